This is an optimization exercise on Yosys and OpenROAD, whose aim is small area and a short achievable clock period, not a production implementation.
Where RTL was checked, it was by simulation tests only, not by an equivalence proof against the original.
The runs stand in the order in which they began. Some may have run side by side, so a run need not build on the results above it, and the first need not be the original design.
Not every run is shown, and edits may drop behaviour that the tests do not exercise.
No functional check of the RTL was part of runs 2 to 4, 14 and 15.
Power figures rest on the tool's default switching activity, not on a simulated workload.

File: flow/design.v
module ifetcher_pcCtrl #(PCW=32)(
	iClk,
	iResetn,
	iJumpVld,
	iJumpPC,
	iNext,
	oPC
);
	input iClk,iResetn;
	input iNext;
	input iJumpVld;
	input [PCW-1:0] iJumpPC;
	output reg [PCW-1:0] oPC;
	reg [PCW-1:0] rPCCount;
	reg iNext_d1;
	reg [PCW-1:0] rPCHold;  
	always @(posedge iClk or negedge iResetn) begin
		if (!iResetn) begin
			rPCCount<={PCW{1'b0}};
			iNext_d1<=1'b0;
			rPCHold<={PCW{1'b0}};
		end else begin
			if (iNext) begin
				rPCCount<=oPC+3'b100;
			end else begin
				rPCCount<=rPCCount;
			end
			iNext_d1<=iNext;
			rPCHold<=oPC;
		end
	end
	always @(*) begin
		case ({iNext_d1,iJumpVld})
			2'b01: oPC=iJumpPC;
			2'b10: oPC=rPCCount;
			2'b11: oPC=iJumpPC;
			default: oPC=rPCHold;
		endcase
	end
endmodule
module ifetcher_cachePort#(PCW=32,IW=32) (
	iClk,
	iResetn,
	fromCache_resp,
	fromCache_instr,
	toCache_req,
	toCache_pc,
	iRcvFifoFull,
	oRcvFifoWE,
	oRcvFifoWD,
	oNext,
	iPC,
	oCountDone,
	oCountEn
);
	input iClk,iResetn;
	input iRcvFifoFull;
	input fromCache_resp;
	input [PCW-1:0] iPC;
	input [IW*4-1:0] fromCache_instr;
	output toCache_req;
	output oNext;
	output oRcvFifoWE;
	output [PCW-1:0] toCache_pc;
	output oCountDone;
	output [IW*4-1:0] oRcvFifoWD;
	output oCountEn;
	assign oNext=fromCache_resp;
	assign toCache_pc=iPC;
	assign oCountDone=fromCache_resp;
	assign oRcvFifoWD=fromCache_instr;
	assign oRcvFifoWE=fromCache_resp;
	reg rToCache_req;
	assign toCache_req=rToCache_req;
	assign oCountEn=rToCache_req;
	always @(posedge iClk or negedge iResetn) begin
		if (!iResetn) begin
			rToCache_req<=1'b0;
		end else begin
			case ({fromCache_resp,iRcvFifoFull})
				2'b01: rToCache_req<=1'b0;
				2'b10: rToCache_req<=1'b1;
				2'b11: rToCache_req<=1'b0;
				default: rToCache_req<=1'b1;
			endcase
		end
	end
endmodule
module ifetcher_jumpReset #(CW=8) (
	iClk,
	iResetn,
	iJumpVld,
	iCounter,
	oClear,
	oClearSync
);
	input iClk,iResetn;
	input iJumpVld;
	input [CW-1:0] iCounter;
	output oClear;
	output oClearSync;
	reg rClear;
	reg jumpVld_hold;
	wire outstanding;
	assign outstanding = (|iCounter)? 1'b1:1'b0;
	assign oClear=rClear;
	assign oClearSync=rClear|(jumpVld_hold&!outstanding);
	always @(posedge iClk or negedge iResetn) begin
		if (!iResetn) begin
			rClear<=1'b0;
			jumpVld_hold<=1'b0;
		end else begin
			if (iJumpVld)
				jumpVld_hold<=1'b1;
			else if (rClear)
				jumpVld_hold<=1'b0;
			if (jumpVld_hold&!outstanding) rClear<=1'b1;
			if (rClear) rClear<=1'b0;  
		end
	end
endmodule
module ifetcher_timeoutCounter #(CW=8) (
	iClk,
	iResetn,
	iCountEn,
	iCountDone,
	oTimeoutFatal,
	oCounter
);
	output [CW-1:0] oCounter;
	input iClk,iResetn;
	input iCountEn,iCountDone;
	output oTimeoutFatal;
	reg [CW-1:0] rCounter;
	assign oTimeoutFatal=(&rCounter)? 1'b1 : 1'b0;
	assign oCounter=rCounter;
	always @(posedge iClk or negedge iResetn) begin
		if (!iResetn) begin
			rCounter<={CW{1'b0}};
		end else begin
			case ({iCountDone,iCountEn})
				2'b01: rCounter<=rCounter+1'b1;
				2'b10,2'b11: rCounter<={CW{1'b0}};  
				default: rCounter<=rCounter;
			endcase
		end
	end
endmodule
module ifetcher_rcvdb #(IW=32) (
	iClk,
	iResetn,
	iClear,
	iWE,
	iWD,
	iRE,
	oRD,
	oEmpty,
	oFull
);
	input iClk,iResetn;
	input iClear,iWE,iRE;
	output oEmpty,oFull;
	input  [IW*4-1:0] iWD;
	output [IW*4-1:0] oRD;
	wire [2:0] count;
	reg[IW*4-1:0] mem[7:0];
	reg[2:0] rPtr,wPtr;
	assign oEmpty=(rPtr==wPtr)? 1'b1:1'b0;
	assign count=wPtr-rPtr;
	assign oFull=(count>=3'd6)? 1'b1:1'b0;
	assign oRD=mem[rPtr];
	always @(posedge iClk or negedge iResetn) begin
		if (!iResetn) begin
			rPtr<=3'h0;
			wPtr<=3'h0;
		end else if (iClear) begin
			rPtr<=3'h0;
			wPtr<=3'h0;
		end else begin
			if (iWE) begin
				wPtr<=wPtr+1'b1;
			end
			if (iRE) begin
				rPtr<=rPtr+1'b1;
			end
		end
	end
	always @(posedge iClk) begin
		if (iWE) begin
			mem[wPtr]<=iWD;
		end
	end
endmodule
module ifetcher_top #(PCW=32,IW=32,CW=8) (
	iClk,
	iResetn,
	fromCache_resp,
	fromCache_instr,
	toCache_req,
	toCache_pc,
	iJumpVld,
	iJumpPC,
	fromDec_RE,
	toDec_RD,
	toDec_empty,
	oTimeoutFatal
);  
	input iClk,iResetn;
	input fromCache_resp;
	input iJumpVld;
	input [PCW-1:0] iJumpPC;
	input [IW*4-1:0] fromCache_instr;
	input fromDec_RE;
	output toCache_req;
	output [PCW-1:0] toCache_pc;
	output oTimeoutFatal;
	output [IW*4-1:0] toDec_RD;
	output toDec_empty;
	wire wNext;
	wire [PCW-1:0] wPC;
	wire wRcvFifoFull,wRcvFifoWE;
	wire [IW*4-1:0] wRcvFifoWD;
	wire wCountDone,wCountEn;
	wire [CW-1:0] wCounter;
	wire wClear;
	wire wClearSync;
	ifetcher_pcCtrl #(PCW) pcCtrl(
		.iClk    (iClk),
		.iResetn (iResetn),
		.iJumpVld(iJumpVld),
		.iJumpPC (iJumpPC),
		.iNext   (wNext),
		.oPC     (wPC)
	);
	ifetcher_cachePort #(PCW,IW) cachePort(
		.iClk           (iClk),
		.iResetn        (iResetn),
		.fromCache_resp (fromCache_resp),
		.fromCache_instr(fromCache_instr),
		.toCache_req    (toCache_req),
		.toCache_pc     (toCache_pc),
		.iRcvFifoFull   (wRcvFifoFull),
		.oRcvFifoWE     (wRcvFifoWE),
		.oRcvFifoWD     (wRcvFifoWD),
		.oNext          (wNext),
		.iPC            (wPC),
		.oCountDone     (wCountDone),
		.oCountEn       (wCountEn)
	);
	ifetcher_jumpReset #(CW) jumpReset(
		.iClk    (iClk),
		.iResetn (iResetn),
		.iJumpVld(iJumpVld),
		.iCounter(wCounter),
		.oClear  (wClear),
		.oClearSync(wClearSync)
	);
	ifetcher_timeoutCounter #(CW) timeoutCunter(
		.iClk         (iClk),
		.iResetn      (iResetn),
		.iCountEn     (wCountEn),
		.iCountDone   (wCountDone),
		.oTimeoutFatal(oTimeoutFatal),
		.oCounter     (wCounter)
	);
	ifetcher_rcvdb #(IW) rcvdb(
		.iClk   (iClk),
		.iResetn(iResetn),
		.iClear (wClearSync),
		.iWE    (wRcvFifoWE),
		.iWD    (wRcvFifoWD),
		.iRE    (fromDec_RE),
		.oRD    (toDec_RD),
		.oEmpty (toDec_empty),
		.oFull  (wRcvFifoFull)
	);
endmodule  
File: flow/run.sh
#!/bin/bash
# synth_recipe.tcl (not shown) runs the flow's synth.tcl, then flattens the netlist and writes it again
# the make line also repeats each setting of config.mk as NAME=value (left out here)
make -C /OpenROAD-flow-scripts/flow DESIGN_CONFIG=/design/flow/config.mk WORK_HOME=/design/flow/orfs CLKGATE_MAP_FILE= SYNTH_SCRIPT=/design/flow/synth_recipe.tcl finish
File: flow/config.mk
export PLATFORM = sky130hd
export DESIGN_NAME = ifetcher_top
export DESIGN_NICKNAME = ifetcher_top
export VERILOG_FILES = /design/flow/design.v
export SDC_FILE = /design/flow/constraint.sdc
export NUM_CORES = 4
export LEC_CHECK = 0
export CAP_MARGIN = 20
export CORE_MARGIN = 2
export CORE_UTILIZATION = 30
export PLACE_DENSITY = 0.5
export SLEW_MARGIN = 20
File: flow/constraint.sdc
create_clock -name core_clock -period 4.0 [get_ports {iClk}]
set_input_delay 0.8000 -clock core_clock [delete_from_list [all_inputs] [get_ports {iClk}]]
set_output_delay 0.8000 -clock core_clock [all_outputs]
set_load 0.01 [all_outputs]
==> results.txt, run 1 <==
* Reg power frac at 0.418
* Final Hold Fails at 0
* CP bufs+invs at 3
* Antenna Violating Nets Remaining at 0
* Clock sinks at roughly 1100
* Slew headroom at 0.477
* Mapped cell area at around 43000 sq um
* Critical Path AT at approximately 3000 ps
* Clock H-tree levels at 3
* Pins over their slew limit at 0
* Worst Setup SP: rcvdb.rPtr[0]
* Synth top cells by count: edfxtp_1, mux4_2, mux2_2
* CTS tree: yes
* Clock Skew at between 20 and 30 ps
* Distinct cells, synth at between 40 and 50
* Die H at approximately 380 um
* Cells after synthesis at 1904
* Residual DRC at 0
* Cell mode on critical path: buf_12
* Int Pwr at between 20000 and 25000 uW
* Fin area at ~53000 sq um
* Top delay family on crit path: buffers and inverters
* Sw frac at 0.263
* Slowest CP cell: clkdlybuf4s50_1
* Final Wtd Congestion at around 0.75
* Worst R2R Setup Slack at 1370 ps
* Initial antenna violation count at 13
* Root buf cell: clkbuf_16
* Clock Path Buffers at 3
* Max-Cap Viols at 0
* Final Routed Wirelength at a little over 100000 um
* Largest area contributor in the netlist: edfxtp_1
* Cts bufs inserted at 119
* # nets final at 2528
* Synth area leaders: edfxtp_1, mux4_2, dfrtp_1
* Comb power frac at 0.252
* Synth top area share at 0.722
* Via count at ~20000
* DRT Pass-1 Iters at 5
* Area added between synthesis and finish at 24.7%
* Vias in the first global route at approximately 22000
* Critical Path Sink Type: primary output
* First-pass GRT wire length at roughly 150000 um
* R2R depth at 9
* Max Clk Rate at around 0.26 GHz
* Hpwl dp at about 60000 um
* Max VDD drop at roughly 0.43 mV
* Count leader, synth: edfxtp_1
* Sequential area share after synthesis at 0.771
* Initial drt markers at around 1200
* Die Wd at 381 um
* Mapped Nets at around 2100
* FFs w/ async S/R, synth at 0.0741
* Clock slew at reported path FFs at ~60 ps
* EDFF count, synth at between 1000 and 1500
* Worst-path cell chain: buf_12 > buf_12 > mux4_2 > mux2_2 > clkdlybuf4s50_1
* GRT Util Overall at 0.142
* Die area at roughly 140000 sq um
* Final period utilization at 0.953
* Worst Setup Path Type: flip-flop to primary output
* Core area at roughly 140000 sq um
* RSZ-0062 raised after global routing: no
* Reg2reg end: pcCtrl.rPCCount[30]
* Pwr/cell area at roughly 630 nW/um^2
* Clk Latency, worst-skew pair at between 700 and 800 ps
* Drt wl/cell at 23.7 um
* Fin crit period at between 3000 and 4000 ps
* Net Sw Power at slightly below 9000 uW
* Post-Route Utilization at 0.376
* DR vias/cell at about 4.7
* Clock Power Share at 0.330
* Number of synthesized register bits at roughly 1100
* Top_reg_cell synth: edfxtp_1
* Worst slew pin tran at approximately 780 ps
* I/O Pins at 328
* Delay of the slowest critical-path stage at about 570 ps
* GR Overflow Total at 0
* Synth warnings at 5
* Startpoint types: flip-flop
* Layout cells sized above 1 at 0.287
* Hold Path Class: primary input to async pin
* Rows at ~140
* CTS Hold Bufs at 0
* Worst-path fanout max at 22
* Avg Cell Area, Syn at roughly 22 sq um
* Dpl cell area at just under 50000 sq um
* Outcome: finished clean
* Worst Path Required at about 3200 ps
* Final setup viols at 0
* Critical R2R Launch: pcCtrl.iNext_d1
* # port buffers at between 300 and 400
* Largest net degree at the start of global routing at a little under 80
* Lkg Pwr at approximately 0.017 uW
* Starting Density at 0.301
[registers in the layout (all words and copies together), names as in the netlist]
signal / cells
pcCtrl.rPCCount: 32
jumpReset.jumpVld_hold: 1
pcCtrl.rPCHold: 32
rcvdb.wPtr: 3
timeoutCunter.rCounter: 8
jumpReset.rClear: 1
pcCtrl.iNext_d1: 1
rcvdb.mem: 1024
rcvdb.rPtr: 3
cachePort.rToCache_req: 1
[metal layers]
metal / track usage / vias up / wire (um)
li1: - / 8792 / -
met1: 0.183 / 11000 / 44300
met2: 0.237 / 462 / 51300
met3: 0.0309 / 138 / 5170
met4: 0.0446 / 16 / 2230
met5: 0 / - / 90
[cell families (layout without fill, tap and decap cells)]
logic type               after synthesis  after routing  synth area share
XOR/XNOR                              36             36           0.00741
AND/OR/NAND/NOR                      143            143            0.0180
adder cells (fa/ha/maj)                8              8           0.00253
AO/OA/AOI/OAI                         56             56           0.00758
multiplexers                         436            436             0.182
other                                  0              3                 0
flip-flops                          1106           1106             0.771
buffers and inverters                119            670            0.0119
[cell usage in the layout (no fill, tap or decap), types with 33 or more instances in the layout]
cell type	count
edfxtp_1	1024
clkdlybuf4s50_1	324
mux4_2	256
mux2_2	141
clkbuf_16	120
dfrtp_1	79
buf_4	58
nor2_1	50
buf_12	39
mux2i_1	33
[stage by stage]
step | hold WS [ps] | setup TNS (ps) | power (uW) | worst slack (ps) | instances
floorplan | 403 | -437180 | 18800 | -796 | 1904
global placement | 416 | 0 | 22700 | 539 | 4115
detailed placement | 426 | 0 | 22800 | 505 | 4115
CTS | 113 | 0 | 34100 | 43.7 | 4345
global route | 197 | 0 | 34900 | 29.8 | 4347
finish | 179 | 0 | 33400 | 187 | 4348
[power by group through the flow]
stage	logic [uW]	registers, uW	clock network (uW)
after floorplan	4640	14200	0
after global placement	8420	14200	0
after detailed placement	8460	14300	0
after CTS	8710	14000	11400
after global routing	9040	14000	11900
final	8410	14000	11000
[area by class of cell]
class / instances / area (sq um)
Clock inverter: 71 / 836
Tap cell: 1890 / 2360
Sequential cell: 1106 / 32800
Timing Repair Buffer: 423 / 4470
Multi-Input combinational cell: 679 / 9360
Antenna cell: 3 / 7.51
Inverter: 26 / 97.6
Clock buffer: 150 / 3150
Fill cell: 12900 / 88100
[timing repair]
action / in CTS / in global routing
endpoints found under the setup margin: 128 / 0
setup buffers: 9 / 0
gates resized for setup: 0 / 0
[how the worst max path moves through the flow]
stage | slack (ps) | cells after the start | end
after global placement | 540 | 4 | toCache_pc[6]
after CTS | 40 | 5 | toDec_RD[95]
after floorplan | -800 | 3 | rcvdb.mem[3][0]
after detailed placement | 510 | 4 | toCache_pc[6]
after global routing | 30 | 5 | toDec_RD[95]
final | 190 | 5 | toDec_RD[81]
==> run 2, diff against run 1 <==
==> flow/design.v (replaced) <==
module ifetcher_top #(parameter PCW=32, parameter IW=32, parameter CW=8) (
	iClk,
	iResetn,
	fromCache_resp,
	fromCache_instr,
	toCache_req,
	toCache_pc,
	iJumpVld,
	iJumpPC,
	fromDec_RE,
	toDec_RD,
	toDec_empty,
	oTimeoutFatal
);
	input iClk,iResetn;
	input fromCache_resp;
	input iJumpVld;
	input [PCW-1:0] iJumpPC;
	input [IW*4-1:0] fromCache_instr;
	input fromDec_RE;
	output toCache_req;
	output [PCW-1:0] toCache_pc;
	output oTimeoutFatal;
	output [IW*4-1:0] toDec_RD;
	output toDec_empty;
	localparam N = 7;
	localparam W = IW*4;
	reg [PCW-1:0] rPC;
	wire [PCW-1:0] pc = iJumpVld ? iJumpPC : rPC;
	assign toCache_pc = pc;
	wire [PCW-1:0] pcInc = {pc[PCW-1:2] + 1'b1, pc[1:0]};
	always @(posedge iClk or negedge iResetn) begin
		if (!iResetn)
			rPC <= {PCW{1'b0}};
		else if (fromCache_resp)
			rPC <= pcInc;
		else
			rPC <= pc;
	end
	reg rReq;
	reg [CW-1:0] rCnt;
	reg rFatal;
	reg rJumpPend;
	reg rFlush;
	reg [2:0] rCount;
	reg rEmpty;
	assign toCache_req = rReq;
	assign oTimeoutFatal = rFatal;
	assign toDec_empty = rEmpty;
	wire cntZero = ~|rCnt;
	wire clear = rFlush | (rJumpPend & cntZero);
	wire [CW-1:0] cntNext = fromCache_resp ? {CW{1'b0}} :
	                        rReq ? rCnt + 1'b1 : rCnt;
	wire [2:0] countNext = clear ? 3'd0 :
	                       rCount + {2'b0,fromCache_resp} - {2'b0,fromDec_RE};
	always @(posedge iClk or negedge iResetn) begin
		if (!iResetn) begin
			rReq <= 1'b0;
			rCnt <= {CW{1'b0}};
			rFatal <= 1'b0;
			rJumpPend <= 1'b0;
			rFlush <= 1'b0;
			rCount <= 3'd0;
			rEmpty <= 1'b1;
		end else begin
			rReq <= (rCount < 3'd6);
			rCnt <= cntNext;
			rFatal <= &cntNext;
			if (iJumpVld)
				rJumpPend <= 1'b1;
			else if (rFlush)
				rJumpPend <= 1'b0;
			rFlush <= ~rFlush & rJumpPend & cntZero;
			rCount <= countNext;
			rEmpty <= (countNext == 3'd0);
		end
	end
	reg [N-1:0] rWSel, rRSel;
	always @(posedge iClk or negedge iResetn) begin
		if (!iResetn) begin
			rWSel <= {{N-1{1'b0}},1'b1};
			rRSel <= {{N-1{1'b0}},1'b1};
		end else if (clear) begin
			rWSel <= {{N-1{1'b0}},1'b1};
			rRSel <= {{N-1{1'b0}},1'b1};
		end else begin
			if (fromCache_resp)
				rWSel <= {rWSel[N-2:0],rWSel[N-1]};
			if (fromDec_RE)
				rRSel <= {rRSel[N-2:0],rRSel[N-1]};
		end
	end
	reg [W-1:0] mem [0:N-1];
	integer i;
	always @(posedge iClk) begin
		for (i = 0; i < N; i = i + 1)
			if (fromCache_resp & rWSel[i])
				mem[i] <= fromCache_instr;
	end
	reg [W-1:0] rd;
	always @(*) begin
		rd = {W{1'b0}};
		for (i = 0; i < N; i = i + 1)
			rd = rd | (mem[i] & {W{rRSel[i]}});
	end
	assign toDec_RD = rd;
endmodule
==> results.txt, run 2 <==
* RSZ-0062 raised after global routing: no
* EDFF count, synth at between 800 and 900
* Die Wd at between 300 and 400 um
* Worst R2R Setup Slack at about 1900 ps
* Vias in the first global route at 20300
* Post-Synth XOR/XNOR Area at 0.00887
* Startpoint types: flip-flop
* Clock slew at reported path FFs at roughly 60 ps
* Final Hold Fails at 0
* Met1 Track Usage GR at 0.204
* Final setup viols at 0
* GR Overflow Total at 0
* Area added between synthesis and finish at 26.5%
* Outcome: finished clean
* Largest family of logic cells by synthesized area: compound AO/OA/AOI/OAI gates
* Count leader, synth: edfxtp_1
* Via count at slightly below 20000
* GRT Util Overall at 0.159
* Lkg Pwr at ~0.014 uW
* Clock sinks at between 900 and 1000
* Adder-cell area share of the yosys netlist at 0.00275
* Slowest CP cell: dfrtp_4
* Rows at about 120
* Number of synthesized register bits at around 960
* Worst-path fanout max at 48
* Fin crit period at around 3900 ps
* Starting Density at 0.302
* Pins over their slew limit at 0
* Sequential area share after synthesis at 0.824
* Max reg flops at approximately 900
* Setup ws final at roughly 120 ps
* Layout cells sized above 1 at 0.122
* Root buf cell: clkbuf_16
* Mapped Nets at 2001
* Synth top area share at 0.779
* Mapped cell area at around 35000 sq um
* CP bufs+invs at 2
* Drt wl/cell at ~25 um
* Synth warnings at 2
* Residual DRC at 0
* # fillers at 10400
* Reg2reg end: rPC[28]
* Slew headroom at 0.267
* Global route hottest layer: met2
* Clk Latency, worst-skew pair at about 680 ps
* Largest area contributor in the netlist: edfxtp_1
* CTS tree: yes
* Delay of the slowest critical-path stage at 1020 ps
* Hpwl dp at between 50000 and 60000 um
* Final Wtd Congestion at approximately 0.77
* Synth area leaders: edfxtp_1, a22oi_1, dfrtp_1
* Avg Cell Area, Syn at ~19 sq um
* FF+latch area at between 20000 and 30000 sq um
* Dpl cell area at just over 40000 sq um
* DRT Pass-1 Iters at 6
* Clock H-tree levels at 3
* Pwr/cell area at 621 nW/um^2
* Commonest non-fill, non-tap cell in the layout: edfxtp_1
* Max Clk Rate at 0.258 GHz
* Max-Cap Viols at 0
* Core area at around 110000 sq um
* Largest net degree at the start of global routing at 75
* Critical Path AT at just over 3000 ps
* Final period utilization at 0.970
* Top delay family on crit path: flip-flops
* Initial drt markers at roughly 1900
* Worst Setup Path Type: flip-flop to primary output
* Clock Skew at 25.1 ps
* Antenna Violating Nets Remaining at 0
* # port buffers at 327
* R2R depth at 7
* Mux cell area share after synthesis at 0.0119
* Critical Path Sink Type: primary output
* Die area at around 120000 sq um
* # nets final at roughly 2400
* Biggest regs: mem (896), rPC (32), rCnt (8)
* DR vias/cell at ~5
* Met2 GRT Util at 0.272
* Hold Path Class: primary input to async pin
* Max VDD drop at 0.341 mV
* Cells after synthesis at roughly 1800
* Die H at around 340 um
* Setup TNS at 0 ps
* Cts bufs inserted at about 100
* Worst slew pin tran at 1100 ps
* Setup crit end: toDec_RD[92]
* Post-Place Worst Slack at a little under 800 ps
* Initial antenna violation count at 11
* Worst Path Required at between 3000 and 4000 ps
* Area of the multi-input gates at 5590 sq um
* Post-Synth Simple-Gate Area at 0.0383
* Reg with most FFs: mem
* Critical R2R Launch: rPC[2]
* Commonest cells after routing, fill and taps aside: edfxtp_1, clkdlybuf4s50_1, a22oi_1
* Top_reg_cell synth: edfxtp_1
* Clock Path Buffers at 3
* Distinct cells, synth at a little over 50
* Worst-path cell chain: buf_12 > a222oi_1 > nand3_1 > clkdlybuf4s50_1
* Worst Setup SP: rRSel[2]
* First-pass GRT wire length at 138000 um
* Synth top cells by count: edfxtp_1, a22oi_1, nand3_1
* Synth Area in Compound Gates at 0.0995
* Worst path depth at 4
* CTS Hold Bufs at 0
* Post-CTS setup buffer count at 0
* CTS resizes at 0
* Fin area at between 40000 and 50000 sq um
* Met3 Use GR at 0.0304
* Final Routed Wirelength at between 90000 and 100000 um
* I/O Pins at ~330
* FFs w/ async S/R, synth at 0.0647
-- run 2: cell count changes after synthesis, moves of 23 or more --
cell / change
a22oi_1: +257
mux4_2: -256
nand3_1: +132
a222oi_1: +128
edfxtp_1: -128
mux2_2: -117
clkbuf_1: +49
buf_1: -28
dfrtp_1: -23
-- run 2: final cells by class --
type | count | area share
Clock inverter | 53 | 0.0116
Tap cell | 1512 | 0.0433
Inverter | 17 | 0.00146
Clock buffer | 127 | 0.0620
Multi-Input combinational cell | 743 | 0.128
Timing Repair Buffer | 421 | 0.102
Sequential cell | 958 | 0.652
Antenna cell | 2 | 0.000114
-- run 2: worst min path at each step --
stage	from	to	slack, ps	cells after the start
after floorplan	rFlush	rFlush	400	1
after global placement	rFlush	rFlush	410	1
after detailed placement	rFlush	rFlush	440	1
after CTS	iResetn	rPC[3]	280	1
after global routing	iResetn	rPC[3]	130	1
final	iResetn	rPC[3]	120	1
-- run 2: cell families after synthesis --
family	after synthesis
AOI/OAI and AO/OA	415
xor gates and xnor gates	35
adders and majority gates	7
and+or+nand+nor	248
buffers and inverters	128
muxes	38
DFF	958
-- run 2: through the flow --
step | cells | hold slack (ps) | power (uW) | utilization
finish | 3833 | 117 | 27200 | 0.382
global route | 3832 | 132 | 28300 | 0.382
detailed placement | 3651 | 439 | 18400 | 0.354
global placement | 3651 | 415 | 18300 | 0.354
floorplan | 1829 | 403 | 14700 | -
CTS | 3831 | 281 | 27600 | 0.382
-- run 2: where the power goes --
group	leakage [uW]	switching, uW	internal [uW]
combinational	0.00367	3310	2670
sequential	0.00890	294	11800
clock	0.00157	3810	5300
-- run 2: routing by layer --
metal  vias up  share of wire
li1       8551              -
met1     10200           0.41
met2       620           0.50
met3       145          0.063
met4        18          0.021
met5         -         0.0013
==> run 3, diff against run 2 <==
--- a/flow/design.v
+++ b/flow/design.v
@@ -77,31 +77,45 @@
 	end
-	reg [N-1:0] rWSel, rRSel;
+	localparam NB = N-1;
+	reg [NB-1:0] rWSel, rRSel;
+	reg rBEmpty;
+	reg [W-1:0] rHead;
+	reg [W-1:0] ring [0:NB-1];
+	wire toHead = rEmpty | (fromDec_RE & rBEmpty);
+	wire ringWr = fromCache_resp & ~toHead;
+	wire ringRd = fromDec_RE & ~rBEmpty;
 	always @(posedge iClk or negedge iResetn) begin
 		if (!iResetn) begin
-			rWSel <= {{N-1{1'b0}},1'b1};
-			rRSel <= {{N-1{1'b0}},1'b1};
-		end else if (clear) begin
-			rWSel <= {{N-1{1'b0}},1'b1};
-			rRSel <= {{N-1{1'b0}},1'b1};
+			rWSel <= {{NB-1{1'b0}},1'b1};
+			rRSel <= {{NB-1{1'b0}},1'b1};
+			rBEmpty <= 1'b1;
 		end else begin
-			if (fromCache_resp)
-				rWSel <= {rWSel[N-2:0],rWSel[N-1]};
-			if (fromDec_RE)
-				rRSel <= {rRSel[N-2:0],rRSel[N-1]};
+			if (clear) begin
+				rWSel <= {{NB-1{1'b0}},1'b1};
+				rRSel <= {{NB-1{1'b0}},1'b1};
+			end else begin
+				if (ringWr)
+					rWSel <= {rWSel[NB-2:0],rWSel[NB-1]};
+				if (ringRd)
+					rRSel <= {rRSel[NB-2:0],rRSel[NB-1]};
+			end
+			rBEmpty <= (countNext <= 3'd1);
 		end
 	end
-	reg [W-1:0] mem [0:N-1];
 	integer i;
 	always @(posedge iClk) begin
-		for (i = 0; i < N; i = i + 1)
+		for (i = 0; i < NB; i = i + 1)
 			if (fromCache_resp & rWSel[i])
-				mem[i] <= fromCache_instr;
+				ring[i] <= fromCache_instr;
 	end
-	reg [W-1:0] rd;
+	reg [W-1:0] ringRD;
 	always @(*) begin
-		rd = {W{1'b0}};
-		for (i = 0; i < N; i = i + 1)
-			rd = rd | (mem[i] & {W{rRSel[i]}});
+		ringRD = {W{1'b0}};
+		for (i = 0; i < NB; i = i + 1)
+			ringRD = ringRD | (ring[i] & {W{rRSel[i]}});
 	end
-	assign toDec_RD = rd;
+	always @(posedge iClk) begin
+		if (fromDec_RE | rEmpty)
+			rHead <= rBEmpty ? fromCache_instr : ringRD;
+	end
+	assign toDec_RD = rHead;
 endmodule
==> results.txt, run 3 <==
* Synth top area share at 0.754
* Clock Path Buffers at 3
* Max-Cap Viols at 0
* I/O Pins at between 300 and 400
* GR Overflow Total at 0
* Startpoint types: primary input
* Synth Area in Compound Gates at 0.0875
* DR vias/cell at 4.97
* Pins over their slew limit at 0
* CTS Hold Bufs at 0
* CTS tree: yes
* Root buf cell: clkbuf_16
* Dpl cell area at 41300 sq um
* Vias in the first global route at ~20000
* Initial drt markers at 1445
* Max VDD drop at ~0.36 mV
* Lkg Pwr at between 0.01 and 0.015 uW
* GRT Util Overall at 0.154
* Slew headroom at 0.336
* Post-Synth XOR/XNOR Area at 0.00834
* R2R depth at 4
* RSZ-0062 raised after global routing: no
* Max reg flops at ~770
* Fin area at about 45000 sq um
* Critical R2R Launch: rRSel[0]
* Final period utilization at 0.839
* Layout cells sized above 1 at 0.161
* Post-Synth Simple-Gate Area at 0.0374
* First-pass GRT wire length at roughly 140000 um
* Drt wl/cell at 24.2 um
* Fin crit period at between 3000 and 4000 ps
* Final Routed Wirelength at around 96000 um
* Post-CTS setup buffer count at 0
* Final Hold Fails at 0
* Setup crit end: toCache_pc[30]
* Cts bufs inserted at a little over 100
* Met3 Use GR at 0.0334
* EDFF count, synth at ~900
* Clk Latency, worst-skew pair at 680 ps
* Clock H-tree levels at 3
* Reg with most FFs: ring
* PnR Total Power at about 27000 uW
* Hpwl dp at 53700 um
* FF+latch area at roughly 28000 sq um
* # nets final at 2505
* Residual DRC at 0
* Met1 Track Usage GR at 0.195
* Top_reg_cell synth: edfxtp_1
* Hold Path Class: primary input to async pin
* Critical Path AT at roughly 2600 ps
* Largest net degree at the start of global routing at between 60 and 70
* FFs w/ async S/R, synth at 0.0637
* # fillers at approximately 11000
* Synth top cells by count: edfxtp_1, a22oi_1, mux2_2
* Critical Path Sink Type: primary output
* Area of the multi-input gates at approximately 6800 sq um
* Met2 GRT Util at 0.262
* Area added between synthesis and finish at 24.8%
* Worst Setup SP: iJumpVld
* Max Clk Rate at approximately 0.30 GHz
* Die area at about 120000 sq um
* Placed Cells at between 3000 and 4000
* Post-Layout Cell Count at between 3000 and 4000
* Worst-path fanout max at 26
* Synth area leaders: edfxtp_1, a22oi_1, mux2_2
* Clock slew at reported path FFs at 60 ps
* Mux cell area share after synthesis at 0.0535
* Final setup viols at 0
* Clock sinks at roughly 960
* Antenna Violating Nets Remaining at 0
* Rows at 126
* Distinct cells, synth at between 40 and 50
* Avg Cell Area, Syn at between 15 and 20 sq um
* Number of synthesized register bits at 957
* Adder-cell area share of the yosys netlist at 0.00266
* Die Wd at 349 um
* Final Wtd Congestion at a little under 0.8
* Largest area contributor in the netlist: edfxtp_1
* Initial antenna violation count at 15
* Mapped Nets at between 2000 and 2500
* Via count at 19700
* Reg2reg end: rHead[34]
* DRT Pass-1 Iters at 5
* Die H at approximately 350 um
* Starting Density at 0.302
* CTS resizes at 0
* Core area at 118000 sq um
* Cells after synthesis at 1954
* Commonest non-fill, non-tap cell in the layout: edfxtp_1
* Largest family of logic cells by synthesized area: compound AO/OA/AOI/OAI gates
* Sequential area share after synthesis at 0.796
* Post-Route Utilization at 0.378
* Outcome: finished clean
* Count leader, synth: edfxtp_1
* Commonest cells after routing, fill and taps aside: edfxtp_1, a22oi_1, clkdlybuf4s50_1
* Clock Skew at between 30 and 40 ps
* Worst slew pin tran at 996 ps
* Worst Path Required at around 3200 ps
* # port buffers at approximately 330
* Worst R2R Setup Slack at between 1500 and 2000 ps
* Synth warnings at 2
* Global route hottest layer: met2
* Biggest regs: ring (768), rHead (128), rPC (32)
* Mapped cell area at 35700 sq um
* Pwr/cell area at about 610 nW/um^2
* Setup TNS at 0 ps
* Worst Setup Path Type: primary input to primary output
==> run 3: changes by cell type in the layout (fill, tap and decap cells not counted), sizes merged, moves of 4 or more <==
cell	before	now
a222oi	128	0
mux2i	14	21
diode	2	6
a22oi	258	386
nor2	35	26
buf	96	59
nand2	23	27
clkbuf	127	134
mux2	24	151
==> run 3: critical path: stages <==
cell             delay (ps)
buf_2                   480
buf_4                   320
mux2i_1                 380
inv_1                    70
clkdlybuf4s50_1         480
==> run 3: cell families after synthesis <==
kind of cell	Yosys count
flip-flops	957
AO/OA/AOI/OAI	415
AND/OR/NAND/NOR	241
multiplexers	172
buffers and inverters	128
XOR/XNOR	34
adder cells (fa/ha/maj)	7
==> run 3: how the worst min path moves through the flow <==
stage                        from       end  slack [ps]  cells past startpoint
after floorplan            rFlush  rRSel[0]         480                      2
after global placement     rPC[0]    rPC[0]         480                      1
after detailed placement   rPC[0]    rPC[0]         490                      1
after CTS                 iResetn    rPC[0]         200                      1
after global routing      iResetn   rCnt[0]         270                      1
final                     iResetn    rPC[2]         230                      1
==> run 3: metrics by stage <==
step | setup WS (ps) | hold slack (ps)
CTS | 597 | 199
global placement | 632 | 480
detailed placement | 593 | 492
global route | 495 | 272
floorplan | 725 | 480
finish | 645 | 228
==> run 3: power breakdown <==
group | switching [uW] | leakage [uW] | total [uW] | internal [uW]
logic | 2580 | 0.00386 | 5150 | 2570
clock network | 3890 | 0.00158 | 9110 | 5220
registers | 756 | 0.00906 | 13100 | 12400
total | 7240 | 0.0145 | 27400 | 20100
==> run 3: metal layers <==
metal,wire (um),vias up,share of wire
met2,47700,548,0.50
met3,5430,136,0.057
met4,2030,18,0.021
met5,116,-,0.0012
li1,-,8733,-
met1,40400,10300,0.42
==> run 3: area by class of cell <==
cell class / instances / area share
diodes: 6 / 0.000337
clock buffers: 134 / 0.0613
clock inverters: 54 / 0.0116
inverters: 18 / 0.00152
multi-input cells: 869 / 0.152
flip-flops and latches: 957 / 0.639
well taps: 1536 / 0.0431
repair buffers: 384 / 0.0915
==> run 4, diff against run 3 <==
--- a/flow/config.mk
+++ b/flow/config.mk
@@ -7,6 +7,8 @@
 export LEC_CHECK = 0
+export ABC_CLOCK_PERIOD_IN_PS = 2500
 export CAP_MARGIN = 20
 export CORE_MARGIN = 2
-export CORE_UTILIZATION = 30
-export PLACE_DENSITY = 0.5
+export CORE_UTILIZATION = 50
+export PLACE_DENSITY = 0.65
+export SETUP_SLACK_MARGIN = 1.4
 export SLEW_MARGIN = 20
==> results.txt, run 4 <==
* Slew headroom at 0.284
* Synth top area share at 0.754
* Final setup viols at 0
* Hpwl dp at 46100 um
* Synth top cells by count: edfxtp_1, a22oi_1, mux2_2
* Critical Path Sink Type: primary output
* Layout cells sized above 1 at 0.168
* Clock H-tree levels at 3
* # nets final at 2499
* Max-Cap Viols at 0
* Fin area at 43600 sq um
* CTS Hold Bufs at 0
* GR Overflow Total at 0
* Reg with most FFs: ring
* Placed Cells at 3149
* Hold Path Class: primary input to async pin
* Final Wtd Congestion at between 0.8 and 0.9
* Worst R2R Setup Slack at ~1800 ps
* Largest net degree at the start of global routing at 82
* Outcome: finished clean
* First-pass GRT wire length at 127000 um
* Area added between synthesis and finish at 22.2%
* Final Routed Wirelength at about 84000 um
* Commonest non-fill, non-tap cell in the layout: edfxtp_1
* Max reg flops at ~770
* I/O Pins at roughly 330
* Pins over their slew limit at 0
* Post-Layout Cell Count at approximately 3300
* Commonest cells after routing, fill and taps aside: edfxtp_1, a22oi_1, clkdlybuf4s50_1
* Biggest regs: ring (768), rHead (128), rPC (32)
* Worst Path Required at approximately 3200 ps
* Post-Place Worst Slack at between 500 and 600 ps
* Starting Density at 0.507
* Number of synthesized register bits at 957
* Antenna Violating Nets Remaining at 0
* Setup ws final at 1390 ps
* Delay of the slowest critical-path stage at approximately 290 ps
* EDFF count, synth at 896
* Die H at 271 um
* Distinct cells, synth at 49
* Fin crit period at around 2600 ps
* Clock slew at reported path FFs at around 60 ps
* Root buf cell: clkbuf_16
* Final Hold Fails at 0
* Die area at between 70000 and 80000 sq um
* Clk Latency, worst-skew pair at approximately 650 ps
* Cts bufs inserted at 95
* Initial drt markers at around 1600
* Avg Cell Area, Syn at approximately 18 sq um
* Critical Path AT at around 1800 ps
* Worst-path fanout max at 11
* Dpl cell area at 40300 sq um
* Mapped Nets at 2126
* Sequential area share after synthesis at 0.796
* Clock Skew at about 26 ps
* Cells after synthesis at approximately 2000
* Lkg Pwr at ~0.015 uW
* Pwr/cell area at between 600 and 700 nW/um^2
* Vias in the first global route at ~20000
* Clock Path Buffers at 3
* Cell mode on critical path: buf_16
* Max Clk Rate at 0.384 GHz
* DRT Pass-1 Iters at 8
* Core area at 70400 sq um
* GRT Util Overall at 0.228
* FFs w/ async S/R, synth at 0.0637
* Via count at 19500
* DR vias/cell at roughly 5.8
* Startpoint types: primary input
* Final period utilization at 0.652
* Count leader, synth: edfxtp_1
* Largest area contributor in the netlist: edfxtp_1
* Mapped cell area at 35700 sq um
* Residual DRC at 0
* Die Wd at ~270 um
* Worst slew pin tran at 1070 ps
* Slowest CP cell: dlygate4sd2_1
* RSZ-0062 raised after global routing: yes
* Rows at 97
* Top_reg_cell synth: edfxtp_1
* Synth area leaders: edfxtp_1, a22oi_1, mux2_2
* Max VDD drop at between 0.3 and 0.4 mV
* Worst Setup Path Type: primary input to primary output
* Setup TNS at 0 ps
* Initial antenna violation count at 14
* PnR Total Power at approximately 27000 uW
* CTS tree: yes
* Synth warnings at 2
* Drt wl/cell at between 20 and 30 um
* Clock sinks at ~960
* # port buffers at between 300 and 400
* Worst-path cell chain: buf_16 > buf_16 > buf_4 > mux2i_2 > inv_1 > dlygate4sd2_1
==> run 4: path summary, 6_finish.rpt <==
path                          start            end  cells past startpoint
max                        iJumpVld  toCache_pc[7]                      6
min                         iResetn        rPC[29]                      1
max reg2reg                rRSel[1]       rHead[4]                      4
min reg2reg                  rPC[1]         rPC[1]                      1
max in group asynchronous   iResetn       rWSel[0]                      2
min in group core_clock      rPC[1]         rPC[1]                      1
==> run 4: cell type report <==
type	count	area, sq um
diodes	5	12.5
inverters	18	67.6
repair buffers	386	4020
well taps	940	1180
fillers	5010	26700
clock buffers	106	2440
clock inverters	66	612
multi-input cells	869	6860
flip-flops and latches	957	28500
==> run 4: worst max-delay path, delay by kind of cell <==
family,cells,cell delay [ps]
multiplexers,1,240
buffers and inverters,5,760
==> run 4: per-stage QoR <==
| step | utilization | hold slack (ps) |
|---|---|---|
| floorplan | - | 480 |
| global placement | 0.573 | 483 |
| detailed placement | 0.573 | 492 |
| CTS | 0.620 | 374 |
| global route | 0.620 | 195 |
| finish | 0.620 | 172 |
==> run 4: cells by family (layout without fill, tap and decap cells) <==
family / count (synthesis) / after routing / synth area share
multiplexers: 172 / 172 / 0.0535
buffers and inverters: 128 / 576 / 0.0142
AO/OA/AOI/OAI: 415 / 415 / 0.0875
XOR/XNOR: 34 / 34 / 0.00834
AND/OR/NAND/NOR: 241 / 241 / 0.0374
other: 0 / 5 / 0
adder cells (fa/ha/maj): 7 / 7 / 0.00266
flip-flops: 957 / 957 / 0.796
==> run 4: power by group <==
part	internal (uW)	total, uW	switching [uW]
Clock	4980	8650	3670
Sequential	12400	13100	723
Combinational	2530	5000	2470
==> run 4: per-layer routing <==
metal | vias up | wire, um | track usage
li1 | 8708 | - | -
met1 | 9993 | 35600 | 0.308
met2 | 657 | 41700 | 0.379
met3 | 111 | 5660 | 0.0468
met4 | 16 | 1350 | 0.0659
met5 | - | 94 | 0
==> run 4: repair_timing <==
item                       4_1_cts  5_1_grt
resized for setup               84       15
setup endpoints to repair       33       22
pin swaps                        0        0
buffers inserted                14        5
cloned                           2        0
==> run 5, diff against run 4 <==
--- a/flow/design.v
+++ b/flow/design.v
@@ -109,7 +109,8 @@
 	end
-	reg [W-1:0] ringRD;
+	wire [NB-1:0] rdSel = rRSel & {NB{~rBEmpty}};
+	reg [W-1:0] headD;
 	always @(*) begin
-		ringRD = {W{1'b0}};
+		headD = fromCache_instr & {W{rBEmpty}};
 		for (i = 0; i < NB; i = i + 1)
-			ringRD = ringRD | (ring[i] & {W{rRSel[i]}});
+			headD = headD | (ring[i] & {W{rdSel[i]}});
 	end
@@ -117,3 +118,3 @@
 		if (fromDec_RE | rEmpty)
-			rHead <= rBEmpty ? fromCache_instr : ringRD;
+			rHead <= headD;
 	end
--- a/flow/config.mk
+++ b/flow/config.mk
@@ -7,8 +7,10 @@
 export LEC_CHECK = 0
-export ABC_CLOCK_PERIOD_IN_PS = 2500
+export ABC_CLOCK_PERIOD_IN_PS = 2000
 export CAP_MARGIN = 20
 export CORE_MARGIN = 2
-export CORE_UTILIZATION = 50
-export PLACE_DENSITY = 0.65
-export SETUP_SLACK_MARGIN = 1.4
+export CORE_UTILIZATION = 65
+export CTS_BUF_LIST = sky130_fd_sc_hd__clkbuf_8
+export CTS_CLUSTER_SIZE = 30
+export PLACE_DENSITY = 0.7
+export SETUP_SLACK_MARGIN = 2.0
 export SLEW_MARGIN = 20
==> results.txt, run 5 <==
* Outcome: finished clean
* Count leader, synth: edfxtp_1
* GRT Util Overall at 0.328
* Largest area contributor in the netlist: edfxtp_1
* Top_reg_cell synth: edfxtp_1
* Lkg Pwr at ~0.016 uW
* # port buffers at between 300 and 400
* Initial antenna violation count at 17
* Die area at about 55000 sq um
* Residual DRC at 0
* EDFF count, synth at 896
* DRT Pass-1 Iters at 9
* Worst slew pin tran at around 670 ps
* Commonest cells after routing, fill and taps aside: edfxtp_1, a22oi_1, clkbuf_8
* Final setup viols at 0
* Hold Path Class: primary input to flip-flop
* Final period utilization at 0.630
* Critical Path AT at approximately 1700 ps
* Final Wtd Congestion at ~0.80
* # nets final at between 2000 and 3000
* GR Overflow Total at 0
* Reg with most FFs: ring
* Layout cells sized above 1 at 0.290
* Max Clk Rate at 0.397 GHz
* Clock slew at reported path FFs at 60 ps
* Clock sinks at 957
* Die Wd at ~230 um
* Clock Path Buffers at 3
* Worst Path Required at 3200 ps
* Max VDD drop at 0.417 mV
* Critical Path Sink Type: primary output
* Area added between synthesis and finish at 28.1%
* RSZ-0062 raised after global routing: yes
* I/O Pins at 328
* Pwr/cell area at 581 nW/um^2
* Die H at between 200 and 250 um
* Antenna Violating Nets Remaining at 0
* Dpl cell area at between 30000 and 40000 sq um
* Commonest non-fill, non-tap cell in the layout: edfxtp_1
* Cts bufs inserted at about 150
* Mux cell area share after synthesis at 0.0133
* Hpwl dp at approximately 42000 um
* CTS tree: yes
* Synth top area share at 0.777
* Root buf cell: clkbuf_8
* # fillers at ~2400
* Adder-cell area share of the yosys netlist at 0.00275
* Clock H-tree levels at 4
* Max-Cap Viols at 0
* WL met1 at between 30000 and 40000 um
* Core area at between 50000 and 60000 sq um
* DR top layer: met5
* Wire length on met2 at a little under 50000 um
* Worst-path cell chain: mux2i_1 > inv_1 > buf_6
* Startpoint types: flip-flop
* Mapped Nets at 2007
* Sequential area share after synthesis at 0.821
* Post-Synth Simple-Gate Area at 0.0397
* Biggest regs: ring (768), rHead (128), rPC (32)
* Slowest CP cell: dfrtp_1
* Worst Setup Path Type: flip-flop to primary output
* Fin crit period at 2520 ps
* Drt wl/cell at ~32 um
* Mapped cell area at between 30000 and 40000 sq um
* Slew headroom at 0.556
* Initial drt markers at around 3800
* PnR Total Power at roughly 26000 uW
* Via count at around 22000
* Distinct cells, synth at 56
* Largest family of logic cells by synthesized area: compound AO/OA/AOI/OAI gates
* Max reg flops at between 700 and 800
* Worst-path fanout max at 2
* DR vias/cell at around 6.8
* Final Hold Fails at 0
* Fin area at 44400 sq um
* FFs w/ async S/R, synth at 0.0637
* Clk Latency, worst-skew pair at 810 ps
* First-pass GRT wire length at 133000 um
* Synth top cells by count: edfxtp_1, a22oi_1, nand3_1
* Avg Cell Area, Syn at roughly 19 sq um
* Rows at 84
* Synth area leaders: edfxtp_1, a22oi_1, dfrtp_1
* Met3 Wirelength at around 14000 um
* Post-Synth XOR/XNOR Area at 0.00835
* Delay of the slowest critical-path stage at about 400 ps
* Synth Area in Compound Gates at 0.0987
* Setup TNS at 0 ps
* Starting Density at 0.658
* Cells after synthesis at between 1500 and 2000
* Clock Skew at 47.3 ps
* Pins over their slew limit at 0
* Number of synthesized register bits at between 900 and 1000
* Final Routed Wirelength at ~100000 um
* Synth warnings at 2
* Vias in the first global route at about 21000
* Largest net degree at the start of global routing at between 80 and 90
[run 5: changes by cell type in the layout (fill, tap and decap cells not counted), sizes merged, moves of 54 or more]
| cell | before | now |
|---|---|---|
| a222oi | 0 | 128 |
| a22oi | 386 | 257 |
| buf | 63 | 381 |
| clkbuf | 110 | 170 |
| clkdlybuf4s50 | 274 | 129 |
| inv | 22 | 76 |
| mux2 | 151 | 24 |
[run 5: repair_timing]
action	in CTS	in global routing
cloned	25	32
pin swaps	67	126
hold endpoints to repair	19	0
setup endpoints to repair	973	327
resized for setup	839	144
hold buffers	1	0
buffers inserted	94	48
[run 5: worst max-delay path, delay by kind of cell, from the launching register on]
| family | cells | cell delay, ps |
|---|---|---|
| muxes | 1 | 230 |
| buffers and inverters | 2 | 290 |
| DFF | 1 | 400 |
[run 5: path summary, 6_finish.rpt]
check / slack (ps) / cells past startpoint / end / start
setup / recovery: 1480 / 3 / toCache_pc[20] / rPC[20]
hold / removal: 370 / 3 / rPC[0] / iJumpPC[0]
setup reg to reg: 1520 / 16 / rPC[21] / rPC[20]
hold reg to reg: 530 / 2 / rHead[31] / ring[5][31]
max in group asynchronous: 2470 / 3 / rRSel[4] / iResetn
min in group asynchronous: 520 / 2 / rPC[13] / iResetn
[run 5: cell families (layout without fill, tap and decap cells)]
logic type,after synthesis,in the layout
compound gates,410,410
xor+xnor,33,33
fa+ha+maj,7,7
buf+inv,131,833
flops,957,957
mux,43,43
other cells,0,14
simple gates,254,258
[run 5: metal layers]
| layer | up-vias | global-route usage |
|---|---|---|
| li1 | 8992 | - |
| met1 | 11100 | 0.450 |
| met2 | 1792 | 0.520 |
| met3 | 287 | 0.0771 |
| met4 | 12 | 0.126 |
| met5 | - | 0 |
[run 5: through the flow]
step           setup slack (ps)  hold WS (ps)   util  instances
3_5_place_dp                740           479  0.741       2778
2_1_floorplan              1230           480      -       1835
4_1_cts                    1560           341  0.813       3149
6_report                   1480           370  0.843       3243
5_1_grt                    1420           343  0.843       3239
3_3_place_gp                771           476  0.741       2778
[run 5: layout make-up]
class / count / area [sq um] / area share
tap: 688 / 861 / 0.0194
clock buffer: 151 / 2080 / 0.0468
sequential: 957 / 28400 / 0.641
inverter: 17 / 63.8 / 0.00144
antenna: 14 / 35.0 / 0.000790
clock inverter: 100 / 464 / 0.0105
multi-input combinational: 751 / 6390 / 0.144
timing repair buffer: 565 / 6040 / 0.136
[run 5: report_power, final]
part / switching (uW) / leakage, uW / total, uW / internal, uW
Clock: 3720 / 0.00148 / 7230 / 3510
Sequential: 489 / 0.00909 / 13000 / 12500
Combinational: 3230 / 0.00512 / 5590 / 2350
Total: 7440 / 0.0157 / 25800 / 18300
==> run 6, diff against run 5 <==
==> flow/flow/run.sh (new file) <==
#!/bin/bash
# Standard layout, with plain buf_1 cells as the port buffers.
set -euo pipefail
export BUFFER_PORTS_ARGS="-buffer_cell sky130_fd_sc_hd__buf_1"
bash standard.sh > flow_make.log 2>&1
==> flow/standard.sh (new file) <==
#!/bin/bash
# synth_recipe.tcl (not shown) runs the flow's synth.tcl, then flattens the netlist and writes it again
# the make line also repeats each setting of config.mk as NAME=value (left out here)
make -C /OpenROAD-flow-scripts/flow DESIGN_CONFIG=/design/flow/config.mk WORK_HOME=/design/flow/orfs CLKGATE_MAP_FILE= SYNTH_SCRIPT=/design/flow/synth_recipe.tcl "${@:-finish}"
removed: flow/run.sh
==> results.txt, run 6 <==
* Die area at ~55000 sq um
* Synth top cells by count: edfxtp_1, a22oi_1, nand3_1
* Outcome: finished clean
* Post-Synth Simple-Gate Area at 0.0397
* Top_reg_cell synth: edfxtp_1
* Max Clk Rate at roughly 0.4 GHz
* Startpoint types: flip-flop
* Clock Path Buffers at 3
* Avg Cell Area, Syn at between 15 and 20 sq um
* RSZ-0062 raised after global routing: yes
* Critical Path Sink Type: primary output
* Root buf cell: clkbuf_8
* Max reg flops at 768
* Initial antenna violation count at 14
* Final setup viols at 0
* Residual DRC at 0
* # fillers at 2834
* Final Routed Wirelength at 90100 um
* Clock slew at reported path FFs at approximately 60 ps
* Drt wl/cell at 28.5 um
* First-pass GRT wire length at about 120000 um
* Cts bufs inserted at 150
* Largest family of logic cells by synthesized area: compound AO/OA/AOI/OAI gates
* Mux cell area share after synthesis at 0.0133
* Mapped Nets at about 2000
* Reg with most FFs: ring
* Via count at about 21000
* Pwr/cell area at roughly 600 nW/um^2
* Lkg Pwr at approximately 0.014 uW
* Starting Density at 0.658
* Commonest non-fill, non-tap cell in the layout: edfxtp_1
* Number of synthesized register bits at around 960
* Rows at 84
* Largest area contributor in the netlist: edfxtp_1
* Layout cells sized above 1 at 0.232
* Worst Setup Path Type: flip-flop to primary output
* GRT Util Overall at 0.303
* Largest net degree at the start of global routing at 81
* Delay of the slowest critical-path stage at slightly above 400 ps
* Clock H-tree levels at 4
* Post-Place Worst Slack at between 1000 and 1500 ps
* Count leader, synth: edfxtp_1
* Slowest CP cell: dfrtp_1
* Fin crit period at approximately 2400 ps
* DR vias/cell at around 6.6
* Setup ws final at around 1600 ps
* Slew headroom at 0.498
* Synth top area share at 0.777
* Die Wd at 235 um
* Max-Cap Viols at 0
* Worst slew pin tran at 752 ps
* Final Wtd Congestion at about 0.85
* Adder-cell area share of the yosys netlist at 0.00275
* Clk Latency, worst-skew pair at ~800 ps
* I/O Pins at 328
* Clock Skew at between 20 and 30 ps
* Area added between synthesis and finish at 20.1%
* Clock sinks at roughly 960
* CTS tree: yes
* Antenna Violating Nets Remaining at 0
* Initial drt markers at approximately 3000
* Hold Path Class: primary input to flip-flop
* Post-Synth XOR/XNOR Area at 0.00835
* Pins over their slew limit at 0
* Sequential area share after synthesis at 0.821
* Vias in the first global route at a little over 20000
* Worst Path Required at about 3200 ps
* Die H at between 200 and 250 um
* Cells after synthesis at approximately 1800
* Mapped cell area at 34600 sq um
* Worst-path fanout max at 2
* Synth Area in Compound Gates at 0.0987
* Distinct cells, synth at 56
* Synth area leaders: edfxtp_1, a22oi_1, dfrtp_1
* FFs w/ async S/R, synth at 0.0637
* Worst hold slack at ~270 ps
* EDFF count, synth at about 900
* Final period utilization at 0.612
* Critical Path AT at approximately 1700 ps
* Worst-path cell chain: mux2_4 > buf_6
* Final Hold Fails at 0
* GR Overflow Total at 0
* Max VDD drop at approximately 0.47 mV
* PnR Total Power at between 20000 and 25000 uW
* Commonest cells after routing, fill and taps aside: edfxtp_1, a22oi_1, buf_1
* Setup TNS at 0 ps
* Synth warnings at 2
* # port buffers at ~330
* DRT Pass-1 Iters at 7
* Post-Route Utilization at 0.790
* # nets final at about 2500
* Biggest regs: ring (768), rHead (128), rPC (32)
* Hpwl dp at ~41000 um
* Core area at 52700 sq um
[run 6: cell counts after synthesis]
Identical to the previous run, type by type.
[run 6: critical path: cells and delay by family, from the launching register on]
kind | cells | cell delay [ps]
DFF | 1 | 410
muxes | 1 | 310
buffers and inverters | 1 | 130
[run 6: logic make-up (layout without fill, tap and decap cells)]
kind of cell / Yosys count / in the layout
DFF: 957 / 957
AOI/OAI and AO/OA: 410 / 410
and+or+nand+nor: 254 / 259
buffers and inverters: 131 / 761
muxes: 43 / 43
xor gates and xnor gates: 33 / 33
adders and majority gates: 7 / 7
other: 0 / 9
[run 6: report_power, final]
| group | switching, uW | leakage, uW | total, uW | internal (uW) |
|---|---|---|---|---|
| Combinational | 2800 | 0.00380 | 4590 | 1790 |
| Sequential | 471 | 0.00909 | 12900 | 12500 |
| Clock | 3640 | 0.00151 | 7280 | 3640 |
| Total | 6920 | 0.0144 | 24800 | 17900 |
[run 6: worst paths after layout]
check / startpoint / to / slack, ps / depth (start not counted)
setup / recovery: rPC[18] / toCache_pc[18] / 1550 / 2
hold / removal: iJumpPC[1] / rPC[1] / 270 / 2
setup reg to reg: rPC[22] / rPC[22] / 1610 / 17
hold reg to reg: rPC[1] / rPC[1] / 520 / 1
max in group asynchronous: iResetn / rReq / 2460 / 3
min in group asynchronous: iResetn / rPC[16] / 530 / 2
[run 6: cell type report]
class                   count  area [sq um]  area share
diodes                      9          22.5    0.000542
clock buffers             155          2130      0.0513
clock inverters           106           478      0.0115
inverters                  17          63.8     0.00153
multi-input cells         752          6030       0.145
flip-flops and latches    957         28400       0.684
well taps                 688           861      0.0207
repair buffers            483          3560      0.0856
[run 6: routing by layer]
metal | vias to the layer above | routed length, um | GRT usage
met2 | 1278 | 44000 | 0.485
met5 | - | 86 | 0
li1 | 8817 | - | -
met3 | 190 | 8900 | 0.0677
met1 | 10700 | 34400 | 0.416
met4 | 12 | 2740 | 0.111
[run 6: per-stage QoR]
step | area [sq um] | instances
floorplan | 34800 | 1835
detailed placement | 36900 | 2774
CTS | 40800 | 3115
finish | 41600 | 3167
global route | 41600 | 3164
global placement | 36900 | 2774
[run 6: what timing repair did]
item | in CTS | in global routing
setup endpoints to repair | 360 | 251
hold buffers | 1 | 0
hold endpoints to repair | 21 | 0
setup buffers | 67 | 26
pin swaps | 3 | 34
gates resized for setup | 125 | 174
cloned | 12 | 17
==> run 7, diff against run 6 <==
--- a/flow/design.v
+++ b/flow/design.v
@@ -28,5 +28,7 @@
 	reg [PCW-1:0] rPC;
-	wire [PCW-1:0] pc = iJumpVld ? iJumpPC : rPC;
-	assign toCache_pc = pc;
-	wire [PCW-1:0] pcInc = {pc[PCW-1:2] + 1'b1, pc[1:0]};
+	assign toCache_pc = iJumpVld ? iJumpPC : rPC;
+	wire [PCW-1:0] jumpInc = {iJumpPC[PCW-1:2] + 1'b1, iJumpPC[1:0]};
+	wire [PCW-1:0] holdInc = {rPC[PCW-1:2] + 1'b1, rPC[1:0]};
+	wire [PCW-1:0] jumpNext = fromCache_resp ? jumpInc : iJumpPC;
+	wire [PCW-1:0] holdNext = fromCache_resp ? holdInc : rPC;
 	always @(posedge iClk or negedge iResetn) begin
@@ -34,6 +36,4 @@
 			rPC <= {PCW{1'b0}};
-		else if (fromCache_resp)
-			rPC <= pcInc;
 		else
-			rPC <= pc;
+			rPC <= iJumpVld ? jumpNext : holdNext;
 	end
==> flow/flow/run.sh (replaced) <==
#!/bin/bash
# Standard layout, with plain buf_1 cells as the port buffers and a clock
# tree of fewer, larger leaf clusters without dummy loads.
set -euo pipefail
export BUFFER_PORTS_ARGS="-buffer_cell sky130_fd_sc_hd__buf_1"
export CTS_ARGS="-sink_clustering_enable -repair_clock_nets -dont_use_dummy_load -buf_list sky130_fd_sc_hd__clkbuf_16 -sink_clustering_size 30 -sink_clustering_max_diameter 45"
bash standard.sh > flow_make.log 2>&1
--- a/flow/config.mk
+++ b/flow/config.mk
@@ -11,4 +11,2 @@
 export CORE_UTILIZATION = 65
-export CTS_BUF_LIST = sky130_fd_sc_hd__clkbuf_8
-export CTS_CLUSTER_SIZE = 30
 export PLACE_DENSITY = 0.7
@@ -16 +14,2 @@
 export SLEW_MARGIN = 20
+export TNS_END_PERCENT = 0
==> results.txt, run 7 <==
* Cells after synthesis at about 1900
* Synth warnings at 2
* DRT Pass-1 Iters at 6
* PnR Total Power at around 24000 uW
* I/O Pins at approximately 330
* Post-Place Worst Slack at ~1000 ps
* Largest net degree at the start of global routing at between 100 and 150
* # port buffers at approximately 330
* Post-Synth XOR/XNOR Area at 0.0132
* Sequential area share after synthesis at 0.807
* Setup TNS at 0 ps
* FFs w/ async S/R, synth at 0.0637
* Rows at 85
* Residual DRC at 0
* Count leader, synth: edfxtp_1
* Mapped cell area at around 35000 sq um
* Critical Path AT at 1540 ps
* Global route hottest layer: met2
* Root buf cell: clkbuf_16
* Worst hold slack at roughly 240 ps
* Area added between synthesis and finish at 13.9%
* Max Clk Rate at ~0.43 GHz
* First-pass GRT wire length at roughly 120000 um
* CTS tree: yes
* Lkg Pwr at approximately 0.013 uW
* Mux cell area share after synthesis at 0.0177
* Antenna Violating Nets Remaining at 0
* Distinct cells, synth at 46
* Setup ws final at approximately 1700 ps
* Die H at 237 um
* Final period utilization at 0.586
* Largest area contributor in the netlist: edfxtp_1
* Final setup viols at 0
* Fin crit period at between 2000 and 2500 ps
* Final Wtd Congestion at 0.857
* Clock sinks at roughly 960
* DR vias/cell at between 6 and 7
* Initial drt markers at roughly 2600
* Critical Path Sink Type: primary output
* Synth top cells by count: edfxtp_1, a22oi_1, nand3_1
* Via count at roughly 20000
* Final Routed Wirelength at about 83000 um
* Met1 Track Usage GR at 0.397
* Clock H-tree levels at 3
* # nets final at approximately 2500
* GRT Util Overall at 0.293
* EDFF count, synth at 896
* Worst Path Required at about 3200 ps
* Adder-cell area share of the yosys netlist at 0.00305
* Largest family of logic cells by synthesized area: compound AO/OA/AOI/OAI gates
* Worst-path fanout max at 5
* Synth area leaders: edfxtp_1, a22oi_1, dfrtp_1
* Slew headroom at 0.281
* Commonest non-fill, non-tap cell in the layout: edfxtp_1
* Met3 Use GR at 0.0673
* Commonest cells after routing, fill and taps aside: edfxtp_1, buf_1, a22oi_1
* Die Wd at between 200 and 250 um
* Met2 GRT Util at 0.472
* Synth Area in Compound Gates at 0.0979
* Cts bufs inserted at 85
* Clk Latency, worst-skew pair at roughly 640 ps
* Final Hold Fails at 0
* Clock slew at reported path FFs at roughly 70 ps
* Vias in the first global route at 20200
* Outcome: finished clean
* Die area at approximately 56000 sq um
* RSZ-0062 raised after global routing: yes
* Hpwl dp at around 44000 um
* Core area at 53700 sq um
* Clock Path Buffers at 3
* Hold Path Class: primary input to async pin
* Clock Skew at between 50 and 60 ps
* GR Overflow Total at 0
* Post-Synth Simple-Gate Area at 0.0462
* Layout cells sized above 1 at 0.0980
* Avg Cell Area, Syn at 18.1 sq um
* Max-Cap Viols at 0
* Mapped Nets at ~2100
* CTS Hold Bufs at 0
* Post-Layout Cell Count at 3013
* Worst Setup Path Type: primary input to primary output
* Biggest regs: ring (768), rHead (128), rPC (32)
* Max VDD drop at 0.472 mV
* Synth top area share at 0.763
* Drt wl/cell at 27.4 um
* Pins over their slew limit at 0
* Initial antenna violation count at 17
* Worst slew pin tran at ~1100 ps
* Startpoint types: primary input
* Placed Cells at 2896
* Top_reg_cell synth: edfxtp_1
* Max reg flops at roughly 770
* Starting Density at 0.656
* Reg with most FFs: ring
* Number of synthesized register bits at around 960
* Pwr/cell area at roughly 590 nW/um^2
-- run 7: what timing repair did --
action | in CTS | in global routing
setup endpoints to repair | 786 | 987
setup buffers | 5 | 10
cloned | 4 | 3
pin swaps | 0 | 1
gates resized for setup | 11 | 30
-- run 7: stage by stage --
step / utilization / instance area [sq um]
floorplan: - / 35300
finish: 0.748 / 40200
global route: 0.747 / 40100
CTS: 0.743 / 39900
global placement: 0.700 / 37600
detailed placement: 0.700 / 37600
-- run 7: final timing paths --
path	from	end	slack [ps]	cells after the start
worst min-delay path	iResetn	rPC[26]	240	1
min in group core_clock	rFlush	rFlush	440	1
max in group asynchronous	iResetn	rRSel[0]	2770	2
worst max-delay path	iJumpVld	toCache_pc[2]	1660	4
worst max register to register	rBEmpty	rHead[79]	1750	4
worst min register to register	rFlush	rFlush	440	1
-- run 7: cell families after synthesis --
group                    after synthesis
AO/OA/AOI/OAI                        424
XOR/XNOR                              53
adder cells (fa/ha/maj)                8
buffers and inverters                140
flip-flops                           957
multiplexers                          59
AND/OR/NAND/NOR                      304
-- run 7: report_power, final --
group,switching (uW),internal [uW]
registers,545,12500
logic,2630,1310
clock network,3160,3720
-- run 7: layout make-up --
type | instances | area [sq um]
diodes | 10 | 25.0
fillers | 3187 | 13600
flip-flops and latches | 957 | 28400
multi-input cells | 851 | 6410
clock buffers | 85 | 2130
repair buffers | 395 | 2210
well taps | 696 | 871
inverters | 19 | 71.3
-- run 7: routing by layer --
layer	vias up	part of all wire	wire, um
met3	170	0.097	8030
li1	8821	-	-
met4	14	0.029	2360
met5	-	0.0012	96
met1	10400	0.39	31800
met2	988	0.49	40300
-- run 7: critical path, cell delays in order --
cell and delay (ps):
clkbuf_16 150, clkbuf_16 150, mux2_4 310, buf_6 120
==> run 8, diff against run 7 <==
==> flow/flow/run.sh (replaced) <==
#!/bin/bash
# Standard layout, with plain buf_1 cells as the port buffers and a clock
# tree of fewer, larger leaf clusters without dummy loads.
set -euo pipefail
export BUFFER_PORTS_ARGS="-buffer_cell sky130_fd_sc_hd__buf_1"
export CTS_ARGS="-sink_clustering_enable -repair_clock_nets -dont_use_dummy_load -buf_list sky130_fd_sc_hd__clkbuf_16 -sink_clustering_size 24 -sink_clustering_max_diameter 60"
bash standard.sh > flow_make.log 2>&1
==> results.txt, run 8 <==
* Outcome: finished clean
* Layout cells sized above 1 at 0.0866
* Hold Path Class: primary input to async pin
* Worst slew pin tran at around 1000 ps
* Reg with most FFs: ring
* Synth warnings at 2
* Die Wd at around 240 um
* First-pass GRT wire length at about 120000 um
* Commonest non-fill, non-tap cell in the layout: edfxtp_1
* Via count at 20200
* GR Overflow Total at 0
* Area added between synthesis and finish at 11.5%
* Clock Path Buffers at 3
* # port buffers at 327
* Startpoint types: primary input
* Clk Latency, worst-skew pair at 630 ps
* Biggest regs: ring (768), rHead (128), rPC (32)
* Avg Cell Area, Syn at between 15 and 20 sq um
* Sequential area share after synthesis at 0.807
* Residual DRC at 0
* Core area at around 54000 sq um
* Cells after synthesis at just under 2000
* Distinct cells, synth at between 40 and 50
* Synth top cells by count: edfxtp_1, a22oi_1, nand3_1
* Clock sinks at around 960
* Pins over their slew limit at 0
* Dpl cell area at ~38000 sq um
* Max reg flops at roughly 770
* Max VDD drop at ~0.5 mV
* Vias in the first global route at just under 20000
* Worst-path fanout max at 5
* Critical Path Sink Type: primary output
* Hpwl dp at 44300 um
* Reg power frac at 0.590
* Commonest cells after routing, fill and taps aside: edfxtp_1, buf_1, a22oi_1
* Met3 Wirelength at 7330 um
* Net Sw Power at about 6000 uW
* Clock Skew at around 41 ps
* Fin crit period at 2340 ps
* FFs w/ async S/R, synth at 0.0637
* Int Pwr at around 16000 uW
* Antenna Violating Nets Remaining at 0
* Clock Power Share at 0.231
* Critical Path AT at around 1500 ps
* Final setup viols at 0
* Lkg Pwr at 0.0126 uW
* Pwr/cell area at around 560 nW/um^2
* DRT Pass-1 Iters at 7
* EDFF count, synth at approximately 900
* Final Hold Fails at 0
* Synth top area share at 0.763
* Wire length on met2 at approximately 40000 um
* Initial antenna violation count at 19
* Drt wl/cell at 27.4 um
* Top_reg_cell synth: edfxtp_1
* Initial drt markers at ~2600
* Clock H-tree levels at 2
* Die area at about 56000 sq um
* Final period utilization at 0.585
* WL met1 at ~32000 um
* DR top layer: met5
* Largest net degree at the start of global routing at approximately 100
* Mapped Nets at approximately 2100
* Synth area leaders: edfxtp_1, a22oi_1, dfrtp_1
* # nets final at 2451
* GRT Util Overall at 0.288
* Reg2reg end: rHead[96]
* Final Routed Wirelength at about 82000 um
* Die H at around 240 um
* Root buf cell: clkbuf_16
* DR vias/cell at 6.76
* Critical R2R Launch: rBEmpty
* Number of synthesized register bits at approximately 960
* I/O Pins at around 330
* Worst Setup Path Type: primary input to primary output
* Starting Density at 0.656
* Max-Cap Viols at 0
* Fin area at around 39000 sq um
* CTS tree: yes
* Final Wtd Congestion at 0.857
* Rows at 85
* Clock slew at reported path FFs at 80 ps
* CTS Hold Bufs at 0
* R2R depth at 4
* Worst Path Required at roughly 3200 ps
* Max Clk Rate at between 0.4 and 0.5 GHz
* Mapped cell area at 35300 sq um
* Largest area contributor in the netlist: edfxtp_1
* Sw frac at 0.274
* Count leader, synth: edfxtp_1
* Slew headroom at 0.314
* PnR Total Power at between 20000 and 25000 uW
* RSZ-0062 raised after global routing: yes
* Comb power frac at 0.179
* Cts bufs inserted at 50
* Worst R2R Setup Slack at ~1800 ps
* # fillers at roughly 3300
* Setup TNS at 0 ps
==> run 8: cell counts after synthesis <==
Identical to the previous run, type by type.
==> run 8: final cells by class <==
type                       instances  area, sq um  area share
tap                              696          871      0.0222
timing repair buffer             399         2240      0.0570
clock buffer                      50         1250      0.0318
multi-input combinational        851         6400       0.163
sequential                       957        28400       0.724
inverter                          19         71.3     0.00181
antenna                           10         25.0    0.000637
==> run 8: logic make-up after synthesis <==
group	count (synthesis)	share of synthesized area
compound gates	424	0.0979
xor+xnor	53	0.0132
fa+ha+maj	8	0.00305
buf+inv	140	0.0152
flops	957	0.807
mux	59	0.0177
simple gates	304	0.0462
==> run 8: critical path, cell delays in order <==
cell and delay [ps]:
clkbuf_16 150, clkbuf_16 150, mux2_4 310, buf_6 120
==> run 8: timing repair <==
| item | 4_1_cts | 5_1_grt |
|---|---|---|
| setup endpoints to repair | 806 | 939 |
| pin swaps | 0 | 0 |
| gates cloned | 4 | 3 |
| setup buffers | 5 | 14 |
| gates resized for setup | 12 | 30 |
==> run 8: worst max-delay path by stage <==
stage	to	cells past startpoint	slack (ps)	from
after CTS	toCache_pc[2]	4	1610	iJumpVld
after global placement	toCache_pc[2]	4	1040	iJumpVld
after floorplan	ring[4][0]	3	1600	fromCache_resp
final	toCache_pc[2]	4	1660	iJumpVld
after global routing	toCache_pc[2]	4	1650	iJumpVld
after detailed placement	toCache_pc[2]	4	1000	iJumpVld
==> run 8: power by group through the flow <==
stage	registers [uW]	logic, uW	clock network [uW]
6_report	13000	3950	5080
5_1_grt	13100	4280	5490
4_1_cts	13000	3890	5150
3_5_place_dp	13300	3740	0
3_3_place_gp	13200	3690	0
2_1_floorplan	13400	1800	0
==> run 8: per-stage QoR <==
| step | setup slack [ps] | instances | util | hold slack (ps) |
|---|---|---|---|---|
| floorplan | 1600 | 1945 | - | 403 |
| global placement | 1040 | 2896 | 0.700 | 413 |
| detailed placement | 998 | 2896 | 0.700 | 444 |
| CTS | 1610 | 2955 | 0.727 | 229 |
| global route | 1650 | 2978 | 0.732 | 269 |
| finish | 1660 | 2982 | 0.732 | 247 |
==> run 8: routing by layer <==
metal  track usage  up-vias
met3        0.0598      155
met4         0.102       18
li1              -     8757
met1         0.397    10300
met5             0        -
met2         0.465      984
==> run 9, diff against run 8 <==
--- a/flow/config.mk
+++ b/flow/config.mk
@@ -7,3 +7,3 @@
 export LEC_CHECK = 0
-export ABC_CLOCK_PERIOD_IN_PS = 2000
+export ABC_CLOCK_PERIOD_IN_PS = 300
 export CAP_MARGIN = 20
==> results.txt, run 9 <==
* Dpl cell area at 37600 sq um
* Fin area at roughly 40000 sq um
* Worst slew pin tran at a little over 1000 ps
* # nets final at between 2000 and 2500
* I/O Pins at 328
* CTS Hold Bufs at 0
* Pwr/cell area at 560 nW/um^2
* Synth warnings at 2
* Max Clk Rate at 0.427 GHz
* Synth top cells by count: edfxtp_1, a22oi_1, nand3_1
* Synth area leaders: edfxtp_1, a22oi_1, dfrtp_1
* Hpwl dp at 44300 um
* Layout cells sized above 1 at 0.0866
* Largest area contributor in the netlist: edfxtp_1
* Initial drt markers at 2554
* EDFF count, synth at 896
* Clk Latency, worst-skew pair at 630 ps
* Area added between synthesis and finish at 11.5%
* Avg Cell Area, Syn at approximately 18 sq um
* Worst R2R Setup Slack at approximately 1800 ps
* Drt wl/cell at between 20 and 30 um
* Final setup viols at 0
* Clock Skew at around 41 ps
* Residual DRC at 0
* Clock Path Buffers at 3
* Commonest cells after routing, fill and taps aside: edfxtp_1, buf_1, a22oi_1
* Commonest non-fill, non-tap cell in the layout: edfxtp_1
* Critical Path Sink Type: primary output
* Largest net degree at the start of global routing at roughly 100
* Reg with most FFs: ring
* Post-Place Worst Slack at between 900 and 1000 ps
* Pins over their slew limit at 0
* CTS tree: yes
* Core area at roughly 54000 sq um
* Root buf cell: clkbuf_16
* Via count at ~20000
* Outcome: finished clean
* Worst Setup Path Type: primary input to primary output
* Rows at 85
* # fillers at roughly 3300
* Distinct cells, synth at 46
* Die Wd at between 200 and 250 um
* Final Routed Wirelength at between 80000 and 90000 um
* Setup TNS at 0 ps
* FFs w/ async S/R, synth at 0.0637
* Die H at between 200 and 250 um
* Cells after synthesis at 1945
* First-pass GRT wire length at between 100000 and 150000 um
* RSZ-0062 raised after global routing: yes
* Biggest regs: ring (768), rHead (128), rPC (32)
* Final period utilization at 0.585
* Setup ws final at 1660 ps
* Clock sinks at 957
* Fin crit period at around 2300 ps
* Top_reg_cell synth: edfxtp_1
* Max-Cap Viols at 0
* Count leader, synth: edfxtp_1
* Vias in the first global route at roughly 20000
* Worst-path fanout max at 5
* Lkg Pwr at around 0.013 uW
* DRT Pass-1 Iters at 7
* Initial antenna violation count at 19
* Mapped cell area at ~35000 sq um
* Number of synthesized register bits at 957
* Slew headroom at 0.314
* Mapped Nets at roughly 2100
* Clock slew at reported path FFs at 80 ps
* # port buffers at about 330
* Max VDD drop at ~0.50 mV
* Hold Path Class: primary input to async pin
* DR vias/cell at slightly below 7
* Critical Path AT at between 1500 and 2000 ps
* Final Wtd Congestion at ~0.86
* Starting Density at 0.656
* Cts bufs inserted at 50
* Max reg flops at between 700 and 800
* Final Hold Fails at 0
* Clock H-tree levels at 2
* Antenna Violating Nets Remaining at 0
* Synth top area share at 0.763
* GRT Util Overall at 0.288
* Worst Path Required at roughly 3200 ps
* Startpoint types: primary input
* GR Overflow Total at 0
* Sequential area share after synthesis at 0.807
* Die area at 56100 sq um
run 9: cell counts after synthesis:
Identical to the previous run, type by type.
run 9: what timing repair did:
item / in CTS / in global routing
gates cloned: 4 / 3
setup buffers: 5 / 14
setup endpoints to repair: 806 / 939
gates resized for setup: 12 / 30
run 9: through the flow:
stage          utilization  hold WS (ps)  cells  total power [uW]
3_3_place_gp         0.700           413   2896             16900
4_1_cts              0.727           229   2955             22000
2_1_floorplan            -           403   1945             15200
3_5_place_dp         0.700           444   2896             17000
6_report             0.732           247   2982             22000
5_1_grt              0.732           269   2978             22800
run 9: metal layers:
metal	global-route usage	vias to the layer above	wire (um)
li1	-	8757	-
met1	0.397	10300	31900
met2	0.465	984	39900
met3	0.0598	155	7330
met4	0.102	18	2510
met5	0	-	116
run 9: logic make-up after synthesis:
| kind of cell | share of synthesized area |
|---|---|
| adder cells (fa/ha/maj) | 0.00305 |
| buffers and inverters | 0.0152 |
| AO/OA/AOI/OAI | 0.0979 |
| flip-flops | 0.807 |
| AND/OR/NAND/NOR | 0.0462 |
| XOR/XNOR | 0.0132 |
| multiplexers | 0.0177 |
run 9: worst max-delay path, stage by stage:
cell and delay, ps:
clkbuf_16 150, clkbuf_16 150, mux2_4 310, buf_6 120
run 9: layout make-up:
| cell class | instances | area [sq um] | share of cell area |
|---|---|---|---|
| repair buffers | 399 | 2240 | 0.0570 |
| diodes | 10 | 25.0 | 0.000637 |
| flip-flops and latches | 957 | 28400 | 0.724 |
| multi-input cells | 851 | 6400 | 0.163 |
| well taps | 696 | 871 | 0.0222 |
| clock buffers | 50 | 1250 | 0.0318 |
| inverters | 19 | 71.3 | 0.00181 |
run 9: worst paths after layout:
kind / start / cells past startpoint / to
max in group asynchronous: iResetn / 2 / rBEmpty
max: iJumpVld / 4 / toCache_pc[2]
max reg2reg: rBEmpty / 4 / rHead[96]
min: iResetn / 1 / rPC[27]
min reg2reg: rFlush / 1 / rFlush
min in group core_clock: rFlush / 1 / rFlush
run 9: report_power, final:
part           internal, uW  switching (uW)  total, uW
clock                  2220            2860       5080
combinational          1310            2640       3950
sequential            12400             536      13000
==> run 10, diff against run 9 <==
==> flow/flow/run.sh (replaced) <==
#!/bin/bash
# Standard synthesis, then a small netlist rewrite of the toCache_pc muxes
# (flow/eco_pc.tcl), then the standard layout with plain buf_1 port buffers
# and a clock tree of larger leaf clusters without dummy loads.
set -euo pipefail
export BUFFER_PORTS_ARGS="-buffer_cell sky130_fd_sc_hd__buf_1"
export CTS_ARGS="-sink_clustering_enable -repair_clock_nets -dont_use_dummy_load -buf_list sky130_fd_sc_hd__clkbuf_16 -sink_clustering_size 24 -sink_clustering_max_diameter 60"
bash standard.sh synth > flow_synth.log 2>&1
R=orfs/results/${FLOW_PLATFORM}/ifetcher_top/base
ECO_IN=$R/1_synth.odb ECO_OUT=$R/1_synth.odb openroad -no_init -exit flow/eco_pc.tcl > flow_eco.log 2>&1
bash standard.sh > flow_make.log 2>&1
==> flow/flow/eco_pc.tcl (new file) <==
# Post-synthesis rewrite of the toCache_pc output muxes: each address bit
# gets its own NAND-NAND mux (iJumpVld ? iJumpPC[i] : rPC[i]) that drives
# only the port; logic the old mux output also fed keeps the old mux.
# Logic left without loads is then removed. No register is touched.
read_db $::env(ECO_IN)
set block [ord::get_db_block]
proc master {n} { return [[ord::get_db] findMaster sky130_fd_sc_hd__$n] }
proc bnet {name} {
  foreach bt [[ord::get_db_block] getBTerms] { if {[$bt getName] eq $name} { return [$bt getNet] } }
  error "no port $name"
}
set ffq [dict create]
foreach inst [$block getInsts] {
  if {[regexp {^rPC\\?\[([0-9]+)\\?\]} [$inst getName] -> i]} {
    dict set ffq $i [[$inst findITerm Q] getNet]
  }
}
if {[dict size $ffq] != 32} { error "found [dict size $ffq] rPC flops" }
set jv [bnet iJumpVld]
set inv [odb::dbInst_create $block [master inv_2] eco_jvb]
set jvb [odb::dbNet_create $block eco_jvb_n]
[$inv findITerm A] connect $jv
[$inv findITerm Y] connect $jvb
for {set i 0} {$i < 32} {incr i} {
  set onet [bnet "toCache_pc\[$i\]"]
  set old [odb::dbNet_create $block eco_pc_old_$i]
  foreach it [$onet getITerms] { $it disconnect; $it connect $old }
  set a [odb::dbNet_create $block eco_pc_a_$i]
  set b [odb::dbNet_create $block eco_pc_b_$i]
  set g1 [odb::dbInst_create $block [master nand2_1] eco_pc_g1_$i]
  set g2 [odb::dbInst_create $block [master nand2_1] eco_pc_g2_$i]
  set g3 [odb::dbInst_create $block [master nand2_1] eco_pc_g3_$i]
  [$g1 findITerm A] connect $jv
  [$g1 findITerm B] connect [bnet "iJumpPC\[$i\]"]
  [$g1 findITerm Y] connect $a
  [$g2 findITerm A] connect $jvb
  [$g2 findITerm B] connect [dict get $ffq $i]
  [$g2 findITerm Y] connect $b
  [$g3 findITerm A] connect $a
  [$g3 findITerm B] connect $b
  [$g3 findITerm Y] connect $onet
}
# remove logic whose outputs drive nothing
set removed 0
while 1 {
  set dead {}
  foreach inst [$block getInsts] {
    set outs 0; set used 0
    foreach it [$inst getITerms] {
      if {[$it getSigType] ne "SIGNAL"} continue
      if {![$it isOutputSignal]} continue
      incr outs
      set n [$it getNet]
      if {$n eq "NULL" || $n eq ""} continue
      if {[llength [$n getBTerms]] > 0 || [llength [$n getITerms]] > 1} { set used 1 }
    }
    if {$outs > 0 && !$used} { lappend dead $inst }
  }
  if {[llength $dead] == 0} break
  foreach inst $dead {
    set nets {}
    foreach it [$inst getITerms] { set n [$it getNet]; if {$n ne "NULL" && $n ne ""} { lappend nets $n } }
    odb::dbInst_destroy $inst
    incr removed
    foreach n $nets { if {[llength [$n getITerms]] == 0 && [llength [$n getBTerms]] == 0} { odb::dbNet_destroy $n } }
  }
}
puts "eco_pc: removed $removed dead instances"
write_db $::env(ECO_OUT)
--- a/flow/config.mk
+++ b/flow/config.mk
@@ -7,3 +7,3 @@
 export LEC_CHECK = 0
-export ABC_CLOCK_PERIOD_IN_PS = 300
+export ABC_CLOCK_PERIOD_IN_PS = 2000
 export CAP_MARGIN = 20
==> results.txt, run 10 <==
* Outcome: finished clean
* Root buf cell: clkbuf_16
* Antenna Violating Nets Remaining at 0
* DR vias/cell at slightly below 7
* Area added between synthesis and finish at 12.2%
* Core area at 53800 sq um
* Residual DRC at 0
* Worst hold slack at ~280 ps
* Dpl cell area at 37800 sq um
* # nets final at approximately 2500
* Slowest CP cell: dfstp_4
* Max reg flops at 768
* Reg2reg end: rHead[87]
* Largest net degree at the start of global routing at 100
* Critical Path Sink Type: flip-flop
* Starting Density at 0.657
* Final Routed Wirelength at ~84000 um
* PnR Total Power at between 20000 and 25000 uW
* Delay of the slowest critical-path stage at slightly below 700 ps
* Die H at 237 um
* Worst-path fanout max at 18
* Worst-path cell chain: buf_4 > nor2b_4 > buf_4 > buf_4 > a222oi_1 > nand3_1
* Biggest regs: ring (768), rHead (128), rPC (32)
* Worst slew pin tran at between 900 and 1000 ps
* Startpoint types: flip-flop
* Pwr/cell area at between 500 and 600 nW/um^2
* Initial antenna violation count at 17
* Hold Path Class: primary input to async pin
* Cell mode on critical path: buf_4
* Mapped Nets at approximately 2200
* Final Hold Fails at 0
* Cts bufs inserted at 52
* Drt wl/cell at around 28 um
* I/O Pins at 328
* Worst Path Required at approximately 4400 ps
* Critical Path AT at about 2600 ps
* Critical R2R Launch: rBEmpty
* Clock sinks at around 960
* Avg Cell Area, Syn at ~18 sq um
* DRT Pass-1 Iters at 8
* Fin area at about 40000 sq um
* Max VDD drop at 0.475 mV
* Fin crit period at between 2000 and 2500 ps
* Cells after synthesis at just over 2000
* Die Wd at ~240 um
* Top delay family on crit path: flip-flops
* # port buffers at 327
* Setup TNS at 0 ps
* Worst Setup Path Type: flip-flop to flip-flop
* Final setup viols at 0
* Clk Latency, worst-skew pair at between 600 and 700 ps
* Final period utilization at 0.561
* Mapped cell area at 35300 sq um
* Post-Route Utilization at 0.737
* Worst R2R Setup Slack at 1760 ps
* GRT Util Overall at 0.293
* Initial drt markers at ~2600
* GR Overflow Total at 0
* Commonest cells after routing, fill and taps aside: edfxtp_1, buf_1, a22oi_1
* Clock Skew at around 47 ps
* First-pass GRT wire length at approximately 120000 um
* Clock H-tree levels at 2
* R2R depth at 6
* RSZ-0062 raised after global routing: yes
* Pins over their slew limit at 0
* CTS tree: yes
* Final Wtd Congestion at 0.841
* Reg with most FFs: ring
* Rows at between 80 and 90
* Vias in the first global route at 20400
* Synth warnings at 2
* Layout cells sized above 1 at 0.0950
* Clock Path Buffers at 3
* Max-Cap Viols at 0
* Lkg Pwr at around 0.013 uW
* Hpwl dp at between 40000 and 50000 um
* CP bufs+invs at 3
* Commonest non-fill, non-tap cell in the layout: edfxtp_1
* Max Clk Rate at between 0.4 and 0.5 GHz
* # fillers at between 3000 and 4000
* Die area at 56200 sq um
* Via count at 20700
* Clock slew at reported path FFs at 90 ps
* Slew headroom at 0.378
-- run 10: report_power, final --
| group | switching (uW) | internal, uW | leakage (uW) | total (uW) |
|---|---|---|---|---|
| logic | 2700 | 1320 | 0.00316 | 4020 |
| clock network | 2840 | 2310 | 0.000641 | 5140 |
| registers | 493 | 12400 | 0.00909 | 12900 |
| total | 6030 | 16100 | 0.0129 | 22100 |
-- run 10: cell type report --
| class | instances | area, sq um | share of cell area |
|---|---|---|---|
| clock buffer | 52 | 1300 | 0.0328 |
| sequential | 957 | 28400 | 0.718 |
| inverter | 20 | 105 | 0.00265 |
| timing repair buffer | 396 | 2370 | 0.0599 |
| multi-input combinational | 921 | 6510 | 0.164 |
| tap | 696 | 871 | 0.0220 |
| timing repair inverter | 1 | 11.3 | 0.000284 |
| antenna | 8 | 20.0 | 0.000505 |
-- run 10: repair_timing --
item	CTS	global route
pin swaps	6	11
hold buffers	0	0
setup endpoints to repair	899	998
buffers inserted	2	12
hold endpoints to repair	0	0
cloned	9	6
gates resized for setup	34	58
-- run 10: per-layer routing --
| layer | wire length (um) | part of all wire | GRT usage | vias to the layer above |
|---|---|---|---|---|
| met4 | 1740 | 0.021 | 0.0770 | 16 |
| met1 | 33200 | 0.39 | 0.415 | 10500 |
| met3 | 8200 | 0.097 | 0.0581 | 133 |
| met2 | 41000 | 0.49 | 0.478 | 1054 |
| li1 | - | - | - | 8933 |
| met5 | 99 | 0.0012 | 0 | - |
-- run 10: worst max path at each step --
stage,from,to,slack (ps),cells after the start
floorplan,fromCache_resp,ring[4][0],1600,3
global placement,fromCache_resp,ring[1][70],1070,4
detailed placement,fromCache_resp,ring[1][68],1060,4
CTS,iJumpVld,toCache_pc[15],1740,5
global route,rBEmpty,rHead[42],1800,4
finish,rBEmpty,rHead[87],1760,6
-- run 10: metrics by stage --
| stage | setup slack (ps) | instances |
|---|---|---|
| after floorplan | 1600 | 2012 |
| after global placement | 1070 | 2961 |
| after CTS | 1740 | 3025 |
| after global routing | 1800 | 3046 |
| final | 1760 | 3051 |
| after detailed placement | 1060 | 2962 |
==> run 11, diff against run 10 <==
==> flow/flow/run.sh (replaced) <==
#!/bin/bash
# Standard layout, with plain buf_1 cells as the port buffers and a clock
# tree of fewer, larger leaf clusters without dummy loads.
set -euo pipefail
export BUFFER_PORTS_ARGS="-buffer_cell sky130_fd_sc_hd__buf_1"
export CTS_ARGS="-sink_clustering_enable -repair_clock_nets -dont_use_dummy_load -buf_list sky130_fd_sc_hd__clkbuf_16 -sink_clustering_size 24 -sink_clustering_max_diameter 60"
bash standard.sh > flow_make.log 2>&1
--- a/flow/config.mk
+++ b/flow/config.mk
@@ -7,7 +7,7 @@
 export LEC_CHECK = 0
-export ABC_CLOCK_PERIOD_IN_PS = 2000
+export ABC_AREA = 1
 export CAP_MARGIN = 20
 export CORE_MARGIN = 2
-export CORE_UTILIZATION = 65
-export PLACE_DENSITY = 0.7
+export CORE_UTILIZATION = 75
+export PLACE_DENSITY = 0.8
 export SETUP_SLACK_MARGIN = 2.0
removed: flow/flow/eco_pc.tcl
==> results.txt, run 11 <==
* Outcome: finished clean
* Final Wtd Congestion at between 0.9 and 1
* Biggest regs: ring (768), rHead (128), rPC (32)
* Clock Skew at just under 60 ps
* Critical Path AT at 2670 ps
* Residual DRC at 0
* Avg Cell Area, Syn at 13.4 sq um
* GR Overflow Total at 0
* Worst slew pin tran at around 860 ps
* Synth warnings at 2
* Setup TNS at 0 ps
* Core area at a little under 50000 sq um
* Number of synthesized register bits at about 960
* Max VDD drop at around 0.54 mV
* Top_reg_cell synth: edfxtp_1
* Drt wl/cell at ~25 um
* Rows at 81
* Worst-path fanout max at 55
* Commonest non-fill, non-tap cell in the layout: nand2_1
* Cells after synthesis at ~2800
* Commonest cells after routing, fill and taps aside: nand2_1, edfxtp_1, buf_1
* Largest area contributor in the netlist: edfxtp_1
* Mapped cell area at 37300 sq um
* Hpwl dp at between 50000 and 60000 um
* Count leader, synth: nand2_1
* Distinct cells, synth at 47
* Lkg Pwr at 0.0142 uW
* Final setup viols at 0
* Cts bufs inserted at 51
* CTS tree: yes
* Worst Path Required at 4340 ps
* Synth top cells by count: nand2_1, edfxtp_1, nand3_1
* EDFF count, synth at 896
* Area added between synthesis and finish at 9.74%
* Largest net degree at the start of global routing at between 100 and 150
* RSZ-0062 raised after global routing: yes
* Post-Layout Cell Count at ~3800
* Die H at 227 um
* Antenna Violating Nets Remaining at 0
* Worst Setup Path Type: flip-flop to flip-flop
* Pwr/cell area at between 500 and 600 nW/um^2
* DR vias/cell at about 6.5
* Max Clk Rate at approximately 0.43 GHz
* Clock sinks at between 900 and 1000
* Post-Route Utilization at 0.835
* First-pass GRT wire length at 137000 um
* Pins over their slew limit at 0
* Via count at between 20000 and 25000
* Starting Density at 0.761
* DRT Pass-1 Iters at 6
* # nets final at 3271
* Final period utilization at 0.583
* # fillers at around 2500
* Clock Path Buffers at 3
* Clock H-tree levels at 2
* Die Wd at around 230 um
* I/O Pins at around 330
* Max-Cap Viols at 0
* Mapped Nets at around 3000
* Synth area leaders: edfxtp_1, nand2_1, dfrtp_1
* Hold Path Class: primary input to async pin
* Clock slew at reported path FFs at roughly 90 ps
* Reg with most FFs: ring
* Initial drt markers at 3185
* Final Hold Fails at 0
* Sequential area share after synthesis at 0.762
* Die area at 51600 sq um
* Fin crit period at 2330 ps
* CTS Hold Bufs at 0
* Root buf cell: clkbuf_16
* PnR Total Power at 24600 uW
* Vias in the first global route at ~24000
* GRT Util Overall at 0.360
* Slew headroom at 0.426
* # port buffers at 327
* Layout cells sized above 1 at 0.0775
* Initial antenna violation count at 20
* Max reg flops at roughly 770
* Clk Latency, worst-skew pair at 630 ps
* Startpoint types: flip-flop
* Final Routed Wirelength at approximately 93000 um
* Placed Cells at about 3700
* FFs w/ async S/R, synth at 0.0637
* Critical Path Sink Type: flip-flop
* Synth top area share at 0.721
[run 11: changes by cell type in the layout (fill, tap and decap cells not counted), moves of 60 or more]
cell	previous run	this run
inv_1	18	87
a222oi_1	128	0
a22oi_1	256	2
a221oi_1	0	100
nand4_1	23	83
nand2_1	115	918
nor2_1	32	93
[run 11: per-layer routing]
layer | track usage | part of all wire | vias to the layer above
met4 | 0.151 | 0.034 | 16
met5 | 0 | 0.0010 | -
met1 | 0.474 | 0.36 | 12000
li1 | - | - | 10600
met3 | 0.0869 | 0.12 | 246
met2 | 0.587 | 0.49 | 1734
[run 11: kinds of logic after synthesis]
| logic type | after synthesis | share of synthesized area |
|---|---|---|
| AOI/OAI and AO/OA | 242 | 0.0517 |
| xor gates and xnor gates | 13 | 0.00305 |
| and+or+nand+nor | 1339 | 0.151 |
| DFF | 957 | 0.762 |
| buffers and inverters | 223 | 0.0292 |
| adders and majority gates | 8 | 0.00288 |
[run 11: report_power, final]
part,internal [uW],total (uW),switching (uW),leakage [uW]
Sequential,13200,13900,718,0.00914
Combinational,1540,5520,3980,0.00446
Clock,2260,5110,2850,0.000629
[run 11: per-stage QoR]
stage / cell area [sq um] / setup slack, ps / hold WS, ps
floorplan: 37400 / 582 / 437
global placement: 39200 / 1290 / 449
detailed placement: 39200 / 1250 / 455
CTS: 40800 / 1710 / 186
global route: 40900 / 1640 / 221
finish: 41000 / 1670 / 200
[run 11: what timing repair did]
| item | 4_1_cts | 5_1_grt |
|---|---|---|
| gates cloned | 2 | 2 |
| resized for setup | 72 | 21 |
| setup endpoints to repair | 263 | 336 |
| setup buffers | 12 | 0 |
| pin swaps | 1 | 0 |
[run 11: final timing paths]
kind	to	from	slack (ps)	depth (start not counted)
min in group core_clock	rPC[1]	iJumpPC[1]	450	3
max in group asynchronous	rPC[0]	iResetn	2760	2
hold / removal	rPC[24]	iResetn	200	1
hold reg to reg	rPC[0]	rPC[0]	460	2
setup / recovery	rHead[61]	rBEmpty	1670	6
setup reg to reg	rHead[61]	rBEmpty	1670	6
[run 11: layout make-up]
class	instances	area (sq um)	area share
flip-flops and latches	957	28400	0.695
well taps	664	831	0.0203
clock buffers	51	1280	0.0312
diodes	13	32.5	0.000794
inverters	104	470	0.0115
multi-input cells	1602	7900	0.193
repair buffers	382	2000	0.0488
[run 11: critical path, stage by stage (launching register included)]
cell      delay (ps)
dfstp_4          670
inv_4             60
nand2_1          140
inv_6            220
buf_4            330
a221oi_1         460
nand3_1          160
==> run 12, diff against run 11 <==
--- a/flow/design.v
+++ b/flow/design.v
@@ -28,7 +28,5 @@
 	reg [PCW-1:0] rPC;
-	assign toCache_pc = iJumpVld ? iJumpPC : rPC;
-	wire [PCW-1:0] jumpInc = {iJumpPC[PCW-1:2] + 1'b1, iJumpPC[1:0]};
-	wire [PCW-1:0] holdInc = {rPC[PCW-1:2] + 1'b1, rPC[1:0]};
-	wire [PCW-1:0] jumpNext = fromCache_resp ? jumpInc : iJumpPC;
-	wire [PCW-1:0] holdNext = fromCache_resp ? holdInc : rPC;
+	wire [PCW-1:0] pc = iJumpVld ? iJumpPC : rPC;
+	assign toCache_pc = pc;
+	wire [PCW-1:0] pcInc = {pc[PCW-1:2] + 1'b1, pc[1:0]};
 	always @(posedge iClk or negedge iResetn) begin
@@ -36,4 +34,6 @@
 			rPC <= {PCW{1'b0}};
+		else if (fromCache_resp)
+			rPC <= pcInc;
 		else
-			rPC <= iJumpVld ? jumpNext : holdNext;
+			rPC <= pc;
 	end
==> flow/flow/run.sh (replaced) <==
#!/bin/bash
# Standard synthesis, then a small netlist rewrite of the toCache_pc muxes
# (flow/eco_pc.tcl), then the standard layout with plain buf_1 port buffers
# and a clock tree of larger leaf clusters without dummy loads.
set -euo pipefail
export BUFFER_PORTS_ARGS="-buffer_cell sky130_fd_sc_hd__buf_1"
export CTS_ARGS="-sink_clustering_enable -repair_clock_nets -dont_use_dummy_load -buf_list sky130_fd_sc_hd__clkbuf_16 -sink_clustering_size 24 -sink_clustering_max_diameter 60"
bash standard.sh synth > flow_synth.log 2>&1
R=orfs/results/${FLOW_PLATFORM}/ifetcher_top/base
ECO_IN=$R/1_synth.odb ECO_OUT=$R/1_synth.odb openroad -no_init -exit flow/eco_pc.tcl > flow_eco.log 2>&1
bash standard.sh > flow_make.log 2>&1
==> flow/flow/eco_pc.tcl: back to that of run 10 <==
--- a/flow/config.mk
+++ b/flow/config.mk
@@ -7,7 +7,7 @@
 export LEC_CHECK = 0
-export ABC_AREA = 1
+export ABC_CLOCK_PERIOD_IN_PS = 2000
 export CAP_MARGIN = 20
 export CORE_MARGIN = 2
-export CORE_UTILIZATION = 75
-export PLACE_DENSITY = 0.8
+export CORE_UTILIZATION = 65
+export PLACE_DENSITY = 0.7
 export SETUP_SLACK_MARGIN = 2.0
==> results.txt, run 12 <==
* Avg Cell Area, Syn at 18.1 sq um
* Rows at 85
* Clock Skew at 43.1 ps
* Commonest cells after routing, fill and taps aside: edfxtp_1, buf_1, a22oi_1
* Worst slew pin tran at around 1100 ps
* I/O Pins at approximately 330
* Setup TNS at 0 ps
* Slew headroom at 0.280
* Clock H-tree levels at 2
* Initial antenna violation count at 18
* Final Routed Wirelength at approximately 80000 um
* Critical Path Sink Type: primary output
* Root buf cell: clkbuf_16
* DRT Pass-1 Iters at 7
* Antenna Violating Nets Remaining at 0
* # port buffers at between 300 and 400
* Die H at ~240 um
* Worst hold slack at 371 ps
* Area of the multi-input gates at 6100 sq um
* Worst Setup Path Type: primary input to primary output
* Max reg flops at approximately 770
* Via count at just under 20000
* CTS Hold Bufs at 0
* Worst-path fanout max at 8
* PnR Total Power at approximately 22000 uW
* Vias in the first global route at 19100
* FF+latch area at roughly 28000 sq um
* Mapped Nets at 2101
* Cell mode on critical path: nand2_1
* First-pass GRT wire length at between 100000 and 150000 um
* Max Clk Rate at around 0.46 GHz
* Delay of the slowest critical-path stage at between 150 and 200 ps
* Setup ws final at about 1800 ps
* GRT Util Overall at 0.278
* Clock slew at reported path FFs at approximately 60 ps
* Commonest non-fill, non-tap cell in the layout: edfxtp_1
* Largest net degree at the start of global routing at 129
* Starting Density at 0.654
* Residual DRC at 0
* Worst Path Required at about 3200 ps
* Clock sinks at 957
* Hpwl dp at between 40000 and 50000 um
* Startpoint types: primary input
* Synth warnings at 2
* Hold Path Class: primary input to async pin
* Post-Place Worst Slack at 932 ps
* Max-Cap Viols at 0
* Slowest CP cell: clkbuf_16
* Drt wl/cell at between 20 and 30 um
* DR vias/cell at approximately 6.7
* Final Hold Fails at 0
* Core area at between 50000 and 60000 sq um
* Die area at ~56000 sq um
* GR Overflow Total at 0
* Lkg Pwr at roughly 0.013 uW
* Fin crit period at between 2000 and 2500 ps
* Clk Latency, worst-skew pair at approximately 620 ps
* Reg with most FFs: ring
* Area added between synthesis and finish at 11.6%
* Final period utilization at 0.540
* Critical Path AT at ~1400 ps
* Mapped cell area at around 35000 sq um
* # fillers at between 3000 and 4000
* Worst-path cell chain: buf_16 > clkbuf_16 > nand2_1 > nand2_1 > buf_2
* RSZ-0062 raised after global routing: yes
* Die Wd at 236 um
* Cts bufs inserted at 52
* Pwr/cell area at 567 nW/um^2
* Final setup viols at 0
* Initial drt markers at around 2500
* Final Wtd Congestion at 0.854
* # nets final at around 2400
* Layout cells sized above 1 at 0.0902
* Outcome: finished clean
* Pins over their slew limit at 0
* Biggest regs: ring (768), rHead (128), rPC (32)
* Fin area at approximately 40000 sq um
* Max VDD drop at roughly 0.43 mV
* Dpl cell area at about 37000 sq um
* CTS tree: yes
* Clock Path Buffers at 3
* Cells after synthesis at a little under 2000
## run 12: timing repair
| item | CTS | global route |
|---|---|---|
| resized for setup | 8 | 49 |
| setup buffers | 1 | 8 |
| pin swaps | 1 | 4 |
| cloned | 1 | 7 |
| endpoints found under the setup margin | 926 | 565 |
## run 12: where the power goes
group	switching, uW	internal [uW]	total, uW
sequential	487	12400	12900
combinational	2680	1400	4080
clock	2820	2310	5130
total	5990	16200	22100
## run 12: final cells by class
class                           instances  share of cell area
Clock buffer                           52              0.0333
Sequential cell                       957               0.728
Antenna cell                           10            0.000641
Timing Repair Buffer                  383              0.0568
Multi-Input combinational cell        843               0.156
Inverter                               16             0.00221
Tap cell                              696              0.0223
## run 12: final timing paths
kind	startpoint	slack (ps)	end	cells past startpoint
hold reg to reg	rPC[0]	520	rPC[0]	1
hold / removal	iResetn	370	rPC[20]	1
setup reg to reg	rBEmpty	1910	rHead[69]	4
min in group core_clock	iJumpVld	470	rJumpPend	2
max in group asynchronous	iResetn	2690	rBEmpty	2
setup / recovery	iJumpVld	1840	toCache_pc[25]	5
## run 12: layer usage
metal	GRT usage	routed length, um
met1	0.395	32100
met3	0.0652	7470
met4	0.0708	1660
met5	0	144
met2	0.444	38400
## run 12: worst max-delay path, delay by kind of cell
kind / cells / cell delay, ps
buffers and inverters: 3 / 430
and+or+nand+nor: 2 / 120
## run 12: stage by stage
step                utilization  instances
floorplan                     -       1929
global placement          0.697       2878
detailed placement        0.697       2878
CTS                       0.723       2932
global route              0.730       2953
finish                    0.730       2957
==> run 13, diff against run 12 <==
--- a/flow/design.v
+++ b/flow/design.v
@@ -45,6 +45,6 @@
 	reg [2:0] rCount;
-	reg rEmpty;
+	reg rFilled;  
 	assign toCache_req = rReq;
 	assign oTimeoutFatal = rFatal;
-	assign toDec_empty = rEmpty;
+	assign toDec_empty = ~rFilled;
 	wire cntZero = ~|rCnt;
@@ -63,3 +63,3 @@
 			rCount <= 3'd0;
-			rEmpty <= 1'b1;
+			rFilled <= 1'b0;
 		end else begin
@@ -74,3 +74,3 @@
 			rCount <= countNext;
-			rEmpty <= (countNext == 3'd0);
+			rFilled <= (countNext != 3'd0);
 		end
@@ -82,3 +82,3 @@
 	reg [W-1:0] ring [0:NB-1];
-	wire toHead = rEmpty | (fromDec_RE & rBEmpty);
+	wire toHead = ~rFilled | (fromDec_RE & rBEmpty);
 	wire ringWr = fromCache_resp & ~toHead;
@@ -117,3 +117,3 @@
 	always @(posedge iClk) begin
-		if (fromDec_RE | rEmpty)
+		if (fromDec_RE | ~rFilled)
 			rHead <= headD;
--- a/flow/flow/run.sh
+++ b/flow/flow/run.sh
@@ -3,5 +3,7 @@
 # (flow/eco_pc.tcl), then the standard layout with plain buf_1 port buffers
-# and a clock tree of larger leaf clusters without dummy loads.
+# and a clock tree of larger leaf clusters without dummy loads; pin
+# placement constrained by flow/io.tcl.
 set -euo pipefail
 export BUFFER_PORTS_ARGS="-buffer_cell sky130_fd_sc_hd__buf_1"
+export IO_CONSTRAINTS="$PWD/flow/io.tcl"
 export CTS_ARGS="-sink_clustering_enable -repair_clock_nets -dont_use_dummy_load -buf_list sky130_fd_sc_hd__clkbuf_16 -sink_clustering_size 24 -sink_clustering_max_diameter 60"
==> flow/flow/io.tcl (new file) <==
# Keep the jump address, the fetch address and iJumpVld together on one
# edge, bit by bit, with iJumpVld in the middle; the clock pin mid-edge.
set_io_pin_constraint -group -order -region bottom:* -pin_names [list {iJumpPC[0]} {toCache_pc[0]} {iJumpPC[1]} {toCache_pc[1]} {iJumpPC[2]} {toCache_pc[2]} {iJumpPC[3]} {toCache_pc[3]} {iJumpPC[4]} {toCache_pc[4]} {iJumpPC[5]} {toCache_pc[5]} {iJumpPC[6]} {toCache_pc[6]} {iJumpPC[7]} {toCache_pc[7]} {iJumpPC[8]} {toCache_pc[8]} {iJumpPC[9]} {toCache_pc[9]} {iJumpPC[10]} {toCache_pc[10]} {iJumpPC[11]} {toCache_pc[11]} {iJumpPC[12]} {toCache_pc[12]} {iJumpPC[13]} {toCache_pc[13]} {iJumpPC[14]} {toCache_pc[14]} {iJumpPC[15]} {toCache_pc[15]} {iJumpVld} {iJumpPC[16]} {toCache_pc[16]} {iJumpPC[17]} {toCache_pc[17]} {iJumpPC[18]} {toCache_pc[18]} {iJumpPC[19]} {toCache_pc[19]} {iJumpPC[20]} {toCache_pc[20]} {iJumpPC[21]} {toCache_pc[21]} {iJumpPC[22]} {toCache_pc[22]} {iJumpPC[23]} {toCache_pc[23]} {iJumpPC[24]} {toCache_pc[24]} {iJumpPC[25]} {toCache_pc[25]} {iJumpPC[26]} {toCache_pc[26]} {iJumpPC[27]} {toCache_pc[27]} {iJumpPC[28]} {toCache_pc[28]} {iJumpPC[29]} {toCache_pc[29]} {iJumpPC[30]} {toCache_pc[30]} {iJumpPC[31]} {toCache_pc[31]}]
set_io_pin_constraint -region top:100-137 -pin_names [list iClk]
--- a/flow/config.mk
+++ b/flow/config.mk
@@ -10,4 +10,4 @@
 export CORE_MARGIN = 2
-export CORE_UTILIZATION = 65
-export PLACE_DENSITY = 0.7
+export CORE_UTILIZATION = 75
+export PLACE_DENSITY = 0.8
 export SETUP_SLACK_MARGIN = 2.0
==> results.txt, run 13 <==
* Outcome: finished clean
* Final Hold Fails at 0
* Placed Cells at ~2800
* Final period utilization at 0.553
* Die H at 220 um
* Met2 GRT Util at 0.565
* R2R depth at 8
* Clock H-tree levels at 2
* Reg with most FFs: ring
* I/O Pins at around 330
* Clock slew at reported path FFs at around 90 ps
* Worst-path cell chain: buf_1 > nand2_1 > nand2_1 > clkbuf_2
* Top delay family on crit path: buffers and inverters
* Worst slew pin tran at just under 1000 ps
* Delay of the slowest critical-path stage at ~260 ps
* Post-Route Utilization at 0.847
* CP bufs+invs at 2
* Worst Path Required at ~3200 ps
* Setup TNS at 0 ps
* Met1 Track Usage GR at 0.455
* Max-Cap Viols at 0
* Rows at approximately 80
* GRT Util Overall at 0.342
* Critical Path Sink Type: primary output
* Global route hottest layer: met2
* Starting Density at 0.756
* Critical Path AT at 1410 ps
* Fin area at approximately 40000 sq um
* Synth warnings at 2
* Slew headroom at 0.351
* Max reg flops at about 770
* Vias in the first global route at between 20000 and 25000
* Root buf cell: clkbuf_16
* Max Clk Rate at ~0.45 GHz
* Slowest CP cell: buf_1
* DRT Pass-1 Iters at 10
* DR vias/cell at between 7 and 8
* Die area at 48300 sq um
* # nets final at approximately 2500
* Pwr/cell area at ~560 nW/um^2
* Biggest regs: ring (768), rHead (128), rPC (32)
* Via count at between 20000 and 25000
* Cell mode on critical path: nand2_1
* Dpl cell area at around 37000 sq um
* Antenna Violating Nets Remaining at 0
* Fin crit period at about 2200 ps
* Worst path depth at 4
* Max VDD drop at between 0.5 and 0.6 mV
* First-pass GRT wire length at 122000 um
* CTS tree: yes
* Post-Layout Cell Count at 2897
* Area added between synthesis and finish at 12.1%
* Mapped cell area at between 30000 and 40000 sq um
* Cells after synthesis at roughly 1900
* Avg Cell Area, Syn at ~18 sq um
* Initial antenna violation count at 14
* Initial drt markers at 3380
* Clock Skew at ~50 ps
* Hold Path Class: primary input to async pin
* Die Wd at ~220 um
* Mapped Nets at roughly 2100
* Met3 Use GR at 0.0689
* Final Routed Wirelength at approximately 84000 um
* # port buffers at about 330
* Cts bufs inserted at 50
* Commonest non-fill, non-tap cell in the layout: edfxtp_1
* Clk Latency, worst-skew pair at 630 ps
* RSZ-0062 raised after global routing: yes
* Largest net degree at the start of global routing at just under 100
* Residual DRC at 0
* GR Overflow Total at 0
* Startpoint types: primary input
* Clock Path Buffers at 3
* Core area at 46300 sq um
* Pins over their slew limit at 0
* Lkg Pwr at between 0.01 and 0.015 uW
* Final Wtd Congestion at approximately 0.9
* Layout cells sized above 1 at 0.104
* Drt wl/cell at 29.0 um
* Worst Setup Path Type: primary input to primary output
* Final setup viols at 0
* Worst-path fanout max at 4
* Clock sinks at roughly 960
* Hpwl dp at roughly 44000 um
* Commonest cells after routing, fill and taps aside: edfxtp_1, buf_1, a22oi_1
run 13: per-stage QoR:
stage / hold WS [ps] / setup slack, ps / total power [uW]
finish: 355 / 1790 / 22000
global route: 419 / 1770 / 22700
CTS: 400 / 1850 / 21900
detailed placement: 503 / 1070 / 16800
global placement: 490 / 1170 / 16700
floorplan: 476 / 1580 / 15100
run 13: final timing paths:
| check | slack [ps] | startpoint | end |
|---|---|---|---|
| max | 1790 | iJumpPC[27] | toCache_pc[27] |
| min | 360 | iResetn | rPC[18] |
| max reg2reg | 1880 | rPC[7] | rPC[25] |
| min reg2reg | 510 | rPC[0] | rPC[0] |
| max in group asynchronous | 2750 | iResetn | rWSel[0] |
| min in group core_clock | 490 | iJumpPC[1] | rPC[1] |
run 13: report_power, final:
group          switching (uW)  leakage [uW]  internal (uW)
combinational            2720       0.00322           1220
sequential                520       0.00909          12500
clock                    2830      0.000616           2220
run 13: worst reg2reg max path, cell delays in order (launching register included):
cell      delay (ps)
dfrtp_2          410
buf_4            130
nand4b_4         120
a221oi_4         400
nand4b_4         250
buf_4            220
buf_6            100
nor3b_2          190
xor2_1           190
run 13: final cells by class:
type	count	area, sq um
repair inverters	1	16.3
flip-flops and latches	957	28400
inverters	17	90.1
clock buffers	50	1250
well taps	607	759
fillers	2002	7090
diodes	8	20.0
multi-input cells	845	6120
repair buffers	412	2460
run 13: repair_timing:
action	4_1_cts	5_1_grt
setup endpoints to repair	353	706
resized for setup	29	44
setup buffers	6	27
cloned	8	5
hold buffers	0	0
endpoints found under the hold margin	0	0
pin swaps	4	16
run 13: metal layers:
metal,part of all wire,vias up
met1,0.35,10400
met4,0.036,14
met3,0.11,216
met5,0.0011,-
met2,0.50,1528
li1,-,8649
==> run 14, diff against run 13 <==
--- a/flow/design.v
+++ b/flow/design.v
@@ -40,2 +40,3 @@
 	reg rReq;
+	reg rFullD;  
 	reg [CW-1:0] rCnt;
@@ -52,3 +53,3 @@
 	wire [CW-1:0] cntNext = fromCache_resp ? {CW{1'b0}} :
-	                        rReq ? rCnt + 1'b1 : rCnt;
+	                        ~rFullD ? rCnt + 1'b1 : rCnt;
 	wire [2:0] countNext = clear ? 3'd0 :
@@ -58,2 +59,3 @@
 			rReq <= 1'b0;
+			rFullD <= 1'b1;
 			rCnt <= {CW{1'b0}};
@@ -66,2 +68,3 @@
 			rReq <= (rCount < 3'd6);
+			rFullD <= (rCount >= 3'd6);
 			rCnt <= cntNext;
--- a/flow/config.mk
+++ b/flow/config.mk
@@ -10,6 +10,6 @@
 export CORE_MARGIN = 2
-export CORE_UTILIZATION = 75
-export PLACE_DENSITY = 0.8
+export CORE_UTILIZATION = 65
+export PLACE_DENSITY = 0.7
 export SETUP_SLACK_MARGIN = 2.0
 export SLEW_MARGIN = 20
-export TNS_END_PERCENT = 0
+export TNS_END_PERCENT = 15
==> results.txt, run 14 <==
* # nets final at around 2400
* # port buffers at 327
* Drt wl/cell at 28.3 um
* Clock H-tree levels at 2
* Max-Cap Viols at 0
* Slowest CP cell: buf_16
* Largest net degree at the start of global routing at 77
* Wire length on met2 at between 40000 and 50000 um
* Clock Skew at about 60 ps
* Initial drt markers at around 2800
* Cells after synthesis at approximately 1900
* Avg Cell Area, Syn at between 15 and 20 sq um
* Met3 Wirelength at about 7500 um
* Fin crit period at ~2200 ps
* Hpwl dp at ~44000 um
* Hold Path Class: primary input to async pin
* Die Wd at roughly 240 um
* CTS Hold Bufs at 0
* Worst R2R Setup Slack at between 1500 and 2000 ps
* Final period utilization at 0.561
* GRT Util Overall at 0.301
* Final Routed Wirelength at about 84000 um
* Initial antenna violation count at 18
* Biggest regs: ring (768), rHead (128), rPC (32)
* Worst slew pin tran at slightly below 1000 ps
* Max Clk Rate at 0.445 GHz
* Core area at around 54000 sq um
* Cts bufs inserted at 50
* CTS tree: yes
* Rows at 85
* Clk Latency, worst-skew pair at approximately 620 ps
* DR top layer: met5
* Max reg flops at 768
* Clock slew at reported path FFs at roughly 80 ps
* Critical Path Sink Type: primary output
* Critical Path AT at ~1500 ps
* Comb power frac at 0.192
* WL met1 at 31700 um
* Mapped cell area at 35000 sq um
* Net Sw Power at around 6200 uW
* Max VDD drop at between 0.4 and 0.5 mV
* Via count at approximately 20000
* Sw frac at 0.277
* Antenna Violating Nets Remaining at 0
* Residual DRC at 0
* Worst-path fanout max at 8
* DR vias/cell at around 6.7
* Startpoint types: primary input
* Reg with most FFs: ring
* Final Hold Fails at 0
* Worst Setup Path Type: primary input to primary output
* I/O Pins at 328
* Die H at 236 um
* DRT Pass-1 Iters at 8
* FF+latch area at roughly 28000 sq um
* Mapped Nets at 2100
* Vias in the first global route at slightly below 20000
* Root buf cell: clkbuf_16
* First-pass GRT wire length at 124000 um
* GR Overflow Total at 0
* Slew headroom at 0.335
* RSZ-0062 raised after global routing: yes
* Placed Cells at ~2900
* Commonest cells after routing, fill and taps aside: edfxtp_1, buf_1, a22oi_1
* Setup TNS at 0 ps
* Area added between synthesis and finish at 12.5%
* Delay of the slowest critical-path stage at 170 ps
* Commonest non-fill, non-tap cell in the layout: edfxtp_1
* Synth warnings at 2
* Layout cells sized above 1 at 0.106
* # fillers at 3198
* Worst-path cell chain: buf_16 > buf_16 > inv_12 > nand2_1 > nand2_1 > buf_2
* Lkg Pwr at between 0.01 and 0.015 uW
* Reg power frac at 0.581
* Area of the multi-input gates at approximately 6300 sq um
* Final setup viols at 0
* Int Pwr at 16100 uW
* Die area at ~56000 sq um
* Pins over their slew limit at 0
* Starting Density at 0.654
* Final Wtd Congestion at 0.888
* Post-Layout Cell Count at around 3000
* Clock Power Share at 0.227
* Outcome: finished clean
* Pwr/cell area at 565 nW/um^2
* Clock sinks at about 960
* Worst Path Required at 3200 ps
* Clock Path Buffers at 3
-- run 14: changes by cell type in the layout (fill, tap and decap cells not counted), moves of 8 or more --
cell,change
nand2_1,-18
buf_2,+21
clkbuf_2,-25
buf_4,-15
mux2i_1,-8
nand2_2,+11
-- run 14: repair_timing --
item,4_1_cts,5_1_grt
resized for setup,57,27
cloned,16,0
pin swaps,2,13
buffers inserted,19,1
setup endpoints to repair,605,174
-- run 14: layout make-up --
class / instances / area share
Antenna cell: 8 / 0.000508
Inverter: 11 / 0.00146
Multi-Input combinational cell: 853 / 0.159
Timing Repair Buffer: 397 / 0.0619
Clock buffer: 50 / 0.0317
Sequential cell: 958 / 0.722
Timing Repair inverter: 3 / 0.00111
Tap cell: 696 / 0.0221
-- run 14: power by group through the flow --
stage | registers [uW] | clock network, uW | logic (uW)
floorplan | 13400 | 0 | 1840
global placement | 13200 | 0 | 3790
detailed placement | 13200 | 0 | 3850
CTS | 12900 | 5130 | 4260
global route | 13000 | 5470 | 4590
finish | 12900 | 5060 | 4270
-- run 14: per-stage QoR --
step           power [uW]  area (sq um)  setup WS [ps]  utilization  hold slack [ps]
6_report            22300         39400           1750        0.736              169
5_1_grt             23100         39400           1750        0.736              208
4_1_cts             22300         39300           1790        0.733              161
3_5_place_dp        17100         37400            842        0.698              504
3_3_place_gp        17000         37400            900        0.698              499
2_1_floorplan       15200         35100           1400            -              476
-- run 14: layer usage --
layer | up-vias | track usage
li1 | 8665 | -
met1 | 10200 | 0.411
met2 | 970 | 0.498
met3 | 169 | 0.0525
met4 | 18 | 0.108
met5 | - | 0
-- run 14: worst paths after layout --
kind,from,end,depth (start not counted)
worst min-delay path,iResetn,rCount[2],1
worst max-delay path,iJumpVld,toCache_pc[8],6
worst max register to register,rBEmpty,rHead[37],5
worst min register to register,rPC[0],rPC[0],1
min in group core_clock,iJumpPC[1],rPC[1],2
max in group asynchronous,iResetn,rPC[15],2
-- run 14: critical path: cells and delay by family --
kind,cells,cell delay (ps)
buffers and inverters,4,500
and+or+nand+nor,2,150
==> run 15, diff against run 14 <==
--- a/flow/flow/eco_pc.tcl
+++ b/flow/flow/eco_pc.tcl
@@ -1,4 +1,6 @@
 # Post-synthesis rewrite of the toCache_pc output muxes: each address bit
-# gets its own NAND-NAND mux (iJumpVld ? iJumpPC[i] : rPC[i]) that drives
-# only the port; logic the old mux output also fed keeps the old mux.
+# gets its own mux (iJumpVld ? iJumpPC[i] : rPC[i]) that drives only the
+# port, built as o21ai(iJumpVld, ~rPC[i], nand2(iJumpVld, iJumpPC[i])) so
+# that iJumpVld needs no inverter; logic the old mux output also fed keeps
+# the old mux.
 # Logic left without loads is then removed. No register is touched.
@@ -19,6 +21,2 @@
 set jv [bnet iJumpVld]
-set inv [odb::dbInst_create $block [master inv_2] eco_jvb]
-set jvb [odb::dbNet_create $block eco_jvb_n]
-[$inv findITerm A] connect $jv
-[$inv findITerm Y] connect $jvb
 for {set i 0} {$i < 32} {incr i} {
@@ -28,6 +26,8 @@
   set a [odb::dbNet_create $block eco_pc_a_$i]
-  set b [odb::dbNet_create $block eco_pc_b_$i]
+  set qn [odb::dbNet_create $block eco_pc_qn_$i]
+  set gi [odb::dbInst_create $block [master inv_1] eco_pc_inv_$i]
   set g1 [odb::dbInst_create $block [master nand2_1] eco_pc_g1_$i]
-  set g2 [odb::dbInst_create $block [master nand2_1] eco_pc_g2_$i]
-  set g3 [odb::dbInst_create $block [master nand2_1] eco_pc_g3_$i]
+  set g3 [odb::dbInst_create $block [master o21ai_1] eco_pc_g3_$i]
+  [$gi findITerm A] connect [dict get $ffq $i]
+  [$gi findITerm Y] connect $qn
   [$g1 findITerm A] connect $jv
@@ -35,7 +35,5 @@
   [$g1 findITerm Y] connect $a
-  [$g2 findITerm A] connect $jvb
-  [$g2 findITerm B] connect [dict get $ffq $i]
-  [$g2 findITerm Y] connect $b
-  [$g3 findITerm A] connect $a
-  [$g3 findITerm B] connect $b
+  [$g3 findITerm A1] connect $jv
+  [$g3 findITerm A2] connect $qn
+  [$g3 findITerm B1] connect $a
   [$g3 findITerm Y] connect $onet
--- a/flow/config.mk
+++ b/flow/config.mk
@@ -14,2 +14,2 @@
 export SLEW_MARGIN = 20
-export TNS_END_PERCENT = 15
+export TNS_END_PERCENT = 0
==> results.txt, run 15 <==
* Max Clk Rate at about 0.46 GHz
* Mapped cell area at 35100 sq um
* First-pass GRT wire length at 121000 um
* # port buffers at about 330
* Root buf cell: clkbuf_16
* CTS Hold Bufs at 0
* Core area at roughly 54000 sq um
* DR top layer: met5
* # nets final at between 2000 and 2500
* Die area at around 56000 sq um
* Clock Path Buffers at 3
* Via count at 19800
* Pwr/cell area at 564 nW/um^2
* Largest net degree at the start of global routing at 82
* Critical Path Sink Type: primary output
* Pins over their slew limit at 0
* Worst Setup Path Type: primary input to primary output
* GRT Util Overall at 0.286
* DR vias/cell at 6.68
* Critical Path AT at 1390 ps
* Commonest cells after routing, fill and taps aside: edfxtp_1, buf_1, a22oi_1
* Worst hold slack at between 200 and 250 ps
* PnR Total Power at around 22000 uW
* Max reg flops at between 700 and 800
* Avg Cell Area, Syn at roughly 18 sq um
* Worst-path fanout max at 7
* Top delay family on crit path: buffers and inverters
* Cts bufs inserted at 51
* Die Wd at around 240 um
* I/O Pins at ~330
* Final Hold Fails at 0
* Initial drt markers at roughly 2400
* Starting Density at 0.654
* Slew headroom at 0.447
* CP bufs+invs at 3
* Drt wl/cell at 27.1 um
* Hpwl dp at 42200 um
* Wire length on met2 at between 30000 and 40000 um
* Synth warnings at 2
* CTS tree: yes
* Layout cells sized above 1 at 0.103
* Startpoint types: primary input
* Final setup viols at 0
* R2R depth at 4
* Critical R2R Launch: rBEmpty
* RSZ-0062 raised after global routing: yes
* DRT Pass-1 Iters at 9
* Worst Path Required at 3200 ps
* Clock sinks at 958
* Clock H-tree levels at 2
* GR Overflow Total at 0
* Final Wtd Congestion at approximately 0.9
* Vias in the first global route at 19900
* Residual DRC at 0
* Worst path depth at 4
* Initial antenna violation count at 12
* Hold Path Class: primary input to async pin
* Clock slew at reported path FFs at ~80 ps
* Reg with most FFs: ring
* Lkg Pwr at around 0.013 uW
* Worst-path cell chain: clkbuf_16 > buf_16 > o21ai_2 > buf_2
* Delay of the slowest critical-path stage at 160 ps
* Area added between synthesis and finish at 11.7%
* Worst slew pin tran at about 830 ps
* Clock Skew at a little over 50 ps
* Slowest CP cell: clkbuf_16
* Clk Latency, worst-skew pair at 630 ps
* Antenna Violating Nets Remaining at 0
* Cells after synthesis at about 1900
* Met3 Wirelength at 7190 um
* Max VDD drop at around 0.53 mV
* Final period utilization at 0.548
* Outcome: finished clean
* Rows at 85
* Die H at 236 um
* Biggest regs: ring (768), rHead (128), rPC (32)
* Commonest non-fill, non-tap cell in the layout: edfxtp_1
* # fillers at about 3400
* Setup TNS at 0 ps
* Final Routed Wirelength at between 80000 and 90000 um
* Max-Cap Viols at 0
* Fin crit period at 2190 ps
* Worst Setup SP: iJumpVld
* Mapped Nets at around 2100
* WL met1 at around 32000 um
## run 15: per-stage QoR
step / worst slack, ps / util / area, sq um / cells
CTS: 1830 / 0.729 / 39100 / 2950
floorplan: 1400 / - / 35200 / 1927
finish: 1810 / 0.731 / 39200 / 2959
detailed placement: 929 / 0.696 / 37300 / 2876
global route: 1790 / 0.731 / 39200 / 2958
global placement: 1030 / 0.696 / 37300 / 2876
## run 15: worst paths after layout
path	endpoint	slack [ps]
min in group core_clock	rPC[0]	450
hold / removal	rPC[8]	240
setup / recovery	toCache_pc[28]	1810
hold reg to reg	rPC[1]	510
max in group asynchronous	rRSel[0]	2750
setup reg to reg	rHead[116]	1880
## run 15: report_power, final
| group | internal (uW) | total, uW | switching (uW) |
|---|---|---|---|
| logic | 1320 | 4030 | 2710 |
| clock network | 2260 | 5100 | 2840 |
| registers | 12500 | 13000 | 501 |
| total | 16100 | 22100 | 6050 |
## run 15: layout make-up
class | instances | area [sq um] | share of cell area
antenna | 6 | 15.0 | 0.000383
tap | 696 | 871 | 0.0222
multi-input combinational | 817 | 6180 | 0.158
timing repair buffer | 389 | 2200 | 0.0563
inverter | 42 | 158 | 0.00402
sequential | 958 | 28500 | 0.727
clock buffer | 51 | 1280 | 0.0326
## run 15: worst reg2reg max path: stages, from the launching register on
cell and delay [ps]:
dfstp_4 550, nor2b_4 540, buf_4 600, a222oi_1 220, nand3_1 120
## run 15: routing by layer
metal | GRT usage | vias to the layer above
met1 | 0.398 | 10100
met4 | 0.0788 | 14
met5 | 0 | -
li1 | - | 8616
met2 | 0.471 | 911
met3 | 0.0573 | 119
## run 15: what timing repair did
item / CTS / global route
cloned: 9 / 1
hold endpoints to repair: 0 / 0
endpoints found under the setup margin: 630 / 224
resized for setup: 63 / 16
setup buffers: 14 / 2
pin swaps: 1 / 13
==> run 16, diff against run 15 <==
--- a/flow/design.v
+++ b/flow/design.v
@@ -40,3 +40,2 @@
 	reg rReq;
-	reg rFullD;  
 	reg [CW-1:0] rCnt;
@@ -53,3 +52,3 @@
 	wire [CW-1:0] cntNext = fromCache_resp ? {CW{1'b0}} :
-	                        ~rFullD ? rCnt + 1'b1 : rCnt;
+	                        rReq ? rCnt + 1'b1 : rCnt;
 	wire [2:0] countNext = clear ? 3'd0 :
@@ -59,3 +58,2 @@
 			rReq <= 1'b0;
-			rFullD <= 1'b1;
 			rCnt <= {CW{1'b0}};
@@ -68,3 +66,2 @@
 			rReq <= (rCount < 3'd6);
-			rFullD <= (rCount >= 3'd6);
 			rCnt <= cntNext;
==> results.txt, run 16 <==
* Setup ws final at 1770 ps
* First-pass GRT wire length at approximately 120000 um
* GRT Util Overall at 0.280
* Die H at approximately 240 um
* Area of the multi-input gates at about 6000 sq um
* # port buffers at between 300 and 400
* Fin crit period at 2230 ps
* Initial drt markers at between 2000 and 3000
* I/O Pins at ~330
* Critical R2R Launch: rBEmpty
* FF+latch area at roughly 28000 sq um
* Lkg Pwr at 0.0127 uW
* RSZ-0062 raised after global routing: yes
* Sw frac at 0.271
* Outcome: finished clean
* Worst Setup SP: iJumpVld
* Hold Path Class: primary input to async pin
* Largest net degree at the start of global routing at 129
* Clock slew at reported path FFs at about 90 ps
* Reg power frac at 0.597
* Clock Skew at approximately 60 ps
* Antenna Violating Nets Remaining at 0
* Final Wtd Congestion at 0.910
* Cts bufs inserted at 50
* Met2 GRT Util at 0.463
* Drt wl/cell at roughly 27 um
* Met1 Track Usage GR at 0.388
* Net Sw Power at 5890 uW
* Clock H-tree levels at 2
* Slew headroom at 0.258
* Clock Path Buffers at 3
* Final period utilization at 0.556
* Avg Cell Area, Syn at between 15 and 20 sq um
* Pins over their slew limit at 0
* Layout cells sized above 1 at 0.0878
* Clock sinks at 957
* Setup TNS at 0 ps
* Clk Latency, worst-skew pair at about 630 ps
* Max VDD drop at between 0.4 and 0.5 mV
* Biggest regs: ring (768), rHead (128), rPC (32)
* Worst R2R Setup Slack at around 1800 ps
* Synth warnings at 2
* Cells after synthesis at roughly 1900
* Global route hottest layer: met2
* Worst Setup Path Type: primary input to primary output
* CTS tree: yes
* Final setup viols at 0
* Die area at between 50000 and 60000 sq um
* Reg with most FFs: ring
* Rows at 85
* Met3 Use GR at 0.0468
* # nets final at 2418
* Max Clk Rate at between 0.4 and 0.5 GHz
* Post-Place Worst Slack at around 740 ps
* Critical Path Sink Type: primary output
* Int Pwr at 15800 uW
* Initial antenna violation count at 17
* Startpoint types: primary input
* Area added between synthesis and finish at 11.2%
* Final Hold Fails at 0
* Starting Density at 0.654
* Max-Cap Viols at 0
* Final Routed Wirelength at between 70000 and 80000 um
* GR Overflow Total at 0
* Vias in the first global route at 19600
* Die Wd at 236 um
* # fillers at between 3000 and 4000
* Root buf cell: clkbuf_16
* Comb power frac at 0.171
* Hpwl dp at 41100 um
* Residual DRC at 0
* Pwr/cell area at around 560 nW/um^2
* Core area at 53500 sq um
* Fin area at a little under 40000 sq um
* DR vias/cell at roughly 6.6
* Critical Path AT at about 1400 ps
* Mapped cell area at about 35000 sq um
* Post-Route Utilization at 0.727
* Worst slew pin tran at around 1100 ps
* Worst-path fanout max at 12
* Max reg flops at around 770
* Worst Path Required at 3200 ps
* Commonest non-fill, non-tap cell in the layout: edfxtp_1
* DRT Pass-1 Iters at 7
* Mapped Nets at 2098
* Clock Power Share at 0.232
* Dpl cell area at 37300 sq um
* Commonest cells after routing, fill and taps aside: edfxtp_1, buf_1, a22oi_1
* Via count at around 20000
-- run 16: changes by cell type in the layout (fill, tap and decap cells not counted), moves of 3 or more --
cell / change
nand4_1: +4
a21o_1: -3
buf_4: -5
o21ai_2: -13
mux2_2: -4
o21ai_1: +13
inv_1: +6
buf_12: +3
nor2b_1: -3
nand2_1: +5
a32o_1: -3
buf_6: -6
mux2i_1: +8
-- run 16: cell type report --
class / count / share of cell area
Clock buffer: 50 / 0.0322
Multi-Input combinational cell: 811 / 0.155
Sequential cell: 957 / 0.731
Inverter: 48 / 0.00463
Timing Repair Buffer: 378 / 0.0544
Antenna cell: 8 / 0.000515
Tap cell: 696 / 0.0224
-- run 16: power by group through the flow --
| stage | clock network [uW] | logic [uW] | registers (uW) |
|---|---|---|---|
| global placement | 0 | 3580 | 13100 |
| CTS | 5140 | 3720 | 13000 |
| floorplan | 0 | 1690 | 13400 |
| finish | 5050 | 3710 | 13000 |
| detailed placement | 0 | 3630 | 13200 |
| global route | 5450 | 4030 | 13000 |
-- run 16: stage by stage --
stage	hold WS (ps)	power, uW	cells
CTS	265	21800	2940
global placement	492	16700	2876
global route	318	22500	2946
finish	273	21700	2948
detailed placement	499	16800	2876
floorplan	476	15100	1926
-- run 16: path summary, 6_finish.rpt --
kind / end / cells after the start
min in group core_clock: rPC[1] / 2
min reg2reg: rPC[0] / 1
max in group asynchronous: rWSel[0] / 2
max: toCache_pc[2] / 4
max reg2reg: rHead[117] / 4
min: rCnt[2] / 1
-- run 16: routing by layer --
metal / vias up / part of all wire
met5: - / 0.0017
li1: 8564 / -
met3: 124 / 0.089
met4: 20 / 0.025
met2: 904 / 0.49
met1: 9974 / 0.39
-- run 16: repair_timing --
item	in CTS	in global routing
setup endpoints to repair	523	719
hold endpoints to repair	0	0
pin swaps	1	0
gates resized for setup	52	4
hold buffers	0	0
cloned	9	0
buffers inserted	5	0
-- run 16: worst max-delay path, cell delays in order --
cell       delay (ps)
clkbuf_16         160
buf_16            160
o21ai_1           150
buf_2             150
==> run 17, diff against run 16 <==
--- a/flow/flow/eco_pc.tcl
+++ b/flow/flow/eco_pc.tcl
@@ -1,6 +1,4 @@
 # Post-synthesis rewrite of the toCache_pc output muxes: each address bit
-# gets its own mux (iJumpVld ? iJumpPC[i] : rPC[i]) that drives only the
-# port, built as o21ai(iJumpVld, ~rPC[i], nand2(iJumpVld, iJumpPC[i])) so
-# that iJumpVld needs no inverter; logic the old mux output also fed keeps
-# the old mux.
+# gets its own NAND-NAND mux (iJumpVld ? iJumpPC[i] : rPC[i]) that drives
+# only the port; logic the old mux output also fed keeps the old mux.
 # Logic left without loads is then removed. No register is touched.
@@ -21,2 +19,6 @@
 set jv [bnet iJumpVld]
+set inv [odb::dbInst_create $block [master inv_2] eco_jvb]
+set jvb [odb::dbNet_create $block eco_jvb_n]
+[$inv findITerm A] connect $jv
+[$inv findITerm Y] connect $jvb
 for {set i 0} {$i < 32} {incr i} {
@@ -26,8 +28,6 @@
   set a [odb::dbNet_create $block eco_pc_a_$i]
-  set qn [odb::dbNet_create $block eco_pc_qn_$i]
-  set gi [odb::dbInst_create $block [master inv_1] eco_pc_inv_$i]
+  set b [odb::dbNet_create $block eco_pc_b_$i]
   set g1 [odb::dbInst_create $block [master nand2_1] eco_pc_g1_$i]
-  set g3 [odb::dbInst_create $block [master o21ai_1] eco_pc_g3_$i]
-  [$gi findITerm A] connect [dict get $ffq $i]
-  [$gi findITerm Y] connect $qn
+  set g2 [odb::dbInst_create $block [master nand2_1] eco_pc_g2_$i]
+  set g3 [odb::dbInst_create $block [master nand2_1] eco_pc_g3_$i]
   [$g1 findITerm A] connect $jv
@@ -35,5 +35,7 @@
   [$g1 findITerm Y] connect $a
-  [$g3 findITerm A1] connect $jv
-  [$g3 findITerm A2] connect $qn
-  [$g3 findITerm B1] connect $a
+  [$g2 findITerm A] connect $jvb
+  [$g2 findITerm B] connect [dict get $ffq $i]
+  [$g2 findITerm Y] connect $b
+  [$g3 findITerm A] connect $a
+  [$g3 findITerm B] connect $b
   [$g3 findITerm Y] connect $onet
==> results.txt, run 17 <==
* Outcome: finished clean
* Worst-path fanout max at 32
* Hold Path Class: primary input to async pin
* Setup TNS at 0 ps
* Biggest regs: ring (768), rHead (128), rPC (32)
* RSZ-0062 raised after global routing: yes
* DRT Pass-1 Iters at 8
* Critical R2R Launch: rBEmpty
* Commonest cells after routing, fill and taps aside: edfxtp_1, buf_1, a22oi_1
* Avg Cell Area, Syn at between 15 and 20 sq um
* Final Routed Wirelength at approximately 79000 um
* Worst slew pin tran at approximately 1100 ps
* Area added between synthesis and finish at 10.8%
* Final Wtd Congestion at roughly 0.93
* Mapped Nets at between 2000 and 2500
* I/O Pins at between 300 and 400
* Max VDD drop at 0.495 mV
* Clock Skew at 56.6 ps
* Lkg Pwr at 0.0126 uW
* Reg power frac at 0.593
* DR vias/cell at 6.67
* Vias in the first global route at 19800
* Mapped cell area at 35000 sq um
* First-pass GRT wire length at approximately 120000 um
* Core area at 52900 sq um
* Cts bufs inserted at around 50
* Clock Power Share at 0.233
* GRT Util Overall at 0.284
* Drt wl/cell at about 27 um
* Initial antenna violation count at 17
* Layout cells sized above 1 at 0.0781
* Clock H-tree levels at 2
* Worst Setup SP: iJumpVld
* Commonest non-fill, non-tap cell in the layout: edfxtp_1
* Pins over their slew limit at 0
* Cells after synthesis at ~1900
* Fin crit period at approximately 2100 ps
* Clock slew at reported path FFs at ~80 ps
* Clock sinks at 957
* Max reg flops at around 770
* Worst Setup Path Type: primary input to primary output
* Die area at between 50000 and 60000 sq um
* Reg with most FFs: ring
* Slew headroom at 0.280
* Root buf cell: clkbuf_16
* Die H at about 240 um
* Via count at approximately 20000
* # nets final at 2416
* Final period utilization at 0.536
* Critical Path Sink Type: primary output
* Max-Cap Viols at 0
* Pwr/cell area at 564 nW/um^2
* Rows at 84
* # port buffers at roughly 330
* Int Pwr at between 15000 and 20000 uW
* Clock Path Buffers at 3
* Comb power frac at 0.174
* Hpwl dp at approximately 41000 um
* Critical Path AT at 1340 ps
* Worst hold slack at 253 ps
* Initial drt markers at roughly 2500
* R2R depth at 5
* Final setup viols at 0
* Die Wd at 236 um
* Net Sw Power at a little under 6000 uW
* Antenna Violating Nets Remaining at 0
* Max Clk Rate at roughly 0.47 GHz
* Starting Density at 0.661
* Largest net degree at the start of global routing at roughly 100
* Final Hold Fails at 0
* Startpoint types: primary input
* Residual DRC at 0
* CTS tree: yes
* Post-Route Utilization at 0.733
* Worst Path Required at approximately 3200 ps
* Sw frac at 0.273
* Clk Latency, worst-skew pair at just over 600 ps
* GR Overflow Total at 0
* Synth warnings at 2
[run 17: path summary, 6_finish.rpt]
check / end / slack [ps]
worst max-delay path: toCache_pc[26] / 1860
worst min-delay path: rRSel[2] / 250
worst max register to register: rHead[16] / 1870
worst min register to register: rReq / 510
max in group asynchronous: rPC[8] / 2790
min in group core_clock: rPC[0] / 440
[run 17: layout make-up]
type,instances,area [sq um]
well taps,688,861
inverters,17,76.3
multi-input cells,844,6090
clock buffers,51,1280
fillers,3276,14100
repair buffers,373,1960
diodes,7,17.5
flip-flops and latches,957,28400
[run 17: routing by layer]
metal | vias up | routed length, um | global-route usage
li1 | 8552 | - | -
met1 | 10000 | 30100 | 0.378
met2 | 870 | 39900 | 0.478
met3 | 121 | 7090 | 0.0578
met4 | 18 | 2160 | 0.0909
met5 | - | 110 | 0
[run 17: through the flow]
stage               total power (uW)  worst slack, ps  instance area (sq um)  cells
CTS                            22000             1850                  38700   2929
floorplan                      15100             1580                  35000   1927
detailed placement             16800              835                  37100   2865
global route                   22600             1800                  38700   2935
global placement               16700              935                  37100   2865
finish                         21800             1860                  38700   2937
[run 17: repair_timing]
item,in CTS,in global routing
buffers inserted,7,1
hold buffers,0,0
cloned,6,0
resized for setup,40,1
endpoints found under the setup margin,601,230
pin swaps,2,0
[run 17: power groups by stage]
stage / logic, uW / registers [uW] / clock network (uW)
2_1_floorplan: 1690 / 13400 / 0
3_3_place_gp: 3590 / 13100 / 0
3_5_place_dp: 3640 / 13200 / 0
4_1_cts: 3830 / 12900 / 5190
5_1_grt: 4120 / 13000 / 5490
6_report: 3800 / 12900 / 5090
[run 17: worst max-delay path: stages]
cell and delay [ps]:
buf_16 140, inv_12 120, nand2_1 70, nand2_1 70, buf_2 130
==> run 18, diff against run 17 <==
--- a/flow/flow/run.sh
+++ b/flow/flow/run.sh
@@ -8,3 +8,3 @@
 export IO_CONSTRAINTS="$PWD/flow/io.tcl"
-export CTS_ARGS="-sink_clustering_enable -repair_clock_nets -dont_use_dummy_load -buf_list sky130_fd_sc_hd__clkbuf_16 -sink_clustering_size 24 -sink_clustering_max_diameter 60"
+export CTS_ARGS="-sink_clustering_enable -repair_clock_nets -dont_use_dummy_load -buf_list sky130_fd_sc_hd__clkbuf_16 -sink_clustering_size 28 -sink_clustering_max_diameter 80"
 bash standard.sh synth > flow_synth.log 2>&1
==> results.txt, run 18 <==
* DR vias/cell at around 6.7
* Fin crit period at between 2000 and 2500 ps
* # fillers at 3279
* Final setup viols at 0
* Synth warnings at 2
* Die area at about 56000 sq um
* Worst Path Required at roughly 3200 ps
* Hpwl dp at between 40000 and 50000 um
* Clock sinks at approximately 960
* PnR Total Power at about 21000 uW
* Rows at between 80 and 90
* Max-Cap Viols at 0
* Commonest cells after routing, fill and taps aside: edfxtp_1, buf_1, a22oi_1
* RSZ-0062 raised after global routing: yes
* Mapped cell area at between 30000 and 40000 sq um
* Clock slew at reported path FFs at 100 ps
* Startpoint types: primary input
* Max VDD drop at 0.527 mV
* Layout cells sized above 1 at 0.0849
* Pins over their slew limit at 0
* Core area at 52900 sq um
* Slew headroom at 0.240
* First-pass GRT wire length at about 120000 um
* Clock Path Buffers at 3
* Worst Setup SP: iJumpVld
* Largest net degree at the start of global routing at about 100
* Lkg Pwr at about 0.013 uW
* Final Hold Fails at 0
* Area added between synthesis and finish at 10.5%
* Clock H-tree levels at 2
* Max Clk Rate at approximately 0.47 GHz
* Drt wl/cell at roughly 28 um
* Met2 GRT Util at 0.480
* Global route hottest layer: met2
* Die H at approximately 240 um
* I/O Pins at 328
* Commonest non-fill, non-tap cell in the layout: edfxtp_1
* CTS Hold Bufs at 0
* CTS tree: yes
* Met1 Track Usage GR at 0.386
* Avg Cell Area, Syn at between 15 and 20 sq um
* Final Wtd Congestion at between 0.9 and 1
* Via count at 19800
* Vias in the first global route at between 15000 and 20000
* Critical R2R Launch: rBEmpty
* # port buffers at approximately 330
* Final period utilization at 0.534
* Critical Path Sink Type: primary output
* Critical Path AT at 1330 ps
* Initial antenna violation count at 13
* Clock Skew at ~36 ps
* Cts bufs inserted at 40
* Residual DRC at 0
* Root buf cell: clkbuf_16
* Hold Path Class: primary input to async pin
* Met3 Use GR at 0.0514
* GR Overflow Total at 0
* Reg with most FFs: ring
* Pwr/cell area at around 550 nW/um^2
* Max reg flops at between 700 and 800
* Worst-path fanout max at 11
* Worst Setup Path Type: primary input to primary output
* Clk Latency, worst-skew pair at approximately 600 ps
* # nets final at 2412
* Mapped Nets at approximately 2100
* Outcome: finished clean
* Initial drt markers at roughly 2700
* Starting Density at 0.661
* Die Wd at 236 um
* Worst slew pin tran at between 1000 and 1500 ps
* Final Routed Wirelength at ~80000 um
* Antenna Violating Nets Remaining at 0
* DRT Pass-1 Iters at 8
* GRT Util Overall at 0.286
* Cells after synthesis at approximately 1900
* Biggest regs: ring (768), rHead (128), rPC (32)
* Setup TNS at 0 ps
## run 18: timing repair
item / CTS / global route
pin swaps: 4 / 4
setup endpoints to repair: 576 / 203
cloned: 8 / 2
hold endpoints to repair: 0 / 0
buffers inserted: 11 / 0
gates resized for setup: 54 / 16
## run 18: worst max-delay path, cell delays in order
cell	delay [ps]
buf_16	140
buf_16	150
nand2_1	50
nand2_1	50
buf_2	140
## run 18: final timing paths
kind / slack (ps) / depth (start not counted) / to
setup / recovery: 1870 / 5 / toCache_pc[26]
hold / removal: 250 / 1 / rRSel[1]
setup reg to reg: 1870 / 5 / rHead[98]
hold reg to reg: 520 / 1 / rPC[1]
max in group asynchronous: 2810 / 2 / rPC[8]
min in group core_clock: 450 / 2 / rPC[0]
## run 18: final cells by class
cell class	instances	area [sq um]	share of cell area
Antenna cell	6	15.0	0.000389
Clock buffer	40	1000	0.0259
Inverter	17	80.1	0.00207
Multi-Input combinational cell	844	6110	0.158
Sequential cell	957	28400	0.736
Tap cell	688	861	0.0223
Timing Repair Buffer	380	2120	0.0548
## run 18: where the power goes
group | leakage [uW] | total [uW] | internal, uW | switching, uW
registers | 0.00909 | 12900 | 12400 | 485
clock network | 0.000493 | 4530 | 1810 | 2720
logic | 0.00303 | 3880 | 1180 | 2700
total | 0.0126 | 21300 | 15400 | 5910
## run 18: metal layers
metal  vias to the layer above  routed length (um)
met1                     10100               30600
met5                         -                  97
met4                        14                2280
met2                      1016               40700
li1                       8552                   -
met3                       127                8170
## run 18: stage by stage
stage	utilization	instance area (sq um)	setup slack, ps	instances	hold WS [ps]
2_1_floorplan	-	35000	1580	1927	476
3_3_place_gp	0.702	37100	935	2865	494
3_5_place_dp	0.702	37100	835	2865	502
4_1_cts	0.729	38500	1870	2924	247
5_1_grt	0.731	38600	1810	2931	290
6_report	0.731	38600	1870	2932	249
==> run 19, diff against run 18 <==
--- a/flow/design.v
+++ b/flow/design.v
@@ -40,2 +40,3 @@
 	reg rReq;
+	reg rFullD;  
 	reg [CW-1:0] rCnt;
@@ -46,2 +47,3 @@
 	reg rFilled;  
+	reg rEmptyD;  
 	assign toCache_req = rReq;
@@ -52,3 +54,3 @@
 	wire [CW-1:0] cntNext = fromCache_resp ? {CW{1'b0}} :
-	                        rReq ? rCnt + 1'b1 : rCnt;
+	                        ~rFullD ? rCnt + 1'b1 : rCnt;
 	wire [2:0] countNext = clear ? 3'd0 :
@@ -58,2 +60,3 @@
 			rReq <= 1'b0;
+			rFullD <= 1'b1;
 			rCnt <= {CW{1'b0}};
@@ -64,4 +67,6 @@
 			rFilled <= 1'b0;
+			rEmptyD <= 1'b1;
 		end else begin
 			rReq <= (rCount < 3'd6);
+			rFullD <= (rCount >= 3'd6);
 			rCnt <= cntNext;
@@ -75,2 +80,3 @@
 			rFilled <= (countNext != 3'd0);
+			rEmptyD <= (countNext == 3'd0);
 		end
@@ -82,3 +88,3 @@
 	reg [W-1:0] ring [0:NB-1];
-	wire toHead = ~rFilled | (fromDec_RE & rBEmpty);
+	wire toHead = rEmptyD | (fromDec_RE & rBEmpty);
 	wire ringWr = fromCache_resp & ~toHead;
@@ -117,3 +123,3 @@
 	always @(posedge iClk) begin
-		if (fromDec_RE | ~rFilled)
+		if (fromDec_RE | rEmptyD)
 			rHead <= headD;
--- a/flow/config.mk
+++ b/flow/config.mk
@@ -12,4 +12,4 @@
 export PLACE_DENSITY = 0.7
-export SETUP_SLACK_MARGIN = 2.0
+export SETUP_SLACK_MARGIN = 1.9
 export SLEW_MARGIN = 20
-export TNS_END_PERCENT = 0
+export TNS_END_PERCENT = 100
==> results.txt, run 19 <==
* Die Wd at approximately 240 um
* Mapped Nets at roughly 2100
* Clk Latency, worst-skew pair at between 600 and 700 ps
* Critical Path AT at around 1400 ps
* Startpoint types: primary input
* Initial antenna violation count at 17
* Max-Cap Viols at 0
* Layout cells sized above 1 at 0.0972
* First-pass GRT wire length at ~120000 um
* Die H at 236 um
* # nets final at 2438
* Largest net degree at the start of global routing at 86
* GR Overflow Total at 0
* # fillers at 3368
* Cells after synthesis at ~1900
* Initial drt markers at approximately 2500
* Pins over their slew limit at 0
* Max reg flops at around 770
* Root buf cell: clkbuf_16
* GRT Util Overall at 0.278
* Cts bufs inserted at 42
* Area added between synthesis and finish at 11.4%
* Final Routed Wirelength at 80100 um
* Worst Setup SP: iJumpVld
* Post-Route Utilization at 0.729
* Hpwl dp at 42200 um
* R2R depth at 5
* Biggest regs: ring (768), rHead (128), rPC (32)
* Clock sinks at 959
* Final Hold Fails at 0
* Fin crit period at 2150 ps
* Core area at ~54000 sq um
* Antenna Violating Nets Remaining at 0
* Worst-path fanout max at 7
* FF+latch area at 28500 sq um
* Clock H-tree levels at 2
* Critical R2R Launch: rBEmpty
* Die area at between 50000 and 60000 sq um
* Avg Cell Area, Syn at ~18 sq um
* Final setup viols at 0
* CTS tree: yes
* CTS Hold Bufs at 0
* Mapped cell area at roughly 35000 sq um
* Drt wl/cell at around 27 um
* PnR Total Power at around 22000 uW
* DRT Pass-1 Iters at 9
* Commonest non-fill, non-tap cell in the layout: edfxtp_1
* I/O Pins at around 330
* Lkg Pwr at about 0.013 uW
* Worst Setup Path Type: primary input to primary output
* Clock Skew at around 56 ps
* Starting Density at 0.654
* Clock Path Buffers at 3
* Clock slew at reported path FFs at about 100 ps
* Hold Path Class: primary input to async pin
* Rows at 85
* Residual DRC at 0
* Final Wtd Congestion at a little under 0.9
* RSZ-0062 raised after global routing: yes
* Synth warnings at 2
* DR vias/cell at around 6.7
* Final period utilization at 0.537
* Dpl cell area at 37400 sq um
* Reg with most FFs: ring
* Worst slew pin tran at 776 ps
* Max Clk Rate at ~0.47 GHz
* Vias in the first global route at approximately 19000
* Area of the multi-input gates at between 6000 and 7000 sq um
* # port buffers at about 330
* Pwr/cell area at about 560 nW/um^2
* Critical Path Sink Type: primary output
* Setup TNS at 0 ps
* Commonest cells after routing, fill and taps aside: edfxtp_1, buf_1, a22oi_1
* Worst Path Required at 3200 ps
* Outcome: finished clean
* Slew headroom at 0.480
* Max VDD drop at 0.442 mV
* Via count at 19800
* Fin area at 39100 sq um
-- run 19: layout make-up --
type / count / area share
inverter: 16 / 0.00221
timing repair buffer: 395 / 0.0586
sequential: 959 / 0.729
multi-input combinational: 851 / 0.159
timing repair inverter: 1 / 0.000288
clock buffer: 42 / 0.0269
tap: 696 / 0.0223
antenna: 12 / 0.000769
-- run 19: stage by stage --
stage	setup WS (ps)	hold slack, ps	cells
final	1850	83.3	2972
after global routing	1830	84.1	2969
after CTS	1860	60.5	2951
after detailed placement	908	426	2887
after global placement	1000	415	2887
after floorplan	1580	402	1936
-- run 19: path summary, 6_finish.rpt --
path / to / slack [ps]
min: rCnt[7] / 80
min in group core_clock: rFullD / 430
max in group asynchronous: rPC[17] / 2890
max: toCache_pc[23] / 1850
max reg2reg: rHead[86] / 1940
min reg2reg: rFullD / 430
-- run 19: critical path, stage by stage --
cell and delay [ps]:
buf_16 150, clkbuf_16 170, nand2_2 40, nand2_1 70
buf_2 120
-- run 19: routing by layer --
layer,wire [um],global-route usage,vias to the layer above
li1,-,-,8627
met4,2690,0.108,14
met5,91,0,-
met2,39700,0.457,955
met3,6970,0.0490,143
met1,30700,0.379,10000
-- run 19: report_power, final --
part           switching [uW]  total (uW)  internal [uW]  leakage, uW
registers                 487       13000          12500      0.00912
logic                    2760        4160           1400      0.00315
clock network            2730        4620           1890     0.000518
-- run 19: repair_timing --
| action | 4_1_cts | 5_1_grt |
|---|---|---|
| cloned | 5 | 5 |
| gates resized for setup | 67 | 19 |
| setup endpoints to repair | 289 | 88 |
| setup buffers | 17 | 4 |
| pin swaps | 8 | 8 |
==> run 20, diff against run 19 <==
--- a/flow/config.mk
+++ b/flow/config.mk
@@ -12,4 +12,4 @@
 export PLACE_DENSITY = 0.7
-export SETUP_SLACK_MARGIN = 1.9
+export SETUP_SLACK_MARGIN = 2.0
 export SLEW_MARGIN = 20
-export TNS_END_PERCENT = 100
+export TNS_END_PERCENT = 0
==> results.txt, run 20 <==
* Critical R2R Launch: rBEmpty
* Clock Skew at 50.2 ps
* Final Hold Fails at 0
* Die Wd at around 240 um
* Mapped cell area at ~35000 sq um
* Core area at around 54000 sq um
* Clock H-tree levels at 2
* Delay of the slowest critical-path stage at around 150 ps
* # fillers at between 3000 and 4000
* RSZ-0062 raised after global routing: yes
* Clk Latency, worst-skew pair at about 600 ps
* I/O Pins at roughly 330
* Pwr/cell area at about 560 nW/um^2
* Final Wtd Congestion at between 0.8 and 0.9
* Avg Cell Area, Syn at approximately 18 sq um
* Fin crit period at 2150 ps
* Hpwl dp at roughly 43000 um
* Pins over their slew limit at 0
* Critical Path Sink Type: primary output
* Reg2reg end: rHead[32]
* Worst R2R Setup Slack at 1910 ps
* Setup crit end: toCache_pc[18]
* Cell mode on critical path: nand2_1
* Worst-path cell chain: clkbuf_16 > buf_16 > nand2_1 > nand2_1 > buf_2
* Max VDD drop at about 0.45 mV
* Worst Setup Path Type: primary input to primary output
* Lkg Pwr at approximately 0.013 uW
* Final setup viols at 0
* Max reg flops at 768
* # port buffers at ~330
* Worst-path fanout max at 7
* Max Clk Rate at roughly 0.47 GHz
* Worst Setup SP: iJumpVld
* GR Overflow Total at 0
* Critical Path AT at between 1000 and 1500 ps
* Die area at 55800 sq um
* Antenna Violating Nets Remaining at 0
* Starting Density at 0.654
* Slew headroom at 0.457
* Final period utilization at 0.537
* Commonest non-fill, non-tap cell in the layout: edfxtp_1
* Initial antenna violation count at 10
* # nets final at ~2400
* Cells after synthesis at 1936
* CTS tree: yes
* Vias in the first global route at a little under 20000
* Residual DRC at 0
* Largest net degree at the start of global routing at approximately 130
* First-pass GRT wire length at approximately 120000 um
* Clock Path Buffers at 3
* Cts bufs inserted at 42
* Commonest cells after routing, fill and taps aside: edfxtp_1, buf_1, a22oi_1
* Max-Cap Viols at 0
* Worst Path Required at 3200 ps
* Final Routed Wirelength at 79300 um
* Top delay family on crit path: buffers and inverters
* CP bufs+invs at 3
* Rows at 85
* PnR Total Power at between 20000 and 25000 uW
* Root buf cell: clkbuf_16
* Via count at between 15000 and 20000
* Hold Path Class: primary input to async pin
* Outcome: finished clean
* Slowest CP cell: buf_2
* Synth warnings at 2
* Area added between synthesis and finish at 10.7%
* DR vias/cell at 6.68
* Drt wl/cell at roughly 27 um
* R2R depth at 4
* Biggest regs: ring (768), rHead (128), rPC (32)
* Clock slew at reported path FFs at about 100 ps
* Initial drt markers at ~2300
* Layout cells sized above 1 at 0.0884
* Setup TNS at 0 ps
* Mapped Nets at 2108
* GRT Util Overall at 0.282
* Worst path depth at 5
* DRT Pass-1 Iters at 9
* Reg with most FFs: ring
* Clock sinks at about 960
* Worst slew pin tran at roughly 810 ps
* Startpoint types: primary input
* Die H at roughly 240 um
[run 20: cell type report]
type	count	area [sq um]	share of cell area
well taps	696	871	0.0224
inverters	16	86.3	0.00222
flip-flops and latches	959	28500	0.734
repair buffers	383	2130	0.0548
clock buffers	42	1050	0.0271
repair inverters	1	11.3	0.000290
multi-input cells	851	6180	0.159
diodes	3	7.51	0.000193
[run 20: worst min path at each step]
stage	cells past startpoint	startpoint	endpoint	slack (ps)
after global placement	1	rCount[0]	rFullD	420
after detailed placement	1	rCount[0]	rFullD	420
after floorplan	1	rCount[0]	rFullD	400
after CTS	1	iResetn	rFlush	160
after global routing	1	iResetn	rFlush	220
final	1	iResetn	rFlush	170
[run 20: metrics by stage]
step	hold slack (ps)	util	std cells	setup WS (ps)	instance area, sq um
after floorplan	402	-	1936	1580	35100
after global placement	418	0.697	2887	965	37400
after detailed placement	421	0.697	2887	847	37400
after CTS	165	0.723	2945	1890	38800
after global routing	219	0.724	2951	1830	38800
final	170	0.724	2951	1850	38800
[run 20: power breakdown]
group          internal (uW)  total [uW]  switching, uW
combinational           1270        3960           2700
clock                   1890        4650           2760
sequential             12500       13000            486
[run 20: per-layer routing]
layer  vias up  part of all wire  GRT usage
met3       124             0.079     0.0454
met2       874              0.51      0.483
met1     10100              0.39      0.385
li1       8604                 -          -
met5         -            0.0010          0
met4        14             0.022     0.0729
[run 20: timing repair]
action | CTS | global route
gates resized for setup | 60 | 7
buffers inserted | 11 | 1
setup endpoints to repair | 225 | 250
gates cloned | 5 | 2
pin swaps | 2 | 4
hold buffers | 0 | 0
[run 20: worst register-to-register path: cells and delay by family (launching register included)]
family	cells	cell delay [ps]
DFF	1	760
AOI/OAI and AO/OA	1	510
buffers and inverters	1	270
and+or+nand+nor	2	280
==> run 21, diff against run 20 <==
--- a/flow/flow/run.sh
+++ b/flow/flow/run.sh
@@ -2,3 +2,3 @@
 # Standard synthesis, then a small netlist rewrite of the toCache_pc muxes
-# (flow/eco_pc.tcl), then the standard layout with plain buf_1 port buffers
+# (flow/eco_pc.tcl), then the standard layout with buf_2 port buffers
 # and a clock tree of larger leaf clusters without dummy loads; pin
@@ -6,3 +6,3 @@
 set -euo pipefail
-export BUFFER_PORTS_ARGS="-buffer_cell sky130_fd_sc_hd__buf_1"
+export BUFFER_PORTS_ARGS="-buffer_cell sky130_fd_sc_hd__buf_2"
 export IO_CONSTRAINTS="$PWD/flow/io.tcl"
==> results.txt, run 21 <==
* Root buf cell: clkbuf_16
* Clk Latency, worst-skew pair at 610 ps
* CTS tree: yes
* CTS Hold Bufs at 0
* Startpoint types: flip-flop
* Largest net degree at the start of global routing at 129
* Worst R2R Setup Slack at about 1600 ps
* Worst slew pin tran at 1170 ps
* Commonest non-fill, non-tap cell in the layout: edfxtp_1
* Layout cells sized above 1 at 0.213
* Max Clk Rate at 0.412 GHz
* Die area at ~56000 sq um
* Core area at 53600 sq um
* # nets final at 2414
* Clock H-tree levels at 2
* Setup TNS at 0 ps
* Via count at between 15000 and 20000
* Residual DRC at 0
* Pwr/cell area at around 560 nW/um^2
* Worst Path Required at 4320 ps
* Slowest CP cell: dfstp_4
* Reg with most FFs: ring
* Commonest cells after routing, fill and taps aside: edfxtp_1, buf_2, a22oi_1
* Final period utilization at 0.607
* Area of the multi-input gates at 6170 sq um
* Area added between synthesis and finish at 11.5%
* Cells after synthesis at roughly 1900
* Critical R2R Launch: rBEmpty
* R2R depth at 5
* Final Routed Wirelength at 79100 um
* Max VDD drop at 0.490 mV
* Clock Skew at roughly 60 ps
* RSZ-0062 raised after global routing: yes
* Lkg Pwr at 0.0134 uW
* First-pass GRT wire length at approximately 120000 um
* Max reg flops at 768
* Clock slew at reported path FFs at about 100 ps
* Initial antenna violation count at 25
* Initial drt markers at approximately 2400
* Worst Setup Path Type: flip-flop to flip-flop
* Antenna Violating Nets Remaining at 0
* Cts bufs inserted at 41
* Clock Path Buffers at 3
* Critical Path Sink Type: flip-flop
* Post-Place Worst Slack at approximately 800 ps
* Die H at 236 um
* GRT Util Overall at 0.280
* Vias in the first global route at around 20000
* Clock sinks at between 900 and 1000
* Final Hold Fails at 0
* Hpwl dp at between 40000 and 50000 um
* Synth warnings at 2
* DR vias/cell at 6.63
* Worst-path cell chain: buf_4 > nor2b_4 > buf_12 > a22oi_1 > nand3_1
* Int Pwr at 15800 uW
* Reg power frac at 0.598
* Pins over their slew limit at 0
* Rows at between 80 and 90
* Mapped cell area at between 30000 and 40000 sq um
* # port buffers at 327
* Die Wd at around 240 um
* # fillers at 3335
* Dpl cell area at 37700 sq um
* Clock Power Share at 0.211
* Biggest regs: ring (768), rHead (128), rPC (32)
* Final setup viols at 0
* DRT Pass-1 Iters at 7
* Reg2reg end: rHead[53]
* Mapped Nets at 2108
* Fin area at between 30000 and 40000 sq um
* Starting Density at 0.654
* I/O Pins at ~330
* Worst-path fanout max at approximately 130
* Hold Path Class: primary input to async pin
* Critical Path AT at roughly 2800 ps
* Comb power frac at 0.192
* Setup ws final at roughly 1600 ps
* Final Wtd Congestion at ~0.9
* Worst hold slack at ~290 ps
* GR Overflow Total at 0
* Post-Route Utilization at 0.729
* Max-Cap Viols at 0
* Delay of the slowest critical-path stage at around 760 ps
* Outcome: finished clean
* Net Sw Power at about 5900 uW
* Slew headroom at 0.222
* Fin crit period at ~2400 ps
* Avg Cell Area, Syn at between 15 and 20 sq um
* Sw frac at 0.272
* FF+latch area at 28500 sq um
* Drt wl/cell at between 20 and 30 um
[run 21: changes by cell type in the layout (fill, tap and decap cells not counted), sizes merged]
| cell | delta |
|---|---|
| clkbuf | -4 |
| clkinv | -1 |
| bufbuf | +1 |
| diode | +12 |
| buf | -8 |
[run 21: routing by layer]
metal,share of wire,wire length (um),vias up,track usage
met4,0.028,2180,22,0.0934
met3,0.090,7140,131,0.0555
li1,-,-,8591,-
met1,0.39,30700,9906,0.382
met5,0.0018,140,-,0
met2,0.49,38900,902,0.463
[run 21: repair_timing]
item | CTS | global route
pin swaps | 3 | 0
setup endpoints to repair | 311 | 505
setup buffers | 9 | 0
cloned | 5 | 0
gates resized for setup | 19 | 1
endpoints found under the hold margin | 0 | 0
[run 21: layout make-up]
cell class,instances,share of cell area
timing repair buffer,373,0.0615
antenna,15,0.000961
tap,696,0.0223
clock buffer,41,0.0263
sequential,959,0.729
multi-input combinational,851,0.158
inverter,16,0.00186
[run 21: worst max-delay path by stage]
stage / startpoint / end / depth (start not counted)
finish: rBEmpty / rHead[53] / 5
global placement: iJumpVld / rPC[30] / 7
global route: rBEmpty / rHead[28] / 4
CTS: rPC[13] / toCache_pc[13] / 3
detailed placement: iJumpVld / rPC[30] / 7
floorplan: iJumpVld / rPC[30] / 9
[run 21: power groups by stage]
stage | clock network (uW) | registers [uW] | logic, uW
floorplan | 0 | 13400 | 1860
global placement | 0 | 13200 | 3980
detailed placement | 0 | 13300 | 4020
CTS | 4660 | 13000 | 4200
global route | 4950 | 13100 | 4500
finish | 4580 | 13000 | 4160
[run 21: stage by stage]
step,std cells,total power (uW)
floorplan,1936,15300
global placement,2881,17200
detailed placement,2881,17300
CTS,2936,21800
global route,2947,22500
finish,2951,21700
[run 21: critical path, delay by kind of cell (launching register included)]
| kind | cells | cell delay, ps |
|---|---|---|
| flip-flops | 1 | 760 |
| AO/OA/AOI/OAI | 1 | 490 |
| buffers and inverters | 2 | 350 |
| AND/OR/NAND/NOR | 2 | 170 |
==> run 22, diff against run 21 <==
--- a/flow/flow/run.sh
+++ b/flow/flow/run.sh
@@ -2,3 +2,3 @@
 # Standard synthesis, then a small netlist rewrite of the toCache_pc muxes
-# (flow/eco_pc.tcl), then the standard layout with buf_2 port buffers
+# (flow/eco_pc.tcl), then the standard layout with plain buf_1 port buffers
 # and a clock tree of larger leaf clusters without dummy loads; pin
@@ -6,3 +6,3 @@
 set -euo pipefail
-export BUFFER_PORTS_ARGS="-buffer_cell sky130_fd_sc_hd__buf_2"
+export BUFFER_PORTS_ARGS="-buffer_cell sky130_fd_sc_hd__buf_1"
 export IO_CONSTRAINTS="$PWD/flow/io.tcl"
--- a/flow/config.mk
+++ b/flow/config.mk
@@ -11,3 +11,3 @@
 export CORE_UTILIZATION = 65
-export PLACE_DENSITY = 0.7
+export PLACE_DENSITY = 0.8
 export SETUP_SLACK_MARGIN = 2.0
==> results.txt, run 22 <==
* Clock slew at reported path FFs at ~100 ps
* Hpwl dp at ~44000 um
* Cells after synthesis at 1936
* Setup TNS at 0 ps
* Reg2reg end: rHead[43]
* Hold Path Class: primary input to async pin
* Max Clk Rate at about 0.44 GHz
* Clock Path Buffers at 3
* Max-Cap Viols at 0
* Vias in the first global route at just over 20000
* Avg Cell Area, Syn at between 15 and 20 sq um
* Clk Latency, worst-skew pair at roughly 600 ps
* Initial antenna violation count at 17
* Worst Setup Path Type: primary input to primary output
* Met3 Use GR at 0.0513
* Max reg flops at roughly 770
* Cts bufs inserted at 40
* Mapped cell area at ~35000 sq um
* Antenna Violating Nets Remaining at 0
* Worst slew pin tran at 931 ps
* Slew headroom at 0.377
* Layout cells sized above 1 at 0.0867
* Rows at 85
* Largest net degree at the start of global routing at 97
* Core area at 53600 sq um
* Reg with most FFs: ring
* Pwr/cell area at 556 nW/um^2
* Final setup viols at 0
* Mapped Nets at between 2000 and 2500
* Die area at ~56000 sq um
* I/O Pins at around 330
* Worst R2R Setup Slack at about 1900 ps
* PnR Total Power at between 20000 and 25000 uW
* Critical R2R Launch: rRSel[0]
* Commonest non-fill, non-tap cell in the layout: edfxtp_1
* Final Hold Fails at 0
* # nets final at between 2000 and 2500
* RSZ-0062 raised after global routing: yes
* Worst-path fanout max at 6
* CTS tree: yes
* Met2 GRT Util at 0.484
* Clock H-tree levels at 2
* Clock Skew at about 56 ps
* Final period utilization at 0.568
* # port buffers at roughly 330
* GR Overflow Total at 0
* Lkg Pwr at roughly 0.013 uW
* Pins over their slew limit at 0
* CTS Hold Bufs at 0
* Initial drt markers at 2692
* Die H at around 240 um
* Die Wd at between 200 and 250 um
* Clock sinks at 959
* Critical Path AT at 1470 ps
* GRT Util Overall at 0.284
* Commonest cells after routing, fill and taps aside: edfxtp_1, buf_1, a22oi_1
* Final Routed Wirelength at about 79000 um
* Residual DRC at 0
* First-pass GRT wire length at 120000 um
* Synth warnings at 2
* Final Wtd Congestion at approximately 0.91
* Startpoint types: primary input
* Worst Path Required at ~3200 ps
* Starting Density at 0.654
* Max VDD drop at between 0.5 and 0.6 mV
* Drt wl/cell at roughly 27 um
* Outcome: finished clean
* Met1 Track Usage GR at 0.381
* R2R depth at 4
* Biggest regs: ring (768), rHead (128), rPC (32)
* Global route hottest layer: met2
* DRT Pass-1 Iters at 12
* Fin crit period at about 2300 ps
* Area added between synthesis and finish at 10.8%
* Critical Path Sink Type: primary output
* Via count at approximately 20000
* Root buf cell: clkbuf_16
* DR vias/cell at 6.78
## run 22: cell type report
cell class | instances | area, sq um
antenna | 5 | 12.5
clock buffer | 40 | 1000
fill | 3161 | 14800
inverter | 16 | 67.6
multi-input combinational | 852 | 6200
sequential | 959 | 28500
tap | 696 | 871
timing repair buffer | 394 | 2190
## run 22: through the flow
stage	utilization	setup slack (ps)	hold WS, ps	cell area (sq um)	std cells
after floorplan	-	1580	402	35100	1936
after global placement	0.697	1100	413	37400	2894
after detailed placement	0.698	979	417	37400	2896
after CTS	0.723	1770	406	38800	2954
after global routing	0.724	1710	224	38800	2959
final	0.725	1730	194	38800	2962
## run 22: worst max path at each step
stage / start / end / slack, ps / cells after the start
after floorplan: iJumpVld / rPC[30] / 1580 / 9
after global placement: iJumpVld / rPC[29] / 1100 / 8
after detailed placement: iJumpVld / rPC[29] / 980 / 7
after CTS: iJumpVld / toCache_pc[29] / 1770 / 6
after global routing: iJumpVld / toCache_pc[21] / 1710 / 6
final: iJumpVld / toCache_pc[21] / 1730 / 6
## run 22: where the power goes
| part | internal (uW) | total (uW) | switching, uW |
|---|---|---|---|
| Combinational | 1290 | 4000 | 2700 |
| Clock | 1810 | 4550 | 2750 |
| Sequential | 12500 | 13000 | 531 |
| Total | 15600 | 21600 | 5980 |
## run 22: layer usage
metal | up-vias | wire length, um
met4 | 28 | 1910
met1 | 10200 | 29500
li1 | 8624 | -
met2 | 1069 | 40500
met5 | - | 177
met3 | 160 | 7320
## run 22: worst max-delay path: stages
cell       delay [ps]
clkbuf_16         140
buf_12            140
clkbuf_16         140
nand2_1            60
nand2_1            60
buf_1             120
## run 22: repair_timing
action / in CTS / in global routing
endpoints found under the hold margin: 0 / 0
buffers inserted: 12 / 2
cloned: 6 / 1
gates resized for setup: 36 / 14
pin swaps: 2 / 4
endpoints found under the setup margin: 270 / 495
==> run 23, diff against run 22 <==
--- a/flow/design.v
+++ b/flow/design.v
@@ -84,3 +84,3 @@
 	localparam NB = N-1;
-	reg [NB-1:0] rWSel, rRSel;
+	reg [NB-1:0] rWSel, rRdSel;
 	reg rBEmpty;
@@ -91,2 +91,6 @@
 	wire ringRd = fromDec_RE & ~rBEmpty;
+	wire bEmptyNext = (countNext <= 3'd1);
+	wire [NB-1:0] rdPtr = rBEmpty ? rWSel : rRdSel;
+	wire [NB-1:0] rdPtrNext = clear ? {{NB-1{1'b0}},1'b1} :
+	                          ringRd ? {rdPtr[NB-2:0],rdPtr[NB-1]} : rdPtr;
 	always @(posedge iClk or negedge iResetn) begin
@@ -94,15 +98,11 @@
 			rWSel <= {{NB-1{1'b0}},1'b1};
-			rRSel <= {{NB-1{1'b0}},1'b1};
+			rRdSel <= {NB{1'b0}};
 			rBEmpty <= 1'b1;
 		end else begin
-			if (clear) begin
+			if (clear)
 				rWSel <= {{NB-1{1'b0}},1'b1};
-				rRSel <= {{NB-1{1'b0}},1'b1};
-			end else begin
-				if (ringWr)
-					rWSel <= {rWSel[NB-2:0],rWSel[NB-1]};
-				if (ringRd)
-					rRSel <= {rRSel[NB-2:0],rRSel[NB-1]};
-			end
-			rBEmpty <= (countNext <= 3'd1);
+			else if (ringWr)
+				rWSel <= {rWSel[NB-2:0],rWSel[NB-1]};
+			rRdSel <= rdPtrNext & {NB{~bEmptyNext}};
+			rBEmpty <= bEmptyNext;
 		end
@@ -115,3 +115,2 @@
 	end
-	wire [NB-1:0] rdSel = rRSel & {NB{~rBEmpty}};
 	reg [W-1:0] headD;
@@ -120,3 +119,3 @@
 		for (i = 0; i < NB; i = i + 1)
-			headD = headD | (ring[i] & {W{rdSel[i]}});
+			headD = headD | (ring[i] & {W{rRdSel[i]}});
 	end
--- a/flow/config.mk
+++ b/flow/config.mk
@@ -11,3 +11,3 @@
 export CORE_UTILIZATION = 65
-export PLACE_DENSITY = 0.8
+export PLACE_DENSITY = 0.7
 export SETUP_SLACK_MARGIN = 2.0
==> results.txt, run 23 <==
* Synth warnings at 2
* Antenna Violating Nets Remaining at 0
* Layout cells sized above 1 at 0.0902
* Worst R2R Setup Slack at 1940 ps
* CTS tree: yes
* Final Hold Fails at 0
* Hold Path Class: primary input to async pin
* Drt wl/cell at 27.4 um
* Final Routed Wirelength at between 80000 and 90000 um
* Via count at between 15000 and 20000
* # fillers at around 3300
* Setup crit end: toCache_pc[4]
* GRT Util Overall at 0.287
* Core area at 53600 sq um
* WL met1 at between 30000 and 40000 um
* DR top layer: met5
* Avg Cell Area, Syn at approximately 18 sq um
* Commonest non-fill, non-tap cell in the layout: edfxtp_1
* Outcome: finished clean
* Net Sw Power at slightly below 6000 uW
* Die Wd at 236 um
* # nets final at about 2400
* Lkg Pwr at between 0.01 and 0.015 uW
* Pwr/cell area at 552 nW/um^2
* GR Overflow Total at 0
* Residual DRC at 0
* I/O Pins at 328
* Cells after synthesis at about 1900
* Startpoint types: primary input
* Clock Path Buffers at 3
* Clock sinks at 959
* Worst Path Required at between 3000 and 4000 ps
* Critical R2R Launch: rRdSel[4]
* Wire length on met2 at ~41000 um
* Worst Setup Path Type: primary input to primary output
* Commonest cells after routing, fill and taps aside: edfxtp_1, buf_1, a22oi_1
* Initial drt markers at between 2000 and 3000
* Max Clk Rate at 0.469 GHz
* Max reg flops at roughly 770
* Max-Cap Viols at 0
* Area added between synthesis and finish at 10.7%
* Pins over their slew limit at 0
* Post-Route Utilization at 0.724
* Final Wtd Congestion at between 0.9 and 1
* Reg with most FFs: ring
* Starting Density at 0.654
* Clock slew at reported path FFs at roughly 100 ps
* Hpwl dp at between 40000 and 50000 um
* Clk Latency, worst-skew pair at between 600 and 700 ps
* Clock Skew at 75.1 ps
* Reg2reg end: rHead[84]
* Reg power frac at 0.613
* CTS Hold Bufs at 0
* Clock Power Share at 0.215
* Worst slew pin tran at 938 ps
* Final setup viols at 0
* Vias in the first global route at between 20000 and 25000
* Setup TNS at 0 ps
* Initial antenna violation count at 10
* Slew headroom at 0.375
* Die area at 55800 sq um
* Worst-path fanout max at 16
* Area of the multi-input gates at slightly above 6000 sq um
* First-pass GRT wire length at roughly 120000 um
* Clock H-tree levels at 2
* Mapped Nets at between 2000 and 2500
* Final period utilization at 0.533
* Int Pwr at between 15000 and 20000 uW
* Die H at 236 um
* Largest net degree at the start of global routing at between 80 and 90
* Met3 Wirelength at 7130 um
* Root buf cell: clkbuf_16
* Critical Path AT at 1330 ps
* Comb power frac at 0.173
* Mapped cell area at 35100 sq um
* R2R depth at 3
* Sw frac at 0.274
* RSZ-0062 raised after global routing: yes
* Cts bufs inserted at 41
* DRT Pass-1 Iters at 9
* Fin crit period at 2130 ps
* DR vias/cell at 6.73
* FF+latch area at approximately 29000 sq um
* Critical Path Sink Type: primary output
* Rows at between 80 and 90
* Max VDD drop at around 0.38 mV
* # port buffers at about 330
* Biggest regs: ring (768), rHead (128), rPC (32)
* Worst Setup SP: iJumpVld
==> run 23: cell types whose count changed in the layout (fill, tap and decap cells not counted), moves of 4 or more <==
cell,delta
nand2_1,-4
nand3_1,-8
dfrtp_4,+6
nand4_1,+4
buf_1,-13
a21oi_1,+4
nand3b_1,+4
buf_4,-5
mux2i_1,+4
nor3_2,+4
dfrtp_1,-8
nor2b_4,-6
a22oi_1,+4
clkbuf_2,+15
==> run 23: area by class of cell <==
| cell class | instances | share of cell area |
|---|---|---|
| diodes | 6 | 0.000387 |
| well taps | 696 | 0.0224 |
| repair inverters | 1 | 0.000290 |
| repair buffers | 387 | 0.0556 |
| clock buffers | 41 | 0.0264 |
| multi-input cells | 847 | 0.158 |
| inverters | 15 | 0.00213 |
| flip-flops and latches | 959 | 0.735 |
==> run 23: worst min path at each step <==
stage,start,endpoint,slack (ps),cells after the start
after floorplan,rCount[0],rFullD,400,1
after global placement,rFlush,rFlush,420,1
after detailed placement,rFlush,rFlush,410,1
after CTS,iResetn,rPC[6],370,1
after global routing,iResetn,rPC[6],380,1
final,iResetn,rPC[0],330,1
==> run 23: repair_timing <==
action / 4_1_cts / 5_1_grt
setup endpoints to repair: 246 / 174
pin swaps: 0 / 6
gates resized for setup: 24 / 38
gates cloned: 3 / 3
buffers inserted: 1 / 7
==> run 23: routing by layer <==
layer	global-route usage	vias to the layer above
li1	-	8599
met3	0.0417	136
met4	0.0997	10
met2	0.483	1025
met5	0	-
met1	0.390	10100
==> run 23: worst max-delay path: stages <==
cell	delay [ps]
clkbuf_16	150
inv_8	100
nand2_1	60
nand2_1	60
buf_1	140
==> run 23: power groups by stage <==
stage                     combinational, uW  clock [uW]  sequential [uW]
after global routing                   3990        4990            13200
after detailed placement               3600           0            13300
final                                  3700        4590            13100
after floorplan                        1770           0            13400
after CTS                              3640        4670            13100
after global placement                 3550           0            13300
==> run 23: per-stage QoR <==
step	area [sq um]	total power, uW	hold slack, ps	instances	setup WS (ps)
floorplan	35200	15200	402	1931	1570
finish	38800	21400	333	2952	1870
detailed placement	37400	16900	413	2891	744
global placement	37400	16900	416	2891	822
global route	38800	22200	381	2950	1810
CTS	38600	21400	368	2936	1830
==> run 24, diff against run 23 <==
--- a/flow/flow/run.sh
+++ b/flow/flow/run.sh
@@ -4,3 +4,4 @@
 # and a clock tree of larger leaf clusters without dummy loads; pin
-# placement constrained by flow/io.tcl.
+# placement constrained by flow/io.tcl; after global placement the output
+# port buffers are upsized (flow/upsize_out.tcl).
 set -euo pipefail
@@ -12,2 +13,4 @@
 ECO_IN=$R/1_synth.odb ECO_OUT=$R/1_synth.odb openroad -no_init -exit flow/eco_pc.tcl > flow_eco.log 2>&1
+bash standard.sh "$PWD/$R/3_3_place_gp.odb" > flow_place.log 2>&1
+ECO_IN=$R/3_3_place_gp.odb ECO_OUT=$R/3_3_place_gp.odb openroad -no_init -exit flow/upsize_out.tcl > flow_upsize.log 2>&1
 bash standard.sh > flow_make.log 2>&1
==> flow/flow/upsize_out.tcl (new file) <==
# After global placement: give each output port's buffer more drive
# (buf_4 for toCache_pc, buf_2 for the other outputs); the standard flow's
# detailed placement legalizes them afterwards.
read_db $::env(ECO_IN)
set block [ord::get_db_block]
set db [ord::get_db]
set n 0
foreach bt [$block getBTerms] {
  if {[$bt getIoType] ne "OUTPUT"} continue
  set name [$bt getName]
  set want [expr {[string match toCache_pc* $name] ? "sky130_fd_sc_hd__buf_4" : "sky130_fd_sc_hd__buf_2"}]
  foreach it [[$bt getNet] getITerms] {
    if {![$it isOutputSignal]} continue
    set inst [$it getInst]
    set m [[$inst getMaster] getName]
    if {$m eq "sky130_fd_sc_hd__buf_1"} { $inst swapMaster [$db findMaster $want]; incr n }
  }
}
puts "upsize_out: resized $n output buffers"
write_db $::env(ECO_OUT)
==> results.txt, run 24 <==
* Critical Path Sink Type: primary output
* CTS tree: yes
* Delay of the slowest critical-path stage at about 440 ps
* First-pass GRT wire length at 121000 um
* Worst-path fanout max at 2
* Slew headroom at 0.393
* Clock Path Buffers at 3
* Lkg Pwr at about 0.013 uW
* Max reg flops at 768
* Max Clk Rate at between 0.4 and 0.5 GHz
* Starting Density at 0.654
* Final Routed Wirelength at ~80000 um
* Biggest regs: ring (768), rHead (128), rPC (32)
* Critical Path AT at between 1000 and 1500 ps
* Layout cells sized above 1 at 0.155
* Final setup viols at 0
* Worst slew pin tran at approximately 910 ps
* Worst-path cell chain: nand2_1 > nand2_1 > buf_4
* Fin crit period at roughly 2100 ps
* Commonest non-fill, non-tap cell in the layout: edfxtp_1
* Residual DRC at 0
* Outcome: finished clean
* Avg Cell Area, Syn at 18.2 sq um
* Commonest cells after routing, fill and taps aside: edfxtp_1, a22oi_1, buf_1
* Initial drt markers at between 2000 and 3000
* Final Hold Fails at 0
* Reg with most FFs: ring
* Core area at 53600 sq um
* Via count at just under 20000
* Clock sinks at around 960
* Root buf cell: clkbuf_16
* I/O Pins at roughly 330
* # nets final at 2437
* Mapped Nets at between 2000 and 2500
* Pins over their slew limit at 0
* Slowest CP cell: dfrtp_1
* Cts bufs inserted at just over 40
* Final Wtd Congestion at between 0.9 and 1
* GR Overflow Total at 0
* Cell mode on critical path: nand2_1
* Worst Path Required at around 3200 ps
* DRT Pass-1 Iters at 7
* GRT Util Overall at 0.286
* Rows at 85
* Initial antenna violation count at 10
* Worst Setup Path Type: flip-flop to primary output
* Hold Path Class: primary input to async pin
* Die Wd at between 200 and 250 um
* CTS Hold Bufs at 0
* Synth warnings at 2
* Pwr/cell area at between 500 and 600 nW/um^2
* PnR Total Power at 21600 uW
* Max-Cap Viols at 0
* RSZ-0062 raised after global routing: yes
* Mapped cell area at between 30000 and 40000 sq um
* Vias in the first global route at a little over 20000
* Drt wl/cell at approximately 27 um
* Final period utilization at 0.532
* Die area at 55800 sq um
* # port buffers at about 330
* Clock slew at reported path FFs at approximately 100 ps
* Antenna Violating Nets Remaining at 0
* Die H at 236 um
* Dpl cell area at ~38000 sq um
* Setup TNS at 0 ps
* Fin area at between 30000 and 40000 sq um
* Cells after synthesis at 1931
* Max VDD drop at a little over 0.4 mV
* Startpoint types: flip-flop
* Hpwl dp at roughly 44000 um
* Clk Latency, worst-skew pair at between 600 and 700 ps
* Largest net degree at the start of global routing at just under 90
* Clock Skew at 66.2 ps
* Clock H-tree levels at 2
* DR vias/cell at roughly 6.7
* Area added between synthesis and finish at 11.9%
* Post-Route Utilization at 0.732
==> run 24: worst paths after layout <==
path / from / to / slack (ps) / depth (start not counted)
max in group asynchronous: iResetn / rBEmpty / 2720 / 2
setup reg to reg: rRdSel[2] / rHead[66] / 2000 / 3
hold / removal: iResetn / rPC[1] / 330 / 1
min in group core_clock: rFlush / rFlush / 440 / 1
hold reg to reg: rFlush / rFlush / 440 / 1
setup / recovery: rPC[18] / toCache_pc[18] / 1870 / 3
==> run 24: timing repair <==
item,in CTS,in global routing
pin swaps,3,8
setup buffers,15,5
gates cloned,7,0
gates resized for setup,33,11
endpoints found under the setup margin,232,164
==> run 24: power by group <==
group          switching [uW]  internal [uW]
clock                    2750           1850
combinational            2480           1440
sequential                622          12500
total                    5850          15800
==> run 24: worst max-delay path, delay by kind of cell (launching register included) <==
family / cells / cell delay, ps
flops: 1 / 440
simple gates: 2 / 180
buf+inv: 1 / 140
==> run 24: cell type report <==
type	count	area, sq um
inverter	15	72.6
sequential	959	28500
fill	3301	14400
timing repair inverter	1	11.3
antenna	8	20.0
clock buffer	41	1030
timing repair buffer	400	2560
tap	696	871
multi-input combinational	847	6130
==> run 24: stage by stage <==
stage               setup WS, ps  std cells  hold slack, ps
finish                      1870       2967             330
global route                1800       2964             386
CTS                         1900       2954             383
detailed placement           764       2891             424
global placement             822       2891             416
floorplan                   1570       1931             402
==> run 24: metal layers <==
| layer | vias to the layer above | global-route usage | share of wire |
|---|---|---|---|
| met4 | 8 | 0.0944 | 0.032 |
| met3 | 147 | 0.0532 | 0.086 |
| met5 | - | 0 | 0.00057 |
| met1 | 10100 | 0.380 | 0.38 |
| met2 | 982 | 0.487 | 0.51 |
| li1 | 8625 | - | - |
==> run 25, diff against run 24 <==
--- a/flow/flow/run.sh
+++ b/flow/flow/run.sh
@@ -4,4 +4,3 @@
 # and a clock tree of larger leaf clusters without dummy loads; pin
-# placement constrained by flow/io.tcl; after global placement the output
-# port buffers are upsized (flow/upsize_out.tcl).
+# placement constrained by flow/io.tcl.
 set -euo pipefail
@@ -13,4 +12,2 @@
 ECO_IN=$R/1_synth.odb ECO_OUT=$R/1_synth.odb openroad -no_init -exit flow/eco_pc.tcl > flow_eco.log 2>&1
-bash standard.sh "$PWD/$R/3_3_place_gp.odb" > flow_place.log 2>&1
-ECO_IN=$R/3_3_place_gp.odb ECO_OUT=$R/3_3_place_gp.odb openroad -no_init -exit flow/upsize_out.tcl > flow_upsize.log 2>&1
 bash standard.sh > flow_make.log 2>&1
--- a/flow/flow/eco_pc.tcl
+++ b/flow/flow/eco_pc.tcl
@@ -1,4 +1,6 @@
 # Post-synthesis rewrite of the toCache_pc output muxes: each address bit
-# gets its own NAND-NAND mux (iJumpVld ? iJumpPC[i] : rPC[i]) that drives
-# only the port; logic the old mux output also fed keeps the old mux.
+# gets its own mux (iJumpVld ? iJumpPC[i] : rPC[i]) that drives only the
+# port: nand2(nand2(iJumpVld, iJumpPC[i]), nand2b(A_N=iJumpVld, B=rPC[i])),
+# so that iJumpVld needs no separate inverter; logic the old mux output also
+# fed keeps the old mux.
 # Logic left without loads is then removed. No register is touched.
@@ -19,6 +21,2 @@
 set jv [bnet iJumpVld]
-set inv [odb::dbInst_create $block [master inv_2] eco_jvb]
-set jvb [odb::dbNet_create $block eco_jvb_n]
-[$inv findITerm A] connect $jv
-[$inv findITerm Y] connect $jvb
 for {set i 0} {$i < 32} {incr i} {
@@ -30,3 +28,3 @@
   set g1 [odb::dbInst_create $block [master nand2_1] eco_pc_g1_$i]
-  set g2 [odb::dbInst_create $block [master nand2_1] eco_pc_g2_$i]
+  set g2 [odb::dbInst_create $block [master nand2b_1] eco_pc_g2_$i]
   set g3 [odb::dbInst_create $block [master nand2_1] eco_pc_g3_$i]
@@ -35,3 +33,3 @@
   [$g1 findITerm Y] connect $a
-  [$g2 findITerm A] connect $jvb
+  [$g2 findITerm A_N] connect $jv
   [$g2 findITerm B] connect [dict get $ffq $i]
removed: flow/flow/upsize_out.tcl
==> results.txt, run 25 <==
* Largest net degree at the start of global routing at between 80 and 90
* Worst hold slack at ~170 ps
* Commonest non-fill, non-tap cell in the layout: edfxtp_1
* Critical Path AT at between 1000 and 1500 ps
* Fin crit period at ~2200 ps
* Clock Skew at about 66 ps
* Die area at about 56000 sq um
* Worst Path Required at roughly 3200 ps
* Pwr/cell area at 551 nW/um^2
* Mapped Nets at roughly 2100
* Final Wtd Congestion at 0.858
* # fillers at 3348
* Worst R2R Setup Slack at 1900 ps
* Lkg Pwr at between 0.01 and 0.015 uW
* Layout cells sized above 1 at 0.0814
* Die H at about 240 um
* Root buf cell: clkbuf_16
* Hold Path Class: primary input to async pin
* Final setup viols at 0
* Initial antenna violation count at 16
* Synth warnings at 2
* Clk Latency, worst-skew pair at slightly above 600 ps
* DR vias/cell at roughly 6.7
* Residual DRC at 0
* Via count at 19600
* Mapped cell area at about 35000 sq um
* Max Clk Rate at 0.450 GHz
* Final period utilization at 0.555
* Final Routed Wirelength at approximately 81000 um
* Global route hottest layer: met2
* # nets final at 2409
* Avg Cell Area, Syn at approximately 18 sq um
* Worst-path cell chain: clkbuf_16 > buf_12 > nand2b_1 > nand2_1 > buf_2
* Hpwl dp at around 42000 um
* Die Wd at 236 um
* Setup TNS at 0 ps
* Initial drt markers at roughly 2700
* GRT Util Overall at 0.280
* DRT Pass-1 Iters at 7
* Final Hold Fails at 0
* Worst slew pin tran at 824 ps
* Max-Cap Viols at 0
* Slowest CP cell: clkbuf_16
* Critical Path Sink Type: primary output
* CTS Hold Bufs at 0
* Max VDD drop at around 0.44 mV
* Worst Setup Path Type: primary input to primary output
* Critical R2R Launch: rRdSel[1]
* Clock H-tree levels at 2
* Clock Path Buffers at 3
* Clock slew at reported path FFs at approximately 100 ps
* Worst-path fanout max at 9
* Core area at approximately 54000 sq um
* Max reg flops at 768
* # port buffers at about 330
* First-pass GRT wire length at between 100000 and 150000 um
* Clock sinks at 959
* Cells after synthesis at slightly below 2000
* RSZ-0062 raised after global routing: yes
* Slew headroom at 0.451
* Met2 GRT Util at 0.470
* GR Overflow Total at 0
* Vias in the first global route at between 15000 and 20000
* Outcome: finished clean
* Startpoint types: primary input
* CTS tree: yes
* Rows at between 80 and 90
* Commonest cells after routing, fill and taps aside: edfxtp_1, buf_1, a22oi_1
* Reg2reg end: rHead[25]
* Area added between synthesis and finish at 10.5%
* I/O Pins at 328
* Pins over their slew limit at 0
* Biggest regs: ring (768), rHead (128), rPC (32)
* Setup ws final at between 1500 and 2000 ps
* Post-Route Utilization at 0.724
* Cts bufs inserted at a little over 40
* R2R depth at 3
* PnR Total Power at between 20000 and 25000 uW
* Reg with most FFs: ring
* Antenna Violating Nets Remaining at 0
* Met3 Use GR at 0.0480
* Met1 Track Usage GR at 0.382
* Delay of the slowest critical-path stage at roughly 150 ps
* Starting Density at 0.655
* Post-Place Worst Slack at ~850 ps
* Drt wl/cell at between 20 and 30 um
-- run 25: layout make-up --
class | count | area, sq um | share of cell area
Antenna cell | 13 | 32.5 | 0.000838
Tap cell | 696 | 871 | 0.0224
Multi-Input combinational cell | 847 | 6270 | 0.162
Sequential cell | 959 | 28500 | 0.735
Inverter | 14 | 52.6 | 0.00135
Timing Repair Buffer | 374 | 2040 | 0.0525
Clock buffer | 41 | 1030 | 0.0264
-- run 25: timing repair --
action,CTS,global route
pin swaps,9,9
resized for setup,37,8
gates cloned,5,0
endpoints found under the setup margin,319,222
buffers inserted,2,4
-- run 25: report_power, final --
part	switching, uW	total, uW	internal [uW]
registers	668	13100	12500
logic	2440	3660	1220
clock network	2740	4590	1850
total	5850	21400	15500
-- run 25: per-stage QoR --
step,cell area (sq um),cells
finish,38800,2944
global route,38800,2941
CTS,38600,2927
detailed placement,37300,2879
global placement,37300,2878
floorplan,35200,1930
-- run 25: worst max-delay path: cells and delay by family --
family | cells | cell delay (ps)
simple gates | 2 | 200
buf+inv | 3 | 410
-- run 25: layer usage --
| layer | up-vias | wire length [um] |
|---|---|---|
| met2 | 872 | 40800 |
| met1 | 10000 | 31000 |
| met4 | 12 | 2120 |
| met3 | 121 | 6680 |
| li1 | 8573 | - |
| met5 | - | 84 |
-- run 25: worst max-delay path by stage --
stage | from | endpoint | slack [ps] | depth (start not counted)
2_1_floorplan | iJumpVld | rPC[22] | 1570 | 10
3_3_place_gp | iJumpVld | rPC[22] | 970 | 7
3_5_place_dp | iJumpVld | rPC[22] | 850 | 7
4_1_cts | iJumpVld | toCache_pc[27] | 1790 | 5
5_1_grt | fromDec_RE | rFilled | 1760 | 10
6_report | iJumpVld | toCache_pc[27] | 1780 | 5
==> run 26, diff against run 25 <==
--- a/flow/flow/eco_pc.tcl
+++ b/flow/flow/eco_pc.tcl
@@ -1,6 +1,4 @@
 # Post-synthesis rewrite of the toCache_pc output muxes: each address bit
-# gets its own mux (iJumpVld ? iJumpPC[i] : rPC[i]) that drives only the
-# port: nand2(nand2(iJumpVld, iJumpPC[i]), nand2b(A_N=iJumpVld, B=rPC[i])),
-# so that iJumpVld needs no separate inverter; logic the old mux output also
-# fed keeps the old mux.
+# gets its own NAND-NAND mux (iJumpVld ? iJumpPC[i] : rPC[i]) that drives
+# only the port; logic the old mux output also fed keeps the old mux.
 # Logic left without loads is then removed. No register is touched.
@@ -21,2 +19,6 @@
 set jv [bnet iJumpVld]
+set inv [odb::dbInst_create $block [master inv_2] eco_jvb]
+set jvb [odb::dbNet_create $block eco_jvb_n]
+[$inv findITerm A] connect $jv
+[$inv findITerm Y] connect $jvb
 for {set i 0} {$i < 32} {incr i} {
@@ -28,3 +30,3 @@
   set g1 [odb::dbInst_create $block [master nand2_1] eco_pc_g1_$i]
-  set g2 [odb::dbInst_create $block [master nand2b_1] eco_pc_g2_$i]
+  set g2 [odb::dbInst_create $block [master nand2_1] eco_pc_g2_$i]
   set g3 [odb::dbInst_create $block [master nand2_1] eco_pc_g3_$i]
@@ -33,3 +35,3 @@
   [$g1 findITerm Y] connect $a
-  [$g2 findITerm A_N] connect $jv
+  [$g2 findITerm A] connect $jvb
   [$g2 findITerm B] connect [dict get $ffq $i]
--- a/flow/config.mk
+++ b/flow/config.mk
@@ -8,3 +8,3 @@
 export ABC_CLOCK_PERIOD_IN_PS = 2000
-export CAP_MARGIN = 20
+export CAP_MARGIN = 10
 export CORE_MARGIN = 2
@@ -13,3 +13,3 @@
 export SETUP_SLACK_MARGIN = 2.0
-export SLEW_MARGIN = 20
+export SLEW_MARGIN = 10
 export TNS_END_PERCENT = 0
==> results.txt, run 26 <==
* Outcome: finished clean
* Clock Power Share at 0.215
* Antenna Violating Nets Remaining at 0
* Die area at about 56000 sq um
* Post-Route Utilization at 0.724
* Area of the multi-input gates at just over 6000 sq um
* Post-Place Worst Slack at between 700 and 800 ps
* Reg2reg end: rHead[84]
* R2R depth at 3
* Clock sinks at 959
* Avg Cell Area, Syn at roughly 18 sq um
* DRT Pass-1 Iters at 8
* Worst-path fanout max at 16
* Reg with most FFs: ring
* Reg power frac at 0.613
* Int Pwr at around 16000 uW
* Core area at roughly 54000 sq um
* Vias in the first global route at 20000
* Max VDD drop at 0.378 mV
* PnR Total Power at 21400 uW
* Clock Skew at approximately 75 ps
* Clock slew at reported path FFs at around 100 ps
* Lkg Pwr at ~0.013 uW
* Clock Path Buffers at 3
* Setup TNS at 0 ps
* Final period utilization at 0.533
* Layout cells sized above 1 at 0.0902
* Synth warnings at 2
* Critical Path AT at 1330 ps
* Worst Setup Path Type: primary input to primary output
* Mapped Nets at 2103
* Final Wtd Congestion at 0.928
* Worst Path Required at around 3200 ps
* First-pass GRT wire length at 121000 um
* Die Wd at between 200 and 250 um
* Commonest cells after routing, fill and taps aside: edfxtp_1, buf_1, a22oi_1
* Die H at about 240 um
* Hold Path Class: primary input to async pin
* Final Hold Fails at 0
* Worst R2R Setup Slack at between 1500 and 2000 ps
* Worst Setup SP: iJumpVld
* Via count at 19800
* Area added between synthesis and finish at 10.7%
* # fillers at 3334
* Worst slew pin tran at 1030 ps
* DR vias/cell at about 6.7
* Root buf cell: clkbuf_16
* Biggest regs: ring (768), rHead (128), rPC (32)
* Setup ws final at around 1900 ps
* Cells after synthesis at approximately 1900
* Net Sw Power at 5880 uW
* Critical Path Sink Type: primary output
* Pwr/cell area at 552 nW/um^2
* Mapped cell area at between 30000 and 40000 sq um
* Startpoint types: primary input
* RSZ-0062 raised after global routing: yes
* Hpwl dp at ~44000 um
* Comb power frac at 0.172
* Cts bufs inserted at between 40 and 50
* Sw frac at 0.274
* Fin crit period at between 2000 and 2500 ps
* Slew headroom at 0.317
* Pins over their slew limit at 0
* FF+latch area at approximately 29000 sq um
* Max-Cap Viols at 0
* Initial antenna violation count at 10
* Rows at 85
* Final setup viols at 0
* Clock H-tree levels at 2
* Initial drt markers at around 2700
* I/O Pins at approximately 330
* Commonest non-fill, non-tap cell in the layout: edfxtp_1
* Critical R2R Launch: rRdSel[4]
* GR Overflow Total at 0
* Largest net degree at the start of global routing at 89
* # nets final at around 2400
* Setup crit end: toCache_pc[4]
* Max Clk Rate at about 0.47 GHz
* Starting Density at 0.654
* Max reg flops at 768
* GRT Util Overall at 0.287
* # port buffers at roughly 330
* Drt wl/cell at between 20 and 30 um
* Final Routed Wirelength at ~80000 um
* Residual DRC at 0
* CTS tree: yes
* Clk Latency, worst-skew pair at ~610 ps
[run 26: power groups by stage]
stage / sequential [uW] / clock, uW / combinational, uW
after floorplan: 13400 / 0 / 1770
after global placement: 13300 / 0 / 3550
after detailed placement: 13300 / 0 / 3600
after CTS: 13100 / 4670 / 3640
after global routing: 13200 / 4990 / 3990
final: 13100 / 4600 / 3690
[run 26: layer usage]
metal | up-vias | global-route usage | wire (um)
li1 | 8599 | - | -
met1 | 10100 | 0.390 | 30500
met2 | 997 | 0.483 | 41000
met3 | 131 | 0.0417 | 7060
met4 | 10 | 0.0997 | 2290
met5 | - | 0 | 67
[run 26: final cells by class]
| type | count | area share |
|---|---|---|
| repair buffers | 387 | 0.0556 |
| inverters | 15 | 0.00213 |
| clock buffers | 41 | 0.0264 |
| multi-input cells | 847 | 0.158 |
| well taps | 696 | 0.0224 |
| repair inverters | 1 | 0.000290 |
| diodes | 6 | 0.000387 |
| flip-flops and latches | 959 | 0.735 |
[run 26: per-stage QoR]
| step | hold WS, ps | cell area, sq um | instances |
|---|---|---|---|
| final | 368 | 38800 | 2952 |
| after global routing | 425 | 38800 | 2950 |
| after CTS | 368 | 38600 | 2936 |
| after detailed placement | 413 | 37400 | 2891 |
| after global placement | 416 | 37400 | 2891 |
| after floorplan | 402 | 35200 | 1931 |
[run 26: what timing repair did]
action,in CTS,in global routing
endpoints found under the hold margin,0,0
resized for setup,24,38
hold buffers,0,0
setup endpoints to repair,246,174
gates cloned,3,3
setup buffers,1,7
pin swaps,0,6
[run 26: worst min-delay path by stage]
| stage | from | endpoint | slack, ps |
|---|---|---|---|
| after global placement | rFlush | rFlush | 420 |
| after floorplan | rCount[0] | rFullD | 400 |
| after global routing | iResetn | rPC[6] | 430 |
| after detailed placement | rFlush | rFlush | 410 |
| after CTS | iResetn | rPC[6] | 370 |
| final | iResetn | rPC[6] | 370 |
[run 26: critical path, cell delays in order]
cell and delay [ps]:
clkbuf_16 150, inv_8 100, nand2_1 60, nand2_1 60
buf_1 140
==> run 27, diff against run 26 <==
--- a/flow/config.mk
+++ b/flow/config.mk
@@ -8,8 +8,9 @@
 export ABC_CLOCK_PERIOD_IN_PS = 2000
-export CAP_MARGIN = 10
+export CAP_MARGIN = 20
 export CORE_MARGIN = 2
 export CORE_UTILIZATION = 65
+export GPL_ROUTABILITY_DRIVEN = 0
 export PLACE_DENSITY = 0.7
 export SETUP_SLACK_MARGIN = 2.0
-export SLEW_MARGIN = 10
+export SLEW_MARGIN = 20
 export TNS_END_PERCENT = 0
==> results.txt, run 27 <==
* Max reg flops at about 770
* GRT Util Overall at 0.281
* Net Sw Power at roughly 5800 uW
* Initial drt markers at 2760
* GR Overflow Total at 0
* R2R depth at 3
* Dpl cell area at around 37000 sq um
* Final period utilization at 0.537
* Rows at 85
* Die H at between 200 and 250 um
* Vias in the first global route at about 20000
* Final setup viols at 0
* I/O Pins at around 330
* Critical R2R Launch: rRdSel[4]
* Critical Path Sink Type: primary output
* Worst slew pin tran at about 960 ps
* Pwr/cell area at roughly 550 nW/um^2
* Fin crit period at roughly 2100 ps
* Antenna Violating Nets Remaining at 0
* # port buffers at ~330
* Mapped Nets at roughly 2100
* # fillers at 3345
* Int Pwr at about 16000 uW
* Commonest cells after routing, fill and taps aside: edfxtp_1, buf_1, a22oi_1
* Setup TNS at 0 ps
* Worst Setup SP: iJumpVld
* Comb power frac at 0.166
* Outcome: finished clean
* RSZ-0062 raised after global routing: yes
* Biggest regs: ring (768), rHead (128), rPC (32)
* Worst path depth at 5
* Cts bufs inserted at 42
* Clock sinks at ~960
* First-pass GRT wire length at ~120000 um
* Hold Path Class: primary input to async pin
* Worst-path fanout max at 11
* CTS tree: yes
* Layout cells sized above 1 at 0.0798
* Clock Path Buffers at 3
* Drt wl/cell at around 27 um
* Starting Density at 0.654
* Sw frac at 0.273
* Clock H-tree levels at 2
* Lkg Pwr at 0.0125 uW
* Mapped cell area at between 30000 and 40000 sq um
* Core area at 53600 sq um
* Die area at between 50000 and 60000 sq um
* Root buf cell: clkbuf_16
* Synth warnings at 2
* Residual DRC at 0
* Slowest CP cell: buf_1
* Commonest non-fill, non-tap cell in the layout: edfxtp_1
* Clock slew at reported path FFs at approximately 100 ps
* Delay of the slowest critical-path stage at ~160 ps
* Final Hold Fails at 0
* Worst-path cell chain: buf_16 > buf_12 > nand2_1 > nand2_1 > buf_1
* Reg power frac at 0.617
* Final Routed Wirelength at approximately 80000 um
* # nets final at between 2000 and 2500
* DRT Pass-1 Iters at 6
* Clock Skew at approximately 43 ps
* Worst R2R Setup Slack at between 1500 and 2000 ps
* Die Wd at around 240 um
* Cells after synthesis at around 1900
* Slew headroom at 0.361
* Setup crit end: toCache_pc[2]
* Fin area at about 39000 sq um
* Top delay family on crit path: buffers and inverters
* Critical Path AT at approximately 1400 ps
* Area added between synthesis and finish at 10.4%
* Max VDD drop at between 0.4 and 0.5 mV
* Clock Power Share at 0.217
* Reg2reg end: rHead[77]
* Clk Latency, worst-skew pair at slightly below 600 ps
* CP bufs+invs at 3
* Startpoint types: primary input
* Avg Cell Area, Syn at between 15 and 20 sq um
* Max-Cap Viols at 0
* Largest net degree at the start of global routing at just under 80
* DR vias/cell at between 6 and 7
* Via count at 19700
* Hpwl dp at roughly 43000 um
* Worst Setup Path Type: primary input to primary output
* Reg with most FFs: ring
* Cell mode on critical path: nand2_1
* Max Clk Rate at approximately 0.47 GHz
* Pins over their slew limit at 0
* Initial antenna violation count at 12
* Worst Path Required at between 3000 and 4000 ps
## run 27: worst min path at each step
stage                          to  slack [ps]  cells past startpoint
after floorplan            rFullD         400                      1
after global placement     rFlush         410                      1
after detailed placement   rFlush         420                      1
after CTS                 rPC[31]         300                      1
after global routing      rPC[31]         340                      1
final                     rPC[31]         310                      1
## run 27: per-layer routing
| metal | vias up | track usage | share of wire |
|---|---|---|---|
| met4 | 16 | 0.0821 | 0.028 |
| met1 | 10000 | 0.380 | 0.38 |
| met3 | 137 | 0.0510 | 0.085 |
| met2 | 924 | 0.475 | 0.51 |
| li1 | 8593 | - | - |
| met5 | - | 0 | 0.0013 |
## run 27: power groups by stage
stage | registers [uW] | clock network (uW) | logic (uW)
2_1_floorplan | 13400 | 0 | 1770
3_3_place_gp | 13400 | 0 | 3460
3_5_place_dp | 13400 | 0 | 3520
4_1_cts | 13200 | 4750 | 3550
5_1_grt | 13300 | 5070 | 3870
6_report | 13200 | 4650 | 3550
## run 27: layout make-up
cell class	instances	area, sq um	area share
Clock buffer	42	1050	0.0272
Multi-Input combinational cell	850	6140	0.159
Inverter	15	72.6	0.00187
Sequential cell	959	28500	0.737
Timing Repair Buffer	378	2040	0.0527
Antenna cell	4	10.0	0.000259
Tap cell	696	871	0.0225
## run 27: what timing repair did
action                     CTS  global route
buffers inserted             1             6
resized for setup           15            25
hold endpoints to repair     0             0
pin swaps                    0             2
cloned                       1             6
setup endpoints to repair  675           719
hold buffers                 0             0
## run 27: worst register-to-register path, stage by stage (launching register included)
cell	delay, ps
dfrtp_4	790
buf_12	400
a222oi_1	420
nand3_1	200
## run 27: per-stage QoR
step / utilization / total power [uW] / hold WS [ps] / instances / setup WS [ps]
2_1_floorplan: - / 15200 / 402 / 1931 / 1570
3_3_place_gp: 0.697 / 16900 / 414 / 2884 / 942
3_5_place_dp: 0.697 / 16900 / 418 / 2884 / 829
4_1_cts: 0.719 / 21500 / 299 / 2928 / 1790
5_1_grt: 0.722 / 22200 / 344 / 2944 / 1810
6_report: 0.722 / 21400 / 307 / 2944 / 1850

[static timing again, ports no longer ideal]
No port has a modelled driver above. Below, the same layouts with a new extraction and two added sets of constraints.
Step 1 sets driving cells, clkbuf_16 on the clock port and buf_2 on the other inputs (assumed; they add their load-dependent delay and slew).
Step 2 adds t to the input delays and takes it off the output delays; t is the mean of the earliest and latest rising clock arrival at the registers after step 1. Input paths then give back, and output paths get back, about the clock's delay inside the block.
a / b / c = no drivers / after step 1 / after step 2; a / b = the first two.
run | t (ns) | setup slack, ns | worst hold slack (ns) | worst data-port slew with drivers (ns)
run 1 | 0.799 | 0.187 / 0.112 / 0.472 | 0.179 / 0.133 / 0.426 | 0.13
run 2 | 0.740 | 0.122 / 0.051 / 0.754 | 0.117 / 0.068 / 0.438 | 0.13
run 3 | 0.735 | 0.645 / 0.622 / 0.622 | 0.228 / 0.189 / 0.501 | 0.13
run 4 | 0.698 | 1.393 / 1.253 / 1.032 | 0.172 / 0.139 / 0.504 | 0.14
run 5 | 0.849 | 1.480 / 1.422 / 0.693 | 0.370 / 0.347 / 0.534 | 0.14
run 6 | 0.853 | 1.551 / 1.484 / 0.760 | 0.268 / 0.232 / 0.516 | 0.12
run 7 | 0.664 | 1.658 / 1.550 / 1.242 | 0.236 / 0.197 / 0.444 | 0.11
run 8 | 0.665 | 1.658 / 1.554 / 1.104 | 0.247 / 0.208 / 0.447 | 0.12
run 9 | 0.665 | 1.658 / 1.554 / 1.104 | 0.247 / 0.208 / 0.447 | 0.12
run 10 | 0.668 | 1.755 / 1.733 / 1.302 | 0.276 / 0.239 / 0.437 | 0.11
run 11 | 0.648 | 1.670 / 1.627 / 1.293 | 0.200 / 0.165 / 0.465 | 0.13
run 12 | 0.663 | 1.839 / 1.634 / 1.214 | 0.371 / 0.329 / 0.515 | 0.21
run 13 | 0.646 | 1.787 / 1.577 / 1.010 | 0.355 / 0.330 / 0.513 | 0.25
run 14 | 0.643 | 1.754 / 1.619 / 1.254 | 0.169 / 0.145 / 0.526 | 0.16
run 15 | 0.645 | 1.809 / 1.654 / 1.188 | 0.243 / 0.217 / 0.512 | 0.16
run 16 | 0.641 | 1.774 / 1.668 / 1.247 | 0.273 / 0.249 / 0.511 | 0.12
run 17 | 0.637 | 1.858 / 1.751 / 1.222 | 0.253 / 0.249 / 0.507 | 0.12
run 18 | 0.637 | 1.865 / 1.748 / 1.238 | 0.249 / 0.243 / 0.522 | 0.12
run 19 | 0.631 | 1.850 / 1.665 / 1.280 | 0.083 / 0.065 / 0.428 | 0.19
run 20 | 0.631 | 1.851 / 1.683 / 1.234 | 0.170 / 0.140 / 0.431 | 0.18
run 21 | 0.623 | 1.573 / 1.573 / 1.301 | 0.287 / 0.262 / 0.434 | 0.14
run 22 | 0.630 | 1.728 / 1.614 / 1.089 | 0.194 / 0.171 / 0.434 | 0.12
run 23 | 0.621 | 1.870 / 1.706 / 1.233 | 0.333 / 0.309 / 0.417 | 0.19
run 24 | 0.624 | 1.874 / 1.710 / 1.186 | 0.330 / 0.304 / 0.442 | 0.20
run 25 | 0.627 | 1.780 / 1.679 / 1.290 | 0.173 / 0.146 / 0.426 | 0.15
run 26 | 0.622 | 1.870 / 1.706 / 1.241 | 0.368 / 0.341 / 0.417 | 0.19
run 27 | 0.627 | 1.851 / 1.685 / 1.328 | 0.307 / 0.279 / 0.433 | 0.17
After both steps setup and hold are still met in every run listed. The setup slack of run 6, which loses most, moves by -0.067 ns with the drivers and by -0.791 ns with both steps.
